Background: an optimization exercise with open tools, aiming at small area and few clock cycles. Do not read the settings as production practice. Where RTL was checked, it was by simulation tests only, not by an equivalence proof against the original. Runs are listed by start time; runs that overlapped did not see each other's results, and the first one shown may already differ from the original design. The series may have gaps, and a smaller design here may also do less where the tests do not look. Function not checked in runs 3, 4, 7 to 9 and 15: the RTL went through the layout flow alone. Power figures rest on the tool's default switching activity, not on a simulated workload.

## run.sh

```bash
#!/bin/bash
# synth_recipe.tcl (not shown) runs the flow's synth.tcl, then flattens the netlist and writes it again
# the make line also repeats each setting of config.mk as NAME=value (left out here)
make -C /OpenROAD-flow-scripts/flow DESIGN_CONFIG=/design/flow/config.mk WORK_HOME=/design/flow/orfs CLKGATE_MAP_FILE= SYNTH_SCRIPT=/design/flow/synth_recipe.tcl finish
```

## config.mk

```make
export PLATFORM = sky130hd
export DESIGN_NAME = drawing_engine
export DESIGN_NICKNAME = drawing_engine
export VERILOG_FILES = /design/flow/design.v
export SDC_FILE = /design/flow/constraint.sdc
export NUM_CORES = 4
export LEC_CHECK = 0
export CAP_MARGIN = 20
export CORE_MARGIN = 2
export CORE_UTILIZATION = 40
export PLACE_DENSITY = 0.6
export SLEW_MARGIN = 20
```

## constraint.sdc

```tcl
create_clock -name core_clock -period 7.0 [get_ports {clk}]
set_input_delay 1.4000 -clock core_clock [delete_from_list [all_inputs] [get_ports {clk}]]
set_output_delay 1.4000 -clock core_clock [all_outputs]
set_load 0.01 [all_outputs]
```

## design.v

```verilog
module drawing_demux( input  wire       de_req,
                      input  wire [1:0] de_cmd,
                      output wire       de_req0,
                      output wire       de_req1,
                      output wire       de_req2,
                      output wire       de_req3,
		      input  wire       de_ack0,
		      input  wire       de_ack1,
		      input  wire       de_ack2,
		      input  wire       de_ack3,
                      output wire       de_ack);
reg [3:0] req;
always @ (*)
begin
req = 4'b0000;		 
req[de_cmd] = de_req;	 
end
assign de_req0 = req[0];
assign de_req1 = req[1];
assign de_req2 = req[2];
assign de_req3 = req[3];
assign de_ack = de_ack3 ||  de_ack2 ||  de_ack1 ||  de_ack0;
endmodule
module drawing_mux(input  wire        clk,
		    input  wire        req0,
		    output wire        ack0,
		    input  wire        rnw0,
		    input  wire [17:0] addr0,
		    input  wire  [3:0] nbyte0,
		    input  wire [31:0] data0,
		    output wire [31:0] rd_data0,
		    input  wire        req1,
		    output wire        ack1,
		    input  wire        rnw1,
		    input  wire [17:0] addr1,
		    input  wire  [3:0] nbyte1,
		    input  wire [31:0] data1,
		    output wire [31:0] rd_data1,
		    input  wire        req2,
		    output wire        ack2,
		    input  wire        rnw2,
		    input  wire [17:0] addr2,
		    input  wire  [3:0] nbyte2,
		    input  wire [31:0] data2,
		    output wire [31:0] rd_data2,
		    input  wire        req3,
		    output wire        ack3,
		    input  wire        rnw3,
		    input  wire [17:0] addr3,
		    input  wire  [3:0] nbyte3,
		    input  wire [31:0] data3,
		    output wire [31:0] rd_data3,
		    output wire        de_req,
		    input  wire        de_ack,
		    output wire        de_rnw,
		    output wire [17:0] de_addr,
		    output wire  [3:0] de_nbyte,
		    output wire [31:0] de_data,
		    input  wire [31:0] de_rd_data);
reg  [1:0] pending_req;
reg  [1:0] current_req;
reg  [3:0] current_ack;
reg        mux_rnw;
reg [17:0] mux_addr;
reg  [3:0] mux_nbyte;
reg [31:0] mux_data;
assign de_req = req3 | req2 | req1 | req0;
assign ack3 = current_ack[3];
assign ack2 = current_ack[2];
assign ack1 = current_ack[1];
assign ack0 = current_ack[0];
assign de_rnw   = mux_rnw;
assign de_addr  = mux_addr;	 
assign de_nbyte = mux_nbyte;	 
assign de_data  = mux_data;	 
assign rd_data0 = de_rd_data;
assign rd_data1 = de_rd_data;
assign rd_data2 = de_rd_data;
assign rd_data3 = de_rd_data;
always @ (*)
casex ({req3, req2, req1, req0})
  4'bxxx1: pending_req = 0;
  4'bxx10: pending_req = 1;
  4'bx100: pending_req = 2;
  4'b1000: pending_req = 3;
  default: pending_req = 0;
endcase
always @ (*)
case (pending_req)
  0: begin			 
     mux_rnw   = rnw0;
     mux_addr  = addr0;
     mux_nbyte = nbyte0;
     mux_data  = data0;
     end
  1: begin
     mux_rnw   = rnw1;
     mux_addr  = addr1;
     mux_nbyte = nbyte1;
     mux_data  = data1;
     end
  2: begin
     mux_rnw   = rnw2;
     mux_addr  = addr2;
     mux_nbyte = nbyte2;
     mux_data  = data2;
     end
  3: begin
     mux_rnw   = rnw3;
     mux_addr  = addr3;
     mux_nbyte = nbyte3;
     mux_data  = data3;
     end
endcase
always @ (posedge clk)		 
if (!de_ack) current_req <= pending_req;
always @ (*)
case (current_req)
  0: current_ack = {1'b0, 1'b0, 1'b0, de_ack};
  1: current_ack = {1'b0, 1'b0, de_ack, 1'b0};
  2: current_ack = {1'b0, de_ack, 1'b0, 1'b0};
  3: current_ack = {de_ack, 1'b0, 1'b0, 1'b0};
  default: current_ack = 4'b0000;
endcase
endmodule
module drawing_line (  input  wire        clk,
		       input  wire        rst,
		       input  wire        req,
		       output reg         ack,
		       output wire        busy,
		       input  wire [15:0] r0,
		       input  wire [15:0] r1,
		       input  wire [15:0] r2,
		       input  wire [15:0] r3,
		       input  wire [15:0] r4,
		       input  wire [15:0] r5,
		       input  wire [15:0] r6,
		       input  wire [15:0] r7,
		       output wire        de_req,
		       input  wire        de_ack,
		       output wire [17:0] de_addr,
		       output reg   [3:0] de_nbyte,
		       output wire [31:0] de_data);
reg draw_state;				 
reg [11:0] error;			 
reg  [9:0] dab;				 
reg  [9:0] db;				 
reg [10:0] onestep;			 
reg [10:0] twostep;			 
reg [19:0] address;			 
reg  [9:0] length;			 
reg  [7:0] colour;
wire [19:0] onestep_ext;		 
wire [19:0] twostep_ext;		 
assign onestep_ext[10:0]  = onestep[10:0];
assign onestep_ext[19:11] = {9{onestep[10]}};
assign twostep_ext[10:0]  = twostep[10:0];
assign twostep_ext[19:11] = {9{twostep[10]}};
wire [11:0] compare;			 
assign compare = error - (db << 1);
assign de_req = busy && ((length != 0) || !de_ack);
assign busy = (draw_state == 1);
wire [19:0] address_in = {r5[3:0], r4};
always @ (posedge clk)
  if (rst)
    begin
    draw_state <= 0;
    ack        <= 0;
    end
  else
  case (draw_state)
    0:				 
      if (req)				 
        begin
        ack <= 1;			 
        error <= r0[9:0];		 
        dab   <= r0[9:0] - r1[9:0];	 
        db    <= r1[9:0];		 
        onestep	<= r2[10:0];		 
        twostep	<= r3[10:0];		 
        address	<= address_in;		 
        length	<= r0[9:0];		 
        colour 	<= r6[7:0];
        draw_state <= 1;		 
        end
    1:				 
      begin
      ack <= 0;				 
      if (de_ack)			 
        begin
        if (length == 0)		 
          draw_state <= 0;		 
        else
          begin				 
          if (!compare[11])		 
            begin			 
            error <= compare;
            address <= address + onestep_ext;
            end
          else
            begin			 
            error <= error + (dab << 1);
            address <= address + twostep_ext;
            end
          length <= length - 1;		 
          end
        end				 
      end				 
  endcase
assign de_addr = address[19:2];   
assign de_data = {4{colour}};
always @(*)
  case(address[1:0])
    2'b00 : de_nbyte = 4'b1110;
    2'b01 : de_nbyte = 4'b1101;
    2'b10 : de_nbyte = 4'b1011;
    default:de_nbyte = 4'b0111;
  endcase
endmodule
module drawing_jp_rect( input  wire        clk,
                      input  wire        rst,
                      input  wire        req,
                      output wire        ack,
                      output wire        busy,
                      input  wire [15:0] r0,
                      input  wire [15:0] r1,
                      input  wire [15:0] r2,
                      input  wire [15:0] r3,
                      input  wire [15:0] r4,
                      input  wire [15:0] r5,
                      input  wire [15:0] r6,
                      input  wire [15:0] r7,
                      output wire        de_req,
                      input  wire        de_ack,
                      output wire [17:0] de_addr,
                      output wire  [3:0] de_nbyte,
                      output wire        de_rnw,
                      output wire [31:0] de_w_data,
                      input  wire [31:0] de_r_data );
reg  [2:0]  state;
wire        cols_to_draw;   
wire        last_col;       
wire        rows_to_draw;   
reg  [15:0] startx;         
reg  [15:0] starty;         
reg  [ 7:0] width;          
reg  [ 7:0] height;         
reg  [ 7:0] colourPalet [1:0];
reg  [15:0] patternRegBank [3:0];
wire [15:0] startxWord;     
wire [15:0] nextStartx;     
wire [ 2:0] pxDone;         
wire [15:0] nextWidth;      
reg  [15:0] remHeight;      
wire [15:0] nextRemHeight;  
wire [15:0] colx;           
reg  [ 3:0] colmask;        
wire [15:0] coloffset;      
wire [15:0] curY;           
wire [ 1:0] patternRegSel;  
wire [15:0] patternReg;     
wire [ 7:0] row;            
wire [ 3:0] pattern;        
always @ (posedge clk)
begin
  if (rst)
    state <= 0;
  else
  case (state)
    0:
      state <= (req)? 1:0;
    1:
      state <= 2;
    2:
      state <= (cols_to_draw)? 3:4; 
    3:
      if(rows_to_draw || !de_ack)
        state <= 3;
      else
        state <= (last_col)? 2:4;
    4:
      state <= 0;
    default:
      state <= 0;
  endcase
end
always @ (posedge clk)
begin
  case (state)
    0:
    begin
      if(req)
      begin
        startx <= r0;
        starty <= r1;
        width <= r2[15:8];
        height <= r2[ 7:0];
        colourPalet[0] <= r3[15:8];
        colourPalet[1] <= r3[ 7:0];
        patternRegBank[0] <= r4;
        patternRegBank[1] <= r5;
        patternRegBank[2] <= r6;
        patternRegBank[3] <= r7;
      end
    end
    1:
    begin
    end
    2:
    begin
      if(cols_to_draw)
      begin
        remHeight <= height;  
      end
    end
    3:
    begin
      if(!de_ack)
        ;
      else if(rows_to_draw)
        remHeight <= remHeight - 1;
      else if(last_col)
        begin
          startx <= nextStartx;
          width <= nextWidth;
        end
    end
  endcase
end
assign busy = (state==0||state==4)? 0:1;
assign ack = (state==1)? 1:0;
assign cols_to_draw = (width>0)? 1:0;
assign last_col = (nextWidth>0)? 1:0;
assign rows_to_draw = nextRemHeight>0;
assign startxWord = startx&((0-1)<<2);
assign pxDone = (width > (3 - coloffset))? (4) - coloffset:width;
assign nextStartx = startxWord + (1<<2);
assign nextWidth = width - pxDone;
assign nextRemHeight = remHeight - 1;
assign curY = starty+nextRemHeight;
assign colx = startxWord;
assign coloffset = startx - startxWord;
assign patternRegSel = curY[2:1];
assign patternReg = patternRegBank[patternRegSel];
assign row = curY[0]? patternReg[15:8]:patternReg[7:0];
assign pattern = startxWord[2]? row[3:0]:row[7:4];
assign de_req = (state==3)? 1:0;
assign de_addr =  ( (curY<<5) + (curY<<7) + (startxWord>>2) );
assign de_nbyte = ~colmask;
assign de_rnw = 0;
assign de_w_data = {
  colourPalet[pattern[0]],
  colourPalet[pattern[1]],
  colourPalet[pattern[2]],
  colourPalet[pattern[3]]};
always @ (*)
begin
  case(pxDone)
    1: begin case (coloffset[1:0])
        3:colmask = 4'b1000;
        2:colmask = 4'b0100;
        1:colmask = 4'b0010;
        default:colmask = 4'b0001;
       endcase end
    2: begin case (coloffset[1:0])
        2:colmask = 4'b1100;
        1:colmask = 4'b0110;
        default:colmask = 4'b0011;
       endcase end
    3: colmask = (coloffset[1:0]==0)? 4'b0111:4'b1110;
    4: colmask = 4'b1111;
    default: colmask = 4'b0000;
  endcase
end
endmodule
module drawing_clear( input  wire        clk,
                      input  wire        rst,
                      input  wire        req,
                      output reg         ack,
                      output wire        busy,
                      input  wire [15:0] r0,
                      input  wire [15:0] r1,
                      input  wire [15:0] r2,
                      input  wire [15:0] r3,
                      input  wire [15:0] r4,
                      input  wire [15:0] r5,
                      input  wire [15:0] r6,
                      input  wire [15:0] r7,
                      output wire        de_req,
                      input  wire        de_ack,
                      output reg  [17:0] de_addr,
                      output wire  [3:0] de_nbyte,
                      output wire        de_rnw,
                      output wire [31:0] de_w_data,
                      input  wire [31:0] de_r_data );
reg         draw_state;			 
reg   [7:0] colour;			 
always @ (posedge clk)			 
  if (rst)
    begin
    draw_state <= 0;
    ack        <= 0;
    end
  else
  case (draw_state)
    0:
      begin
      if (req)				 
        begin
        ack     <= 1;			 
	colour  <= r0[7:0];		 
        de_addr <= 0;			 
        draw_state <= 1;		 
        end
      end
    1:
      begin
      ack <= 0;			         
      if (de_ack)			 
        begin				 
	if (de_addr >= ((640 * 480)>>2) - 1)
          draw_state <= 0;	 
        else
          de_addr <= de_addr + 1;	 
        end
      end
  endcase
assign de_req = (draw_state == 1);	 
assign de_rnw =  0;			 
assign de_nbyte = 4'b0000;		 
assign de_w_data = {4{colour}};		 
assign busy = (draw_state == 1);	 
endmodule
module drawing_engine (input  wire        clk,
                       input  wire        rst,
                       input  wire        req,
                       input  wire  [1:0] cmd,
                       output wire        ack,
                       output wire        busy,
                       input  wire [15:0] r0,
                       input  wire [15:0] r1,
                       input  wire [15:0] r2,
                       input  wire [15:0] r3,
                       input  wire [15:0] r4,
                       input  wire [15:0] r5,
                       input  wire [15:0] r6,
                       input  wire [15:0] r7,
                       output wire        de_req,
                       input  wire        de_ack,
                       output wire [17:0] de_addr,
                       output wire  [3:0] de_nbyte,
                       output wire [31:0] de_data);
wire        req_in;			 
wire  [3:0] req_u, ack_u, busy_u;
wire        req0, req1, req2, req3;
wire        ack0, ack1, ack2, ack3;
wire [17:0] addr0, addr1, addr2, addr3;
wire  [3:0] nbyte0, nbyte1, nbyte2, nbyte3;
wire [31:0] data0, data1, data2, data3;
wire        rnw1, rnw2;
wire [31:0] rd_data0, rd_data1, rd_data2, rd_data3;
wire        de_rnw;
assign busy   = busy_u[3] | busy_u[2] | busy_u[1] | busy_u[0];
assign req_in = req & ~busy;		 
drawing_demux demux (.de_req(req_in), .de_cmd(cmd),
                     .de_req0(req_u[0]), .de_req1(req_u[1]),
                     .de_req2(req_u[2]), .de_req3(req_u[3]),
                     .de_ack0(ack_u[0]), .de_ack1(ack_u[1]),
                     .de_ack2(ack_u[2]), .de_ack3(ack_u[3]),
                     .de_ack(ack));
drawing_line line (.clk(clk), .rst(rst), .req(req_u[0]), .ack(ack_u[0]),
                   .busy(busy_u[0]),
                   .r0(r0), .r1(r1), .r2(r2), .r3(r3),
                   .r4(r4), .r5(r5), .r6(r6), .r7(r7),
                   .de_req(req0), .de_ack(ack0), .de_addr(addr0),
                   .de_nbyte(nbyte0), .de_data(data0));
drawing_jp_rect rectangle (.clk(clk), .rst(rst), .req(req_u[1]),
                   .ack(ack_u[1]), .busy(busy_u[1]),
                   .r0(r0), .r1(r1), .r2(r2), .r3(r3),
                   .r4(r4), .r5(r5), .r6(r6), .r7(r7),
                   .de_req(req1), .de_ack(ack1), .de_addr(addr1),
                   .de_nbyte(nbyte1), .de_rnw(rnw1), .de_w_data(data1),
                   .de_r_data(rd_data1));
drawing_clear clear (.clk(clk), .rst(rst), .req(req_u[2]),
                   .ack(ack_u[2]), .busy(busy_u[2]),
                   .r0(r0), .r1(r1), .r2(r2), .r3(r3),
                   .r4(r4), .r5(r5), .r6(r6), .r7(r7),
                   .de_req(req2), .de_ack(ack2), .de_addr(addr2),
                   .de_nbyte(nbyte2), .de_rnw(rnw2), .de_w_data(data2),
                   .de_r_data(rd_data2));
assign ack_u[3]  = 1'b0;
assign busy_u[3] = 1'b0;
assign req3   = 1'b0;
assign addr3  = 18'h00000;
assign nbyte3 = 4'b1111;
assign data3  = 32'h0000_0000;
drawing_mux mux (.clk(clk),
                 .req0(req0), .ack0(ack0), .rnw0(1'b0), .addr0(addr0),
                 .nbyte0(nbyte0), .data0(data0), .rd_data0(rd_data0),
                 .req1(req1), .ack1(ack1), .rnw1(rnw1), .addr1(addr1),
                 .nbyte1(nbyte1), .data1(data1), .rd_data1(rd_data1),
                 .req2(req2), .ack2(ack2), .rnw2(rnw2), .addr2(addr2),
                 .nbyte2(nbyte2), .data2(data2), .rd_data2(rd_data2),
                 .req3(req3), .ack3(ack3), .rnw3(1'b1), .addr3(addr3),
                 .nbyte3(nbyte3), .data3(data3), .rd_data3(rd_data3),
                 .de_req(de_req), .de_ack(de_ack), .de_rnw(de_rnw),
                 .de_addr(de_addr), .de_nbyte(de_nbyte), .de_data(de_data),
                 .de_rd_data(32'h0000_0000));
endmodule
```

==> results.ini, run 1 <==
[cts]
clockBufferDepth=3
cts_made_buffers=31
clock_sinks=267
htree_levels=1
clk_latency_ns=0.58
cts-root-buf=clkbuf_16
tritoncts=yes
clk_pin_slew_worst_paths_ns=0.06

[logic_synthesis]
seq_area_frac_synth_pct=50.27
yosysTopAreaCell=edfxtp_1
ys_top_cells_by_area=edfxtp_1 (49%), ha_1 (7.5%), xnor2_1 (3.5%)
yosysUniqueCellTypes=79
synth_edf_count=260
yosysWarnings=7
netlist_area_mm2=0.01581
synth.most_common_cell=edfxtp_1
synthCells=1398
synth_nets=1640
synthArstFlopShare_pct=0
synthFlopType=edfxtp_1
yosys_register_bits=267
synth.avg_cell_area_um2=11.31
synth_top_area_share_pct=49.38
synth_common_cells=edfxtp_1 (260), nand2_1 (105), ha_1 (95)

[sta]
tightest_slew_ns=1.042
relSlewSlack_pct=30.37
final-max-slew-violation-count=0
period_share_pct=97.23
holdWs_ns=0.4567
clock_skew_ns=0.01211
setup_tns_ns=0
grt_setup_unrepaired=no
max_freq_ghz=0.1469
finalCriticalPeriod_ns=6.806
setup_viol_count_final=0
hold_viol=0

[finish]
fin_nets=1840
nFillCells=3492
final_cell_area_mm2=0.01936
drive_gt1_share_pct=9.192
fin_cells=2142
multi_input_area_mm2=0.007466
syn2layout_area_growth_pct=22.44
area.sequential_mm2=0.007949

[detailed_routing]
drt_pre_antenna_iters=5
wl_um=42770
drc=0
vias_per_cell=5.394
vias=11560
wl_per_cell_um=19.97
detail-route-antenna-nets=0
drt_iter0_markers=842

[worst_setup_path]
r2r_slack_ns=1.29
r2r_cells=21
path_class=reg2out
required_ns=5.60
critPathMaxFanout=7
reg2reg_from=line.error[1]$_DFFE_PP_
end_kind=primary output
worstPathArrival_ns=5.41
worstReg2RegEnd=line.address[18]$_DFFE_PP_
crit_path_start_kind=flip-flop

[floorplan]
die-area_mm2=0.04113
io_pins=191
die_y_um=202.8
fp.coreArea_mm2=0.03883
start_util_pct=40.72
fp-row-count=72
die_w_um=202.8

[hold_path]
min-delay-start=clear.ack$_SDFFE_PP0P_
whs_path_depth=1
hold_end=clear.ack$_SDFFE_PP0P_
hp-class=reg2reg

[global_routing]
grt_max_degree=62
gr-usage-all-layers_pct=20.63
grt_use_met3_pct=3.515
grt-busiest-layer=met2
grt_overflow=0
use_met1_pct=29.00
antenna_found_initial=0
use_met2_pct=33.41
grt_pass1_vias=11740
grt_pass1_wl_um=65740

[place]
hpwl_um=31880
dp.cells=2075
gp_congestion=0.8609
io_buffers=187
dpl_cell_area_mm2=0.01833

[job]
cap_violations=0

[status]
status=finished clean

[power_and_ir_drop]
p_per_area_mw_per_mm2=209.9
leakagePower_uw=0.007319
ir_drop_mv=0.1873

flip-flops by register name, indices dropped and copies added (netlist names), 10 cells and up:
name / count
clear.de_addr: 18
line.address: 20
line.dab: 10
line.db: 10
line.error: 11
line.length: 10
line.onestep: 11
line.twostep: 11
rectangle.colourPalet: 16
rectangle.patternRegBank: 64
rectangle.remHeight: 16
rectangle.startx: 16
rectangle.starty: 13
logic make-up after synthesis:
logic type	count (synthesis)	share of synthesized area, %
flip-flops	267	50.27
adder cells (fa/ha/maj)	108	9.164
multiplexers	86	6.141
XOR/XNOR	106	5.919
AO/OA/AOI/OAI	340	14.02
buffers and inverters	131	3.221
AND/OR/NAND/NOR	360	11.27
placed cells by master, fill, tap and decap left out, drive strengths merged, types with 14 or more instances in the layout:
cell           count
xnor2             65
a21oi             88
nand2            107
buf               27
mux2              28
clkdlybuf4s50    184
nor3              18
nor2              92
clkinv            21
and2              20
a21o              33
inv               85
a22oi             19
xor2              41
nor2b             18
ha                95
nand2b            14
nand3             28
clkbuf            34
o21ai            110
mux2i             52
edfxtp           260
what timing repair did:
action | 4_1_cts | 5_1_grt
pin swaps | 1 | 3
endpoints found under the hold margin | 0 | 0
hold buffers | 0 | 0
buffers inserted | 2 | 6
setup endpoints to repair | 3 | 3
gates resized for setup | 9 | 4
per-stage QoR:
| stage | util, % | setup slack, ns | total power (µW) |
|---|---|---|---|
| after global routing | 49.84 | 0.005767 | 4238 |
| after CTS | 49.69 | 0.001605 | 4095 |
| after global placement | 47.22 | 0.3164 | 2609 |
| after detailed placement | 47.22 | 0.1783 | 2621 |
| final | 49.86 | 0.1940 | 4064 |
| after floorplan | - | 1.060 | 2346 |
layer usage:
metal / up-vias / wire (µm)
met5: - / 0
met4: 0 / 964
met3: 55 / 2805
met2: 321 / 19390
met1: 5593 / 19620
li1: 5586 / -
worst max-delay path by stage:
stage                                           from           to  slack, ns  depth (start not counted)
finish              rectangle.remHeight[3]$_DFFE_PP_  de_addr[17]       0.19                         19
global route        rectangle.remHeight[3]$_DFFE_PP_  de_addr[17]      0.006                         19
CTS                 rectangle.remHeight[3]$_DFFE_PP_  de_addr[16]      0.002                         19
detailed placement  rectangle.remHeight[3]$_DFFE_PP_  de_addr[17]       0.18                         19
global placement    rectangle.remHeight[4]$_DFFE_PP_  de_addr[17]       0.32                         19
floorplan           rectangle.remHeight[0]$_DFFE_PP_  de_addr[16]       1.06                         20
area by class of cell:
type,count,share of cell area [%]
Clock inverter,22,0.5623
Inverter,84,1.629
Multi-Input combinational cell,1000,38.56
Clock buffer,34,4.065
Tap cell,518,3.348
Timing Repair Buffer,214,10.73
Sequential cell,267,41.06
Antenna cell,3,0.03878
critical path: stages, from the launching register on:
cell and delay, ns:
edfxtp_1 0.44, or3_4 0.43, or4_4 0.48, nor2_1 0.13
xor2_1 0.11, ha_1 0.25, or3_1 0.33, o22a_1 0.25
xor2_2 0.22, inv_1 0.08, fa_1 0.50, inv_1 0.04
ha_2 0.31, a21o_1 0.16, a21o_1 0.17, a41oi_2 0.20
a21oi_1 0.11, xnor2_1 0.13, o21ai_1 0.19, dlygate4sd2_1 0.29
power breakdown:
part | internal (µW) | switching, µW
clock | 803 | 661
combinational | 355 | 409
sequential | 1810 | 28.4
Testbench counts, summed over its fixed seeds: cycles 85,721.
==> run 2: changes to the inputs <==
==> design.v (replaced) <==
module drawing_engine (input  wire        clk,
                       input  wire        rst,
                       input  wire        req,
                       input  wire  [1:0] cmd,
                       output wire        ack,
                       output wire        busy,
                       input  wire [15:0] r0,
                       input  wire [15:0] r1,
                       input  wire [15:0] r2,
                       input  wire [15:0] r3,
                       input  wire [15:0] r4,
                       input  wire [15:0] r5,
                       input  wire [15:0] r6,
                       input  wire [15:0] r7,
                       output wire        de_req,
                       input  wire        de_ack,
                       output wire [17:0] de_addr,
                       output wire  [3:0] de_nbyte,
                       output wire [31:0] de_data);
localparam S_IDLE  = 3'd0,
           S_LINE  = 3'd1,
           S_RINI1 = 3'd2,
           S_RINI2 = 3'd3,
           S_RECT  = 3'd4,
           S_CLEAR = 3'd5;
reg  [2:0]  st;
reg  [19:0] p;
reg  [11:0] e;
reg  [9:0]  n;
reg  [3:0]  m;
wire s_idle  = (st == S_IDLE);
wire s_line  = (st == S_LINE);
wire s_rini1 = (st == S_RINI1);
wire s_rini2 = (st == S_RINI2);
wire s_rect  = (st == S_RECT);
wire s_clear = (st == S_CLEAR);
wire  [9:0] l_d   = r1[9:0];
wire  [9:0] l_a   = r0[9:0] - r1[9:0];
wire [11:0] l_t   = e - {1'b0, l_d, 1'b0};
wire        l_pos = ~l_t[11];
wire [11:0] l_en  = l_pos ? l_t : e + {1'b0, l_a, 1'b0};
wire [10:0] l_s   = l_pos ? r2[10:0] : r3[10:0];
wire        l_end = (n == 10'd0);
wire  [2:0] l_lo  = {1'b0, l_s[1:0]} + {1'b0, p[1:0]};
wire        l_same = ~l_end & (l_lo[2] ? (&l_s[10:2]) : ~(|l_s[10:2]));
wire  [3:0] l_bit = 4'b0001 << p[1:0];
wire  [7:0] r_w   = r2[15:8];
wire  [7:0] r_h   = r2[7:0];
wire  [7:0] r_nw1 = (r_w + {6'd0, r0[1:0]} - 8'd1) >> 2;   
wire  [1:0] r_xe  = r0[1:0] + r_w[1:0] - 2'd1;             
wire  [7:0] r_row1 = e[7:0] + 8'd1;
wire        r_lastrow = (r_row1 == r_h);
wire        r_lastw = (n[6:0] == 7'd0);
wire        r_dir   = m[0];
wire        r_first = m[1];
wire        r_left  = r_dir ? r_lastw : r_first;
wire        r_right = r_dir ? r_first : r_lastw;
wire  [3:0] r_lmask = 4'b1111 << r0[1:0];
wire  [3:0] r_rmask = 4'b1111 >> (2'd3 - r_xe);
wire  [3:0] r_mask  = (r_left ? r_lmask : 4'b1111) & (r_right ? r_rmask : 4'b1111);
wire  [2:0] r_py  = r1[2:0] + e[2:0];
reg  [15:0] r_pr;
always @(*)
  case (r_py[2:1])
    2'd0: r_pr = r4;
    2'd1: r_pr = r5;
    2'd2: r_pr = r6;
    default: r_pr = r7;
  endcase
wire  [7:0] r_rowb = r_py[0] ? r_pr[15:8] : r_pr[7:0];
wire  [3:0] r_pat  = p[2] ? r_rowb[3:0] : r_rowb[7:4];
wire        c_last = (p[19:2] == 18'd76799);
reg  [19:0] addb;
always @(*)
  if (s_line)       addb = {{9{l_s[10]}}, l_s};
  else if (s_rini1) addb = {2'b00, r1[8:0], 9'd0};
  else if (s_rini2) addb = {10'd0, r0[9:7], 7'd0};
  else if (s_rect)  addb = r_lastw ? 20'd640 : (r_dir ? 20'hffffc : 20'd4);
  else              addb = 20'd4;
wire [19:0] psum = p + addb;
wire fin = s_line  ? l_end
         : s_rect  ? (r_lastw & r_lastrow)
         : c_last;
assign busy    = ~s_idle;
assign ack     = (de_ack & fin & (s_line | s_rect | s_clear)) |
                 (s_rini2 & (r_w == 8'd0));
assign de_req  = ~de_ack & ((s_line & ~l_same) | s_rect | s_clear);
assign de_addr = p[19:2];
assign de_nbyte = s_line ? ~(m | l_bit) : s_rect ? ~r_mask : 4'b0000;
wire  [7:0] col = s_line ? r6[7:0] : r0[7:0];
wire  [7:0] c0  = s_rect ? r3[15:8] : col;
wire  [7:0] c1  = s_rect ? r3[7:0]  : col;
assign de_data = {r_pat[0] ? c1 : c0, r_pat[1] ? c1 : c0,
                  r_pat[2] ? c1 : c0, r_pat[3] ? c1 : c0};
always @(posedge clk)
  if (rst)
    st <= S_IDLE;
  else
    case (st)
      S_IDLE:
        if (req)
          case (cmd)
            2'd0: begin
                  st <= S_LINE;
                  p  <= {r5[3:0], r4};
                  e  <= {2'b00, r0[9:0]};
                  n  <= r0[9:0];
                  m  <= 4'b0000;
                  end
            2'd1: begin
                  st <= S_RINI1;
                  p  <= {4'd0, r1[8:0], r0[6:2], 2'b00};
                  end
            2'd2: begin
                  st <= S_CLEAR;
                  p  <= 20'd0;
                  end
            default: ;
          endcase
      S_LINE:
        if (de_ack | l_same) begin
          if (de_ack & l_end)
            st <= S_IDLE;
          else begin
            p <= psum;
            e <= l_en;
            n <= n - 10'd1;
            m <= de_ack ? 4'b0000 : (m | l_bit);
          end
        end
      S_RINI1: begin
        st <= S_RINI2;
        p  <= psum;
        end
      S_RINI2: begin
        st <= (r_w == 8'd0) ? S_IDLE : S_RECT;
        p  <= psum;
        e  <= 12'd0;
        n  <= {2'b00, r_nw1};
        m  <= 4'b0010;
        end
      S_RECT:
        if (de_ack) begin
          if (fin)
            st <= S_IDLE;
          else begin
            p <= psum;
            if (r_lastw) begin
              e <= {4'd0, r_row1};
              n <= {2'b00, r_nw1};
              m <= {2'b01, ~r_dir};
            end else begin
              n <= n - 10'd1;
              m <= {2'b00, r_dir};
            end
          end
        end
      S_CLEAR:
        if (de_ack) begin
          if (c_last)
            st <= S_IDLE;
          else
            p <= psum;
        end
      default: st <= S_IDLE;
    endcase
endmodule
==> run 2 against run 1 <==
Against the previous run:
- synthesized cell count decreased by 36%
- area after synthesis shrank 54%
- register-to-register slack improved by 0.31 ns
- clock-buffer cell count fell by 29
- sequential share of layout area fell by 26 points
- critical path type is now in2out
==> results.ini, run 2 <==
[worst_setup_path]
end_kind=primary output
crit_path_start_kind=input port
critPathMaxFanout=3
crit_path_end=de_req
required_ns=5.60
crit_start=r1[0]
worstReg2RegEnd=p[16]$_DFFE_PP_
worstPathArrival_ns=5.39
reg2reg_from=e[1]$_DFFE_PP_
r2r_cells=22
r2r_slack_ns=1.60
path_class=in2out

[finish]
fin_nets=1261
diodes=0
multi_input_area_mm2=0.005343
top_regs=p: 20 flops, e: 12 flops, n: 10 flops
syn2layout_area_growth_pct=30.08
area.sequential_mm2=0.001441
final_cell_area_mm2=0.009540
layout_common_cells=clkdlybuf4s50_1 (178), a21oi_1 (90), nand2_1 (90)
fin_cells=1284
largest_register_ffs=20
drive_gt1_share_pct=6.825
regMostFlops=p
final_common_cell=clkdlybuf4s50_1
nFillCells=1764

[logic_synthesis]
yosysWarnings=1
yosysUniqueCellTypes=80
synthFlopType=edfxtp_1
ys_top_cells_by_area=edfxtp_1 (19%), ha_1 (11%), mux2i_1 (7.9%)
synth.most_common_cell=a21oi_1
synthCells=896
synth_top_area_share_pct=18.83
seq_area_frac_synth_pct=19.65
yosysTopAreaCell=edfxtp_1
netlist_area_mm2=0.007335
synth_edf_count=46
synth_nets=1103
synth_common_cells=a21oi_1 (91), nand2_1 (90), ha_1 (67)
yosys_register_bits=49
synthArstFlopShare_pct=0
synth.avg_cell_area_um2=8.186

[detailed_routing]
vias=7433
drt_pre_antenna_iters=5
drt_iter0_markers=505
wl_um=26630
vias_per_cell=5.789
detail-route-antenna-nets=0
wl_per_cell_um=20.74
drc=0

[sta]
finalCriticalPeriod_ns=6.791
setup_ws_ns=0.2086
setup_tns_ns=0
hold_viol=0
clock_skew_ns=0.01323
max_freq_ghz=0.1472
relSlewSlack_pct=28.13
setup_viol_count_final=0
final-max-slew-violation-count=0
grt_setup_unrepaired=no
holdWs_ns=0.5677
period_share_pct=97.02
tightest_slew_ns=1.078

[global_routing]
grt_overflow=0
grt_max_degree=30
gr-usage-all-layers_pct=26.90
grt_pass1_vias=7131
antenna_found_initial=0
grt_pass1_wl_um=40610

[cts]
clock_sinks=49
cts-root-buf=clkbuf_16
clk_latency_ns=0.31
clk_pin_slew_worst_paths_ns=0.08
clockBufferDepth=2
htree_levels=2
tritoncts=yes
cts_made_buffers=5
cts_setup_buffers=0

[floorplan]
fp.coreArea_mm2=0.01796
die_w_um=139.4
start_util_pct=40.83
io_pins=191
fp-row-count=49
die-area_mm2=0.01944
die_y_um=139.4

[place]
dp.cells=1276
dpl_cell_area_mm2=0.009358
pre_cts_slack_ns=0.2315
io_buffers=178
hpwl_um=21820
gp_congestion=0.9249

[status]
status=finished clean

[job]
cap_violations=0

[hold_path]
hp-class=reg2reg
min-delay-start=m[3]$_DFFE_PP_

[power_and_ir_drop]
p_per_area_mw_per_mm2=206.8
ir_drop_mv=0.1149
leakagePower_uw=0.003872

==> run 2: repair_timing <==
action                     4_1_cts  5_1_grt
hold buffers                     0        0
setup endpoints to repair        0        1
gates resized for setup          0        1
==> run 2: final cells by class <==
| class | instances | share of cell area, % |
|---|---|---|
| Tap cell | 229 | 3.003 |
| Inverter | 61 | 2.544 |
| Multi-Input combinational cell | 731 | 56.00 |
| Clock buffer | 5 | 1.311 |
| Timing Repair Buffer | 206 | 21.53 |
| Clock inverter | 3 | 0.4984 |
| Sequential cell | 49 | 15.11 |
==> run 2: routing by layer <==
layer / GRT usage, % / share of wire [%] / vias up / wire (µm)
met2: 44.45 / 46 / 316 / 12190
met5: 0 / 0 / - / 0
li1: - / - / 3614 / -
met4: 7.974 / 3.0 / 0 / 799
met3: 4.749 / 7.9 / 47 / 2113
met1: 36.03 / 43 / 3456 / 11530
==> run 2: cells by family after synthesis <==
group,count (synthesis),synth area share (%)
compound gates,280,24.63
xor+xnor,65,8.120
fa+ha+maj,73,13.07
buf+inv,116,7.728
flops,49,19.65
mux,72,11.48
simple gates,241,15.32
==> run 2: report_power, final <==
| group | total [µW] | internal [µW] | switching, µW |
|---|---|---|---|
| combinational | 1260 | 624 | 636 |
| clock | 301 | 172 | 129 |
| sequential | 413 | 370 | 43.2 |
==> run 2: worst min-delay path by stage <==
stage	end	slack, ns	cells after the start
floorplan	m[2]$_DFFE_PP_	0.52	2
global placement	m[2]$_DFFE_PP_	0.54	2
detailed placement	m[2]$_DFFE_PP_	0.55	2
CTS	m[2]$_DFFE_PP_	0.57	2
global route	m[3]$_DFFE_PP_	0.59	2
finish	m[3]$_DFFE_PP_	0.57	2
==> run 2: critical path, stage by stage <==
cell and delay, ns:
clkdlybuf4s50_1 0.54, ha_1 0.20, inv_1 0.06, fa_1 0.44, a211oi_2 0.24, o21ai_1 0.14
a31oi_4 0.25, mux2i_4 0.32, mux2i_1 0.21, inv_1 0.08, ha_1 0.27, nand2_1 0.05
o21bai_1 0.18, mux2i_2 0.31, o21bai_1 0.15, clkdlybuf4s50_1 0.55
==> run 2: metrics by stage <==
| step | total power, µW | util (%) |
|---|---|---|
| 4_1_cts | 1977 | 53.05 |
| 3_3_place_gp | 1664 | 52.09 |
| 3_5_place_dp | 1672 | 52.09 |
| 6_report | 1973 | 53.11 |
| 5_1_grt | 2106 | 53.11 |
| 2_1_floorplan | 1190 | - |
Testbench counts for the RTL of run 2, summed over its fixed seeds: cycles 78,983.
==> run 3: changes to the inputs <==
--- a/design.v
+++ b/design.v
@@ -20,8 +20,20 @@
 localparam S_IDLE  = 3'd0,
            S_LINE  = 3'd1,
+           S_LINE0 = 3'd6,
            S_RINI1 = 3'd2,
            S_RINI2 = 3'd3,
            S_RECT  = 3'd4,
            S_CLEAR = 3'd5;
+function automatic [19:0] radd(input [19:0] a, input [19:0] b, input ci);
+  integer i;
+  reg c;
+  begin
+    c = ci;
+    for (i = 0; i < 20; i = i + 1) begin
+      radd[i] = a[i] ^ b[i] ^ c;
+      c = (a[i] & b[i]) | (a[i] & c) | (b[i] & c);
+    end
+  end
+endfunction
 reg  [2:0]  st;
 reg  [19:0] p;
@@ -31,4 +43,5 @@
 wire s_idle  = (st == S_IDLE);
 wire s_line  = (st == S_LINE);
+wire s_line0 = (st == S_LINE0);
 wire s_rini1 = (st == S_RINI1);
 wire s_rini2 = (st == S_RINI2);
@@ -36,18 +49,28 @@
 wire s_clear = (st == S_CLEAR);
 wire  [9:0] l_d   = r1[9:0];
-wire  [9:0] l_a   = r0[9:0] - r1[9:0];
-wire [11:0] l_t   = e - {1'b0, l_d, 1'b0};
-wire        l_pos = ~l_t[11];
-wire [11:0] l_en  = l_pos ? l_t : e + {1'b0, l_a, 1'b0};
+wire [19:0] l_a20 = radd({10'd0, r0[9:0]}, ~{10'd0, r1[9:0]}, 1'b1);
+wire  [9:0] l_a   = l_a20[9:0];
+wire        l_pos = ~e[11];
+wire        l_sub = l_pos | s_line0;
+wire [19:0] l_tn20 = radd({8'd0, e}, {8'd0, l_sub ? ~{1'b0, l_d, 1'b0} : {1'b0, l_a, 1'b0}}, l_sub);
+wire [11:0] l_tn  = l_tn20[11:0];
+wire        l_pos2 = ~l_tn[11];
 wire [10:0] l_s   = l_pos ? r2[10:0] : r3[10:0];
-wire        l_end = (n == 10'd0);
+wire [10:0] l_s2  = l_pos2 ? r2[10:0] : r3[10:0];
+wire        l_end  = (n == 10'd0);
+wire        l_end2 = (n == 10'd1);
 wire  [2:0] l_lo  = {1'b0, l_s[1:0]} + {1'b0, p[1:0]};
 wire        l_same = ~l_end & (l_lo[2] ? (&l_s[10:2]) : ~(|l_s[10:2]));
+wire  [2:0] l_lo2 = {1'b0, l_s2[1:0]} + {1'b0, l_lo[1:0]};
+wire        l_same2 = ~l_end2 & (l_lo2[2] ? (&l_s2[10:2]) : ~(|l_s2[10:2]));
 wire  [3:0] l_bit = 4'b0001 << p[1:0];
+wire  [3:0] l_bit2 = l_same ? (4'b0001 << l_lo[1:0]) : 4'b0000;
 wire  [7:0] r_w   = r2[15:8];
 wire  [7:0] r_h   = r2[7:0];
-wire  [7:0] r_nw1 = (r_w + {6'd0, r0[1:0]} - 8'd1) >> 2;   
-wire  [1:0] r_xe  = r0[1:0] + r_w[1:0] - 2'd1;             
-wire  [7:0] r_row1 = e[7:0] + 8'd1;
+wire [19:0] r_wx  = radd({12'd0, r_w}, {12'hfff, 6'h3f, r0[1:0]}, 1'b0);   
+wire  [7:0] r_nw1 = {2'b00, r_wx[7:2]};                   
+wire  [1:0] r_xe  = r_wx[1:0];                            
+wire [19:0] r_row20 = radd({12'd0, e[7:0]}, 20'd0, 1'b1);
+wire  [7:0] r_row1 = r_row20[7:0];
 wire        r_lastrow = (r_row1 == r_h);
 wire        r_lastw = (n[6:0] == 7'd0);
@@ -69,5 +92,5 @@
   endcase
 wire  [7:0] r_rowb = r_py[0] ? r_pr[15:8] : r_pr[7:0];
-wire  [3:0] r_pat  = p[2] ? r_rowb[3:0] : r_rowb[7:4];
+wire  [3:0] r_pat  = {4{s_rect}} & (p[2] ? r_rowb[3:0] : r_rowb[7:4]);
 wire        c_last = (p[19:2] == 18'd76799);
 reg  [19:0] addb;
@@ -78,5 +101,7 @@
   else if (s_rect)  addb = r_lastw ? 20'd640 : (r_dir ? 20'hffffc : 20'd4);
   else              addb = 20'd4;
-wire [19:0] psum = p + addb;
+wire [19:0] psum = radd(p, addb, 1'b0);
+wire [19:0] n_dec20 = radd({10'd0, n}, 20'hfffff, 1'b0);
+wire  [9:0] n_dec = n_dec20[9:0];
 wire fin = s_line  ? l_end
          : s_rect  ? (r_lastw & r_lastrow)
@@ -85,10 +110,10 @@
 assign ack     = (de_ack & fin & (s_line | s_rect | s_clear)) |
                  (s_rini2 & (r_w == 8'd0));
-assign de_req  = ~de_ack & ((s_line & ~l_same) | s_rect | s_clear);
+assign de_req  = ~de_ack & ((s_line & ~(l_same & l_same2)) | s_rect | s_clear);
 assign de_addr = p[19:2];
-assign de_nbyte = s_line ? ~(m | l_bit) : s_rect ? ~r_mask : 4'b0000;
+assign de_nbyte = s_line ? ~(m | l_bit | l_bit2) : s_rect ? ~r_mask : 4'b0000;
 wire  [7:0] col = s_line ? r6[7:0] : r0[7:0];
 wire  [7:0] c0  = s_rect ? r3[15:8] : col;
-wire  [7:0] c1  = s_rect ? r3[7:0]  : col;
+wire  [7:0] c1  = r3[7:0];
 assign de_data = {r_pat[0] ? c1 : c0, r_pat[1] ? c1 : c0,
                   r_pat[2] ? c1 : c0, r_pat[3] ? c1 : c0};
@@ -102,5 +127,5 @@
           case (cmd)
             2'd0: begin
-                  st <= S_LINE;
+                  st <= S_LINE0;
                   p  <= {r5[3:0], r4};
                   e  <= {2'b00, r0[9:0]};
@@ -118,4 +143,8 @@
             default: ;
           endcase
+      S_LINE0: begin
+        st <= S_LINE;
+        e  <= l_tn;
+        end
       S_LINE:
         if (de_ack | l_same) begin
@@ -124,6 +153,6 @@
           else begin
             p <= psum;
-            e <= l_en;
-            n <= n - 10'd1;
+            e <= l_tn;
+            n <= n_dec;
             m <= de_ack ? 4'b0000 : (m | l_bit);
           end
@@ -151,5 +180,5 @@
               m <= {2'b01, ~r_dir};
             end else begin
-              n <= n - 10'd1;
+              n <= n_dec;
               m <= {2'b00, r_dir};
             end
==> run 3 against run 2 <==
Against the previous run:
- synthesized cell count down 14%
- wire length down 1.5%
- flip-flop and latch count unchanged
- highest routed layer unchanged
- critical path depth up 10
- worst hold slack better by 0.066 ns
- combinational power up 110%
- utilization up 4.5 points
- global-route usage up 2.4 points
- now fails the layout checks on negative setup slack
- critical endpoint unchanged
- final cell count down 6.2%
- sequential share of layout area up 0.10 points
- fmax down 26%
- sequential power up 44%
==> results.ini, run 3 <==
[cts]
clock_sinks=49
clk_pin_slew_worst_paths_ns=0.07
htree_levels=2
tritoncts=yes
cts_made_buffers=5
clk_latency_ns=0.31
clockBufferDepth=2
cts-root-buf=clkbuf_16

[global_routing]
antenna_found_initial=0
use_met2_pct=49.74
grt_max_degree=48
grt-busiest-layer=met2
grt_pass1_wl_um=39960
grt_pass1_vias=6931
gr-usage-all-layers_pct=29.27
grt_use_met3_pct=5.023
use_met1_pct=38.45
grt_overflow=0

[finish]
diodes=0
regMostFlops=p
final_common_cell=clkdlybuf4s50_1
largest_register_ffs=20
fin_nets=1187
multi_input_area_mm2=0.004832
top_regs=p: 20 flops, e: 12 flops, n: 10 flops
area.sequential_mm2=0.001441
drive_gt1_share_pct=23.48
nFillCells=1446
syn2layout_area_growth_pct=41.46
layout_common_cells=clkdlybuf4s50_1 (167), buf_4 (89), nand2_1 (82)

[floorplan]
die_w_um=133.4
start_util_pct=40.69
fp-row-count=47
die-area_mm2=0.01780
die_y_um=133.4
fp.coreArea_mm2=0.01647
io_pins=191

[sta]
period_share_pct=131.2
hold_viol=0
setup_viol_count_final=6
max_freq_ghz=0.1089
finalCriticalPeriod_ns=9.183
final-max-slew-violation-count=0
setup_ws_ns=-2.183
clock_skew_ns=0.009805
tightest_slew_ns=0.8740
relSlewSlack_pct=41.25
grt_setup_unrepaired=yes
setup_tns_ns=-6.195

[logic_synthesis]
synth_mux_area_share_pct=11.86
synth_simple_gate_area_share_pct=17.12
synthAdderAreaFrac_pct=17.44
synth.avg_cell_area_um2=8.724
yosys_register_bits=49
synth_nets=972
yosysUniqueCellTypes=69
synth_edf_count=46
ys_top_cells_by_area=edfxtp_1 (21%), fa_1 (12%), mux2_2 (7.4%)
synth_top_area_share_pct=20.62
synth.most_common_cell=nand2_1
synth_compound_area_share_pct=19.70
synth_common_cells=nand2_1 (84), o21ai_0 (73), inv_1 (71)
yosysWarnings=1
synth_top_family_by_area=compound AO/OA/AOI/OAI gates
synthXorXnorAreaFrac_pct=2.951
synthArstFlopShare_pct=0
netlist_area_mm2=0.006700
synthFlopType=edfxtp_1
synthCells=768
seq_area_frac_synth_pct=21.51
yosysTopAreaCell=edfxtp_1

[power_and_ir_drop]
p_per_area_mw_per_mm2=378.1
total_power_uw=3584
leakagePower_uw=0.003732
ir_drop_mv=0.2025

[worst_setup_path]
critPathMaxFanout=4
end_kind=primary output
r2r_cells=30
worstPathArrival_ns=7.78
required_ns=5.60
crit_path_start_kind=input port
path_class=in2out

[status]
violations=negative setup slack
status=failed layout checks

[detailed_routing]
drt_iter0_markers=498
wl_um=26220
drt_pre_antenna_iters=5
drc=0
wl_per_cell_um=21.78
vias=6849
vias_per_cell=5.689
detail-route-antenna-nets=0

[place]
io_buffers=178
gp_congestion=0.9416
hpwl_um=21160

[job]
cap_violations=0

[hold_path]
hp-class=reg2reg
whs_path_depth=2

==> run 3: changes by cell type in the layout (fill, tap and decap cells not counted), sizes merged, moves of 7 or more <==
cell           delta
a21oi            -51
a221oi            -9
xor2             -22
a31oi             +7
ha               -36
clkdlybuf4s50    -11
fa               +33
inv               +9
nor2             -13
mux2i            -44
o211ai            -8
buf              +67
mux2             +39
xnor2            -26
==> run 3: per-stage QoR <==
stage               util (%)  area [µm²]  worst slack [ns]  cells  hold slack (ns)
floorplan                  -        6873            -1.764    768           0.5744
global placement       56.02        9224            -2.877   1193           0.6075
detailed placement     56.02        9224            -3.015   1193           0.6171
CTS                    57.39        9449            -2.387   1204           0.6277
global route           57.56        9478            -2.381   1204           0.6453
finish                 57.56        9478            -2.183   1204           0.6339
==> run 3: area by class of cell <==
type / instances / area share [%]
sequential: 49 / 15.21
multi-input combinational: 588 / 50.98
clock buffer: 5 / 1.320
timing repair buffer: 268 / 25.95
clock inverter: 3 / 0.6865
inverter: 71 / 2.944
tap: 220 / 2.904
==> run 3: per-layer routing <==
| layer | routed length, µm | up-vias |
|---|---|---|
| met3 | 1709 | 45 |
| met5 | 0 | - |
| met1 | 11120 | 3300 |
| met4 | 653 | 0 |
| met2 | 12730 | 305 |
| li1 | - | 3199 |
==> run 3: path summary, 6_finish.rpt <==
| path | startpoint | to | slack [ns] |
|---|---|---|---|
| worst max-delay path | r1[0] | de_req | -2.18 |
| worst min-delay path | m[3]$_DFFE_PP_ | m[3]$_DFFE_PP_ | 0.63 |
| worst max register to register | e[11]$_DFFE_PP_ | p[19]$_DFFE_PP_ | -0.88 |
| worst min register to register | m[3]$_DFFE_PP_ | m[3]$_DFFE_PP_ | 0.63 |
==> run 3: kinds of logic (layout without fill, tap and decap cells) <==
family | Yosys count | count (layout)
XOR/XNOR | 19 | 19
AO/OA/AOI/OAI | 200 | 200
buffers and inverters | 131 | 347
flip-flops | 49 | 49
multiplexers | 66 | 66
AND/OR/NAND/NOR | 233 | 233
adder cells (fa/ha/maj) | 70 | 70
==> run 3: what timing repair did <==
item,in CTS,in global routing
pin swaps,42,31
gates resized for setup,41,10
endpoints found under the setup margin,7,7
setup buffers,3,0
hold buffers,0,0
==> run 3: power by group <==
group / switching (µW) / internal (µW) / total, µW
Sequential: 86.3 / 508 / 594
Combinational: 1390 / 1270 / 2660
Clock: 127 / 205 / 332
==> run 3: worst max-delay path, cell delays in order <==
cell	delay, ns
buf_2	0.14
ha_4	0.14
inv_2	0.04
fa_2	0.45
nand2_2	0.07
o21ai_2	0.06
fa_2	0.37
fa_2	0.37
fa_2	0.38
fa_2	0.40
fa_2	0.37
fa_2	0.37
fa_2	0.37
fa_2	0.38
fa_2	0.43
xnor2_2	0.19
mux2_4	0.34
ha_4	0.28
nand4b_1	0.10
a21boi_1	0.21
nor3_2	0.09
buf_4	0.14
mux2i_1	0.12
or3_1	0.33
o21ai_2	0.08
buf_2	0.15
==> run 4: changes to the inputs <==
--- a/design.v
+++ b/design.v
@@ -18,12 +18,5 @@
                        output wire  [3:0] de_nbyte,
                        output wire [31:0] de_data);
-localparam S_IDLE  = 3'd0,
-           S_LINE  = 3'd1,
-           S_LINE0 = 3'd6,
-           S_RINI1 = 3'd2,
-           S_RINI2 = 3'd3,
-           S_RECT  = 3'd4,
-           S_CLEAR = 3'd5;
-function automatic [19:0] radd(input [19:0] a, input [19:0] b, input ci);
+function automatic [20:0] radd(input [19:0] a, input [19:0] b, input ci);
   integer i;
   reg c;
@@ -34,44 +27,61 @@
       c = (a[i] & b[i]) | (a[i] & c) | (b[i] & c);
     end
+    radd[20] = c;
   end
 endfunction
+localparam S_IDLE  = 3'd0,
+           S_LINE0 = 3'd1,
+           S_LINE1 = 3'd2,
+           S_LINE  = 3'd3,
+           S_RINI1 = 3'd4,
+           S_RINI2 = 3'd5,
+           S_RECT  = 3'd6,
+           S_CLEAR = 3'd7;
 reg  [2:0]  st;
 reg  [19:0] p;
 reg  [11:0] e;
+reg         q;
 reg  [9:0]  n;
 reg  [3:0]  m;
 wire s_idle  = (st == S_IDLE);
+wire s_line0 = (st == S_LINE0);
 wire s_line  = (st == S_LINE);
-wire s_line0 = (st == S_LINE0);
 wire s_rini1 = (st == S_RINI1);
 wire s_rini2 = (st == S_RINI2);
 wire s_rect  = (st == S_RECT);
 wire s_clear = (st == S_CLEAR);
-wire  [9:0] l_d   = r1[9:0];
-wire [19:0] l_a20 = radd({10'd0, r0[9:0]}, ~{10'd0, r1[9:0]}, 1'b1);
-wire  [9:0] l_a   = l_a20[9:0];
-wire        l_pos = ~e[11];
-wire        l_sub = l_pos | s_line0;
-wire [19:0] l_tn20 = radd({8'd0, e}, {8'd0, l_sub ? ~{1'b0, l_d, 1'b0} : {1'b0, l_a, 1'b0}}, l_sub);
-wire [11:0] l_tn  = l_tn20[11:0];
-wire        l_pos2 = ~l_tn[11];
-wire [10:0] l_s   = l_pos ? r2[10:0] : r3[10:0];
-wire [10:0] l_s2  = l_pos2 ? r2[10:0] : r3[10:0];
+wire [20:0] n_dec = radd({10'd0, n}, 20'hfffff, 1'b0);
+wire        l_sub = ~e[11] | s_line0;
+wire [11:0] l_x   = l_sub ? 12'd0 : {1'b0, r0[9:0], 1'b0};
+wire [11:0] l_y   = ~{1'b0, r1[9:0], 1'b0};
+wire [11:0] l_cs  = e ^ l_x ^ l_y;
+wire [11:0] l_cc  = (e & l_x) | (e & l_y) | (l_x & l_y);
+wire [20:0] l_sum = radd({8'd0, l_cs}, {8'd0, l_cc[10:0], 1'b1}, 1'b0);
+wire [20:0] l_cmp = radd({10'd0, r0[9:0]}, {10'd0, ~r1[9:0]}, 1'b1);
+wire        l_wrap = ~l_sub & ~l_cmp[10];           
+wire [11:0] l_tn  = {l_sum[11] ^ l_wrap, l_sum[10:0]};
+wire        s1z = ~|r2[10:2], s1o = &r2[10:2];
+wire        s2z = ~|r3[10:2], s2o = &r3[10:2];
+wire  [1:0] l_s1  = q ? r2[1:0] : r3[1:0];
+wire        l_z1  = q ? s1z : s2z;
+wire        l_o1  = q ? s1o : s2o;
+wire  [1:0] l_s2  = ~e[11] ? r2[1:0] : r3[1:0];
+wire        l_z2  = ~e[11] ? s1z : s2z;
+wire        l_o2  = ~e[11] ? s1o : s2o;
 wire        l_end  = (n == 10'd0);
 wire        l_end2 = (n == 10'd1);
-wire  [2:0] l_lo  = {1'b0, l_s[1:0]} + {1'b0, p[1:0]};
-wire        l_same = ~l_end & (l_lo[2] ? (&l_s[10:2]) : ~(|l_s[10:2]));
-wire  [2:0] l_lo2 = {1'b0, l_s2[1:0]} + {1'b0, l_lo[1:0]};
-wire        l_same2 = ~l_end2 & (l_lo2[2] ? (&l_s2[10:2]) : ~(|l_s2[10:2]));
-wire  [3:0] l_bit = 4'b0001 << p[1:0];
+wire  [2:0] l_lo  = {1'b0, l_s1} + {1'b0, p[1:0]};
+wire        l_same  = ~l_end & (l_lo[2] ? l_o1 : l_z1);
+wire  [2:0] l_lo2 = {1'b0, l_s2} + {1'b0, l_lo[1:0]};
+wire        l_same2 = ~l_end2 & (l_lo2[2] ? l_o2 : l_z2);
+wire  [3:0] l_bit  = 4'b0001 << p[1:0];
 wire  [3:0] l_bit2 = l_same ? (4'b0001 << l_lo[1:0]) : 4'b0000;
 wire  [7:0] r_w   = r2[15:8];
 wire  [7:0] r_h   = r2[7:0];
-wire [19:0] r_wx  = radd({12'd0, r_w}, {12'hfff, 6'h3f, r0[1:0]}, 1'b0);   
-wire  [7:0] r_nw1 = {2'b00, r_wx[7:2]};                   
-wire  [1:0] r_xe  = r_wx[1:0];                            
-wire [19:0] r_row20 = radd({12'd0, e[7:0]}, 20'd0, 1'b1);
-wire  [7:0] r_row1 = r_row20[7:0];
-wire        r_lastrow = (r_row1 == r_h);
+wire [20:0] r_wx  = radd({12'd0, r_w}, {{18{~|r0[1:0]}}, r0[1:0] - 2'd1}, 1'b0);
+wire  [6:0] r_nw1 = r_wx[8:2];            
+wire  [1:0] r_xe  = r_wx[1:0];            
+wire [20:0] r_row1 = radd({12'd0, e[7:0]}, 20'd0, 1'b1);
+wire        r_lastrow = (r_row1[7:0] == r_h);
 wire        r_lastw = (n[6:0] == 7'd0);
 wire        r_dir   = m[0];
@@ -96,14 +106,12 @@
 reg  [19:0] addb;
 always @(*)
-  if (s_line)       addb = {{9{l_s[10]}}, l_s};
+  if (s_line)       addb = q ? {{9{r2[10]}}, r2[10:0]} : {{9{r3[10]}}, r3[10:0]};
   else if (s_rini1) addb = {2'b00, r1[8:0], 9'd0};
   else if (s_rini2) addb = {10'd0, r0[9:7], 7'd0};
   else if (s_rect)  addb = r_lastw ? 20'd640 : (r_dir ? 20'hffffc : 20'd4);
   else              addb = 20'd4;
-wire [19:0] psum = radd(p, addb, 1'b0);
-wire [19:0] n_dec20 = radd({10'd0, n}, 20'hfffff, 1'b0);
-wire  [9:0] n_dec = n_dec20[9:0];
-wire fin = s_line  ? l_end
-         : s_rect  ? (r_lastw & r_lastrow)
+wire [20:0] psum = radd(p, addb, 1'b0);
+wire fin = s_line ? l_end
+         : s_rect ? (r_lastw & r_lastrow)
          : c_last;
 assign busy    = ~s_idle;
@@ -144,5 +152,10 @@
           endcase
       S_LINE0: begin
+        st <= S_LINE1;
+        e  <= l_tn;
+        end
+      S_LINE1: begin
         st <= S_LINE;
+        q  <= ~e[11];
         e  <= l_tn;
         end
@@ -152,7 +165,8 @@
             st <= S_IDLE;
           else begin
-            p <= psum;
+            p <= psum[19:0];
+            q <= ~e[11];
             e <= l_tn;
-            n <= n_dec;
+            n <= n_dec[9:0];
             m <= de_ack ? 4'b0000 : (m | l_bit);
           end
@@ -160,11 +174,11 @@
       S_RINI1: begin
         st <= S_RINI2;
-        p  <= psum;
+        p  <= psum[19:0];
         end
       S_RINI2: begin
         st <= (r_w == 8'd0) ? S_IDLE : S_RECT;
-        p  <= psum;
+        p  <= psum[19:0];
         e  <= 12'd0;
-        n  <= {2'b00, r_nw1};
+        n  <= {3'b000, r_nw1};
         m  <= 4'b0010;
         end
@@ -174,11 +188,11 @@
             st <= S_IDLE;
           else begin
-            p <= psum;
+            p <= psum[19:0];
             if (r_lastw) begin
-              e <= {4'd0, r_row1};
-              n <= {2'b00, r_nw1};
+              e <= {4'd0, r_row1[7:0]};
+              n <= {3'b000, r_nw1};
               m <= {2'b01, ~r_dir};
             end else begin
-              n <= n_dec;
+              n <= n_dec[9:0];
               m <= {2'b00, r_dir};
             end
@@ -190,5 +204,5 @@
             st <= S_IDLE;
           else
-            p <= psum;
+            p <= psum[19:0];
         end
       default: st <= S_IDLE;
==> run 4 against run 3 <==
Against the previous run:
- the layout still fails its checks (negative setup slack)
- flip-flop and latch count is 1 higher
- cell area up 0.92%
- area after synthesis increased by 3.9%
- clock skew about the same
- critical path depth is 2 higher
==> results.ini, run 4 <==
[logic_synthesis]
synthFlopType=edfxtp_1
yosysUniqueCellTypes=74
synth_common_cells=nand2_1 (90), inv_1 (67), nor2_1 (57), o21ai_0 (57), mux2_2 (52)
synth_nets=1006
synth_edf_count=47
synthAdderAreaFrac_pct=18.66
synth_compound_area_share_pct=18.03
yosys_register_bits=50
synthCells=799
synth_top_area_share_pct=20.27
ys_top_cells_by_area=edfxtp_1 (20%), fa_1 (13%), mux2_2 (8.4%)
synth.avg_cell_area_um2=8.713
synth_top_family_by_area=adder cells
synthXorXnorAreaFrac_pct=3.145
yosysWarnings=1
synthArstFlopShare_pct=0
yosysTopAreaCell=edfxtp_1
synth_simple_gate_area_share_pct=18.48
synth.most_common_cell=nand2_1
netlist_area_mm2=0.006962
synth_mux_area_share_pct=12.42
seq_area_frac_synth_pct=21.14

[finish]
fin_nets=1207
fin_util_pct=55.69
drive_gt1_share_pct=19.48
layout_common_cells=clkdlybuf4s50_1 (172), nand2_1 (90), buf_4 (78)
largest_register_ffs=20
diodes=0
top_regs=p: 20 flops, e: 12 flops, n: 10 flops
syn2layout_area_growth_pct=37.40
final_common_cell=clkdlybuf4s50_1
regMostFlops=p

[power_and_ir_drop]
clockPowerShare_pct=9.7
ir_drop_mv=0.1490
leakagePower_uw=0.003709
power.internal_uw=1629
p_switching_uw=1380
comb_power_share_pct=70.7
p_per_area_mw_per_mm2=314.6
p_sw_share_pct=45.85
pwr-share-seq_pct=19.6

[hold_path]
min-delay-start=m[3]$_DFFE_PP_
hp-class=reg2reg
hold_end=m[3]$_DFFE_PP_
whs_path_depth=2

[sta]
grt_setup_unrepaired=yes
finalCriticalPeriod_ns=7.798
final-max-slew-violation-count=0
setup_viol_count_final=3
setup_ws_ns=-0.7983
relSlewSlack_pct=33.63
max_freq_ghz=0.1282
clock_skew_ns=0.01006
period_share_pct=111.4
tightest_slew_ns=0.9919
hold_viol=0
setup_tns_ns=-1.762

[detailed_routing]
drt_pre_antenna_iters=5
vias=7056
wl_met1_um=11630
dr.max_layer_used=met5
detail-route-antenna-nets=0
dr_wl_met3_um=2533
wl_um=26840
drt_iter0_markers=569
vias_per_cell=5.755
wl_per_cell_um=21.89
drc=0
wl_met2_um=11810

[worst_setup_path]
worstPathArrival_ns=7.84
r2r_slack_ns=-0.31
required_ns=7.04
worstReg2RegEnd=p[19]$_DFFE_PP_
r2r_cells=28
path_class=in2reg
reg2reg_from=st[1]$_SDFFE_PP0P_
crit_path_start_kind=input port
end_kind=flip-flop
critPathMaxFanout=2

[cts]
cts_hold_buf=0
clk_pin_slew_worst_paths_ns=0.07
tritoncts=yes
cts_made_buffers=5
clk_latency_ns=0.31
htree_levels=2
cts-root-buf=clkbuf_16
clock_sinks=50
clockBufferDepth=2

[floorplan]
fp.coreArea_mm2=0.01718
die-area_mm2=0.01848
start_util_pct=40.53
fp-row-count=48
io_pins=191
die_w_um=135.9
die_y_um=135.9

[global_routing]
antenna_found_initial=1
grt_pass1_wl_um=40550
grt_overflow=0
grt_max_degree=37
grt_pass1_vias=6808
gr-usage-all-layers_pct=29.46

[place]
gp_congestion=0.9347
io_buffers=178
pre_cts_slack_ns=-1.677
hpwl_um=21820

[status]
status=failed layout checks
violations=negative setup slack

[job]
cap_violations=0

[run 4: cell count changes after synthesis, sizes merged, moves of 7 or more]
| cell | before | now |
|---|---|---|
| a21oi | 40 | 29 |
| a22o | 7 | 0 |
| a311oi | 2 | 9 |
| fa | 39 | 46 |
| mux2 | 44 | 52 |
| mux2i | 16 | 23 |
| nand2b | 0 | 11 |
| nand3 | 20 | 5 |
| nor2 | 48 | 59 |
| nor2b | 8 | 22 |
| o21ai | 74 | 59 |
| o221ai | 6 | 13 |
| o311ai | 7 | 0 |
[run 4: how the worst max path moves through the flow]
stage               start         endpoint  slack, ns  cells after the start
global placement    r2[0]  p[19]$_DFFE_PP_      -1.58                     28
floorplan           r3[0]  p[19]$_DFFE_PP_      -0.98                     27
global route        r2[0]  p[19]$_DFFE_PP_      -1.03                     28
finish              r3[0]  p[19]$_DFFE_PP_      -0.80                     28
detailed placement  r2[0]  p[19]$_DFFE_PP_      -1.68                     28
CTS                 r2[0]  p[19]$_DFFE_PP_      -1.14                     28
[run 4: worst max-delay path: stages]
cell     delay (ns)
buf_6          0.07
mux2_4         0.15
and2_4         0.14
ha_4           0.12
fa_2           0.18
inv_2          0.04
fa_2           0.32
inv_2          0.07
fa_2           0.21
fa_2           0.21
fa_2           0.21
fa_2           0.21
fa_2           0.21
fa_2           0.19
inv_2          0.04
fa_2           0.35
fa_2           0.37
fa_2           0.37
fa_2           0.37
fa_2           0.38
fa_2           0.37
fa_2           0.38
fa_2           0.38
fa_2           0.37
fa_2           0.36
xor2_1         0.16
xnor2_1        0.14
o21ai_1        0.07
[run 4: logic make-up after synthesis]
logic type / after synthesis
simple gates: 260
flops: 50
xor+xnor: 19
mux: 77
compound gates: 187
buf+inv: 129
fa+ha+maj: 77
[run 4: routing by layer]
layer,global-route usage (%),up-vias
li1,-,3283
met3,7.271,53
met1,40.60,3355
met2,45.45,363
met4,9.491,2
met5,0,-
[run 4: cell type report]
type                            count  area (µm²)
Inverter                           67       251.5
Fill cell                        1650        7611
Sequential cell                    50        1471
Multi-Input combinational cell    620        5021
Tap cell                          225       281.5
Timing Repair Buffer              256        2370
Clock inverter                      3       45.04
Clock buffer                        5       125.1
[run 4: stage by stage]
stage                     cell area [µm²]  hold WS [ns]  total power, µW  cells
after floorplan                      7023        0.5207             1947    799
after global placement               9339        0.5362             2652   1215
after detailed placement             9339        0.5478             2675   1215
after CTS                            9540        0.5672             2995   1224
after global routing                 9565        0.5863             3263   1226
final                                9565        0.5623             3009   1226
[run 4: what timing repair did]
item                       CTS  global route
setup endpoints to repair    6             5
pin swaps                   21            18
buffers inserted             1             2
gates resized for setup     27             3
[run 4: power groups by stage]
| stage | logic, µW | registers, µW | clock network, µW |
|---|---|---|---|
| after floorplan | 1380 | 563 | 0 |
| after global placement | 2060 | 595 | 0 |
| after detailed placement | 2080 | 596 | 0 |
| after CTS | 2110 | 589 | 297 |
| after global routing | 2360 | 601 | 305 |
| final | 2130 | 590 | 293 |
==> run 5: changes to the inputs <==
--- a/design.v
+++ b/design.v
@@ -111,5 +111,5 @@
   else if (s_rect)  addb = r_lastw ? 20'd640 : (r_dir ? 20'hffffc : 20'd4);
   else              addb = 20'd4;
-wire [20:0] psum = radd(p, addb, 1'b0);
+wire [19:0] psum = p + addb;
 wire fin = s_line ? l_end
          : s_rect ? (r_lastw & r_lastrow)
@@ -165,5 +165,5 @@
             st <= S_IDLE;
           else begin
-            p <= psum[19:0];
+            p <= psum;
             q <= ~e[11];
             e <= l_tn;
@@ -174,9 +174,9 @@
       S_RINI1: begin
         st <= S_RINI2;
-        p  <= psum[19:0];
+        p  <= psum;
         end
       S_RINI2: begin
         st <= (r_w == 8'd0) ? S_IDLE : S_RECT;
-        p  <= psum[19:0];
+        p  <= psum;
         e  <= 12'd0;
         n  <= {3'b000, r_nw1};
@@ -188,5 +188,5 @@
             st <= S_IDLE;
           else begin
-            p <= psum[19:0];
+            p <= psum;
             if (r_lastw) begin
               e <= {4'd0, r_row1[7:0]};
@@ -204,5 +204,5 @@
             st <= S_IDLE;
           else
-            p <= psum[19:0];
+            p <= psum;
         end
       default: st <= S_IDLE;
==> run 5 against run 4 <==
Against the previous run:
- the run now finishes clean
- global-route usage fell by 2.3 points
- cell area fell by 2.6%
- largest power group unchanged
- register-to-register slack improved by 1.3 ns
- clock skew rose by 0.0010 ns
- synthesized cell count rose by 3.8%
- final cell count fell by 1.6%
- non-clock buffer count fell by 50
- fmax rose by 17%
==> results.ini, run 5 <==
[finish]
drive_gt1_share_pct=8.970
layout_common_cells=clkdlybuf4s50_1 (176), nand2_1 (100), inv_1 (58)
fin_cells=1206
final_cell_area_mm2=0.009318
nFillCells=1702
top_regs=p: 20 flops, e: 12 flops, n: 10 flops
diodes=0
regMostFlops=p
final_common_cell=clkdlybuf4s50_1
fin_nets=1188
syn2layout_area_growth_pct=29.90
largest_register_ffs=20

[worst_setup_path]
r2r_cells=23
critical-path-top-delay-family=adder cells
cpPeakStageDelay_ns=0.53
path_class=in2reg
crit_path_top_delay_cell=clkdlybuf4s50_1
r2r_slack_ns=1.00
worstReg2RegEnd=e[11]$_DFFE_PP_
critPathBufInv=2
required_ns=7.06
cpMostUsedCell=fa_2
worstPathArrival_ns=6.70
reg2reg_from=st[2]$_SDFFE_PP0P_
crit_path_start_kind=input port
critPathMaxFanout=3
crit_chain=clkdlybuf4s50_1, nand2_1, fa_1, fa_2, fa_2, fa_2, fa_2, fa_2, fa_2, fa_2, fa_1, inv_1, fa_2, xor2_2, xnor2_1, nor3_1, mux2_1
end_kind=flip-flop

[floorplan]
die-area_mm2=0.01902
fp.coreArea_mm2=0.01742
io_pins=191
start_util_pct=41.19
die_w_um=137.9
die_y_um=137.9
fp-row-count=48

[cts]
clock_sinks=50
cts_made_buffers=5
clockBufferDepth=2
clk_latency_ns=0.31
cts_setup_buffers=0
tritoncts=yes
cts-root-buf=clkbuf_16
clk_pin_slew_worst_paths_ns=0.08
htree_levels=2

[sta]
hold_viol=0
max_freq_ghz=0.1505
clock_skew_ns=0.01107
grt_setup_unrepaired=no
period_share_pct=94.92
finalCriticalPeriod_ns=6.644
relSlewSlack_pct=27.18
setup_viol_count_final=0
final-max-slew-violation-count=0
tightest_slew_ns=1.082

[detailed_routing]
vias=7077
drt_pre_antenna_iters=5
dr_wl_met3_um=2298
wl_um=26450
dr.max_layer_used=met4
drt_iter0_markers=410
detail-route-antenna-nets=0
wl_per_cell_um=21.93
wl_met1_um=11420
vias_per_cell=5.868
wl_met2_um=12070
drc=0

[logic_synthesis]
yosysUniqueCellTypes=77
synth.avg_cell_area_um2=8.653
synth_top_area_share_pct=19.68
yosysWarnings=1
ys_top_cells_by_area=edfxtp_1 (20%), fa_1 (8.1%), ha_1 (7.8%)
seq_area_frac_synth_pct=20.51
netlist_area_mm2=0.007173
synth_nets=1037
synth.most_common_cell=nand2_1
yosysTopAreaCell=edfxtp_1
synthCells=829
synthFlopType=edfxtp_1
synthArstFlopShare_pct=0
synth_edf_count=47
synth_common_cells=nand2_1 (100), inv_1 (58), a21oi_1 (47), edfxtp_1 (47), ha_1 (45)
yosys_register_bits=50

[power_and_ir_drop]
ir_drop_mv=0.2462
p_per_area_mw_per_mm2=382.9
leakagePower_uw=0.003714

[global_routing]
grt_pass1_wl_um=38380
grt_overflow=0
grt_pass1_vias=6730
grt_max_degree=37
antenna_found_initial=0
gr-usage-all-layers_pct=27.16

[place]
dpl_cell_area_mm2=0.009117
dp.cells=1198
io_buffers=178
hpwl_um=20670
gp_congestion=0.9515

[job]
cap_violations=0

[status]
status=finished clean

[hold_path]
hp-class=reg2reg
hold_end=m[2]$_DFFE_PP_
min-delay-start=m[2]$_DFFE_PP_
whs_path_depth=2

## run 5: changes by cell type after synthesis, moves of 18 or more
| cell | delta |
|---|---|
| mux2_2 | -41 |
| mux2_1 | +33 |
| o21ai_0 | -23 |
| a21oi_1 | +18 |
| ha_1 | +18 |
## run 5: per-stage QoR
stage	TNS (ns)	total power [µW]	util [%]	worst slack [ns]	hold slack, ns
floorplan	0	2480	-	0.06744	0.5744
global placement	-0.9104	3192	52.35	-0.6625	0.6016
detailed placement	-1.001	3215	52.35	-0.7085	0.6027
CTS	0	3557	53.45	0.009463	0.6211
global route	0	3860	53.50	0.1315	0.6486
finish	0	3568	53.50	0.3558	0.6196
## run 5: how the worst max path moves through the flow
stage,slack (ns),startpoint,cells past startpoint,end
2_1_floorplan,0.07,r0[0],19,e[11]$_DFFE_PP_
3_3_place_gp,-0.66,r0[0],20,e[11]$_DFFE_PP_
3_5_place_dp,-0.71,r0[0],20,e[11]$_DFFE_PP_
4_1_cts,0.009,r0[0],20,e[11]$_DFFE_PP_
5_1_grt,0.13,r0[1],17,e[11]$_DFFE_PP_
6_report,0.36,r0[1],17,e[11]$_DFFE_PP_
## run 5: timing repair
item,CTS,global route
endpoints found under the setup margin,1,1
pin swaps,1,0
resized for setup,8,3
hold buffers,0,0
## run 5: where the power goes
| part | internal, µW | total (µW) | switching (µW) | leakage [µW] |
|---|---|---|---|---|
| Clock | 170 | 299 | 129 | 0.0000771 |
| Sequential | 520 | 630 | 109 | 0.000466 |
| Combinational | 1190 | 2640 | 1450 | 0.00317 |
## run 5: area by class of cell
cell class	count	area, µm²	area share, %
timing repair buffer	206	1997	21.43
clock buffer	6	128.9	1.383
sequential	50	1471	15.79
tap	225	281.5	3.021
inverter	61	229.0	2.457
multi-input combinational	656	5172	55.51
clock inverter	2	37.54	0.4028
## run 5: cell families (layout without fill, tap and decap cells)
group | count (synthesis) | count (layout) | share of synthesized area [%]
simple gates | 253 | 253 | 17.67
compound gates | 218 | 218 | 20.22
buf+inv | 123 | 275 | 7.779
mux | 81 | 81 | 13.81
fa+ha+maj | 76 | 76 | 16.22
flops | 50 | 50 | 20.51
xor+xnor | 28 | 28 | 3.785
## run 5: worst register-to-register path, stage by stage (launching register included)
cell and delay (ns):
dfxtp_1 0.35, inv_2 0.04, nand2_1 0.08, nor2_1 0.05, nor2_1 0.14, nand2_1 0.10
fa_1 0.44, inv_1 0.09, ha_1 0.15, nor2_1 0.06, fa_2 0.40, fa_2 0.40
fa_2 0.40, fa_2 0.40, fa_2 0.41, fa_2 0.41, fa_2 0.40, fa_1 0.42
inv_1 0.09, fa_2 0.22, xor2_2 0.20, xnor2_1 0.14, nor3_1 0.06, mux2_1 0.31
## run 5: layer usage
layer / vias up / track usage (%)
li1: 3333 / -
met1: 3381 / 36.70
met2: 328 / 44.14
met3: 35 / 5.190
met4: 0 / 8.163
met5: - / 0
Testbench counts for the RTL of run 5, summed over its fixed seeds: cycles 75,778.
==> run 6: changes to the inputs <==
==> flow/run.sh (new file) <==
#!/bin/bash
# The standard ORFS layout, with the port buffers that placement inserts
# (one per input and output port, as standard) made of the smallest buffer
# cell instead of the default choice.
set -euo pipefail
export BUFFER_PORTS_ARGS="-buffer_cell sky130_fd_sc_hd__buf_1"
bash standard.sh finish > standard_flow.log 2>&1
==> standard.sh (new file) <==
#!/bin/bash
# synth_recipe.tcl (not shown) runs the flow's synth.tcl, then flattens the netlist and writes it again
# the make line also repeats each setting of config.mk as NAME=value (left out here)
make -C /OpenROAD-flow-scripts/flow DESIGN_CONFIG=/design/flow/config.mk WORK_HOME=/design/flow/orfs CLKGATE_MAP_FILE= SYNTH_SCRIPT=/design/flow/synth_recipe.tcl "${@:-finish}"
removed: run.sh
==> run 6 against run 5 <==
Against the previous run:
- critical endpoint unchanged
- combinational power shrank 7.6%
- clock power fell by 15%
- fmax fell by 1.2%
- die area unchanged
- cell area is 13% lower
- clock-buffer cell count is 1 lower
- clock skew fell by 0.0019 ns
- power decreased by 6.9%
==> results.ini, run 6 <==
[floorplan]
fp-row-count=48
start_util_pct=41.19
die_y_um=137.9
io_pins=191
die-area_mm2=0.01902
fp.coreArea_mm2=0.01742
die_w_um=137.9

[cts]
clock_sinks=50
cts-root-buf=clkbuf_16
htree_levels=2
cts_hold_buf=0
clk_latency_ns=0.31
tritoncts=yes
cts_setup_buffers=0
clk_pin_slew_worst_paths_ns=0.07
cts_made_buffers=5
clockBufferDepth=2

[logic_synthesis]
yosys_register_bits=50
synthXorXnorAreaFrac_pct=3.785
ys_top_cells_by_area=edfxtp_1 (20%), fa_1 (8.1%), ha_1 (7.8%)
synth_nets=1037
synth.avg_cell_area_um2=8.653
yosysTopAreaCell=edfxtp_1
synth_simple_gate_area_share_pct=17.67
synthAdderAreaFrac_pct=16.22
netlist_area_mm2=0.007173
synthArstFlopShare_pct=0
synth_mux_area_share_pct=13.81
synth.most_common_cell=nand2_1
yosysUniqueCellTypes=77
synth_edf_count=47
synth_top_area_share_pct=19.68
synthCells=829
synth_common_cells=nand2_1 (100), inv_1 (58), a21oi_1 (47), edfxtp_1 (47), ha_1 (45)
synthFlopType=edfxtp_1
seq_area_frac_synth_pct=20.51
synth_top_family_by_area=compound AO/OA/AOI/OAI gates
synth_compound_area_share_pct=20.22
yosysWarnings=1

[hold_path]
whs_path_depth=2
min-delay-start=m[3]$_DFFE_PP_
hold_end=m[3]$_DFFE_PP_
hp-class=reg2reg

[sta]
max_freq_ghz=0.1488
clock_skew_ns=0.009118
finalCriticalPeriod_ns=6.722
period_share_pct=96.03
relSlewSlack_pct=29.93
final-max-slew-violation-count=0
setup_viol_count_final=0
tightest_slew_ns=1.042
setup_ws_ns=0.2778
grt_setup_unrepaired=no
hold_viol=0
setup_tns_ns=0

[global_routing]
grt_pass1_wl_um=37100
grt_pass1_vias=6639
grt_overflow=0
antenna_found_initial=0
grt_max_degree=37
gr-usage-all-layers_pct=26.19

[worst_setup_path]
worstPathArrival_ns=6.78
end_kind=flip-flop
reg2reg_from=st[2]$_SDFFE_PP0P_
critPathMaxFanout=3
crit_path_start_kind=input port
required_ns=7.05
r2r_slack_ns=0.88
r2r_cells=23
worstReg2RegEnd=e[11]$_DFFE_PP_
path_class=in2reg

[detailed_routing]
vias=6979
wl_um=25290
vias_per_cell=5.806
detail-route-antenna-nets=0
drt_iter0_markers=545
drt_pre_antenna_iters=5
wl_per_cell_um=21.04
drc=0

[place]
dpl_cell_area_mm2=0.007981
hpwl_um=20000
io_buffers=178
gp_congestion=0.9171
pre_cts_slack_ns=-0.3662

[finish]
top_regs=p: 20 flops, e: 12 flops, n: 10 flops
fin_nets=1185
final_cell_area_mm2=0.008153
diodes=0
fin_util_pct=46.81
syn2layout_area_growth_pct=13.66
layout_common_cells=buf_1 (178), nand2_1 (100), inv_1 (58)
drive_gt1_share_pct=8.291
regMostFlops=p
largest_register_ffs=20
final_common_cell=buf_1

[power_and_ir_drop]
p_per_area_mw_per_mm2=407.6
leakagePower_uw=0.003187
ir_drop_mv=0.1541

[job]
cap_violations=0

[status]
status=finished clean

-- run 6: cell counts after synthesis --
Identical to the previous run, type by type.
-- run 6: worst max-delay path, stage by stage --
cell     delay (ns)
buf_1          0.13
nand2_1        0.10
fa_1           0.43
inv_1          0.09
ha_1           0.15
nor2_1         0.07
fa_2           0.39
fa_2           0.41
fa_2           0.40
fa_2           0.40
fa_1           0.45
fa_1           0.46
fa_1           0.46
fa_1           0.43
inv_1          0.08
fa_2           0.24
xor2_4         0.18
xnor2_1        0.14
nor3_1         0.06
mux2_1         0.31
-- run 6: timing repair --
item	CTS	global route
gates cloned	0	0
pin swaps	0	2
resized for setup	1	6
endpoints found under the setup margin	1	1
-- run 6: area by class of cell --
type / count / area, µm²
Multi-Input combinational cell: 656 / 5175
Timing Repair Buffer: 203 / 855.8
Tap cell: 225 / 281.5
Inverter: 61 / 229.0
Clock inverter: 2 / 15.01
Sequential cell: 50 / 1471
Fill cell: 1804 / 9264
Clock buffer: 5 / 125.1
-- run 6: worst max path at each step --
stage               slack [ns]   from              end  depth (start not counted)
floorplan                 0.07  r0[0]  e[11]$_DFFE_PP_                         19
global placement         -0.28  r0[0]  e[11]$_DFFE_PP_                         20
global route              0.06  r0[0]  e[11]$_DFFE_PP_                         20
CTS                       0.02  r0[0]  e[11]$_DFFE_PP_                         20
finish                    0.28  r0[0]  e[11]$_DFFE_PP_                         20
detailed placement       -0.37  r0[0]  e[11]$_DFFE_PP_                         20
-- run 6: metal layers --
metal  vias to the layer above  global-route usage (%)  wire, µm
li1                       3330                       -         -
met1                      3321                   35.42     11190
met2                       301                   44.36     11970
met3                        27                   3.253      1652
met4                         0                   6.803       476
met5                         -                       0         0
-- run 6: cells by family (layout without fill, tap and decap cells) --
| logic type | Yosys count | count (layout) |
|---|---|---|
| buf+inv | 123 | 271 |
| mux | 81 | 81 |
| compound gates | 218 | 218 |
| xor+xnor | 28 | 28 |
| fa+ha+maj | 76 | 76 |
| simple gates | 253 | 253 |
| flops | 50 | 50 |
-- run 6: where the power goes --
| part | internal [µW] | switching, µW | leakage, µW |
|---|---|---|---|
| Clock | 131 | 122 | 0.0000619 |
| Sequential | 521 | 111 | 0.000466 |
| Combinational | 1010 | 1430 | 0.00266 |
-- run 6: metrics by stage --
stage          hold WS, ns  std cells  power (µW)
6_report            0.6584       1202        3323
4_1_cts             0.6460       1202        3293
3_3_place_gp        0.6049       1195        2986
3_5_place_dp        0.6264       1195        3016
2_1_floorplan       0.5744        829        2480
5_1_grt             0.7040       1202        3641
==> run 7: changes to the inputs <==
--- a/design.v
+++ b/design.v
@@ -53,11 +53,12 @@
 wire [20:0] n_dec = radd({10'd0, n}, 20'hfffff, 1'b0);
 wire        l_sub = ~e[11] | s_line0;
-wire [11:0] l_x   = l_sub ? 12'd0 : {1'b0, r0[9:0], 1'b0};
-wire [11:0] l_y   = ~{1'b0, r1[9:0], 1'b0};
+wire [11:0] l_x   = s_rini1 ? {1'b0, r1[8:0], 2'b00} :
+                    l_sub   ? 12'd0 : {1'b0, r0[9:0], 1'b0};
+wire [11:0] l_y   = s_rini1 ? {9'd0, r0[9:7]} : ~{1'b0, r1[9:0], 1'b0};
 wire [11:0] l_cs  = e ^ l_x ^ l_y;
 wire [11:0] l_cc  = (e & l_x) | (e & l_y) | (l_x & l_y);
-wire [20:0] l_sum = radd({8'd0, l_cs}, {8'd0, l_cc[10:0], 1'b1}, 1'b0);
+wire [20:0] l_sum = radd({8'd0, l_cs}, {8'd0, l_cc[10:0], ~s_rini1}, 1'b0);
 wire [20:0] l_cmp = radd({10'd0, r0[9:0]}, {10'd0, ~r1[9:0]}, 1'b1);
-wire        l_wrap = ~l_sub & ~l_cmp[10];           
+wire        l_wrap = ~l_sub & ~l_cmp[10] & ~s_rini1;           
 wire [11:0] l_tn  = {l_sum[11] ^ l_wrap, l_sum[10:0]};
 wire        s1z = ~|r2[10:2], s1o = &r2[10:2];
@@ -104,12 +105,19 @@
 wire  [3:0] r_pat  = {4{s_rect}} & (p[2] ? r_rowb[3:0] : r_rowb[7:4]);
 wire        c_last = (p[19:2] == 18'd76799);
-reg  [19:0] addb;
+reg  [10:0] addb;
 always @(*)
-  if (s_line)       addb = q ? {{9{r2[10]}}, r2[10:0]} : {{9{r3[10]}}, r3[10:0]};
-  else if (s_rini1) addb = {2'b00, r1[8:0], 9'd0};
-  else if (s_rini2) addb = {10'd0, r0[9:7], 7'd0};
-  else if (s_rect)  addb = r_lastw ? 20'd640 : (r_dir ? 20'hffffc : 20'd4);
-  else              addb = 20'd4;
-wire [19:0] psum = p + addb;
+  if (s_line)       addb = q ? r2[10:0] : r3[10:0];
+  else if (s_rect)  addb = r_lastw ? 11'd640 : (r_dir ? 11'h7fc : 11'd4);
+  else              addb = 11'd4;
+wire [20:0] plo  = radd({9'd0, p[10:0]}, {9'd0, addb}, 1'b0);
+wire  [8:0] phu  = p[19:11] ^ {9{addb[10]}};
+reg   [8:0] pht;
+integer pi;
+always @(*) begin
+  pht[0] = 1'b1;
+  for (pi = 1; pi < 9; pi = pi + 1)
+    pht[pi] = pht[pi-1] & phu[pi-1];
+end
+wire [19:0] psum = {p[19:11] ^ (pht & {9{plo[11] ^ addb[10]}}), plo[10:0]};
 wire fin = s_line ? l_end
          : s_rect ? (r_lastw & r_lastrow)
@@ -143,5 +151,5 @@
             2'd1: begin
                   st <= S_RINI1;
-                  p  <= {4'd0, r1[8:0], r0[6:2], 2'b00};
+                  e  <= {3'd0, r1[8:0]};
                   end
             2'd2: begin
@@ -174,9 +182,9 @@
       S_RINI1: begin
         st <= S_RINI2;
-        p  <= psum;
+        e  <= l_tn;
         end
       S_RINI2: begin
         st <= (r_w == 8'd0) ? S_IDLE : S_RECT;
-        p  <= psum;
+        p  <= {1'b0, e, r0[6:0]};
         e  <= 12'd0;
         n  <= {3'b000, r_nw1};
==> run.sh (new file) <==
#!/bin/bash
# synth_recipe.tcl (not shown) runs the flow's synth.tcl, then flattens the netlist and writes it again
# the make line also repeats each setting of config.mk as NAME=value (left out here)
make -C /OpenROAD-flow-scripts/flow DESIGN_CONFIG=/design/flow/config.mk WORK_HOME=/design/flow/orfs CLKGATE_MAP_FILE= SYNTH_SCRIPT=/design/flow/synth_recipe.tcl finish
removed: flow/run.sh
removed: standard.sh
==> run 7 against run 6 <==
Against the previous run:
- synthesized cell count down 6.0%
- fmax down 0.70%
- register-to-register slack worse by 0.20 ns
- non-clock buffer count up 26
- largest cell class unchanged
- final cell count down 1.8%
- global-route usage up 2.0 points
- utilization up 8.1 points
- critical path type unchanged
==> results.ini, run 7 <==
[cts]
tritoncts=yes
htree_levels=2
clk_pin_slew_worst_paths_ns=0.08
clockBufferDepth=2
cts-root-buf=clkbuf_16
clk_latency_ns=0.31
clock_sinks=50
cts_made_buffers=5

[worst_setup_path]
required_ns=7.02
critPathMaxFanout=6
end_kind=flip-flop
cpMostUsedCell=fa_2
path_class=in2reg
worstPathArrival_ns=6.79
cpPeakStageDelay_ns=0.45
critical-path-top-delay-family=adder cells
crit_path_start_kind=input port
critPathBufInv=3
crit_path_top_delay_cell=clkdlybuf4s50_1
crit_chain=clkdlybuf4s50_1, mux2i_2, nand2b_1, fa_2, inv_1, fa_2, fa_2, fa_2, fa_2, fa_2, fa_2, fa_2, fa_2, inv_2, fa_2, nand3b_1, mux2i_4, o211ai_1, xor2_1, o221ai_1

[logic_synthesis]
synth.most_common_cell=nand2_1
yosysWarnings=1
synth_top_area_share_pct=20.09
synthArstFlopShare_pct=0
netlist_area_mm2=0.007025
synth.avg_cell_area_um2=9.019
ys_top_cells_by_area=edfxtp_1 (20%), fa_1 (11%), ha_1 (5.2%)
yosysTopAreaCell=edfxtp_1
synth_nets=982
synthCells=779
synth_common_cells=nand2_1 (90), inv_1 (57), edfxtp_1 (47)
seq_area_frac_synth_pct=20.94
yosys_register_bits=50
synth_edf_count=47
yosysUniqueCellTypes=71
synthFlopType=edfxtp_1

[detailed_routing]
wl_per_cell_um=22.48
vias=6979
vias_per_cell=5.914
wl_um=26530
drt_iter0_markers=727
drt_pre_antenna_iters=5
drc=0
detail-route-antenna-nets=0

[sta]
relSlewSlack_pct=42.28
final-max-slew-violation-count=0
hold_viol=0
clock_skew_ns=0.009398
setup_viol_count_final=0
holdWs_ns=0.6057
tightest_slew_ns=0.8633
finalCriticalPeriod_ns=6.770
period_share_pct=96.71
setup_ws_ns=0.2303
max_freq_ghz=0.1477
setup_tns_ns=0

[finish]
diodes=0
regMostFlops=p
top_regs=p: 20 flops, e: 12 flops, n: 10 flops
fin_nets=1157
area.sequential_mm2=0.001471
multi_input_area_mm2=0.005100
final_common_cell=clkdlybuf4s50_1
syn2layout_area_growth_pct=34.64
layout_common_cells=clkdlybuf4s50_1 (172), nand2_1 (89), inv_1 (52)
final_cell_area_mm2=0.009459
nFillCells=1521
largest_register_ffs=20
drive_gt1_share_pct=16.65

[global_routing]
gr-usage-all-layers_pct=28.18
grt_pass1_vias=6918
antenna_found_initial=0
grt_overflow=0
grt_max_degree=37
grt_pass1_wl_um=39630

[place]
io_buffers=178
pre_cts_slack_ns=-0.7153
gp_congestion=0.9227
dpl_cell_area_mm2=0.009179
hpwl_um=21330

[job]
cap_violations=0

[power_and_ir_drop]
p_per_area_mw_per_mm2=391.9
ir_drop_mv=0.2390
leakagePower_uw=0.003630

[floorplan]
fp-row-count=48
die_w_um=136.5
fp.coreArea_mm2=0.01724
die-area_mm2=0.01864
die_y_um=136.5
io_pins=191
start_util_pct=40.76

[hold_path]
hp-class=reg2reg

[status]
status=finished clean

[run 7: cell type report]
type	count	area share, %
multi-input cells	600	53.92
repair buffers	229	23.07
flip-flops and latches	50	15.56
well taps	225	2.976
inverters	68	2.698
clock buffers	5	1.323
clock inverters	3	0.4630
[run 7: tightest hold or removal path: stages (launching register included)]
cell	delay [ns]
dfxtp_1	0.32
inv_2	0.13
a221oi_1	0.10
[run 7: cells by family (layout without fill, tap and decap cells)]
kind of cell    Yosys count  after routing  synth area share [%]
compound gates          203            203                 19.07
simple gates            202            202                 13.48
buf+inv                 129            305                 8.299
mux                      94             94                 17.49
fa+ha+maj                72             72                 16.99
flops                    50             50                 20.94
xor+xnor                 29             29                 3.722
[run 7: metal layers]
metal  track usage [%]  share of wire, %  vias to the layer above
met2             46.86                47                      368
met3             4.444               8.5                       55
met4             9.722               3.4                        0
li1                  -                 -                     3195
met5                 0                 0                        -
met1             37.26                41                     3361
[run 7: what timing repair did]
action / CTS / global route
cloned: 0 / 0
setup buffers: 1 / 1
pin swaps: 12 / 27
endpoints found under the setup margin: 10 / 7
hold buffers: 0 / 0
resized for setup: 16 / 20
[run 7: through the flow]
stage          instances  power (µW)  util [%]
2_1_floorplan        779        2470         -
3_5_place_dp        1170        3313     53.25
4_1_cts             1179        3661     54.50
5_1_grt             1180        4027     54.88
3_3_place_gp        1170        3226     53.25
6_report            1180        3707     54.88
[run 7: worst paths after layout]
kind | start | to | slack [ns] | cells past startpoint
worst min register to register | st[1]$_SDFFE_PP0P_ | st[1]$_SDFFE_PP0P_ | 0.61 | 2
worst max register to register | st[1]$_SDFFE_PP0P_ | e[11]$_DFFE_PP_ | 0.68 | 26
worst max-delay path | r2[1] | p[18]$_DFFE_PP_ | 0.23 | 20
worst min-delay path | st[1]$_SDFFE_PP0P_ | st[1]$_SDFFE_PP0P_ | 0.61 | 2
[run 7: where the power goes]
part	total (µW)	switching, µW	leakage (µW)	internal, µW
registers	671	150	0.000462	521
logic	2740	1450	0.00308	1290
clock network	296	126	0.0000842	170
==> run 8: changes to the inputs <==
==> flow/run.sh (new file) <==
#!/bin/bash
# The standard ORFS layout, with the port buffers that placement inserts
# (one per input and output port, as standard) made of the smallest buffer
# cell instead of the default choice.
set -euo pipefail
export BUFFER_PORTS_ARGS="-buffer_cell sky130_fd_sc_hd__buf_1"
bash standard.sh finish > standard_flow.log 2>&1
==> standard.sh (new file) <==
#!/bin/bash
# synth_recipe.tcl (not shown) runs the flow's synth.tcl, then flattens the netlist and writes it again
# the make line also repeats each setting of config.mk as NAME=value (left out here)
make -C /OpenROAD-flow-scripts/flow DESIGN_CONFIG=/design/flow/config.mk WORK_HOME=/design/flow/orfs CLKGATE_MAP_FILE= SYNTH_SCRIPT=/design/flow/synth_recipe.tcl "${@:-finish}"
--- a/config.mk
+++ b/config.mk
@@ -8,5 +8,5 @@
 export CAP_MARGIN = 20
 export CORE_MARGIN = 2
-export CORE_UTILIZATION = 40
-export PLACE_DENSITY = 0.6
+export CORE_UTILIZATION = 70
+export PLACE_DENSITY = 0.8
 export SLEW_MARGIN = 20
removed: run.sh
==> run 8 against run 7 <==
Against the previous run:
- still clean on timing, DRC and antenna
- sequential share of layout area increased by 2.7 points
- die area decreased by 42%
- critical path depth increased by 3
- largest cell class unchanged
- highest routed layer unchanged
==> results.ini, run 8 <==
[hold_path]
hp-class=reg2reg
min-delay-start=st[1]$_SDFFE_PP0P_
whs_path_depth=2
hold_end=st[1]$_SDFFE_PP0P_

[power_and_ir_drop]
ir_drop_mv=0.4346
p_per_area_mw_per_mm2=426.6
total_power_uw=3437
leakagePower_uw=0.003039

[cts]
cts_made_buffers=5
clk_latency_ns=0.32
clk_pin_slew_worst_paths_ns=0.10
cts-root-buf=clkbuf_8
htree_levels=2
clockBufferDepth=2
clock_sinks=50
cts_hold_buf=0
tritoncts=yes

[sta]
max_freq_ghz=0.1452
final-max-slew-violation-count=0
setup_tns_ns=0
hold_viol=0
finalCriticalPeriod_ns=6.888
relSlewSlack_pct=29.76
period_share_pct=98.41
setup_ws_ns=0.1116
tightest_slew_ns=1.050
holdWs_ns=0.6178
clock_skew_ns=0.01108
setup_viol_count_final=0

[floorplan]
start_util_pct=71.88
fp-row-count=36
die_y_um=104.2
io_pins=191
die_w_um=104.2
die-area_mm2=0.01085
fp.coreArea_mm2=0.009774

[global_routing]
grt_overflow=0
grt_pass1_wl_um=36380
antenna_found_initial=0
grt_pass1_vias=6958
grt_max_degree=37
gr-usage-all-layers_pct=42.52

[worst_setup_path]
crit_chain=buf_1, inv_2, nand2_1, ha_1, ha_1, fa_2, fa_2, fa_2, fa_2, fa_2, fa_2, fa_2, fa_2, fa_1, inv_1, fa_1, xnor2_2, xnor2_2, nand2_1, a211oi_2, o21ai_0, nor3b_2, mux2i_1
r2r_slack_ns=0.24
crit_path_top_delay_cell=fa_2
critPathMaxFanout=2
cpMostUsedCell=fa_2
required_ns=7.07
r2r_cells=25
path_class=in2reg
worstPathArrival_ns=6.96
end_kind=flip-flop
crit_path_start_kind=input port
worstReg2RegEnd=e[11]$_DFFE_PP_
cpPeakStageDelay_ns=0.41
reg2reg_from=st[1]$_SDFFE_PP0P_

[logic_synthesis]
seq_area_frac_synth_pct=20.94
yosysUniqueCellTypes=71
synth_top_area_share_pct=20.09
synth_edf_count=47
yosysWarnings=1
synth.most_common_cell=nand2_1
yosysTopAreaCell=edfxtp_1
netlist_area_mm2=0.007025
ys_top_cells_by_area=edfxtp_1 (20%), fa_1 (11%), ha_1 (5.2%)
synthCells=779
synth_common_cells=nand2_1 (90), inv_1 (57), edfxtp_1 (47)
synthArstFlopShare_pct=0
synth.avg_cell_area_um2=9.019
synth_nets=982
synthFlopType=edfxtp_1
yosys_register_bits=50

[detailed_routing]
vias_per_cell=6.744
wl_per_cell_um=21.64
vias=7263
detail-route-antenna-nets=0
drc=0
wl_um=23300
drt_iter0_markers=958
drt_pre_antenna_iters=5

[finish]
largest_register_ffs=20
drive_gt1_share_pct=14.19
nFillCells=646
regMostFlops=p
diodes=0
syn2layout_area_growth_pct=14.66
multi_input_area_mm2=0.005075
final_cell_area_mm2=0.008055
area.sequential_mm2=0.001471
fin_nets=1146
layout_common_cells=buf_1 (177), nand2_1 (90), inv_1 (56)
final_common_cell=buf_1
top_regs=p: 20 flops, e: 12 flops, n: 10 flops

[place]
io_buffers=178
dpl_cell_area_mm2=0.007863
hpwl_um=18260
pre_cts_slack_ns=-0.3163
gp_congestion=1.047

[job]
cap_violations=0

[status]
status=finished clean

run 8: per-stage QoR:
step	instances	util, %
final	1077	82.41
after global routing	1077	82.41
after CTS	1076	81.64
after detailed placement	1068	80.44
after global placement	1068	80.44
after floorplan	779	-
run 8: area by class of cell:
cell class	instances	area share, %
Multi-Input combinational cell	600	63.00
Timing Repair Buffer	218	12.04
Tap cell	133	2.066
Sequential cell	50	18.27
Clock inverter	3	0.6058
Clock buffer	5	0.8543
Inverter	68	3.169
run 8: cell families (layout without fill, tap and decap cells):
kind of cell | count (synthesis) | in the layout | share of synthesized area (%)
buffers and inverters | 129 | 294 | 8.299
adders and majority gates | 72 | 72 | 16.99
AOI/OAI and AO/OA | 203 | 203 | 19.07
DFF | 50 | 50 | 20.94
xor gates and xnor gates | 29 | 29 | 3.722
and+or+nand+nor | 202 | 202 | 13.48
muxes | 94 | 94 | 17.49
run 8: power breakdown:
part,internal [µW],switching [µW]
registers,521,154
logic,1100,1440
clock network,109,115
total,1730,1710
run 8: what timing repair did:
item | CTS | global route
endpoints found under the setup margin | 0 | 7
buffers inserted | 0 | 1
resized for setup | 0 | 14
run 8: how the worst max path moves through the flow:
stage,from,to,slack [ns],depth (start not counted)
floorplan,r2[0],p[14]$_DFFE_PP_,0.05,21
global placement,r2[0],p[14]$_DFFE_PP_,-0.22,22
detailed placement,r2[0],p[14]$_DFFE_PP_,-0.32,22
CTS,r0[0],e[11]$_DFFE_PP_,0.02,22
global route,r0[7],e[11]$_DFFE_PP_,-0.06,23
finish,r0[7],e[11]$_DFFE_PP_,0.11,23
run 8: worst max-delay path, delay by kind of cell:
family,cells,cell delay (ns)
adders and majority gates,12,4.20
and+or+nand+nor,3,0.37
AOI/OAI and AO/OA,2,0.32
xor gates and xnor gates,2,0.29
buffers and inverters,3,0.25
muxes,1,0.12
run 8: layer usage:
| layer | wire length, µm | GRT usage (%) | vias to the layer above | share of wire (%) |
|---|---|---|---|---|
| li1 | - | - | 3173 | - |
| met1 | 8587 | 57.21 | 3389 | 37 |
| met2 | 10930 | 69.74 | 603 | 47 |
| met3 | 2612 | 5.576 | 98 | 11 |
| met4 | 1171 | 17.66 | 0 | 5.0 |
| met5 | 0 | 0 | - | 0 |
==> run 9: changes to the inputs <==
--- a/design.v
+++ b/design.v
@@ -34,6 +34,5 @@
            S_LINE1 = 3'd2,
            S_LINE  = 3'd3,
-           S_RINI1 = 3'd4,
-           S_RINI2 = 3'd5,
+           S_RINI  = 3'd4,
            S_RECT  = 3'd6,
            S_CLEAR = 3'd7;
@@ -47,18 +46,18 @@
 wire s_line0 = (st == S_LINE0);
 wire s_line  = (st == S_LINE);
-wire s_rini1 = (st == S_RINI1);
-wire s_rini2 = (st == S_RINI2);
+wire s_rini  = (st == S_RINI);
 wire s_rect  = (st == S_RECT);
 wire s_clear = (st == S_CLEAR);
 wire [20:0] n_dec = radd({10'd0, n}, 20'hfffff, 1'b0);
 wire        l_sub = ~e[11] | s_line0;
-wire [11:0] l_x   = s_rini1 ? {1'b0, r1[8:0], 2'b00} :
+wire [11:0] l_x   = s_rini ? {1'b0, r1[8:0], 2'b00} :
                     l_sub   ? 12'd0 : {1'b0, r0[9:0], 1'b0};
-wire [11:0] l_y   = s_rini1 ? {9'd0, r0[9:7]} : ~{1'b0, r1[9:0], 1'b0};
+wire [11:0] l_y   = s_rini ? {9'd0, r0[9:7]} :
+                    s_rect ? 12'd0 : ~{1'b0, r1[9:0], 1'b0};
 wire [11:0] l_cs  = e ^ l_x ^ l_y;
 wire [11:0] l_cc  = (e & l_x) | (e & l_y) | (l_x & l_y);
-wire [20:0] l_sum = radd({8'd0, l_cs}, {8'd0, l_cc[10:0], ~s_rini1}, 1'b0);
+wire [20:0] l_sum = radd({8'd0, l_cs}, {8'd0, l_cc[10:0], ~s_rini}, 1'b0);
 wire [20:0] l_cmp = radd({10'd0, r0[9:0]}, {10'd0, ~r1[9:0]}, 1'b1);
-wire        l_wrap = ~l_sub & ~l_cmp[10] & ~s_rini1;           
+wire        l_wrap = ~l_sub & ~l_cmp[10] & ~s_rini;           
 wire [11:0] l_tn  = {l_sum[11] ^ l_wrap, l_sum[10:0]};
 wire        s1z = ~|r2[10:2], s1o = &r2[10:2];
@@ -83,6 +82,6 @@
 wire  [6:0] r_nw1 = r_wx[8:2];            
 wire  [1:0] r_xe  = r_wx[1:0];            
-wire [20:0] r_row1 = radd({12'd0, e[7:0]}, 20'd0, 1'b1);
-wire        r_lastrow = (r_row1[7:0] == r_h);
+wire  [7:0] r_row1 = l_tn[7:0];           
+wire        r_lastrow = (r_row1 == r_h);
 wire        r_lastw = (n[6:0] == 7'd0);
 wire        r_dir   = m[0];
@@ -125,5 +124,5 @@
 assign busy    = ~s_idle;
 assign ack     = (de_ack & fin & (s_line | s_rect | s_clear)) |
-                 (s_rini2 & (r_w == 8'd0));
+                 (s_rini & (r_w == 8'd0));
 assign de_req  = ~de_ack & ((s_line & ~(l_same & l_same2)) | s_rect | s_clear);
 assign de_addr = p[19:2];
@@ -150,5 +149,5 @@
                   end
             2'd1: begin
-                  st <= S_RINI1;
+                  st <= S_RINI;
                   e  <= {3'd0, r1[8:0]};
                   end
@@ -180,11 +179,7 @@
           end
         end
-      S_RINI1: begin
-        st <= S_RINI2;
-        e  <= l_tn;
-        end
-      S_RINI2: begin
+      S_RINI: begin
         st <= (r_w == 8'd0) ? S_IDLE : S_RECT;
-        p  <= {1'b0, e, r0[6:0]};
+        p  <= {1'b0, l_tn, r0[6:0]};
         e  <= 12'd0;
         n  <= {3'b000, r_nw1};
@@ -198,5 +193,5 @@
             p <= psum;
             if (r_lastw) begin
-              e <= {4'd0, r_row1[7:0]};
+              e <= {4'd0, r_row1};
               n <= {3'b000, r_nw1};
               m <= {2'b01, ~r_dir};
--- a/config.mk
+++ b/config.mk
@@ -8,5 +8,5 @@
 export CAP_MARGIN = 20
 export CORE_MARGIN = 2
-export CORE_UTILIZATION = 70
-export PLACE_DENSITY = 0.8
+export CORE_UTILIZATION = 40
+export PLACE_DENSITY = 0.6
 export SLEW_MARGIN = 20
==> run 9 against run 8 <==
Against the previous run:
- global-route usage fell by 16 points
- largest power group unchanged
- sequential power fell by 6.8%
- wire length fell by 0.64%
- highest routed layer is now met5
- now fails the layout checks on negative setup slack
==> results.ini, run 9 <==
[status]
status=failed layout checks
violations=negative setup slack

[global_routing]
grt_overflow=0
grt_max_degree=31
gr-usage-all-layers_pct=26.63
antenna_found_initial=1
grt_pass1_vias=6072
grt_pass1_wl_um=35690

[sta]
relSlewSlack_pct=36.01
period_share_pct=104.2
holdWs_ns=0.5664
final-max-slew-violation-count=0
grt_setup_unrepaired=yes
clock_skew_ns=0.005054
max_freq_ghz=0.1371
finalCriticalPeriod_ns=7.294
setup_viol_count_final=1
hold_viol=0
tightest_slew_ns=0.9599
setup_ws_ns=-0.2937

[detailed_routing]
wl_per_cell_um=21.48
drt_iter0_markers=663
drc=0
detail-route-antenna-nets=0
drt_pre_antenna_iters=8
wl_um=23160
vias=6184
vias_per_cell=5.737

[worst_setup_path]
cp.depth=20
critical-path-top-delay-family=adder cells
crit_path_end=ack
crit_path_top_delay_cell=fa_1
critPathBufInv=3
crit_path_start_kind=input port
end_kind=primary output
r2r_cells=20
worstPathArrival_ns=5.89
path_class=in2out
worstReg2RegEnd=e[11]$_DFFE_PP_
cpMostUsedCell=fa_2
reg2reg_from=st[2]$_SDFFE_PP0P_
critPathMaxFanout=2
crit_start=r1[0]
crit_chain=clkbuf_2, nor2_2, a21oi_2, fa_1, inv_1, fa_2, fa_2, fa_2, fa_2, fa_2, fa_2, fa_1, xnor2_1, nand4_1, nor2_2, nand2_1, o21ai_1, o2111ai_1, o21ai_1, buf_2
required_ns=5.60
cpPeakStageDelay_ns=0.53
r2r_slack_ns=0.77

[logic_synthesis]
yosysTopAreaCell=edfxtp_1
synthFlopType=edfxtp_1
seq_area_frac_synth_pct=22.57
ys_top_cells_by_area=edfxtp_1 (22%), fa_1 (12%), mux2_2 (6.0%)
yosys_register_bits=50
synth.avg_cell_area_um2=9.729
synth_common_cells=nand2_1 (69), inv_1 (59), edfxtp_1 (47)
yosysWarnings=1
synthArstFlopShare_pct=0
synth_edf_count=47
synth.most_common_cell=nand2_1
synthCells=670
synth_nets=867
synth_top_area_share_pct=21.65
yosysUniqueCellTypes=69
netlist_area_mm2=0.006519

[floorplan]
die_y_um=131.7
fp.coreArea_mm2=0.01589
io_pins=191
start_util_pct=41.04
die-area_mm2=0.01733
fp-row-count=46
die_w_um=131.7

[cts]
clk_latency_ns=0.31
clock_sinks=50
clockBufferDepth=2
clk_pin_slew_worst_paths_ns=0.07
cts-root-buf=clkbuf_16
tritoncts=yes
cts_made_buffers=5
htree_levels=2

[power_and_ir_drop]
pwr-share-seq_pct=17.4
comb_power_share_pct=74.5
p_sw_share_pct=48.27
leakagePower_uw=0.003010
clockPowerShare_pct=8.1
power.internal_uw=1864
ir_drop_mv=0.3724
p_switching_uw=1739
p_per_area_mw_per_mm2=460.1

[finish]
final_cell_area_mm2=0.007830
final_common_cell=buf_1
largest_register_ffs=20
fin_nets=1058
layout_common_cells=buf_1 (175), nand2_1 (69), inv_1 (59)
syn2layout_area_growth_pct=20.12
nFillCells=1573
diodes=0
regMostFlops=p
top_regs=p: 20 flops, e: 12 flops, n: 10 flops
drive_gt1_share_pct=19.26

[hold_path]
hp-class=reg2reg
whs_path_depth=1

[job]
cap_violations=0

[place]
gp_congestion=0.9207
hpwl_um=18820
dpl_cell_area_mm2=0.007606
io_buffers=178

run 9: logic make-up after synthesis:
group           Yosys count  synth area share, %
compound gates          144                16.05
xor+xnor                 25                3.474
fa+ha+maj                67                17.20
buf+inv                 107                7.754
flops                    50                22.57
mux                      90                18.83
simple gates            187                14.13
run 9: repair_timing:
action / 4_1_cts / 5_1_grt
gates resized for setup: 6 / 7
hold buffers: 0 / 0
setup endpoints to repair: 4 / 6
pin swaps: 11 / 9
setup buffers: 2 / 0
run 9: worst min path at each step:
stage	from	endpoint	slack [ns]
2_1_floorplan	m[2]$_DFFE_PP_	m[2]$_DFFE_PP_	0.52
3_3_place_gp	e[11]$_DFFE_PP_	q$_DFFE_PP_	0.55
3_5_place_dp	e[11]$_DFFE_PP_	q$_DFFE_PP_	0.55
4_1_cts	e[11]$_DFFE_PP_	q$_DFFE_PP_	0.57
5_1_grt	e[11]$_DFFE_PP_	q$_DFFE_PP_	0.60
6_report	e[11]$_DFFE_PP_	q$_DFFE_PP_	0.57
run 9: area by class of cell:
type | instances | area (µm²) | share of cell area (%)
Multi-Input combinational cell | 513 | 4623 | 59.04
Sequential cell | 50 | 1471 | 18.79
Timing Repair Buffer | 232 | 1077 | 13.76
Tap cell | 216 | 270.3 | 3.452
Inverter | 59 | 221.5 | 2.828
Clock buffer | 6 | 128.9 | 1.646
Clock inverter | 2 | 37.54 | 0.4794
run 9: power groups by stage:
| stage | clock, µW | sequential, µW | combinational, µW |
|---|---|---|---|
| 3_5_place_dp | 0 | 635 | 2600 |
| 4_1_cts | 296 | 628 | 2630 |
| 5_1_grt | 305 | 646 | 2890 |
| 3_3_place_gp | 0 | 632 | 2580 |
| 2_1_floorplan | 0 | 593 | 1790 |
| 6_report | 292 | 629 | 2680 |
run 9: through the flow:
stage	power [µW]	setup slack, ns	util, %	setup TNS (ns)	std cells
final	3603	-0.2937	49.29	-0.2937	1078
after global placement	3213	-0.5449	47.88	-1.981	1068
after detailed placement	3239	-0.5118	47.88	-2.186	1068
after CTS	3550	-0.3587	49.14	-0.3587	1078
after floorplan	2380	0.006737	-	0	670
after global routing	3840	-0.5071	49.29	-0.5234	1078
run 9: per-layer routing:
metal	global-route usage, %	up-vias	share of wire [%]
met5	0	-	0.056
met4	6.884	2	2.1
met3	5.941	38	8.2
met2	43.28	273	47
met1	35.94	3029	43
li1	-	2842	-
==> run 10: changes to the inputs <==
--- a/design.v
+++ b/design.v
@@ -53,6 +53,5 @@
 wire [11:0] l_x   = s_rini ? {1'b0, r1[8:0], 2'b00} :
                     l_sub   ? 12'd0 : {1'b0, r0[9:0], 1'b0};
-wire [11:0] l_y   = s_rini ? {9'd0, r0[9:7]} :
-                    s_rect ? 12'd0 : ~{1'b0, r1[9:0], 1'b0};
+wire [11:0] l_y   = s_rini ? {9'd0, r0[9:7]} : ~{1'b0, r1[9:0], 1'b0};
 wire [11:0] l_cs  = e ^ l_x ^ l_y;
 wire [11:0] l_cc  = (e & l_x) | (e & l_y) | (l_x & l_y);
@@ -82,5 +81,6 @@
 wire  [6:0] r_nw1 = r_wx[8:2];            
 wire  [1:0] r_xe  = r_wx[1:0];            
-wire  [7:0] r_row1 = l_tn[7:0];           
+wire [20:0] r_row = radd({12'd0, e[7:0]}, 20'd0, 1'b1);
+wire  [7:0] r_row1 = r_row[7:0];
 wire        r_lastrow = (r_row1 == r_h);
 wire        r_lastw = (n[6:0] == 7'd0);
==> run 10 against run 9 <==
Against the previous run:
- the run now finishes clean
- die area up 0.84%
- non-clock buffer count is 12 lower
- area after synthesis is 0.86% higher
- critical path depth up 1
- global-route usage grew 0.44 points
- sequential power up 3%
- power is 4.9% lower
- critical path type is now in2reg
==> results.ini, run 10 <==
[sta]
max_freq_ghz=0.1471
clock_skew_ns=0.004955
final-max-slew-violation-count=0
setup_viol_count_final=0
setup_ws_ns=0.2009
period_share_pct=97.13
tightest_slew_ns=0.9940
hold_viol=0
relSlewSlack_pct=33.73
finalCriticalPeriod_ns=6.799

[logic_synthesis]
synth_top_area_share_pct=21.47
netlist_area_mm2=0.006575
synthCells=715
synth.avg_cell_area_um2=9.196
synthFlopType=edfxtp_1
synth_nets=917
synth_common_cells=nand2_1 (70), inv_1 (62), nor2_1 (49)
ys_top_cells_by_area=edfxtp_1 (21%), fa_1 (12%), mux2_2 (8.0%)
yosysTopAreaCell=edfxtp_1
synthArstFlopShare_pct=0
seq_area_frac_synth_pct=22.38
yosys_register_bits=50
yosysWarnings=1
synth.most_common_cell=nand2_1
synth_edf_count=47
yosysUniqueCellTypes=65

[finish]
regMostFlops=p
fin_util_pct=48.56
top_regs=p: 20 flops, e: 12 flops, n: 10 flops
layout_common_cells=buf_1 (178), nand2_1 (70), inv_1 (61)
final_common_cell=buf_1
largest_register_ffs=20
fin_nets=1089
drive_gt1_share_pct=16.44
syn2layout_area_growth_pct=18.17

[place]
pre_cts_slack_ns=-0.4506
gp_congestion=0.9537
hpwl_um=19560
io_buffers=178

[worst_setup_path]
end_kind=flip-flop
r2r_cells=23
crit_chain=buf_1, nand2_1, o21ai_1, fa_1, inv_1, fa_2, fa_2, fa_2, fa_2, fa_2, fa_2, fa_2, fa_2, fa_1, inv_1, fa_1, xnor2_2, xnor2_2, buf_4, a22oi_1, o21ai_0
path_class=in2reg
critPathMaxFanout=2
r2r_slack_ns=0.55
crit_start=r1[0]
critical-path-top-delay-family=adder cells
required_ns=7.05
worstReg2RegEnd=p[18]$_DFFE_PP_
critPathBufInv=4
worstPathArrival_ns=6.85
crit_path_start_kind=input port
cpPeakStageDelay_ns=0.50
cpMostUsedCell=fa_2
crit_path_top_delay_cell=fa_1
reg2reg_from=st[2]$_SDFFE_PP0P_

[cts]
cts_made_buffers=5
cts-root-buf=clkbuf_16
tritoncts=yes
htree_levels=2
clk_latency_ns=0.31
cts_hold_buf=0
clk_pin_slew_worst_paths_ns=0.07
clock_sinks=50
clockBufferDepth=2

[floorplan]
die-area_mm2=0.01748
fp.coreArea_mm2=0.01600
die_y_um=132.2
io_pins=191
start_util_pct=41.09
fp-row-count=46
die_w_um=132.2

[power_and_ir_drop]
leakagePower_uw=0.002925
p_per_area_mw_per_mm2=440.8
ir_drop_mv=0.3630

[global_routing]
grt_overflow=0
grt_max_degree=34
grt_pass1_vias=6275
grt_pass1_wl_um=36310
antenna_found_initial=1
gr-usage-all-layers_pct=27.07

[detailed_routing]
drt_iter0_markers=667
drc=0
wl_per_cell_um=21.84
detail-route-antenna-nets=0
vias=6528
wl_um=24130
drt_pre_antenna_iters=8
vias_per_cell=5.908

[hold_path]
whs_path_depth=2
hp-class=reg2reg
min-delay-start=m[2]$_DFFE_PP_
hold_end=m[2]$_DFFE_PP_

[status]
status=finished clean

[job]
cap_violations=0

run 10: final cells by class:
type | count | area (µm²)
Sequential cell | 50 | 1471
Clock inverter | 2 | 16.27
Clock buffer | 6 | 138.9
Multi-Input combinational cell | 547 | 4651
Antenna cell | 1 | 2.502
Inverter | 63 | 236.5
Fill cell | 1631 | 8230
Tap cell | 216 | 270.3
Timing Repair Buffer | 220 | 983.4
run 10: kinds of logic after synthesis:
family	synth area share (%)
XOR/XNOR	3.711
flip-flops	22.38
AO/OA/AOI/OAI	18.52
adder cells (fa/ha/maj)	18.15
AND/OR/NAND/NOR	13.15
multiplexers	16.12
buffers and inverters	7.973
run 10: timing repair:
item	in CTS	in global routing
gates resized for setup	2	12
setup buffers	0	1
endpoints found under the setup margin	2	3
pin swaps	1	4
run 10: worst register-to-register path, cell delays in order, from the launching register on:
cell and delay (ns):
dfxtp_1 0.37, inv_1 0.06, nor2_1 0.15, nand2_1 0.22, clkinv_1 0.13, nand2_1 0.07, ha_1 0.29, ha_1 0.24
fa_2 0.41, fa_2 0.41, fa_2 0.41, fa_2 0.41, fa_2 0.40, fa_2 0.40, fa_2 0.42, fa_2 0.40
fa_1 0.42, inv_1 0.09, fa_1 0.21, xnor2_2 0.14, xnor2_2 0.12, buf_4 0.16, a22oi_1 0.15, o21ai_0 0.12
run 10: per-layer routing:
metal / track usage (%) / part of all wire (%)
met1: 36.28 / 42
met2: 43.63 / 47
met3: 5.037 / 7.8
met4: 10.27 / 3.2
met5: 0 / 0
run 10: worst max path at each step:
stage	end	depth (start not counted)
final	p[18]$_DFFE_PP_	21
after global routing	p[19]$_DFFE_PP_	24
after CTS	p[18]$_DFFE_PP_	21
after detailed placement	p[18]$_DFFE_PP_	21
after global placement	p[18]$_DFFE_PP_	21
after floorplan	e[11]$_DFFE_PP_	19
run 10: power breakdown:
group          leakage (µW)  internal (µW)  switching [µW]
clock network     0.0000735            144             132
registers          0.000465            512             135
logic               0.00239           1070            1430
total               0.00293           1730            1700
run 10: per-stage QoR:
| stage | TNS (ns) | hold WS, ns | instances | instance area, µm² | power (µW) |
|---|---|---|---|---|---|
| 6_report | 0 | 0.5840 | 1105 | 7770 | 3425 |
| 5_1_grt | -0.006390 | 0.6229 | 1104 | 7767 | 3649 |
| 4_1_cts | 0 | 0.5742 | 1103 | 7719 | 3306 |
| 3_5_place_dp | -1.307 | 0.5551 | 1095 | 7559 | 3008 |
| 3_3_place_gp | -1.090 | 0.5529 | 1095 | 7559 | 2992 |
| 2_1_floorplan | 0 | 0.5209 | 715 | 6600 | 2201 |
Testbench counts for the RTL of run 10, summed over its fixed seeds: cycles 75,612.
==> run 11: changes to the inputs <==
==> flow/run.sh (replaced) <==
#!/bin/bash
# The standard ORFS layout, with the port buffers that placement inserts
# (one per input and output port, as standard) made of the smallest buffer
# cell, and non-critical gates downsized after global routing.
set -euo pipefail
export BUFFER_PORTS_ARGS="-buffer_cell sky130_fd_sc_hd__buf_1"
export RECOVER_POWER=100
bash standard.sh finish > standard_flow.log 2>&1
--- a/config.mk
+++ b/config.mk
@@ -8,5 +8,5 @@
 export CAP_MARGIN = 20
 export CORE_MARGIN = 2
-export CORE_UTILIZATION = 40
-export PLACE_DENSITY = 0.6
+export CORE_UTILIZATION = 55
+export PLACE_DENSITY = 0.7
 export SLEW_MARGIN = 20
==> run 11 against run 10 <==
Against the previous run:
- still clean on timing, DRC and antenna
- final cell count fell by 7.3%
- worst hold slack improved by 0.012 ns
- sequential power fell by 0.6%
- die area fell by 27%
- combinational power barely moved
- clock-buffer cell count fell by 1
- synthesized cell count did not move
- sequential share of layout area rose by 0.57 points
- wire length fell by 3.3%
- first-iteration DRC count rose by 42%
- clock power fell by 7%
- highest routed layer unchanged
==> results.ini, run 11 <==
[status]
status=finished clean

[detailed_routing]
drc=0
detail-route-antenna-nets=0
vias_per_cell=6.563
drt_pre_antenna_iters=6
dr_wl_met3_um=2567
dr.max_layer_used=met4
wl_per_cell_um=22.79
wl_met1_um=8757
vias=6720
wl_um=23340
drt_iter0_markers=944
wl_met2_um=10970

[cts]
tritoncts=yes
cts_made_buffers=5
htree_levels=2
clk_latency_ns=0.31
clock_sinks=50
clockBufferDepth=2
clk_pin_slew_worst_paths_ns=0.07
cts_setup_buffers=0
cts-root-buf=clkbuf_16

[job]
cap_violations=0

[place]
io_buffers=178
gp_congestion=1.040
hpwl_um=18640

[global_routing]
grt_pass1_vias=6345
grt_pass1_wl_um=34790
gr-usage-all-layers_pct=35.76
grt_overflow=0
antenna_found_initial=0
grt_max_degree=35

[worst_setup_path]
crit_path_top_delay_cell=fa_2
r2r_cells=22
worstReg2RegEnd=e[11]$_DFFE_PP_
path_class=in2reg
crit_path_start_kind=input port
reg2reg_from=st[2]$_SDFFE_PP0P_
worstPathArrival_ns=6.89
end_kind=flip-flop
required_ns=7.06
cpMostUsedCell=fa_2
critPathMaxFanout=6
crit_chain=buf_2, mux2_2, nor2b_1, ha_1, inv_1, fa_1, inv_1, fa_2, fa_2, fa_2, fa_2, fa_2, fa_2, fa_2, fa_2, inv_2, fa_1, nand2b_1, nor4_1, o21ai_1, or3_1, o22ai_2, xnor2_1, o21ai_0
r2r_slack_ns=0.50
cpPeakStageDelay_ns=0.39
crit_start=r3[0]

[sta]
tightest_slew_ns=1.188
max_freq_ghz=0.1464
setup_viol_count_final=0
grt_setup_unrepaired=no
clock_skew_ns=0.007672
period_share_pct=97.56
final-max-slew-violation-count=0
finalCriticalPeriod_ns=6.829
relSlewSlack_pct=20.24
hold_viol=0

[finish]
fin_nets=1082
fin_util_pct=65.22
largest_register_ffs=20
layout_common_cells=buf_1 (176), nand2_1 (71), inv_1 (61)
diodes=0
syn2layout_area_growth_pct=14.71
nFillCells=1020
regMostFlops=p
final_common_cell=buf_1
drive_gt1_share_pct=13.62
top_regs=p: 20 flops, e: 12 flops, n: 10 flops

[power_and_ir_drop]
leakagePower_uw=0.002851
p_per_area_mw_per_mm2=451.2
total_power_uw=3403
p_switching_uw=1717
p_sw_share_pct=50.45
comb_power_share_pct=73.5
ir_drop_mv=0.4298
power.internal_uw=1686
pwr-share-seq_pct=18.9
clockPowerShare_pct=7.6

[logic_synthesis]
synthCells=715
synth_nets=917
synthArstFlopShare_pct=0
yosysUniqueCellTypes=65
netlist_area_mm2=0.006575
synth.most_common_cell=nand2_1
seq_area_frac_synth_pct=22.38
synth_edf_count=47
synthFlopType=edfxtp_1
synth.avg_cell_area_um2=9.196
yosysWarnings=1
synth_common_cells=nand2_1 (70), inv_1 (62), nor2_1 (49)
yosys_register_bits=50
ys_top_cells_by_area=edfxtp_1 (21%), fa_1 (12%), mux2_2 (8.0%)
yosysTopAreaCell=edfxtp_1
synth_top_area_share_pct=21.47

[floorplan]
fp.coreArea_mm2=0.01156
io_pins=191
fp-row-count=39
die-area_mm2=0.01284
start_util_pct=56.85
die_y_um=113.3
die_w_um=113.3

[hold_path]
min-delay-start=m[3]$_DFFE_PP_
whs_path_depth=2
hold_end=m[3]$_DFFE_PP_
hp-class=reg2reg

## run 11: changes by cell type in the layout (fill, tap and decap cells not counted), sizes merged
cell,before,now
clkbuf,6,13
clkinv,1,2
buf,220,205
diode,1,0
## run 11: metrics by stage
stage	std cells	TNS (ns)	cell area (µm²)	worst slack [ns]	hold WS, ns
finish	1024	0	7542	0.1705	0.5964
global route	1024	0	7542	0.01507	0.6410
CTS	1024	0	7595	0.002727	0.5832
detailed placement	1016	-1.800	7420	-0.5093	0.5652
global placement	1016	-1.319	7420	-0.4038	0.5546
floorplan	715	0	6600	0.03442	0.5209
## run 11: final cells by class
class / count / area [µm²] / share of cell area [%]
Clock buffer: 5 / 125.1 / 1.659
Clock inverter: 3 / 20.02 / 0.2654
Inverter: 63 / 236.5 / 3.135
Multi-Input combinational cell: 547 / 4604 / 61.05
Sequential cell: 50 / 1471 / 19.51
Tap cell: 143 / 178.9 / 2.372
Timing Repair Buffer: 213 / 905.9 / 12.01
## run 11: worst max path at each step
stage                                 end  depth (start not counted)
after floorplan           e[11]$_DFFE_PP_                         19
after global placement    e[11]$_DFFE_PP_                         20
after detailed placement  e[11]$_DFFE_PP_                         20
after CTS                 e[11]$_DFFE_PP_                         20
after global routing      p[19]$_DFFE_PP_                         24
final                     p[19]$_DFFE_PP_                         24
## run 11: repair_timing
item | 4_1_cts | 5_1_grt
pin swaps | 4 | 3
hold buffers | 0 | 0
gates resized for setup | 7 | 8
endpoints found under the setup margin | 3 | 4
## run 11: power groups by stage
stage / clock (µW) / sequential [µW] / combinational (µW)
after CTS: 260 / 641 / 2390
after detailed placement: 0 / 647 / 2340
after floorplan: 0 / 596 / 1610
final: 258 / 643 / 2500
after global routing: 272 / 659 / 2650
after global placement: 0 / 638 / 2290
## run 11: kinds of logic (layout without fill, tap and decap cells)
family                   Yosys count  count (layout)  synth area share, %
AND/OR/NAND/NOR                  185             185                13.15
flip-flops                        50              50                22.38
XOR/XNOR                          27              27                3.711
buffers and inverters            118             284                7.973
AO/OA/AOI/OAI                    179             179                18.52
multiplexers                      83              83                16.12
adder cells (fa/ha/maj)           73              73                18.15
## run 11: routing by layer
layer	track usage [%]	vias to the layer above
li1	-	2964
met1	46.11	3214
met2	58.48	463
met3	7.820	79
met4	14.96	0
met5	0	-
## run 11: worst max-delay path, delay by kind of cell
kind                     cells  cell delay [ns]
adder cells (fa/ha/maj)     11             3.53
AND/OR/NAND/NOR              4             0.78
AO/OA/AOI/OAI                3             0.39
buffers and inverters        4             0.34
multiplexers                 1             0.29
XOR/XNOR                     1             0.14
==> run 12: changes to the inputs <==
--- a/config.mk
+++ b/config.mk
@@ -6,7 +6,7 @@
 export NUM_CORES = 4
 export LEC_CHECK = 0
-export CAP_MARGIN = 20
+export CAP_MARGIN = 0
 export CORE_MARGIN = 2
 export CORE_UTILIZATION = 55
 export PLACE_DENSITY = 0.7
-export SLEW_MARGIN = 20
+export SLEW_MARGIN = 0
==> run 12 against run 11 <==
Against the previous run:
- non-clock buffer count unchanged
- clock-buffer cell count stayed put
- setup slack did not move
- wire length unchanged
- cell area unchanged
- critical path depth is the same
- worst hold slack did not move
- synthesized cell count unchanged
- final cell count unchanged
- area after synthesis is the same
- global-route usage did not move
- critical path type unchanged
- critical endpoint unchanged
- highest routed layer unchanged
==> results.ini, run 12 <==
[status]
status=finished clean

[cts]
cts-root-buf=clkbuf_16
clk_latency_ns=0.31
htree_levels=2
cts_setup_buffers=0
cts_hold_buf=0
clockBufferDepth=2
cts_made_buffers=5
clock_sinks=50
clk_pin_slew_worst_paths_ns=0.07
tritoncts=yes

[hold_path]
min-delay-start=m[3]$_DFFE_PP_
hp-class=reg2reg

[logic_synthesis]
yosysTopAreaCell=edfxtp_1
seq_area_frac_synth_pct=22.38
synth_edf_count=47
yosysUniqueCellTypes=65
yosysWarnings=1
synthArstFlopShare_pct=0
netlist_area_mm2=0.006575
synth_top_area_share_pct=21.47
yosys_register_bits=50
synthFlopType=edfxtp_1
synthCells=715
synth.avg_cell_area_um2=9.196
synth_nets=917
synth_common_cells=nand2_1 (70), inv_1 (62), nor2_1 (49)
synth.most_common_cell=nand2_1
ys_top_cells_by_area=edfxtp_1 (21%), fa_1 (12%), mux2_2 (8.0%)

[global_routing]
grt_overflow=0
use_met1_pct=46.11
gr-usage-all-layers_pct=35.76
grt_use_met3_pct=7.820
grt_pass1_wl_um=34790
use_met2_pct=58.48
grt_pass1_vias=6345
antenna_found_initial=0
grt_max_degree=35
grt-busiest-layer=met2

[power_and_ir_drop]
comb_power_share_pct=73.5
total_power_uw=3403
power.internal_uw=1686
p_sw_share_pct=50.45
pwr-share-seq_pct=18.9
p_per_area_mw_per_mm2=451.2
clockPowerShare_pct=7.6
ir_drop_mv=0.4298
p_switching_uw=1717
leakagePower_uw=0.002851

[worst_setup_path]
path_class=in2reg
required_ns=7.06
reg2reg_from=st[2]$_SDFFE_PP0P_
crit_path_start_kind=input port
crit_start=r3[0]
worstPathArrival_ns=6.89
end_kind=flip-flop
critPathMaxFanout=6

[job]
cap_violations=0

[place]
dpl_cell_area_mm2=0.007420
dp.cells=1016
io_buffers=178
gp_congestion=1.040
hpwl_um=18640

[finish]
fin_cells=1024
fin_nets=1082
syn2layout_area_growth_pct=14.71
final_common_cell=buf_1
diodes=0
nFillCells=1020
layout_common_cells=buf_1 (176), nand2_1 (71), inv_1 (61)
regMostFlops=p
final_cell_area_mm2=0.007542
drive_gt1_share_pct=13.62
largest_register_ffs=20
top_regs=p: 20 flops, e: 12 flops, n: 10 flops

[sta]
clock_skew_ns=0.007672
hold_viol=0
finalCriticalPeriod_ns=6.829
tightest_slew_ns=1.188
holdWs_ns=0.5964
final-max-slew-violation-count=0
max_freq_ghz=0.1464
setup_viol_count_final=0
grt_setup_unrepaired=no
setup_tns_ns=0
relSlewSlack_pct=20.24
period_share_pct=97.56

[detailed_routing]
vias_per_cell=6.563
drt_iter0_markers=944
detail-route-antenna-nets=0
wl_per_cell_um=22.79
wl_um=23340
drt_pre_antenna_iters=6
vias=6720
drc=0

[floorplan]
die_w_um=113.3
io_pins=191
start_util_pct=56.85
die_y_um=113.3
fp-row-count=39
die-area_mm2=0.01284
fp.coreArea_mm2=0.01156

-- run 12: cell counts after synthesis --
Identical to the previous run, type by type.
-- run 12: path summary, 6_finish.rpt --
kind                            depth (start not counted)              end  slack [ns]
worst max-delay path                                   24  p[19]$_DFFE_PP_        0.17
worst min register to register                          2   m[3]$_DFFE_PP_        0.60
worst max register to register                         22  e[11]$_DFFE_PP_        0.50
worst min-delay path                                    2   m[3]$_DFFE_PP_        0.60
-- run 12: kinds of logic (layout without fill, tap and decap cells) --
logic type	Yosys count	in the layout	share of synthesized area, %
XOR/XNOR	27	27	3.711
adder cells (fa/ha/maj)	73	73	18.15
AO/OA/AOI/OAI	179	179	18.52
buffers and inverters	118	284	7.973
multiplexers	83	83	16.12
flip-flops	50	50	22.38
AND/OR/NAND/NOR	185	185	13.15
-- run 12: power groups by stage --
stage	logic (µW)	registers (µW)	clock network, µW
finish	2500	643	258
detailed placement	2340	647	0
floorplan	1610	596	0
global route	2650	659	272
CTS	2390	641	260
global placement	2290	638	0
-- run 12: routing by layer --
metal | share of wire (%) | vias to the layer above
met3 | 11 | 79
met1 | 38 | 3214
met5 | 0 | -
li1 | - | 2964
met2 | 47 | 463
met4 | 4.5 | 0
-- run 12: through the flow --
stage	setup WS, ns	util [%]
2_1_floorplan	0.03442	-
3_3_place_gp	-0.4038	64.16
3_5_place_dp	-0.5093	64.16
4_1_cts	0.002727	65.67
5_1_grt	0.01507	65.22
6_report	0.1705	65.22
-- run 12: cell type report --
cell class                 instances  area (µm²)  area share [%]
timing repair buffer             213       905.9           12.01
clock inverter                     3       20.02          0.2654
clock buffer                       5       125.1           1.659
multi-input combinational        547        4604           61.05
sequential                        50        1471           19.51
tap                              143       178.9           2.372
inverter                          63       236.5           3.135
-- run 12: critical path, stage by stage --
cell and delay [ns]:
buf_2 0.14, mux2_2 0.29, nor2b_1 0.14, ha_1 0.18
inv_1 0.07, fa_1 0.17, inv_1 0.06, fa_2 0.36
fa_2 0.37, fa_2 0.37, fa_2 0.37, fa_2 0.37
fa_2 0.38, fa_2 0.39, fa_2 0.38, inv_2 0.07
fa_1 0.19, nand2b_1 0.07, nor4_1 0.18, o21ai_1 0.13
or3_1 0.39, o22ai_2 0.18, xnor2_1 0.14, o21ai_0 0.08
-- run 12: timing repair --
action,CTS,global route
resized for setup,7,8
cloned,0,0
setup endpoints to repair,3,4
pin swaps,4,3
==> run 13: changes to the inputs <==
--- a/config.mk
+++ b/config.mk
@@ -6,7 +6,8 @@
 export NUM_CORES = 4
 export LEC_CHECK = 0
-export CAP_MARGIN = 0
+export CAP_MARGIN = 20
 export CORE_MARGIN = 2
 export CORE_UTILIZATION = 55
+export GPL_TIMING_DRIVEN = 0
 export PLACE_DENSITY = 0.7
-export SLEW_MARGIN = 0
+export SLEW_MARGIN = 20
==> run 13 against run 12 <==
Against the previous run:
- critical endpoint is now e[11]$_DFFE_PP_
- clock skew is 0.0034 ns higher
- global-route usage grew 1.5 points
- utilization up 1.7 points
- still clean on timing, DRC and antenna
- flip-flop and latch count did not move
- fmax hardly changed
- highest routed layer unchanged
- clock power is 6% higher
- cell area rose by 2.7%
- clock-buffer cell count stayed put
- sequential power decreased by 1%
- wire length grew 3.9%
- combinational power is 3% higher
==> results.ini, run 13 <==
[global_routing]
grt_overflow=0
grt_pass1_wl_um=36300
gr-usage-all-layers_pct=37.26
antenna_found_initial=0
grt_pass1_vias=6469
grt_max_degree=21

[worst_setup_path]
required_ns=7.04
path_class=in2reg
worstPathArrival_ns=6.87
cpMostUsedCell=fa_2
crit_path_start_kind=input port
crit_chain=clkbuf_1, nand2_1, o21ai_1, fa_1, inv_1, fa_2, fa_2, fa_2, fa_2, fa_2, fa_2, fa_2, fa_2, fa_1, inv_1, fa_2, xnor2_2, xnor2_2, xor2_1, nor3_1
critPathMaxFanout=5
cpPeakStageDelay_ns=0.51
end_kind=flip-flop
crit_path_top_delay_cell=fa_1

[floorplan]
io_pins=191
fp.coreArea_mm2=0.01156
fp-row-count=39
die-area_mm2=0.01284
die_w_um=113.3
die_y_um=113.3
start_util_pct=56.85

[power_and_ir_drop]
leakagePower_uw=0.002946
p_per_area_mw_per_mm2=450.5
clockPowerShare_pct=7.8
p_sw_share_pct=50.10
p_switching_uw=1748
comb_power_share_pct=73.9
pwr-share-seq_pct=18.2
power.internal_uw=1741
ir_drop_mv=0.6858

[finish]
final_common_cell=buf_1
diodes=0
area.sequential_mm2=0.001473
largest_register_ffs=20
drive_gt1_share_pct=16.08
fin_nets=1109
multi_input_area_mm2=0.004653
regMostFlops=p
fin_util_pct=66.96
top_regs=p: 20 flops, e: 12 flops, n: 10 flops
syn2layout_area_growth_pct=17.77
nFillCells=980
layout_common_cells=buf_1 (171), nand2_1 (71), inv_1 (58)

[logic_synthesis]
yosysWarnings=1
synth_edf_count=47
ys_top_cells_by_area=edfxtp_1 (21%), fa_1 (12%), mux2_2 (8.0%)
synth_top_area_share_pct=21.47
synthArstFlopShare_pct=0
synth_nets=917
yosysUniqueCellTypes=65
yosysTopAreaCell=edfxtp_1
synth.avg_cell_area_um2=9.196
yosys_register_bits=50
netlist_area_mm2=0.006575
synth_common_cells=nand2_1 (70), inv_1 (62), nor2_1 (49)
synth.most_common_cell=nand2_1
synthCells=715
seq_area_frac_synth_pct=22.38
synthFlopType=edfxtp_1

[cts]
htree_levels=2
clockBufferDepth=2
clock_sinks=50
cts-root-buf=clkbuf_16
clk_pin_slew_worst_paths_ns=0.09
cts_made_buffers=5
tritoncts=yes
clk_latency_ns=0.31
cts_hold_buf=0

[detailed_routing]
detail-route-antenna-nets=0
vias=6679
drc=0
wl_per_cell_um=23.06
vias_per_cell=6.355
drt_pre_antenna_iters=5
drt_iter0_markers=965
wl_um=24240

[sta]
hold_viol=0
relSlewSlack_pct=6.858
finalCriticalPeriod_ns=6.825
final-max-slew-violation-count=0
setup_ws_ns=0.1753
period_share_pct=97.50
setup_viol_count_final=0
clock_skew_ns=0.01104
grt_setup_unrepaired=no
setup_tns_ns=0
tightest_slew_ns=1.397
max_freq_ghz=0.1465

[place]
io_buffers=178
pre_cts_slack_ns=-0.7959
hpwl_um=19530
gp_congestion=1.015

[hold_path]
hp-class=reg2reg

[status]
status=finished clean

[job]
cap_violations=0

## run 13: repair_timing
action | CTS | global route
setup buffers | 3 | 7
endpoints found under the setup margin | 7 | 6
pin swaps | 4 | 15
resized for setup | 31 | 16
## run 13: critical path: cells and delay by family
| family | cells | cell delay, ns |
|---|---|---|
| fa+ha+maj | 11 | 4.33 |
| xor+xnor | 3 | 0.60 |
| buf+inv | 3 | 0.29 |
| simple gates | 2 | 0.14 |
| compound gates | 1 | 0.09 |
## run 13: metal layers
metal	wire (µm)	global-route usage (%)
met2	11890	63.27
met3	2240	6.213
met1	9428	49.40
met4	684	10.57
met5	0	0
## run 13: kinds of logic after synthesis
group	Yosys count	share of synthesized area (%)
AND/OR/NAND/NOR	185	13.15
AO/OA/AOI/OAI	179	18.52
buffers and inverters	118	7.973
adder cells (fa/ha/maj)	73	18.15
multiplexers	83	16.12
flip-flops	50	22.38
XOR/XNOR	27	3.711
## run 13: stage by stage
stage	area (µm²)	total power (µW)	instances	hold WS (ns)
after global placement	7447	2982	1036	0.5414
after CTS	7715	3381	1045	0.5838
after floorplan	6600	2201	715	0.5209
after detailed placement	7451	3029	1036	0.5636
final	7744	3489	1051	0.5862
after global routing	7744	3695	1051	0.6196
## run 13: final cells by class
| class | count | area share, % |
|---|---|---|
| plain buffers | 52 | 3.846 |
| flip-flops and latches | 50 | 19.02 |
| repair buffers | 188 | 9.614 |
| inverters | 63 | 3.135 |
| clock buffers | 5 | 1.616 |
| clock inverters | 3 | 0.3716 |
| well taps | 143 | 2.311 |
| multi-input cells | 547 | 60.09 |
## run 13: final timing paths
path                       from              end  slack (ns)  cells after the start
max reg2reg  st[2]$_SDFFE_PP0P_  e[11]$_DFFE_PP_        0.23                     23
min              m[2]$_DFFE_PP_   m[2]$_DFFE_PP_        0.59                      2
min reg2reg      m[2]$_DFFE_PP_   m[2]$_DFFE_PP_        0.59                      2
max                       r1[0]  e[11]$_DFFE_PP_        0.18                     20
## run 13: power groups by stage
stage	clock [µW]	sequential, µW	combinational [µW]
after floorplan	0	596	1610
after global placement	0	625	2360
after detailed placement	0	631	2400
after CTS	271	632	2480
after global routing	278	653	2760
final	273	636	2580
==> run 14: changes to the inputs <==
--- a/config.mk
+++ b/config.mk
@@ -9,5 +9,6 @@
 export CORE_MARGIN = 2
 export CORE_UTILIZATION = 55
-export GPL_TIMING_DRIVEN = 0
+export CTS_CLUSTER_DIAMETER = 200
+export CTS_CLUSTER_SIZE = 50
 export PLACE_DENSITY = 0.7
 export SLEW_MARGIN = 20
==> run 14 against run 13 <==
Against the previous run:
- via count rose by 0.61%
- synthesized cell count did not move
- power fell by 2.5%
- setup slack got worse by 0.0048 ns
- global-route usage fell by 1.5 points
- cell area fell by 2.6%
- fmax barely moved
- sequential power rose by 1%
- largest cell class unchanged
- highest routed layer unchanged
==> results.ini, run 14 <==
[detailed_routing]
drc=0
vias_per_cell=6.563
wl_um=23340
drt_iter0_markers=944
detail-route-antenna-nets=0
wl_per_cell_um=22.79
drt_pre_antenna_iters=6
vias=6720

[worst_setup_path]
crit_path_start_kind=input port
path_class=in2reg
worstPathArrival_ns=6.89
r2r_slack_ns=0.50
r2r_cells=22
critPathMaxFanout=6
end_kind=flip-flop
required_ns=7.06

[place]
gp_congestion=1.040
dp.cells=1016
pre_cts_slack_ns=-0.5093
io_buffers=178
hpwl_um=18640

[logic_synthesis]
synth.most_common_cell=nand2_1
yosysWarnings=1
synth.avg_cell_area_um2=9.196
seq_area_frac_synth_pct=22.38
synth_top_area_share_pct=21.47
synthFlopType=edfxtp_1
synth_edf_count=47
ys_top_cells_by_area=edfxtp_1 (21%), fa_1 (12%), mux2_2 (8.0%)
yosysUniqueCellTypes=65
yosysTopAreaCell=edfxtp_1
netlist_area_mm2=0.006575
yosys_register_bits=50
synth_nets=917
synth_common_cells=nand2_1 (70), inv_1 (62), nor2_1 (49)
synthArstFlopShare_pct=0
synthCells=715

[cts]
clk_pin_slew_worst_paths_ns=0.07
cts-root-buf=clkbuf_16
clock_sinks=50
clk_latency_ns=0.31
cts_hold_buf=0
tritoncts=yes
cts_made_buffers=5
clockBufferDepth=2
htree_levels=2

[floorplan]
die-area_mm2=0.01284
fp-row-count=39
fp.coreArea_mm2=0.01156
die_y_um=113.3
start_util_pct=56.85
die_w_um=113.3
io_pins=191

[finish]
drive_gt1_share_pct=13.62
fin_cells=1024
syn2layout_area_growth_pct=14.71
diodes=0
top_regs=p: 20 flops, e: 12 flops, n: 10 flops
layout_common_cells=buf_1 (176), nand2_1 (71), inv_1 (61)
final_common_cell=buf_1
largest_register_ffs=20
regMostFlops=p
fin_nets=1082

[job]
cap_violations=0

[sta]
grt_setup_unrepaired=no
period_share_pct=97.56
finalCriticalPeriod_ns=6.829
final-max-slew-violation-count=0
relSlewSlack_pct=20.24
hold_viol=0
clock_skew_ns=0.007672
max_freq_ghz=0.1464
tightest_slew_ns=1.188
setup_tns_ns=0
setup_viol_count_final=0
setup_ws_ns=0.1705

[power_and_ir_drop]
ir_drop_mv=0.4298
p_per_area_mw_per_mm2=451.2
leakagePower_uw=0.002851

[hold_path]
hp-class=reg2reg
whs_path_depth=2

[status]
status=finished clean

[global_routing]
grt_pass1_vias=6345
antenna_found_initial=0
gr-usage-all-layers_pct=35.76
grt_pass1_wl_um=34790
grt_max_degree=35
grt_overflow=0

[run 14: path summary, 6_finish.rpt]
kind / from / endpoint
worst min-delay path: m[3]$_DFFE_PP_ / m[3]$_DFFE_PP_
worst max register to register: st[2]$_SDFFE_PP0P_ / e[11]$_DFFE_PP_
worst max-delay path: r3[0] / p[19]$_DFFE_PP_
worst min register to register: m[3]$_DFFE_PP_ / m[3]$_DFFE_PP_
[run 14: layer usage]
metal  track usage, %  routed length (µm)  vias to the layer above
li1                 -                   -                     2964
met1            46.11                8757                     3214
met2            58.48               10970                      463
met3            7.820                2567                       79
met4            14.96                1040                        0
met5                0                   0                        -
[run 14: what timing repair did]
action / CTS / global route
setup endpoints to repair: 3 / 4
pin swaps: 4 / 3
cloned: 0 / 0
buffers inserted: 0 / 0
resized for setup: 7 / 8
[run 14: cell families (layout without fill, tap and decap cells)]
family	Yosys count	in the layout	synth area share (%)
flip-flops	50	50	22.38
AO/OA/AOI/OAI	179	179	18.52
XOR/XNOR	27	27	3.711
adder cells (fa/ha/maj)	73	73	18.15
buffers and inverters	118	284	7.973
AND/OR/NAND/NOR	185	185	13.15
multiplexers	83	83	16.12
[run 14: final cells by class]
class | instances | area, µm²
inverter | 63 | 236.5
timing repair buffer | 213 | 905.9
clock inverter | 3 | 20.02
clock buffer | 5 | 125.1
sequential | 50 | 1471
tap | 143 | 178.9
fill | 1020 | 4023
multi-input combinational | 547 | 4604
[run 14: metrics by stage]
stage / hold slack (ns) / area, µm² / power [µW] / util, %
after floorplan: 0.5209 / 6600 / 2201 / -
after global placement: 0.5546 / 7420 / 2931 / 64.16
after detailed placement: 0.5652 / 7420 / 2990 / 64.16
after CTS: 0.5832 / 7595 / 3291 / 65.67
after global routing: 0.6410 / 7542 / 3581 / 65.22
final: 0.5964 / 7542 / 3403 / 65.22
[run 14: power breakdown]
part           switching, µW  internal, µW  leakage, µW  total, µW
clock network            125           133    0.0000679        258
registers                130           512     0.000465        643
logic                   1460          1040      0.00232       2500
[run 14: critical path: stages]
cell and delay (ns):
buf_2 0.14, mux2_2 0.29, nor2b_1 0.14, ha_1 0.18, inv_1 0.07, fa_1 0.17
inv_1 0.06, fa_2 0.36, fa_2 0.37, fa_2 0.37, fa_2 0.37, fa_2 0.37
fa_2 0.38, fa_2 0.39, fa_2 0.38, inv_2 0.07, fa_1 0.19, nand2b_1 0.07
nor4_1 0.18, o21ai_1 0.13, or3_1 0.39, o22ai_2 0.18, xnor2_1 0.14, o21ai_0 0.08
==> run 15: changes to the inputs <==
--- a/design.v
+++ b/design.v
@@ -56,5 +56,8 @@
 wire [11:0] l_cs  = e ^ l_x ^ l_y;
 wire [11:0] l_cc  = (e & l_x) | (e & l_y) | (l_x & l_y);
-wire [20:0] l_sum = radd({8'd0, l_cs}, {8'd0, l_cc[10:0], ~s_rini}, 1'b0);
+wire [20:0] l_s0  = radd({14'd0, l_cs[5:0]}, {14'd0, l_cc[4:0], ~s_rini}, 1'b0);
+wire [20:0] l_s1a = radd({14'd0, l_cs[11:6]}, {14'd0, l_cc[10:5]}, 1'b0);
+wire [20:0] l_s1b = radd({14'd0, l_cs[11:6]}, {14'd0, l_cc[10:5]}, 1'b1);
+wire [11:0] l_sum = {l_s0[6] ? l_s1b[5:0] : l_s1a[5:0], l_s0[5:0]};
 wire [20:0] l_cmp = radd({10'd0, r0[9:0]}, {10'd0, ~r1[9:0]}, 1'b1);
 wire        l_wrap = ~l_sub & ~l_cmp[10] & ~s_rini;           
@@ -109,5 +112,8 @@
   else if (s_rect)  addb = r_lastw ? 11'd640 : (r_dir ? 11'h7fc : 11'd4);
   else              addb = 11'd4;
-wire [20:0] plo  = radd({9'd0, p[10:0]}, {9'd0, addb}, 1'b0);
+wire [20:0] p_s0  = radd({14'd0, p[5:0]}, {14'd0, addb[5:0]}, 1'b0);
+wire [20:0] p_s1a = radd({15'd0, p[10:6]}, {15'd0, addb[10:6]}, 1'b0);
+wire [20:0] p_s1b = radd({15'd0, p[10:6]}, {15'd0, addb[10:6]}, 1'b1);
+wire [11:0] plo   = {p_s0[6] ? p_s1b[5:0] : p_s1a[5:0], p_s0[5:0]};
 wire  [8:0] phu  = p[19:11] ^ {9{addb[10]}};
 reg   [8:0] pht;
--- a/config.mk
+++ b/config.mk
@@ -9,6 +9,5 @@
 export CORE_MARGIN = 2
 export CORE_UTILIZATION = 55
-export CTS_CLUSTER_DIAMETER = 200
-export CTS_CLUSTER_SIZE = 50
+export CTS_BUF_LIST = sky130_fd_sc_hd__clkbuf_8
 export PLACE_DENSITY = 0.7
 export SLEW_MARGIN = 20
==> run 15 against run 14 <==
Against the previous run:
- via count rose by 9.2%
- sequential share of layout area fell by 0.72 points
- worst hold slack improved by 0.074 ns
- final cell count rose by 9.2%
- cell area rose by 3.8%
- clock-buffer cell count did not move
- power rose by 1.9%
- critical path type is now in2out
- critical endpoint is now de_data[28]
- largest cell class unchanged
- largest power group unchanged
==> results.ini, run 15 <==
[global_routing]
grt_pass1_vias=6746
antenna_found_initial=0
gr-usage-all-layers_pct=35.70
grt_max_degree=34
grt_pass1_wl_um=36670
grt_overflow=0

[finish]
layout_common_cells=buf_1 (175), nand2_1 (78), inv_1 (61)
largest_register_ffs=20
syn2layout_area_growth_pct=11.06
nFillCells=1161
top_regs=p: 20 flops, e: 12 flops, n: 10 flops
regMostFlops=p
multi_input_area_mm2=0.005031
diodes=0
drive_gt1_share_pct=9.937
final_common_cell=buf_1
fin_nets=1148
area.sequential_mm2=0.001471
final_cell_area_mm2=0.007830

[logic_synthesis]
ys_top_cells_by_area=edfxtp_1 (20%), fa_1 (8.2%), ha_1 (7.1%)
synth_top_area_share_pct=20.02
yosysUniqueCellTypes=77
synthCells=796
yosysWarnings=1
yosysTopAreaCell=edfxtp_1
yosys_register_bits=50
synthFlopType=edfxtp_1
synth_nets=999
synth.avg_cell_area_um2=8.857
netlist_area_mm2=0.007051
synth_common_cells=nand2_1 (78), inv_1 (59), nor2_1 (56), o21ai_0 (56), edfxtp_1 (47)
synth.most_common_cell=nand2_1
synth_edf_count=47
seq_area_frac_synth_pct=20.87
synthArstFlopShare_pct=0

[worst_setup_path]
crit_path_start_kind=input port
end_kind=primary output
cpPeakStageDelay_ns=0.89
crit_path_top_delay_cell=xnor2_2
path_class=in2out
worstPathArrival_ns=5.00
crit_chain=clkbuf_1, ha_1, fa_1, xor2_1, xnor2_2, o21ai_0, mux4_2, o22ai_2, mux2_2, buf_1
critPathMaxFanout=33
required_ns=5.60

[detailed_routing]
vias=7338
drc=0
vias_per_cell=6.564
wl_per_cell_um=22.32
drt_pre_antenna_iters=6
wl_um=24960
detail-route-antenna-nets=0
drt_iter0_markers=730

[sta]
finalCriticalPeriod_ns=6.404
relSlewSlack_pct=16.34
setup_viol_count_final=0
grt_setup_unrepaired=no
tightest_slew_ns=1.255
max_freq_ghz=0.1562
holdWs_ns=0.6708
setup_tns_ns=0
clock_skew_ns=0.01361
final-max-slew-violation-count=0
hold_viol=0
setup_ws_ns=0.5961
period_share_pct=91.48

[floorplan]
fp.coreArea_mm2=0.01257
io_pins=191
start_util_pct=56.10
die_w_um=117.2
die_y_um=117.2
fp-row-count=41
die-area_mm2=0.01374

[cts]
clk_latency_ns=0.34
cts_made_buffers=5
cts-root-buf=clkbuf_8
cts_setup_buffers=0
htree_levels=2
clockBufferDepth=2
cts_hold_buf=0
post_cts_resized=0
clock_sinks=50
tritoncts=yes
clk_pin_slew_worst_paths_ns=0.11

[power_and_ir_drop]
leakagePower_uw=0.003026
ir_drop_mv=0.4518
total_power_uw=3467
p_per_area_mw_per_mm2=442.8

[place]
io_buffers=178
gp_congestion=1.014
dpl_cell_area_mm2=0.007792
hpwl_um=19420
pre_cts_slack_ns=0.6567

[hold_path]
hp-class=reg2reg

[status]
status=finished clean

[job]
cap_violations=0

run 15: cell count changes after synthesis, sizes merged, moves of 9 or more:
cell / before / now
mux2: 53 / 44
mux2i: 17 / 37
ha: 29 / 40
fa: 39 / 29
o21ai: 41 / 59
a31oi: 21 / 5
nor2: 49 / 58
run 15: layout make-up:
class                      instances  area share [%]
multi-input combinational        629           64.25
sequential                        50           18.79
timing repair buffer             199           10.26
inverter                          60           2.876
tap                              172           2.748
clock buffer                       5          0.8789
clock inverter                     3          0.1918
run 15: path summary, 6_finish.rpt:
| check | slack [ns] | end | cells past startpoint | startpoint |
|---|---|---|---|---|
| worst max-delay path | 0.60 | de_data[28] | 10 | r1[0] |
| worst min-delay path | 0.67 | m[2]$_DFFE_PP_ | 2 | m[2]$_DFFE_PP_ |
| worst max register to register | 0.78 | p[18]$_DFFE_PP_ | 21 | st[2]$_SDFFE_PP0P_ |
| worst min register to register | 0.67 | m[2]$_DFFE_PP_ | 2 | m[2]$_DFFE_PP_ |
run 15: critical path, delay by kind of cell:
| family | cells | cell delay [ns] |
|---|---|---|
| mux | 2 | 0.93 |
| fa+ha+maj | 2 | 0.63 |
| compound gates | 2 | 0.69 |
| buf+inv | 2 | 0.29 |
| xor+xnor | 2 | 1.08 |
run 15: cells by family (layout without fill, tap and decap cells):
family / Yosys count / after routing / synth area share (%)
compound gates: 208 / 208 / 20.16
xor+xnor: 33 / 33 / 4.206
fa+ha+maj: 71 / 71 / 15.62
buf+inv: 117 / 267 / 7.595
flops: 50 / 50 / 20.87
mux: 91 / 91 / 15.47
simple gates: 226 / 226 / 16.08
run 15: metrics by stage:
| stage | instances | util, % |
|---|---|---|
| 3_5_place_dp | 1110 | 62.00 |
| 2_1_floorplan | 796 | - |
| 3_3_place_gp | 1110 | 62.00 |
| 6_report | 1118 | 62.30 |
| 5_1_grt | 1118 | 62.30 |
| 4_1_cts | 1118 | 62.67 |
run 15: power by group:
| group | internal (µW) | switching, µW |
|---|---|---|
| clock | 68.5 | 118 |
| sequential | 514 | 156 |
| combinational | 1030 | 1580 |
run 15: metal layers:
metal | up-vias | GRT usage [%] | share of wire (%)
met2 | 465 | 56.21 | 47
met5 | - | 0 | 0
met1 | 3555 | 48.32 | 39
met4 | 0 | 16.08 | 4.4
li1 | 3227 | - | -
met3 | 91 | 6.076 | 9.3
==> run 16: changes to the inputs <==
--- a/design.v
+++ b/design.v
@@ -56,8 +56,5 @@
 wire [11:0] l_cs  = e ^ l_x ^ l_y;
 wire [11:0] l_cc  = (e & l_x) | (e & l_y) | (l_x & l_y);
-wire [20:0] l_s0  = radd({14'd0, l_cs[5:0]}, {14'd0, l_cc[4:0], ~s_rini}, 1'b0);
-wire [20:0] l_s1a = radd({14'd0, l_cs[11:6]}, {14'd0, l_cc[10:5]}, 1'b0);
-wire [20:0] l_s1b = radd({14'd0, l_cs[11:6]}, {14'd0, l_cc[10:5]}, 1'b1);
-wire [11:0] l_sum = {l_s0[6] ? l_s1b[5:0] : l_s1a[5:0], l_s0[5:0]};
+wire [20:0] l_sum = radd({8'd0, l_cs}, {8'd0, l_cc[10:0], ~s_rini}, 1'b0);
 wire [20:0] l_cmp = radd({10'd0, r0[9:0]}, {10'd0, ~r1[9:0]}, 1'b1);
 wire        l_wrap = ~l_sub & ~l_cmp[10] & ~s_rini;           
@@ -112,8 +109,5 @@
   else if (s_rect)  addb = r_lastw ? 11'd640 : (r_dir ? 11'h7fc : 11'd4);
   else              addb = 11'd4;
-wire [20:0] p_s0  = radd({14'd0, p[5:0]}, {14'd0, addb[5:0]}, 1'b0);
-wire [20:0] p_s1a = radd({15'd0, p[10:6]}, {15'd0, addb[10:6]}, 1'b0);
-wire [20:0] p_s1b = radd({15'd0, p[10:6]}, {15'd0, addb[10:6]}, 1'b1);
-wire [11:0] plo   = {p_s0[6] ? p_s1b[5:0] : p_s1a[5:0], p_s0[5:0]};
+wire [20:0] plo  = radd({9'd0, p[10:0]}, {9'd0, addb}, 1'b0);
 wire  [8:0] phu  = p[19:11] ^ {9{addb[10]}};
 reg   [8:0] pht;
==> run 16 against run 15 <==
Against the previous run:
- combinational power is 5% lower
- sequential power is 4.3% lower
- largest power group unchanged
- clock power hardly changed
- area after synthesis is 6.7% lower
- critical path type is now in2reg
- synthesized cell count is 10% lower
- flip-flop and latch count stayed put
- utilization is 2.3 points higher
- fmax is 6.4% lower
==> results.ini, run 16 <==
[status]
status=finished clean

[floorplan]
die_y_um=113.3
die_w_um=113.3
fp-row-count=39
start_util_pct=56.85
die-area_mm2=0.01284
io_pins=191
fp.coreArea_mm2=0.01156

[sta]
setup_ws_ns=0.1558
tightest_slew_ns=1.220
clock_skew_ns=0.01081
final-max-slew-violation-count=0
relSlewSlack_pct=18.07
holdWs_ns=0.6070
max_freq_ghz=0.1461
finalCriticalPeriod_ns=6.844
period_share_pct=97.77
hold_viol=0
grt_setup_unrepaired=no
setup_viol_count_final=0

[cts]
clk_pin_slew_worst_paths_ns=0.11
clockBufferDepth=2
clock_sinks=50
htree_levels=2
tritoncts=yes
cts_setup_buffers=0
cts-root-buf=clkbuf_8
clk_latency_ns=0.34
cts_made_buffers=5

[worst_setup_path]
crit_path_start_kind=input port
critical-path-top-delay-family=adder cells
crit_path_top_delay_cell=fa_1
worstPathArrival_ns=6.92
cpPeakStageDelay_ns=0.52
reg2reg_from=n[6]$_DFFE_PP_
worstReg2RegEnd=p[19]$_DFFE_PP_
r2r_cells=21
required_ns=7.08
critPathBufInv=3
cpMostUsedCell=fa_2
crit_chain=buf_1, nand2_1, o21ai_1, fa_1, inv_1, fa_1, fa_2, fa_2, fa_2, fa_1, fa_2, fa_2, fa_2, fa_1, inv_1, fa_1, xnor2_1, xnor2_2, xor2_1, nor3_1
critPathMaxFanout=2
path_class=in2reg
r2r_slack_ns=0.38
end_kind=flip-flop

[power_and_ir_drop]
pwr-share-seq_pct=19.4
ir_drop_mv=0.4089
leakagePower_uw=0.002827
p_sw_share_pct=51.37
p_switching_uw=1695
power.internal_uw=1604
clockPowerShare_pct=5.7
comb_power_share_pct=74.8
p_per_area_mw_per_mm2=441.4

[finish]
top_regs=p: 20 flops, e: 12 flops, n: 10 flops
final_cell_area_mm2=0.007476
final_common_cell=buf_1
regMostFlops=p
fin_util_pct=64.64
fin_nets=1082
layout_common_cells=buf_1 (176), nand2_1 (71), inv_1 (61)
largest_register_ffs=20
diodes=0
fin_cells=1024
drive_gt1_share_pct=13.39
nFillCells=1037
syn2layout_area_growth_pct=13.70

[job]
cap_violations=0

[place]
hpwl_um=18640
io_buffers=178
dp.cells=1016
pre_cts_slack_ns=-0.5093
gp_congestion=1.040
dpl_cell_area_mm2=0.007420

[global_routing]
grt_pass1_wl_um=34560
grt_overflow=0
antenna_found_initial=1
grt_max_degree=35
grt_pass1_vias=6335
gr-usage-all-layers_pct=35.54

[hold_path]
hp-class=reg2reg
min-delay-start=m[3]$_DFFE_PP_
hold_end=m[3]$_DFFE_PP_
whs_path_depth=2

[logic_synthesis]
netlist_area_mm2=0.006575
synthCells=715
synth.avg_cell_area_um2=9.196
synth_top_family_by_area=compound AO/OA/AOI/OAI gates
yosys_register_bits=50
synth_common_cells=nand2_1 (70), inv_1 (62), nor2_1 (49)
synth_edf_count=47
yosysTopAreaCell=edfxtp_1
synth_nets=917
synth_top_area_share_pct=21.47
synth_compound_area_share_pct=18.52
synth.most_common_cell=nand2_1
synthFlopType=edfxtp_1
synthArstFlopShare_pct=0
synth_mux_area_share_pct=16.12
yosysUniqueCellTypes=65
synthAdderAreaFrac_pct=18.15
yosysWarnings=1
seq_area_frac_synth_pct=22.38
synthXorXnorAreaFrac_pct=3.711
synth_simple_gate_area_share_pct=13.15
ys_top_cells_by_area=edfxtp_1 (21%), fa_1 (12%), mux2_2 (8.0%)

[detailed_routing]
drc=0
wl_um=23230
wl_per_cell_um=22.69
drt_iter0_markers=882
vias=6652
drt_pre_antenna_iters=6
vias_per_cell=6.496
detail-route-antenna-nets=0

==> run 16: changes by cell type after synthesis, moves of 9 or more <==
cell | before | now
mux2i_1 | 37 | 17
ha_1 | 40 | 29
nor4_1 | 12 | 3
fa_1 | 29 | 39
o21ai_0 | 56 | 34
a31oi_1 | 5 | 21
==> run 16: kinds of logic (layout without fill, tap and decap cells) <==
logic type,count (synthesis),in the layout
AND/OR/NAND/NOR,185,185
AO/OA/AOI/OAI,179,179
buffers and inverters,118,284
multiplexers,83,83
adder cells (fa/ha/maj),73,73
flip-flops,50,50
XOR/XNOR,27,27
==> run 16: power by group through the flow <==
stage	logic (µW)	registers [µW]	clock network, µW
finish	2470	641	189
global route	2630	658	199
CTS	2380	640	191
detailed placement	2340	647	0
global placement	2290	638	0
floorplan	1610	596	0
==> run 16: layout make-up <==
type                    count  area [µm²]  area share (%)
multi-input cells         547        4591           61.41
flip-flops and latches     50        1471           19.68
repair buffers            213       909.6           12.17
inverters                  63       236.5           3.163
well taps                 143       178.9           2.393
clock buffers               5       68.82          0.9205
clock inverters             3       20.02          0.2678
==> run 16: routing by layer <==
| layer | GRT usage (%) | up-vias | wire (µm) | part of all wire [%] |
|---|---|---|---|---|
| met3 | 8.249 | 76 | 2477 | 11 |
| met4 | 15.37 | 2 | 979 | 4.2 |
| met2 | 57.72 | 422 | 11060 | 48 |
| met1 | 45.65 | 3193 | 8709 | 37 |
| li1 | - | 2959 | - | - |
| met5 | 0 | - | 9 | 0.039 |
==> run 16: through the flow <==
| step | setup TNS (ns) | power [µW] |
|---|---|---|
| 6_report | 0 | 3300 |
| 5_1_grt | 0 | 3491 |
| 4_1_cts | 0 | 3208 |
| 3_5_place_dp | -1.800 | 2990 |
| 3_3_place_gp | -1.319 | 2931 |
| 2_1_floorplan | 0 | 2201 |
==> run 16: worst register-to-register path: stages, from the launching register on <==
cell	delay, ns
edfxtp_1	0.42
nor4_1	0.69
nand3_1	0.33
nor2_1	0.36
a21oi_1	0.13
fa_2	0.37
fa_2	0.37
fa_2	0.37
fa_2	0.37
fa_2	0.37
fa_2	0.38
fa_2	0.38
fa_1	0.43
inv_2	0.08
fa_1	0.19
nand2b_1	0.07
nor4_1	0.18
o21ai_1	0.13
or3_4	0.35
o22ai_2	0.19
xnor2_1	0.14
o21ai_1	0.07
==> run 16: how the worst max path moves through the flow <==
stage | cells after the start | from | slack [ns] | end
after floorplan | 19 | r0[7] | 0.03 | e[11]$_DFFE_PP_
after global placement | 20 | r1[0] | -0.40 | e[11]$_DFFE_PP_
after detailed placement | 20 | r1[0] | -0.51 | e[11]$_DFFE_PP_
after CTS | 24 | r3[0] | 0.03 | p[19]$_DFFE_PP_
after global routing | 20 | r1[0] | 0.006 | e[11]$_DFFE_PP_
final | 20 | r1[0] | 0.16 | e[11]$_DFFE_PP_
==> run 16: repair_timing <==
item / in CTS / in global routing
pin swaps: 2 / 3
hold buffers: 0 / 0
setup endpoints to repair: 3 / 4
resized for setup: 5 / 6
Testbench counts for the RTL of run 16, summed over its fixed seeds: cycles 75,612.
==> run 17: changes to the inputs <==
--- a/config.mk
+++ b/config.mk
@@ -8,6 +8,6 @@
 export CAP_MARGIN = 20
 export CORE_MARGIN = 2
-export CORE_UTILIZATION = 55
+export CORE_UTILIZATION = 65
 export CTS_BUF_LIST = sky130_fd_sc_hd__clkbuf_8
-export PLACE_DENSITY = 0.7
+export PLACE_DENSITY = 0.75
 export SLEW_MARGIN = 20
==> run 17 against run 16 <==
Against the previous run:
- critical endpoint unchanged
- cell area is 1.2% higher
- wire length is 0.72% lower
- synthesized cell count stayed put
- global-route usage is 5.9 points higher
- register-to-register slack worse by 0.07 ns
==> results.ini, run 17 <==
[status]
status=finished clean

[sta]
hold_viol=0
tightest_slew_ns=1.279
relSlewSlack_pct=14.12
max_freq_ghz=0.1446
clock_skew_ns=0.01382
final-max-slew-violation-count=0
finalCriticalPeriod_ns=6.915
setup_viol_count_final=0
period_share_pct=98.79
holdWs_ns=0.5898

[worst_setup_path]
required_ns=7.02
critPathMaxFanout=2
crit_path_start_kind=input port
end_kind=flip-flop
worstPathArrival_ns=6.94
path_class=in2reg

[logic_synthesis]
yosys_register_bits=50
yosysWarnings=1
ys_top_cells_by_area=edfxtp_1 (21%), fa_1 (12%), mux2_2 (8.0%)
yosysUniqueCellTypes=65
synth.most_common_cell=nand2_1
seq_area_frac_synth_pct=22.38
synth_edf_count=47
synthArstFlopShare_pct=0
netlist_area_mm2=0.006575
synth_top_area_share_pct=21.47
synth_common_cells=nand2_1 (70), inv_1 (62), nor2_1 (49)
synthCells=715
yosysTopAreaCell=edfxtp_1
synth_nets=917
synth.avg_cell_area_um2=9.196
synthFlopType=edfxtp_1

[hold_path]
hp-class=reg2reg

[finish]
diodes=0
fin_nets=1087
final_common_cell=buf_1
layout_common_cells=buf_1 (178), nand2_1 (71), inv_1 (63)
top_regs=p: 20 flops, e: 12 flops, n: 10 flops
regMostFlops=p
drive_gt1_share_pct=14.79
final_cell_area_mm2=0.007566
largest_register_ffs=20
nFillCells=734
syn2layout_area_growth_pct=15.07

[global_routing]
grt_pass1_wl_um=35010
grt_pass1_vias=6536
gr-usage-all-layers_pct=41.39
antenna_found_initial=2
use_met2_pct=69.05
grt_overflow=0
grt-busiest-layer=met2
grt_use_met3_pct=10.42
grt_max_degree=35
use_met1_pct=51.83

[cts]
cts_hold_buf=0
cts-root-buf=clkbuf_8
htree_levels=2
cts_setup_buffers=0
clk_latency_ns=0.31
clk_pin_slew_worst_paths_ns=0.09
tritoncts=yes
cts_made_buffers=5
clock_sinks=50
clockBufferDepth=2

[power_and_ir_drop]
leakagePower_uw=0.002877
p_per_area_mw_per_mm2=442.0
ir_drop_mv=0.4865

[detailed_routing]
drc=0
vias=6700
wl_um=23070
drt_iter0_markers=835
drt_pre_antenna_iters=9
detail-route-antenna-nets=0
wl_per_cell_um=22.64
vias_per_cell=6.575

[place]
hpwl_um=18360
io_buffers=178
dpl_cell_area_mm2=0.007445
gp_congestion=1.004

[floorplan]
die_y_um=104.6
fp.coreArea_mm2=0.009774
io_pins=191
die_w_um=104.6
die-area_mm2=0.01094
fp-row-count=36
start_util_pct=67.27

[job]
cap_violations=0

run 17: cell counts after synthesis:
Identical to the previous run, type by type.
run 17: kinds of logic after synthesis:
kind of cell / synth area share [%]
and+or+nand+nor: 13.15
AOI/OAI and AO/OA: 18.52
buffers and inverters: 7.973
muxes: 16.12
adders and majority gates: 18.15
DFF: 22.38
xor gates and xnor gates: 3.711
run 17: power breakdown:
group	switching (µW)	internal [µW]	leakage [µW]	total (µW)
combinational	1440	1050	0.00236	2490
sequential	133	512	0.000465	645
clock	108	106	0.0000556	213
run 17: path summary, 6_finish.rpt:
path / cells after the start / end / from / slack, ns
worst max register to register: 22 / e[11]$_DFFE_PP_ / st[2]$_SDFFE_PP0P_ / 0.31
worst max-delay path: 20 / e[11]$_DFFE_PP_ / r1[0] / 0.08
worst min-delay path: 2 / m[3]$_DFFE_PP_ / m[3]$_DFFE_PP_ / 0.59
worst min register to register: 2 / m[3]$_DFFE_PP_ / m[3]$_DFFE_PP_ / 0.59
run 17: per-layer routing:
| metal | part of all wire, % | vias up |
|---|---|---|
| li1 | - | 2976 |
| met1 | 35 | 3143 |
| met2 | 48 | 493 |
| met3 | 12 | 86 |
| met4 | 4.3 | 2 |
| met5 | 0.056 | - |
run 17: timing repair:
action / CTS / global route
gates resized for setup: 4 / 12
setup endpoints to repair: 2 / 6
pin swaps: 1 / 1
run 17: final cells by class:
| cell class | count | area, µm² | area share (%) |
|---|---|---|---|
| Multi-Input combinational cell | 547 | 4628 | 61.17 |
| Tap cell | 133 | 166.4 | 2.199 |
| Sequential cell | 50 | 1471 | 19.45 |
| Inverter | 63 | 236.5 | 3.126 |
| Clock buffer | 5 | 68.82 | 0.9095 |
| Clock inverter | 3 | 41.29 | 0.5457 |
| Timing Repair Buffer | 218 | 953.4 | 12.60 |
run 17: metrics by stage:
| stage | worst slack (ns) | TNS, ns | util (%) | cells | total power (µW) |
|---|---|---|---|---|---|
| after global placement | -0.3619 | -1.192 | 76.16 | 1011 | 2878 |
| after detailed placement | -0.5125 | -1.810 | 76.16 | 1011 | 2971 |
| after floorplan | 0.03442 | 0 | - | 715 | 2201 |
| after global routing | -0.02039 | -0.02039 | 77.41 | 1019 | 3524 |
| after CTS | 0.01050 | 0 | 77.45 | 1019 | 3214 |
| final | 0.08475 | 0 | 77.41 | 1019 | 3344 |
run 17: critical path: stages:
cell and delay, ns:
buf_1 0.10, nand2_1 0.06, o21ai_1 0.10, fa_1 0.52, inv_1 0.05, fa_1 0.39, fa_2 0.41, fa_2 0.41
fa_2 0.41, fa_2 0.41, fa_2 0.41, fa_2 0.43, fa_2 0.40, fa_1 0.44, inv_1 0.10, fa_2 0.23
xnor2_2 0.09, xnor2_2 0.32, xor2_1 0.19, nor3_1 0.07
==> run 18: changes to the inputs <==
--- a/config.mk
+++ b/config.mk
@@ -6,8 +6,9 @@
 export NUM_CORES = 4
 export LEC_CHECK = 0
+export ABC_AREA = 1
 export CAP_MARGIN = 20
 export CORE_MARGIN = 2
-export CORE_UTILIZATION = 65
+export CORE_UTILIZATION = 55
 export CTS_BUF_LIST = sky130_fd_sc_hd__clkbuf_8
-export PLACE_DENSITY = 0.75
+export PLACE_DENSITY = 0.7
 export SLEW_MARGIN = 20
==> run 18 against run 17 <==
Against the previous run:
- largest cell class unchanged
- still clean on timing, DRC and antenna
- utilization is 14 points lower
- sequential power is 3.3% higher
- critical path type unchanged
- die area is 20% higher
- wire length up 2.5%
- final cell count increased by 26%
- worst hold slack lost 0.036 ns
- largest power group unchanged
==> results.ini, run 18 <==
[job]
cap_violations=0

[detailed_routing]
drt_iter0_markers=964
drt_pre_antenna_iters=7
vias=7397
wl_per_cell_um=18.44
drc=0
wl_um=23640
detail-route-antenna-nets=0
vias_per_cell=5.770

[global_routing]
grt_pass1_vias=6755
antenna_found_initial=1
gr-usage-all-layers_pct=36.13
grt_overflow=0
grt_pass1_wl_um=36240
grt_max_degree=26

[place]
io_buffers=178
gp_congestion=0.9816
hpwl_um=19380
dpl_cell_area_mm2=0.007622

[floorplan]
die_y_um=114.8
start_util_pct=56.19
die_w_um=114.8
io_pins=191
fp-row-count=40
fp.coreArea_mm2=0.01201
die-area_mm2=0.01317

[cts]
cts_made_buffers=5
cts_hold_buf=0
tritoncts=yes
clk_latency_ns=0.34
clockBufferDepth=2
cts_setup_buffers=0
clock_sinks=50
clk_pin_slew_worst_paths_ns=0.10
htree_levels=2
cts-root-buf=clkbuf_8

[finish]
layout_common_cells=nand2_1 (253), buf_1 (177), inv_1 (120)
top_regs=p: 20 flops, e: 12 flops, n: 10 flops
fin_nets=1335
nFillCells=1243
regMostFlops=p
multi_input_area_mm2=0.004382
area.sequential_mm2=0.001471
final_common_cell=nand2_1
largest_register_ffs=20
drive_gt1_share_pct=8.554
syn2layout_area_growth_pct=12.88
final_cell_area_mm2=0.007619

[logic_synthesis]
synth_edf_count=47
synthFlopType=edfxtp_1
seq_area_frac_synth_pct=21.80
ys_top_cells_by_area=edfxtp_1 (21%), nand2_1 (14%), fa_1 (12%)
synthCells=951
synth_common_cells=nand2_1 (253), inv_1 (119), nor2_1 (82)
yosysTopAreaCell=edfxtp_1
yosysUniqueCellTypes=48
synthArstFlopShare_pct=0
yosys_register_bits=50
yosysWarnings=1
synth_nets=1153
synth.avg_cell_area_um2=7.097
synth_top_area_share_pct=20.91
netlist_area_mm2=0.006749
synth.most_common_cell=nand2_1

[sta]
grt_setup_unrepaired=no
relSlewSlack_pct=27.29
tightest_slew_ns=1.087
hold_viol=0
final-max-slew-violation-count=0
max_freq_ghz=0.1495
period_share_pct=95.53
setup_viol_count_final=0
clock_skew_ns=0.01475
finalCriticalPeriod_ns=6.687

[worst_setup_path]
path_class=in2reg
crit_path_top_delay_cell=fa_1
critPathBufInv=7
end_kind=flip-flop
crit_chain=buf_1, inv_1, nand2_1, o21ai_1, fa_1, inv_1, fa_2, fa_2, fa_2, fa_2, fa_2, fa_2, fa_2, fa_2, fa_1, inv_1, fa_1, xnor2_1, xor2_1, buf_4, buf_4, inv_1, nand2_1, a21oi_1
required_ns=7.08
critPathMaxFanout=2
cpMostUsedCell=fa_2
worstPathArrival_ns=6.77
cpPeakStageDelay_ns=0.50
critical-path-top-delay-family=adder cells
crit_path_start_kind=input port

[status]
status=finished clean

[power_and_ir_drop]
total_power_uw=3283
ir_drop_mv=0.3523
leakagePower_uw=0.003355
p_per_area_mw_per_mm2=430.9

[hold_path]
hp-class=reg2reg

## run 18: cell count changes in the layout (fill, tap and decap cells not counted), moves of 33 or more
| cell | delta |
|---|---|
| nand2_1 | +182 |
| inv_1 | +57 |
| mux2_2 | -45 |
| o21ai_0 | +45 |
| nand3_1 | +38 |
| nor2_1 | +33 |
## run 18: worst min-delay path: cells and delay by family, from the launching register on
family,cells,cell delay [ns]
buffers and inverters,1,0.10
DFF,1,0.35
AOI/OAI and AO/OA,1,0.07
## run 18: timing repair
action / 4_1_cts / 5_1_grt
resized for setup: 2 / 7
pin swaps: 0 / 2
endpoints found under the hold margin: 0 / 0
cloned: 0 / 0
setup endpoints to repair: 2 / 8
## run 18: worst paths after layout
path                                    startpoint                  to  slack (ns)  depth (start not counted)
worst min-delay path            st[0]$_SDFFE_PP0P_  st[0]$_SDFFE_PP0P_        0.55                          2
worst min register to register  st[0]$_SDFFE_PP0P_  st[0]$_SDFFE_PP0P_        0.55                          2
worst max register to register  st[0]$_SDFFE_PP0P_     e[11]$_DFFE_PP_        0.59                         25
worst max-delay path                         r0[8]     e[11]$_DFFE_PP_        0.31                         24
## run 18: power by group
part	internal [µW]	total [µW]	switching, µW	leakage, µW
Sequential	537	666	130	0.000467
Combinational	881	2430	1550	0.00284
Clock	70.7	188	117	0.0000441
## run 18: cell type report
class | instances | share of cell area, %
Clock buffer | 5 | 0.9033
Inverter | 133 | 6.586
Clock inverter | 3 | 0.2792
Sequential cell | 50 | 19.31
Multi-Input combinational cell | 720 | 57.51
Antenna cell | 1 | 0.03285
Tap cell | 147 | 2.414
Timing Repair Buffer | 223 | 12.96
## run 18: stage by stage
| step | cells | hold slack [ns] | util (%) | setup WS [ns] | TNS, ns |
|---|---|---|---|---|---|
| floorplan | 951 | 0.5045 | - | 0.04421 | 0 |
| global placement | 1273 | 0.5417 | 63.46 | -0.3964 | -0.9937 |
| detailed placement | 1273 | 0.5432 | 63.46 | -0.4501 | -1.525 |
| CTS | 1281 | 0.5567 | 64.25 | 0.01234 | 0 |
| global route | 1281 | 0.6034 | 63.41 | 0.01803 | 0 |
| finish | 1282 | 0.5539 | 63.43 | 0.3127 | 0 |
## run 18: cell families after synthesis
logic type / Yosys count / share of synthesized area (%)
adder cells (fa/ha/maj): 68 / 16.94
AO/OA/AOI/OAI: 180 / 16.41
buffers and inverters: 181 / 12.31
XOR/XNOR: 15 / 1.947
AND/OR/NAND/NOR: 457 / 30.59
flip-flops: 50 / 21.80
## run 18: metal layers
metal  share of wire, %  up-vias  GRT usage (%)
met5                  0        -              0
met4                2.9        0          10.60
met3                 12       57          7.907
met2                 44      467          54.95
met1                 41     3347          52.13
li1                   -     3526              -

-- static timing again, ports no longer ideal --
The flow's constraints put no driver on any port. The routed layouts listed below were extracted and timed again, unchanged, in two steps.
Step 1, drivers: a clkbuf_16 drives clk and a buf_2 each remaining input, both assumed.
Step 2 also shifts input and output timing later by t, the mid clock arrival at the registers, as if the neighbouring blocks saw the same clock.
Slacks: ideal / step 1 / step 2; pairs: ideal / step 1.
| run | shift t [ns] | slack for setup (ns) | latest minus earliest clock arrival (ns) | slew at the worst register clock pin (ns) |
|---|---|---|---|---|
| run 1 | 0.621 | 0.194 / 0.143 / 0.764 | 0.013 / 0.013 | 0.06 / 0.06 |
| run 2 | 0.342 | 0.209 / 0.185 / 0.185 | 0.013 / 0.014 | 0.08 / 0.08 |
| run 3 | 0.346 | -2.183 / -2.225 / -2.225 | 0.010 / 0.009 | 0.08 / 0.08 |
| run 4 | 0.352 | -0.798 / -0.799 / -1.152 | 0.010 / 0.011 | 0.08 / 0.08 |
| run 5 | 0.351 | 0.356 / 0.375 / 0.023 | 0.011 / 0.011 | 0.08 / 0.08 |
| run 6 | 0.346 | 0.278 / 0.298 / -0.048 | 0.009 / 0.009 | 0.07 / 0.07 |
| run 7 | 0.345 | 0.230 / 0.238 / -0.106 | 0.010 / 0.009 | 0.08 / 0.08 |
| run 8 | 0.346 | 0.112 / 0.115 / -0.231 | 0.011 / 0.011 | 0.11 / 0.11 |
| run 9 | 0.348 | -0.294 / -0.325 / -0.325 | 0.005 / 0.005 | 0.07 / 0.07 |
| run 10 | 0.352 | 0.201 / 0.221 / -0.131 | 0.005 / 0.005 | 0.08 / 0.08 |
| run 11 | 0.350 | 0.171 / 0.177 / -0.172 | 0.008 / 0.008 | 0.08 / 0.08 |
| run 12 | 0.350 | 0.171 / 0.177 / -0.172 | 0.008 / 0.008 | 0.08 / 0.08 |
| run 13 | 0.348 | 0.175 / 0.191 / -0.157 | 0.011 / 0.011 | 0.09 / 0.09 |
| run 14 | 0.350 | 0.171 / 0.177 / -0.172 | 0.008 / 0.008 | 0.08 / 0.08 |
| run 15 | 0.370 | 0.596 / 0.567 / 0.567 | 0.013 / 0.014 | 0.11 / 0.11 |
| run 16 | 0.374 | 0.156 / 0.149 / -0.202 | 0.011 / 0.011 | 0.11 / 0.11 |
| run 17 | 0.342 | 0.085 / 0.099 / -0.243 | 0.014 / 0.014 | 0.11 / 0.11 |
| run 18 | 0.365 | 0.313 / 0.325 / -0.041 | 0.014 / 0.015 | 0.11 / 0.11 |
With both steps, setup timing fails in 11 of these runs, where it was met with ideal ports. For run 16, which loses most, drivers alone change the setup slack by -0.007 ns; drivers and shift together by -0.358 ns.
